Source: an optimization exercise on an open RTL-to-GDS flow (aim: small area). Production flows keep margins and buffers that such runs may drop.
At most, simulation tests tie the RTL to the original design; equivalence was not proved.
Order is by start time. A run may have started before the one above it ended, and the first run may already hold edits.
The series may have gaps, and a smaller design here may also do less where the tests do not look.
Function not checked in runs 1 and 17: the RTL went through the layout flow alone.
No activity file was given, so power comes from the tool's default toggle rates.

### design.v
module fifo_ns(wr_en, rd_en, state, data_count, next_state); 
  input wr_en, rd_en; 
  input[2:0] state; 
  input[3:0] data_count; 
  output reg[2:0] next_state; 
    always @(*) begin
        if (wr_en == 1'b1 && data_count !== 4'b1000) begin
            next_state = 3'b001;  
        end 
		  else if (rd_en == 1'b1 && data_count != 4'b0000) begin
            next_state = 3'b010;  
        end 
		  else if (wr_en == 1'b1 && data_count == 4'b1000) begin
            next_state = 3'b101;  
        end 
		  else if (rd_en == 1'b1 && data_count == 4'b0000) begin
            next_state = 3'b110;  
        end 
		  else if (wr_en == 1'b0 && rd_en == 1'b0) begin
            next_state = 3'b111;  
        end
		  else begin
			next_state<=state;
		  end
    end
endmodule
module fifo_out(state, data_count, full, empty, wr_ack, wr_err, rd_ack, rd_err);
  input[2:0] state;
  input[3:0] data_count;
  output reg full, empty, wr_ack, wr_err, rd_ack, rd_err;
    always @(*) begin
		wr_ack = 1'b0;
        wr_err = 1'b0;
        rd_ack = 1'b0;
        rd_err = 1'b0;
        full = 1'b0;
        empty = 1'b0;
		  case (state)
            3'b000, 3'b111: begin  
                wr_ack = 1'b0;
                wr_err = 1'b0;
                rd_ack = 1'b0;
                rd_err = 1'b0;
            end
            3'b001: begin  
                wr_ack = 1'b1;
                wr_err = 1'b0;
                rd_ack = 1'b0;
                rd_err = 1'b0;
            end
            3'b010: begin  
                wr_ack = 1'b0;
                wr_err = 1'b0;
                rd_ack = 1'b1;
                rd_err = 1'b0;
            end
            3'b101: begin  
                wr_ack = 1'b0;
                wr_err = 1'b1;
                rd_ack = 1'b0;
                rd_err = 1'b0;
            end
            3'b110: begin  
                wr_ack = 1'b0;
                wr_err = 1'b0;
                rd_ack = 1'b0;
                rd_err = 1'b1;
            end
        endcase
		  if (data_count == 4'b1000) begin  
            full = 1'b1;
        end
        if (data_count == 4'b0000) begin  
            empty = 1'b1;
        end
    end
endmodule
module fifo_cal(state, head, tail, data_count, we, re, next_head, next_tail, next_data_count);
  input[2:0] state, head, tail;
  input[3:0] data_count;
  output reg we, re;
  output reg[2:0] next_head, next_tail;
  output reg[3:0] next_data_count;
  always @(*) begin
	we=1'b0;
	re=1'b0;
	case (state)
		3'b001: begin 
			case (data_count)
				4'b1000: begin 
					next_head<=head;
					next_tail<=tail;
					next_data_count<=data_count;
					we=1'b0;
				end
				default: begin 
					next_head<=head;
					next_tail<=tail+1;
					next_data_count<=data_count+1;
					we=1'b1;
				end
			endcase
		end
		3'b010: begin 
			case (data_count)
				4'b0000: begin 
					next_head<=head;
					next_tail<=tail;
					next_data_count<=data_count;
					re=1'b0;
				end
				default: begin 
					next_head<=head+1;
					next_tail<=tail;
					next_data_count<=data_count-1;
					re=1'b1;
				end
			endcase
		end
		default: begin 
			next_head<=head;
			next_tail<=tail;
			next_data_count<=data_count;
		end
	 endcase
	end
endmodule
module _3to8_decoder(wAddr, out_decoder); 
	input[2:0] wAddr;
	output reg[7:0] out_decoder;
	always @(*) begin
		  out_decoder = 8'b00000000;
		  case (wAddr)
            3'b000: out_decoder = 8'b00000001;
            3'b001: out_decoder = 8'b00000010;
            3'b010: out_decoder = 8'b00000100;
            3'b011: out_decoder = 8'b00001000;
            3'b100: out_decoder = 8'b00010000;
            3'b101: out_decoder = 8'b00100000;
            3'b110: out_decoder = 8'b01000000;
            3'b111: out_decoder = 8'b10000000;
        endcase
	end
endmodule
module register_en(clk, en, d, q); 
	input clk, en;
	input [31:0] d;
	output reg[31:0] q;
  always @(posedge clk) begin 
		if(en==1'b1)
			q<=d;
		else
			q<=q;
	end
endmodule
module _8to1_mux_32bits(q0, q1, q2, q3, q4, q5, q6, q7, rAddr, rData, re); 
	input[31:0] q0, q1, q2, q3, q4, q5, q6, q7;
	input[2:0] rAddr;
  	input re;
	output reg[31:0] rData;
  always @(*) begin
    if(re==1'b1) begin 
		case(rAddr)
			3'b000: rData<=q0;
			3'b001: rData<=q1;
			3'b010: rData<=q2;
			3'b011: rData<=q3;
			3'b100: rData<=q4;
			3'b101: rData<=q5;
			3'b110: rData<=q6;
			3'b111: rData<=q7;
		endcase
    end
    else begin
      rData<=8'h00000000; 
    end
  end
endmodule
module register(wAddr, rAddr, wData, we, re, clk, rData);
  input [2:0] wAddr, rAddr; 
  input [31:0] wData; 
  input we, re, clk; 
  output [31:0] rData; 
	wire [7:0] out_decoder, en_register;
	wire[31:0] out_write[7:0];
	_3to8_decoder decoder_in_reg(wAddr, out_decoder);
	assign en_register[0]=we&out_decoder[0];
	assign en_register[1]=we&out_decoder[1];
	assign en_register[2]=we&out_decoder[2];
	assign en_register[3]=we&out_decoder[3];
	assign en_register[4]=we&out_decoder[4];
	assign en_register[5]=we&out_decoder[5];
	assign en_register[6]=we&out_decoder[6];
	assign en_register[7]=we&out_decoder[7];
	register_en reg0(clk, en_register[0], wData, out_write[0]);
	register_en reg1(clk, en_register[1], wData, out_write[1]);
	register_en reg2(clk, en_register[2], wData, out_write[2]);
	register_en reg3(clk, en_register[3], wData, out_write[3]);
	register_en reg4(clk, en_register[4], wData, out_write[4]);
	register_en reg5(clk, en_register[5], wData, out_write[5]);
	register_en reg6(clk, en_register[6], wData, out_write[6]);
	register_en reg7(clk, en_register[7], wData, out_write[7]);
  _8to1_mux_32bits mux_rData(out_write[0], out_write[1], out_write[2], out_write[3], out_write[4], out_write[5], out_write[6], out_write[7], rAddr, rData, re);
endmodule
module dff_r_3bits(clk, reset_n, d, q); 
	input clk,reset_n;
	input [2:0] d;
	output reg [2:0] q;
	always@(posedge clk or negedge reset_n)
	begin
      if(reset_n == 0) q <= 0; 
		else q <= d;
	end
endmodule
module dff_r_4bits(clk, reset_n, d, q); 
	input clk,reset_n;
	input [3:0] d;
	output reg [3:0] q;
	always@(posedge clk or negedge reset_n)
	begin
      if(reset_n == 0) q <= 0; 
		else q <= d;
	end
endmodule
module dff_r_32bits(clk, reset_n, d, q); 
	input clk,reset_n;
	input [31:0] d;
	output reg [31:0] q;
	always@(posedge clk or negedge reset_n)
	begin
      if(reset_n == 0) q <= 0; 
		else q <= d;
	end
endmodule
module mux_2_32bits(A, B, S, Y);
	input S;
	input[31:0] A, B;
	output[31:0] Y;
  assign Y=(S==1'b0)?A:B; 
endmodule
module fifo(clk, reset_n, rd_en, wr_en, d_in, d_out, full, empty, wr_ack, wr_err, rd_ack, rd_err, data_count, next_data_count); 
  input clk, reset_n, rd_en, wr_en;
  input[31:0] d_in;
  output full, empty, wr_ack, wr_err, rd_ack, rd_err;
  output[3:0] data_count, next_data_count;
  output[31:0] d_out;
  wire[2:0] state, head, tail, next_state, next_head, next_tail;
  wire we, re;
  wire[3:0] cal_data_count;
  wire[31:0] rData, reg_rData;
  fifo_ns Next_state_logic(wr_en, rd_en, state, data_count, next_state); 
  fifo_out Output_logic(state, data_count, full, empty, wr_ack, wr_err, rd_ack, rd_err); 
  fifo_cal Calculate_logic(next_state, head, tail, data_count, we, re, next_head, next_tail, next_data_count);
  register register_file(tail, head, d_in, we, re, clk, rData); 
  dff_r_3bits state_dff(clk, reset_n, next_state, state); 
  dff_r_4bits data_count_dff(clk, reset_n, next_data_count, data_count); 
  dff_r_3bits tail_dff(clk, reset_n, next_tail, tail); 
  dff_r_3bits head_dff(clk, reset_n, next_head, head); 
  mux_2_32bits mux_rData(32'b0, rData, re, reg_rData); 
  dff_r_32bits dout_dff(clk, reset_n, reg_rData, d_out); 
endmodule
### run.sh
#!/bin/bash
# synth_recipe.tcl (not shown) runs the flow's synth.tcl, then flattens the netlist and writes it again
# the make line also repeats each setting of config.mk as NAME=value (left out here)
make -C /OpenROAD-flow-scripts/flow DESIGN_CONFIG=/design/flow/config.mk WORK_HOME=/design/flow/orfs CLKGATE_MAP_FILE= SYNTH_SCRIPT=/design/flow/synth_recipe.tcl finish
### config.mk
export PLATFORM = sky130hd
export DESIGN_NAME = fifo
export DESIGN_NICKNAME = fifo
export VERILOG_FILES = /design/flow/design.v
export SDC_FILE = /design/flow/constraint.sdc
export NUM_CORES = 4
export LEC_CHECK = 0
export CAP_MARGIN = 20
export CORE_MARGIN = 2
export CORE_UTILIZATION = 40
export SLEW_MARGIN = 20
### constraint.sdc
create_clock -name core_clock -period 5.0 [get_ports {clk}]
set_input_delay 1.0000 -clock core_clock [delete_from_list [all_inputs] [get_ports {clk}]]
set_output_delay 1.0000 -clock core_clock [all_outputs]
set_load 0.01 [all_outputs]
==> impl_metrics.csv, run 1 <==
group,metric,value,unit
status,run_status,"timing/DRC/antenna clean",
sta,timing_hold_violations_final,0,
die,die_h,173,um
cells_and_area,antenna_cells,0,
clocking,postCtsSetupRepairBufs,0,
synthesis,mappedNetlistArea,11400,sq um
synthesis,synthesis.yosys.warnings,10,
cells_and_area,n_fill_cell,2335,
worst_setup_path,critical_path.startpoint_type,"input pin",
die,io_pins,82,
sta,rsz0062_at_grt,"false",
clocking,number_of_cells_upsized_or_downsized_after_cts,0,
sta,clock_skew,10.0,ps
sta,tightest_slew,1090,ps
cells_and_area,mostFrequentLayoutCell,"sky130_fd_sc_hd__edfxtp_1",
global_route,first_global_vias,6460,
routing,detail_route.wirelength.met1,10.6,mm
sta,layout_setup_ws,753,ps
flow_run,maxCapViolCount,0,
cells_and_area,finalNetCount,771,
global_route,globalRouteOverflowTotal,0,
placed_design,gp_congestion,0.746,
sta,timing.final.max_slew_violations,0,
die,coreArea,27900,sq um
clocking,cts_max_path_buffers,3,
synthesis,ys_seq_elements,301,
synthesis,ys_async_rst_share,0.150,
routing,wl_met2,12.6,mm
routing,vias_per_cell,5.45,
synthesis,synthesis.area_per_instance,18.0,sq um
routing,route.met3.wl,1.46,mm
power,power_density,595,nW/um^2
clocking,cts_tree,"done",
sta,relSlewSlack,0.270,
power,vdd_ir_drop_max,337,uV
worst_setup_path,crit_fanout,13,
die,row_count,61,
synthesis,synth_fp_nets,685,
clocking,numClockSinks,301,
global_route,initial_antenna_violation_count,1,
cells_and_area,final_design_area_no_fill,13700,sq um
clocking,clock_insertion_delay_worst_skew,550,ps
min_path,worstHoldPathType,"reg2reg",
synthesis,syn_inst,634,
clocking,ctsHtreeMaxLevel,1,
cells_and_area,area.sequential,8810,sq um
clocking,holdBufCountCts,0,
die,die_footprint,29900,sq um
routing,route.final.wire_length,25.1,mm
global_route,wire_length_of_the_first_global_routing_pass,37.9,mm
sta,final_period_minus_worst_setup_slack,4250,ps
synthesis,top_flip_flop_cell_by_instance_count_after_synthesis,"sky130_fd_sc_hd__edfxtp_1",
placed_design,dpl_worst_slack,763,ps
global_route,grt_start_max_net_pins,53,
sta,post-route-period-util,0.849,
cells_and_area,multi_input_comb_area,2360,sq um
routing,routed_wire_length_per_instance,22.3,um
placed_design,portBuffers,81,
worst_setup_path,timing_worst_setup_path_type,"in2out",
routing,dr_total_vias,6115,
power,static-leakage-power,0.00474,uW
worst_setup_path,worst_ep_required_time,4000,ps
routing,route.detailed.drc,0,
worst_setup_path,timing.critical_path.arrival,3250,ps
sta,timing.fmax,235,MHz
clocking,clock_slew_at_reported_path_ffs,60,ps
routing,antenna_left,0,
die,die_width,173,um
sta,finalHoldWorstSlack,496,ps
clocking,cts-buffers-inserted,31,
routing,topRoutingLayerUsed,"met5",
routing,detailedRoute.firstIterationViolations,642,
worst_setup_path,endpoint_kind,"primary output",
cells_and_area,mostFrequentLayoutCells,"sky130_fd_sc_hd__edfxtp_1 (256), sky130_fd_sc_hd__clkdlybuf4s50_1 (80), sky130_fd_sc_hd__dfrtp_1 (44)",
placed_design,detailedPlacementHpwl,12.8,mm
cells_and_area,area_growth,20.1,%
placed_design,placed_area,12600,sq um
synthesis,synth-edff-count,256,
synthesis,post_synth_num_cell_types,45,
cells_and_area,drive_above_1_share,0.185,
sta,finalSetupTns,0,ps
sta,setup-violations-final,0,
global_route,gr-usage-all-layers,0.166,
die,initial_core_util,0.409,
clocking,cts_root_buf,"sky130_fd_sc_hd__clkbuf_16",
routing,drtPass1Iterations,7,
synthesis,sequential_fraction_of_the_synthesis_area,0.771,
==> cell usage after synthesis (2+ instances only) <==
master	n	area (sq um)
sky130_fd_sc_hd__xnor2_1	3	26.3
sky130_fd_sc_hd__nor3_1	4	20.0
sky130_fd_sc_hd__or3_1	2	12.5
sky130_fd_sc_hd__nor3b_1	2	15.0
sky130_fd_sc_hd__nand4_1	2	12.5
sky130_fd_sc_hd__inv_1	10	37.5
sky130_fd_sc_hd__a221oi_1	18	158
sky130_fd_sc_hd__o21ai_0	5	25.0
sky130_fd_sc_hd__dfrtp_1	45	1130
sky130_fd_sc_hd__and3_1	30	188
sky130_fd_sc_hd__mux2_2	28	315
sky130_fd_sc_hd__nand3_1	2	10.0
sky130_fd_sc_hd__buf_1	2	7.51
sky130_fd_sc_hd__a21oi_1	2	10.0
sky130_fd_sc_hd__ha_1	15	188
sky130_fd_sc_hd__buf_4	4	30.0
sky130_fd_sc_hd__a222oi_1	32	320
sky130_fd_sc_hd__mux2_1	8	90.1
sky130_fd_sc_hd__nor2_1	33	124
sky130_fd_sc_hd__and3b_1	2	17.5
sky130_fd_sc_hd__nor3_2	29	290
sky130_fd_sc_hd__a22oi_1	24	180
sky130_fd_sc_hd__nand3b_1	2	15.0
sky130_fd_sc_hd__a22o_1	8	70.1
sky130_fd_sc_hd__o221a_2	2	22.5
sky130_fd_sc_hd__buf_2	11	55.1
sky130_fd_sc_hd__edfxtp_1	256	7690
sky130_fd_sc_hd__o21ai_1	3	15.0
sky130_fd_sc_hd__clkbuf_1	17	63.8
sky130_fd_sc_hd__nand2_1	6	22.5
sky130_fd_sc_hd__buf_6	6	67.6
sky130_fd_sc_hd__o211a_1	8	80.1
==> where the power goes <==
part           internal, uW  switching [uW]  leakage (uW)
clock network          1570             914      0.000556
logic                   955            1340       0.00128
registers              3180             201       0.00291
total                  5710            2450       0.00474
==> flip-flops by register name, summed over array words and instances (netlist names) <==
register and count:
data_count_dff.q 4, dout_dff.q 32, head_dff.q 3, register_file.reg0.q 32, register_file.reg1.q 32, register_file.reg2.q 32, register_file.reg3.q 32, register_file.reg4.q 32
register_file.reg5.q 32, register_file.reg6.q 32, register_file.reg7.q 32, state_dff.q 3, tail_dff.q 3
==> layer usage <==
metal | global-route usage | vias to the layer above
met2 | 0.288 | 203
met3 | 0.0292 | 32
met5 | 0 | -
met1 | 0.215 | 3144
li1 | - | 2734
met4 | 0.0441 | 2
==> layout make-up <==
| class | instances | share of cell area |
|---|---|---|
| multi-input combinational | 282 | 0.172 |
| tap | 378 | 0.0345 |
| sequential | 301 | 0.642 |
| clock inverter | 18 | 0.0202 |
| timing repair buffer | 93 | 0.0653 |
| clock buffer | 40 | 0.0626 |
| inverter | 11 | 0.00301 |
==> critical path, cell delays in order <==
cell	delay, ps
sky130_fd_sc_hd__clkdlybuf4s50_1	660
sky130_fd_sc_hd__and2_1	430
sky130_fd_sc_hd__nor3_1	150
sky130_fd_sc_hd__a221oi_1	400
sky130_fd_sc_hd__clkdlybuf4s50_1	610
==> through the flow <==
step	std cells	utilization	power [uW]
after floorplan	634	-	4860
after global placement	1065	0.451	5670
after detailed placement	1065	0.451	5760
after CTS	1123	0.491	8250
after global routing	1123	0.491	8550
final	1123	0.491	8160
==> cells by family after synthesis <==
group,synth area share
adder cells (fa/ha/maj),0.0164
flip-flops,0.771
AO/OA/AOI/OAI,0.0805
buffers and inverters,0.0232
XOR/XNOR,0.00230
AND/OR/NAND/NOR,0.0696
multiplexers,0.0368
==> worst paths after layout <==
path	from	end	slack [ps]	depth (start not counted)
worst max register to register	head_dff.q[2]	dout_dff.q[8]	2180	5
worst min register to register	register_file.reg0.q[18]	dout_dff.q[18]	500	2
min in group asynchronous	reset_n	state_dff.q[2]	580	2
max in group asynchronous	reset_n	head_dff.q[2]	3950	2
worst min-delay path	register_file.reg0.q[18]	dout_dff.q[18]	500	2
worst max-delay path	wr_en	next_data_count[1]	750	5
==> run 2: changes to the inputs <==
==> design.v (replaced) <==
module fifo(clk, reset_n, rd_en, wr_en, d_in, d_out, full, empty, wr_ack, wr_err, rd_ack, rd_err, data_count, next_data_count);
  input clk, reset_n, rd_en, wr_en;
  input [31:0] d_in;
  output full, empty, wr_ack, wr_err, rd_ack, rd_err;
  output [3:0] data_count, next_data_count;
  output [31:0] d_out;
  reg [3:0] cnt;
  reg wack, rack, err;
  reg [31:0] mem0, mem1, mem2, mem3, mem4, mem5, mem6, mem7;
  wire is_full  = cnt[3];
  wire is_empty = (cnt == 4'd0);
  wire do_wr = wr_en & ~is_full;
  wire do_rd = rd_en & ~is_empty & ~do_wr;
  wire do_err = (wr_en & is_full & ~rd_en) | (rd_en & is_empty & ~wr_en);
  assign next_data_count = do_wr ? cnt + 4'd1 : do_rd ? cnt - 4'd1 : cnt;
  always @(posedge clk or negedge reset_n) begin
    if (!reset_n) begin
      cnt  <= 4'd0;
      wack <= 1'b0;
      rack <= 1'b0;
      err  <= 1'b0;
    end else begin
      cnt  <= next_data_count;
      wack <= do_wr;
      rack <= do_rd;
      err  <= do_err;
    end
  end
  always @(posedge clk) begin
    if (do_wr) begin
      mem0 <= d_in;
      mem1 <= mem0;
      mem2 <= mem1;
      mem3 <= mem2;
      mem4 <= mem3;
      mem5 <= mem4;
      mem6 <= mem5;
      mem7 <= mem6;
    end
  end
  reg [31:0] rdata;
  always @(*) begin
    case (cnt[2:0])
      3'd0: rdata = mem0;
      3'd1: rdata = mem1;
      3'd2: rdata = mem2;
      3'd3: rdata = mem3;
      3'd4: rdata = mem4;
      3'd5: rdata = mem5;
      3'd6: rdata = mem6;
      default: rdata = mem7;
    endcase
  end
  assign d_out = rack ? rdata : 32'd0;
  assign data_count = cnt;
  assign full = is_full;
  assign empty = is_empty;
  assign wr_ack = wack;
  assign rd_ack = rack;
  assign wr_err = err & cnt[3];
  assign rd_err = err & ~cnt[3];
endmodule
==> run 2 against run 1 <==
Against the previous run: register-to-register slack worse by 160 ps; non-clock buffer count unchanged; via count down 6.7%; largest cell class unchanged; critical endpoint is now d_out[18]; critical path type is now reg2out; final cell count down 10%; synthesized cell count down 9.1%; hold slack worse by 49 ps; wire length down 13%; count of clock-buffer cells in the layout down 5; first-iteration DRC count down 15%.
==> impl_metrics.csv, run 2 <==
group,metric,value,unit
status,run_status,"timing/DRC/antenna clean",
sta,finalSetupTns,0,ps
sta,clock_skew,8.40,ps
clocking,cts_root_buf,"sky130_fd_sc_hd__clkbuf_16",
cells_and_area,mostFrequentLayoutCells,"sky130_fd_sc_hd__edfxtp_1 (256), sky130_fd_sc_hd__clkdlybuf4s50_1 (81), sky130_fd_sc_hd__a21oi_1 (40)",
synthesis,synthesis.area_per_instance,17.5,sq um
power,design_power_total,7800,uW
placed_design,gp_congestion,0.773,
clocking,cts_max_path_buffers,3,
worst_setup_path,timing_worst_setup_path_type,"reg2out",
routing,drtPass1Iterations,5,
worst_setup_path,timing.critical_path.arrival,3580,ps
synthesis,synthTopCellsByArea,"sky130_fd_sc_hd__edfxtp_1 (76%), sky130_fd_sc_hd__mux2_2 (3.2%), sky130_fd_sc_hd__a22o_1 (2.7%), sky130_fd_sc_hd__a221o_1 (2.3%), sky130_fd_sc_hd__a221oi_1 (2.2%)",
power,power_report.internal_total,5290,uW
flow_run,maxCapViolCount,0,
routing,vias_per_cell,5.67,
worst_setup_path,worst_setup_path_startpoint,"cnt[0]",
cells_and_area,finalNetCount,696,
synthesis,sequential_fraction_of_the_synthesis_area,0.778,
clocking,number_of_cells_upsized_or_downsized_after_cts,0,
clocking,numClockSinks,263,
sta,setup-violations-final,0,
power,sequential_cell_fraction_of_total_power,0.387,
synthesis,synth_top_cell_by_area,"sky130_fd_sc_hd__edfxtp_1",
clocking,postCtsSetupRepairBufs,0,
cells_and_area,drive_above_1_share,0.149,
power,switching_share,0.322,
cells_and_area,area_growth,21.2,%
worst_setup_path,crit_slowest_cell,"sky130_fd_sc_hd__ha_2",
die,row_count,58,
clocking,cts-buffers-inserted,28,
synthesis,synth-edff-count,256,
worst_setup_path,endpoint_kind,"primary output",
global_route,first_global_vias,5855,
die,initial_core_util,0.405,
routing,dr_total_vias,5708,
min_path,worstHoldPathType,"reg2reg",
routing,antenna_left,0,
clocking,clock_insertion_delay_worst_skew,530,ps
global_route,grt_start_max_net_pins,208,
placed_design,detailedPlacementHpwl,11.7,mm
routing,route.final.wire_length,21.8,mm
die,die_footprint,26500,sq um
synthesis,synth_largest_type_area_fraction,0.761,
die,coreArea,25000,sq um
synthesis,synthesis.yosys.warnings,1,
global_route,globalRouteOverflowTotal,0,
clocking,holdBufCountCts,0,
worst_setup_path,worstReg2RegStart,"cnt[3]",
power,p_clk_frac,0.290,
power,power_density,637,nW/um^2
sta,layout_setup_ws,425,ps
synthesis,top_flip_flop_cell_by_instance_count_after_synthesis,"sky130_fd_sc_hd__edfxtp_1",
routing,route.detailed.drc,0,
synthesis,most_repeated_cell_in_the_gate_level_netlist_after_synthesis,"sky130_fd_sc_hd__edfxtp_1",
sta,timing_hold_violations_final,0,
sta,tightest_slew,1210,ps
worst_setup_path,worst_r2r_endpoint,"mem5[28]",
worst_setup_path,critical-path-max-stage-delay,800,ps
synthesis,ys_async_rst_share,0.0266,
placed_design,dpl_worst_slack,893,ps
sta,relSlewSlack,0.193,
worst_setup_path,reg2reg_slack,2020,ps
clocking,ctsHtreeMaxLevel,1,
synthesis,synth_fp_nets,618,
clocking,clock_slew_at_reported_path_ffs,60,ps
synthesis,syn_inst,576,
die,die_width,163,um
clocking,cts_tree,"done",
worst_setup_path,crit_fanout,35,
sta,final_period_minus_worst_setup_slack,4580,ps
worst_setup_path,critical_path.startpoint_type,"register",
sta,timing.fmax,219,MHz
power,share_comb_of_total_power,0.323,
sta,timing.final.max_slew_violations,0,
sta,rsz0062_at_grt,"false",
cells_and_area,antenna_cells,0,
power,static-leakage-power,0.00393,uW
global_route,initial_antenna_violation_count,0,
synthesis,ys_seq_elements,263,
routing,routed_wire_length_per_instance,21.7,um
die,io_pins,82,
sta,post-route-period-util,0.915,
placed_design,portBuffers,81,
synthesis,post_synth_num_cell_types,40,
synthesis,yosys-top-cells-count,"sky130_fd_sc_hd__edfxtp_1 (256), sky130_fd_sc_hd__a21oi_1 (40), sky130_fd_sc_hd__a22o_1 (31)",
cells_and_area,mostFrequentLayoutCell,"sky130_fd_sc_hd__edfxtp_1",
power,p_sw,2510,uW
synthesis,mappedNetlistArea,10100,sq um
worst_setup_path,worstPathCellList,"inv_1 -> ha_2 -> or4_4 -> o21ai_1 -> a21oi_1 -> clkdlybuf4s50_1",
global_route,wire_length_of_the_first_global_routing_pass,33.6,mm
worst_setup_path,worst-r2r-cell-count,3,
power,vdd_ir_drop_max,304,uV
global_route,gr-usage-all-layers,0.162,
routing,detailedRoute.firstIterationViolations,547,
die,die_h,163,um
worst_setup_path,crit_path_end,"d_out[18]",
worst_setup_path,worst_ep_required_time,4000,ps
run 2: cell types whose count changed in the layout (fill, tap and decap cells not counted), moves of 24 or more:
cell / delta
sky130_fd_sc_hd__dfrtp_1: -39
sky130_fd_sc_hd__a21oi_1: +38
sky130_fd_sc_hd__a222oi_1: -32
sky130_fd_sc_hd__nor2_1: -32
sky130_fd_sc_hd__nor3_2: -29
sky130_fd_sc_hd__and3_1: -26
sky130_fd_sc_hd__o21ai_1: +24
run 2: cells by family after synthesis:
| family | Yosys count | synth area share |
|---|---|---|
| adders and majority gates | 6 | 0.00743 |
| muxes | 29 | 0.0323 |
| and+or+nand+nor | 24 | 0.0147 |
| buffers and inverters | 50 | 0.0250 |
| xor gates and xnor gates | 1 | 0.000867 |
| DFF | 263 | 0.778 |
| AOI/OAI and AO/OA | 203 | 0.141 |
run 2: cell type report:
| class | instances | area [sq um] |
|---|---|---|
| Timing Repair Buffer | 93 | 913 |
| Sequential cell | 263 | 7870 |
| Clock buffer | 35 | 778 |
| Multi-Input combinational cell | 263 | 2000 |
| Clock inverter | 17 | 244 |
| Tap cell | 330 | 413 |
| Inverter | 5 | 18.8 |
| Fill cell | 2103 | 12700 |
run 2: worst max-delay path: cells and delay by family, from the launching register on:
kind / cells / cell delay [ps]
AOI/OAI and AO/OA: 2 / 380
DFF: 1 / 460
and+or+nand+nor: 1 / 640
adders and majority gates: 1 / 800
buffers and inverters: 2 / 720
run 2: worst min-delay path by stage:
stage / startpoint / endpoint / slack [ps] / cells past startpoint
4_1_cts: mem5[3] / mem6[3] / 450 / 0
2_1_floorplan: mem4[13] / mem5[13] / 420 / 0
3_5_place_dp: mem6[22] / mem7[22] / 430 / 0
3_3_place_gp: mem4[7] / mem5[7] / 420 / 0
5_1_grt: mem3[31] / mem4[31] / 450 / 0
6_report: mem6[29] / mem7[29] / 450 / 0
run 2: power groups by stage:
| stage | registers [uW] | logic (uW) | clock network, uW |
|---|---|---|---|
| floorplan | 2970 | 1620 | 0 |
| detailed placement | 3060 | 2530 | 0 |
| CTS | 3020 | 2550 | 2310 |
| global route | 3050 | 2710 | 2390 |
| global placement | 3040 | 2510 | 0 |
| finish | 3020 | 2520 | 2260 |
run 2: stage by stage:
stage                     hold slack [ps]  cell area (sq um)  instances  utilization
after floorplan                       420              10100        576            -
after global placement                423              11200        954        0.449
after detailed placement              431              11200        954        0.449
after CTS                             446              12200       1006        0.490
after global routing                  450              12200       1006        0.490
final                                 447              12200       1006        0.490
run 2: metal layers:
| metal | vias up | track usage | share of wire | wire length [um] |
|---|---|---|---|---|
| met4 | 0 | 0.0523 | 0.023 | 495 |
| met2 | 192 | 0.262 | 0.49 | 10600 |
| met1 | 2936 | 0.227 | 0.44 | 9570 |
| met5 | - | 0 | 0 | 0 |
| met3 | 41 | 0.0237 | 0.051 | 1120 |
| li1 | 2539 | - | - | - |
==> run 3: changes to the inputs <==
--- a/design.v
+++ b/design.v
@@ -38,20 +38,17 @@
       mem7 <= mem6;
     end
   end
-  reg [31:0] rdata;
-  always @(*) begin
-    case (cnt[2:0])
-      3'd0: rdata = mem0;
-      3'd1: rdata = mem1;
-      3'd2: rdata = mem2;
-      3'd3: rdata = mem3;
-      3'd4: rdata = mem4;
-      3'd5: rdata = mem5;
-      3'd6: rdata = mem6;
-      default: rdata = mem7;
-    endcase
-  end
-  assign d_out = rack ? rdata : 32'd0;
+  wire [7:0] sel;
+  genvar gi;
+  generate for (gi = 0; gi < 8; gi = gi + 1) begin : g_sel
+    assign sel[gi] = rack & (cnt[2:0] == gi);
+  end endgenerate
+  genvar gb;
+  generate for (gb = 0; gb < 32; gb = gb + 1) begin : g_rd
+    fifo_rd_bit rd_bit(.sel(sel),
+                       .d({mem7[gb], mem6[gb], mem5[gb], mem4[gb], mem3[gb], mem2[gb], mem1[gb], mem0[gb]}),
+                       .q(d_out[gb]));
+  end endgenerate
   assign data_count = cnt;
   assign full = is_full;
   assign empty = is_empty;
@@ -60,3 +57,22 @@
   assign wr_err = err & cnt[3];
   assign rd_err = err & ~cnt[3];
 endmodule
+module fifo_rd_bit(sel, d, q);
+  input [7:0] sel, d;
+  output q;
+  wire n0, n1, n2;
+  fifo_aoi222 a0(.a(sel[2:0]), .b(d[2:0]), .y(n0));
+  fifo_aoi222 a1(.a(sel[5:3]), .b(d[5:3]), .y(n1));
+  fifo_aoi22  a2(.a(sel[7:6]), .b(d[7:6]), .y(n2));
+  assign q = ~(n0 & n1 & n2);
+endmodule
+module fifo_aoi222(a, b, y);
+  input [2:0] a, b;
+  output y;
+  assign y = ~|(a & b);
+endmodule
+module fifo_aoi22(a, b, y);
+  input [1:0] a, b;
+  output y;
+  assign y = ~|(a & b);
+endmodule
--- a/config.mk
+++ b/config.mk
@@ -9,3 +9,5 @@
 export CORE_MARGIN = 2
 export CORE_UTILIZATION = 40
 export SLEW_MARGIN = 20
+export SYNTH_HIERARCHICAL = 1
+export SYNTH_MINIMUM_KEEP_SIZE = 0
==> run 3 against run 2 <==
Against the previous run: still clean on timing, DRC and antenna; clock power decreased by 22%; total power down 21%; global-route usage down 0.82 points; count of clock-buffer cells in the layout fell by 2; utilization is 0.15 points higher; fmax grew 2.4%; final cell count decreased by 12%; largest power group unchanged.
==> impl_metrics.csv, run 3 <==
group,metric,value,unit
status,run_status,"timing/DRC/antenna clean",
clocking,clock_slew_at_reported_path_ffs,60,ps
die,io_pins,82,
min_path,worstHoldPathType,"reg2reg",
power,power_density,539,nW/um^2
power,design_power_total,6180,uW
global_route,first_global_vias,5158,
die,die_h,158,um
synthesis,synth_top_cell_by_area,"sky130_fd_sc_hd__edfxtp_1",
placed_design,dp_cells,846,
worst_setup_path,critical-path-max-stage-delay,780,ps
synthesis,ys_seq_elements,263,
clocking,cts_tree,"done",
worst_setup_path,worst-r2r-cell-count,4,
synthesis,synth_largest_type_area_fraction,0.812,
cells_and_area,area_growth,21.2,%
die,coreArea,23300,sq um
clocking,postCtsSetupRepairBufs,0,
cells_and_area,finalNetCount,599,
clocking,cts-buffers-inserted,27,
sta,timing.fmax,224,MHz
clocking,ctsHtreeMaxLevel,1,
sta,rsz0062_at_grt,"false",
global_route,grt_start_max_net_pins,177,
worst_setup_path,worstPathCellList,"inv_1 -> ha_1 -> nor2b_2 -> and2_2 -> a222oi_1 -> nand3_1 -> clkdlybuf4s50_1",
worst_setup_path,worst_r2r_endpoint,"mem7[16]",
synthesis,most_repeated_cell_in_the_gate_level_netlist_after_synthesis,"sky130_fd_sc_hd__edfxtp_1",
global_route,initial_antenna_violation_count,0,
worst_setup_path,endpoint_kind,"primary output",
placed_design,gp_congestion,0.769,
clocking,clock_insertion_delay_worst_skew,520,ps
synthesis,synth_top_family_by_area,"compound AO/OA/AOI/OAI gates",
worst_setup_path,timing.critical_path.arrival,3470,ps
global_route,gr-usage-all-layers,0.154,
synthesis,synth-edff-count,256,
cells_and_area,drive_above_1_share,0.148,
synthesis,sequential_fraction_of_the_synthesis_area,0.831,
power,p_clk_frac,0.287,
synthesis,top_flip_flop_cell_by_instance_count_after_synthesis,"sky130_fd_sc_hd__edfxtp_1",
clocking,cts_max_path_buffers,3,
worst_setup_path,reg2reg_slack,1940,ps
die,row_count,56,
sta,post-route-period-util,0.894,
sta,tightest_slew,1000,ps
flow_run,maxCapViolCount,0,
power,vdd_ir_drop_max,395,uV
routing,route.detailed.drc,0,
sta,timing_hold_violations_final,0,
synthesis,synthTopCellsByArea,"sky130_fd_sc_hd__edfxtp_1 (81%), sky130_fd_sc_hd__a222oi_1 (6.8%), sky130_fd_sc_hd__a22oi_2 (4.2%), sky130_fd_sc_hd__dfrtp_1 (1.9%), sky130_fd_sc_hd__nand3_1 (1.8%)",
synthesis,post_synth_num_cell_types,31,
cells_and_area,mostFrequentLayoutCells,"sky130_fd_sc_hd__edfxtp_1 (256), sky130_fd_sc_hd__clkdlybuf4s50_1 (81), sky130_fd_sc_hd__a222oi_1 (64)",
power,switching_share,0.272,
cells_and_area,antenna_cells,0,
power,p_sw,1680,uW
placed_design,portBuffers,81,
clocking,numClockSinks,263,
worst_setup_path,crit_slowest_cell,"sky130_fd_sc_hd__and2_2",
global_route,globalRouteOverflowTotal,0,
placed_design,dpl_worst_slack,964,ps
worst_setup_path,critical_path.n_buffers_inverters,2,
power,power_report.internal_total,4510,uW
synthesis,synth_fp_nets,487,
global_route,wire_length_of_the_first_global_routing_pass,29.8,mm
worst_setup_path,crit_fanout,32,
synthesis,yosys-top-cells-count,"sky130_fd_sc_hd__edfxtp_1 (256), sky130_fd_sc_hd__a222oi_1 (64), sky130_fd_sc_hd__nand3_1 (34)",
sta,layout_setup_ws,531,ps
clocking,number_of_cells_upsized_or_downsized_after_cts,0,
routing,antenna_left,0,
synthesis,synthSimpleGateAreaFrac,0.0350,
synthesis,synth_compound_area_frac,0.118,
routing,route.final.wire_length,19.0,mm
die,die_width,158,um
worst_setup_path,crit_family,"simple AND/OR/NAND/NOR gates",
power,static-leakage-power,0.00363,uW
routing,vias_per_cell,5.71,
cells_and_area,n_fill_cell,1913,
sta,final_period_minus_worst_setup_slack,4470,ps
sta,relSlewSlack,0.333,
sta,setup-violations-final,0,
routing,routed_wire_length_per_instance,21.5,um
synthesis,post_synth_mux_area_share,0.00106,
routing,drtPass1Iterations,8,
worst_setup_path,worstReg2RegStart,"cnt[3]",
synthesis,mappedNetlistArea,9460,sq um
power,share_comb_of_total_power,0.225,
worst_setup_path,cp_num_cells,7,
synthesis,synth_xor_area_frac,0.000926,
cells_and_area,multi_input_comb_area,1570,sq um
synthesis,adder_cell_share_of_the_synthesized_area,0.00926,
worst_setup_path,crit_path_end,"d_out[13]",
sta,finalHoldWorstSlack,443,ps
clocking,cts_root_buf,"sky130_fd_sc_hd__clkbuf_16",
synthesis,synthesis.yosys.warnings,7,
placed_design,detailedPlacementHpwl,10.1,mm
synthesis,synthesis.area_per_instance,21.3,sq um
worst_setup_path,timing_worst_setup_path_type,"reg2out",
sta,timing.final.max_slew_violations,0,
die,die_footprint,24900,sq um
worst_setup_path,worst_ep_required_time,4000,ps
power,sequential_cell_fraction_of_total_power,0.488,
clocking,holdBufCountCts,0,
die,initial_core_util,0.406,
cells_and_area,final_cell_count_no_fill,886,
synthesis,syn_inst,444,
sta,finalSetupTns,0,ps
worst_setup_path,worst_setup_path_startpoint,"cnt[0]",
worst_setup_path,critical_path.startpoint_type,"register",
routing,dr_total_vias,5055,
sta,clock_skew,15.2,ps
cells_and_area,mostFrequentLayoutCell,"sky130_fd_sc_hd__edfxtp_1",
routing,detailedRoute.firstIterationViolations,738,
synthesis,ys_async_rst_share,0.0266,
cells_and_area,area.sequential,7860,sq um
[run 3: worst register-to-register path: stages (launching register included)]
cell                         delay, ps
sky130_fd_sc_hd__dfrtp_1           580
sky130_fd_sc_hd__nand2b_4          260
sky130_fd_sc_hd__clkinvlp_4        110
sky130_fd_sc_hd__buf_12            620
sky130_fd_sc_hd__buf_4            1080
[run 3: cell families after synthesis]
group           count (synthesis)
compound gates                106
xor+xnor                        1
fa+ha+maj                       7
buf+inv                         9
flops                         263
mux                             1
simple gates                   57
[run 3: worst min path at each step]
stage / cells past startpoint / endpoint / slack (ps) / startpoint
floorplan: 0 / mem1[0] / 430 / mem0[0]
global placement: 0 / mem6[27] / 430 / mem5[27]
detailed placement: 0 / mem2[15] / 430 / mem1[15]
CTS: 0 / mem4[23] / 450 / mem3[23]
global route: 0 / mem5[26] / 450 / mem4[26]
finish: 0 / mem4[23] / 440 / mem3[23]
[run 3: layer usage]
layer,global-route usage,share of wire,wire length [um]
met3,0.0339,0.073,1400
met4,0.0429,0.018,346
met2,0.233,0.46,8730
met1,0.225,0.45,8570
met5,0,0,0
[run 3: through the flow]
| step | cell area (sq um) | utilization |
|---|---|---|
| finish | 11500 | 0.492 |
| global route | 11500 | 0.492 |
| detailed placement | 10700 | 0.459 |
| CTS | 11500 | 0.492 |
| floorplan | 9480 | - |
| global placement | 10700 | 0.459 |
[run 3: area by class of cell]
cell class,instances,share of cell area
clock inverters,7,0.00491
clock buffers,33,0.0609
multi-input cells,172,0.136
inverters,5,0.00196
repair buffers,87,0.0757
flip-flops and latches,263,0.685
well taps,319,0.0348
[run 3: per-module statistics from Yosys, one instance, submodules excluded]
module | cells inside | copies in the design | flops+latches | cell area, sq um
fifo_aoi222 | 1 | 64 | 0 | 10.0
fifo_aoi22 | 1 | 32 | 0 | 12.5
fifo_rd_bit | 1 | 32 | 0 | 5.00
fifo | 316 | 1 | 263 | 8260
[run 3: power by group through the flow]
stage                     registers, uW  logic (uW)  clock network, uW
after floorplan                    3050         700                  0
after global placement             3040        1390                  0
after detailed placement           3060        1410                  0
after CTS                          3020        1420               1820
after global routing               3060        1510               1900
final                              3020        1390               1770
==> run 4: changes to the inputs <==
==> flow/run.sh (new file) <==
#!/bin/bash
# Standard ORFS layout with two changes: port buffers use the smallest buffer
# cell, and CTS adds no dummy load cells.
set -euo pipefail
export BUFFER_PORTS_ARGS="-buffer_cell sky130_fd_sc_hd__buf_1"
export CTS_ARGS="-sink_clustering_enable -repair_clock_nets -dont_use_dummy_load"
bash standard.sh > flow_make.log 2>&1
==> standard.sh (new file) <==
#!/bin/bash
# synth_recipe.tcl (not shown) runs the flow's synth.tcl, then flattens the netlist and writes it again
# the make line also repeats each setting of config.mk as NAME=value (left out here)
make -C /OpenROAD-flow-scripts/flow DESIGN_CONFIG=/design/flow/config.mk WORK_HOME=/design/flow/orfs CLKGATE_MAP_FILE= SYNTH_SCRIPT=/design/flow/synth_recipe.tcl "${@:-finish}"
removed: run.sh
==> run 4 against run 3 <==
Against the previous run: final cell count fell by 1.7%; highest routed layer unchanged; largest power group unchanged; flip-flop and latch count did not move; utilization is 2.6 points lower; synthesized area did not move.
==> impl_metrics.csv, run 4 <==
group,metric,value,unit
worst_setup_path,critical_path.n_buffers_inverters,2,
worst_setup_path,worstPathCellList,"inv_1 -> ha_1 -> nor2b_2 -> and2_2 -> a222oi_1 -> nand3_1 -> buf_1",
routing,route.final.wire_length,18.7,mm
clocking,number_of_cells_upsized_or_downsized_after_cts,0,
min_path,worstHoldPathType,"in2async",
worst_setup_path,crit_family,"simple AND/OR/NAND/NOR gates",
sta,timing.final.max_slew_violations,0,
synthesis,mappedNetlistArea,9460,sq um
placed_design,placed_area,10200,sq um
die,die_width,158,um
die,die_h,158,um
power,power_density,531,nW/um^2
clocking,clock_insertion_delay_worst_skew,520,ps
cells_and_area,antenna_cells,0,
flow_run,maxCapViolCount,0,
clocking,holdBufCountCts,0,
global_route,grt_start_max_net_pins,187,
synthesis,post_synth_num_cell_types,31,
routing,routed_wire_length_per_instance,21.4,um
routing,detailedRoute.firstIterationViolations,733,
sta,clock_skew,12.9,ps
cells_and_area,mostFrequentLayoutCell,"sky130_fd_sc_hd__edfxtp_1",
clocking,numClockSinks,263,
global_route,first_global_vias,5051,
synthesis,top_flip_flop_cell_by_instance_count_after_synthesis,"sky130_fd_sc_hd__edfxtp_1",
synthesis,yosys-top-cells-count,"sky130_fd_sc_hd__edfxtp_1 (256), sky130_fd_sc_hd__a222oi_1 (64), sky130_fd_sc_hd__nand3_1 (34)",
worst_setup_path,timing.critical_path.arrival,2980,ps
sta,timing.fmax,251,MHz
die,io_pins,82,
worst_setup_path,crit_fanout,32,
placed_design,detailedPlacementHpwl,10.0,mm
clocking,cts_max_path_buffers,3,
clocking,cts-buffers-inserted,27,
global_route,globalRouteOverflowTotal,0,
sta,tightest_slew,1110,ps
clocking,postCtsSetupRepairBufs,0,
sta,post-route-period-util,0.795,
placed_design,dp_cells,844,
cells_and_area,area_growth,14.9,%
routing,antenna_left,0,
placed_design,portBuffers,81,
sta,setup-violations-final,0,
routing,vias_per_cell,5.69,
global_route,wire_length_of_the_first_global_routing_pass,28.8,mm
global_route,gr-usage-all-layers,0.149,
cells_and_area,finalNetCount,597,
synthesis,synth_top_cell_by_area,"sky130_fd_sc_hd__edfxtp_1",
synthesis,synth-edff-count,256,
synthesis,synthesis.yosys.warnings,7,
routing,drtPass1Iterations,5,
cells_and_area,mostFrequentLayoutCells,"sky130_fd_sc_hd__edfxtp_1 (256), sky130_fd_sc_hd__buf_1 (81), sky130_fd_sc_hd__a222oi_1 (64)",
routing,route.detailed.drc,0,
sta,rsz0062_at_grt,"false",
power,vdd_ir_drop_max,347,uV
synthesis,ys_async_rst_share,0.0266,
die,row_count,56,
status,run_status,"timing/DRC/antenna clean",
sta,final_period_minus_worst_setup_slack,3980,ps
synthesis,synth_fp_nets,487,
worst_setup_path,critical-path-max-stage-delay,700,ps
cells_and_area,final_cell_count_no_fill,871,
die,initial_core_util,0.406,
sta,timing_hold_violations_final,0,
synthesis,ys_seq_elements,263,
sta,finalSetupTns,0,ps
synthesis,sequential_fraction_of_the_synthesis_area,0.831,
die,die_footprint,24900,sq um
synthesis,syn_inst,444,
worst_setup_path,critical_path.startpoint_type,"register",
clocking,clock_slew_at_reported_path_ffs,50,ps
synthesis,synthTopCellsByArea,"sky130_fd_sc_hd__edfxtp_1 (81%), sky130_fd_sc_hd__a222oi_1 (6.8%), sky130_fd_sc_hd__a22oi_2 (4.2%), sky130_fd_sc_hd__dfrtp_1 (1.9%), sky130_fd_sc_hd__nand3_1 (1.8%)",
clocking,cts_tree,"done",
clocking,cts_root_buf,"sky130_fd_sc_hd__clkbuf_16",
worst_setup_path,timing_worst_setup_path_type,"reg2out",
cells_and_area,final_design_area_no_fill,10900,sq um
worst_setup_path,crit_slowest_cell,"sky130_fd_sc_hd__and2_2",
clocking,ctsHtreeMaxLevel,1,
sta,finalHoldWorstSlack,375,ps
power,static-leakage-power,0.00337,uW
routing,dr_total_vias,4955,
synthesis,most_repeated_cell_in_the_gate_level_netlist_after_synthesis,"sky130_fd_sc_hd__edfxtp_1",
synthesis,synth_largest_type_area_fraction,0.812,
worst_setup_path,worst_ep_required_time,4000,ps
cells_and_area,drive_above_1_share,0.141,
sta,relSlewSlack,0.263,
die,coreArea,23300,sq um
global_route,initial_antenna_violation_count,0,
placed_design,gp_congestion,0.771,
worst_setup_path,endpoint_kind,"primary output",
synthesis,synthesis.area_per_instance,21.3,sq um
run 4: cell types whose count changed in the layout (fill, tap and decap cells not counted), sizes merged:
cell           previous run  this run
clkdlybuf4s50            81         0
buf                       6        85
clkbuf                   33        27
clkinv                    6         0
bufinv                    1         0
run 4: modules after synthesis (local to each module, per instance):
module | times used | flops+latches
fifo | 1 | 263
fifo_aoi22 | 32 | 0
fifo_aoi222 | 64 | 0
fifo_rd_bit | 32 | 0
run 4: cells by family (layout without fill, tap and decap cells):
kind of cell,Yosys count,count (layout),synth area share
AND/OR/NAND/NOR,57,57,0.0350
buffers and inverters,9,117,0.00502
flip-flops,263,263,0.831
AO/OA/AOI/OAI,106,106,0.118
multiplexers,1,1,0.00106
XOR/XNOR,1,1,0.000926
adder cells (fa/ha/maj),7,7,0.00926
run 4: layer usage:
metal,wire [um],part of all wire,vias up,GRT usage
met5,0,0,-,0
met4,397,0.021,0,0.0385
met3,1340,0.072,31,0.0274
met2,8330,0.45,220,0.221
met1,8590,0.46,2517,0.228
li1,-,-,2187,-
run 4: final timing paths:
path | start | end | slack (ps) | cells after the start
max | cnt[0] | d_out[1] | 1020 | 7
min | reset_n | err | 370 | 1
max reg2reg | cnt[3] | mem6[29] | 2800 | 3
min reg2reg | mem3[12] | mem4[12] | 440 | 0
max in group asynchronous | reset_n | rack | 4360 | 1
min in group core_clock | mem3[12] | mem4[12] | 440 | 0
run 4: final cells by class:
type                            count  area [sq um]
Fill cell                        1959         12500
Sequential cell                   263          7860
Multi-Input combinational cell    172          1570
Timing Repair Buffer               85           347
Inverter                            5          22.5
Tap cell                          319           399
Clock buffer                       27           676
run 4: worst reg2reg max path: stages (launching register included):
cell	delay, ps
sky130_fd_sc_hd__dfrtp_1	570
sky130_fd_sc_hd__nand2b_4	270
sky130_fd_sc_hd__clkinvlp_4	130
sky130_fd_sc_hd__buf_12	640
run 4: metrics by stage:
stage / worst slack (ps) / power, uW / utilization
finish: 1020 / 5780 / 0.466
CTS: 944 / 5860 / 0.466
global placement: 1620 / 4130 / 0.437
detailed placement: 1500 / 4170 / 0.437
global route: 757 / 6060 / 0.466
floorplan: -1200 / 3750 / -
run 4: power by group:
group / internal [uW] / switching [uW] / leakage (uW)
combinational: 355 / 733 / 0.000606
clock: 942 / 726 / 0.000333
sequential: 2840 / 183 / 0.00243
total: 4140 / 1640 / 0.00337
==> run 5: changes to the inputs <==
--- a/design.v
+++ b/design.v
@@ -8,11 +8,16 @@
   reg wack, rack, err;
   reg [31:0] mem0, mem1, mem2, mem3, mem4, mem5, mem6, mem7;
   wire is_full  = cnt[3];
-  wire is_empty = (cnt == 4'd0);
+  wire is_empty = ~(cnt[3] | cnt[2] | cnt[1] | cnt[0]);
   wire do_wr = wr_en & ~is_full;
   wire do_rd = rd_en & ~is_empty & ~do_wr;
   wire do_err = (wr_en & is_full & ~rd_en) | (rd_en & is_empty & ~wr_en);
-  assign next_data_count = do_wr ? cnt + 4'd1 : do_rd ? cnt - 4'd1 : cnt;
+  wire [3:0] tgl;
+  assign tgl[0] = do_wr | do_rd;
+  assign tgl[1] = (do_wr & cnt[0]) | (do_rd & ~cnt[0]);
+  assign tgl[2] = (do_wr & cnt[0] & cnt[1]) | (do_rd & ~cnt[0] & ~cnt[1]);
+  assign tgl[3] = (do_wr & cnt[0] & cnt[1] & cnt[2]) | (do_rd & cnt[3]);
+  assign next_data_count = cnt ^ tgl;
   always @(posedge clk or negedge reset_n) begin
     if (!reset_n) begin
       cnt  <= 4'd0;
@@ -60,19 +65,13 @@
 module fifo_rd_bit(sel, d, q);
   input [7:0] sel, d;
   output q;
-  wire n0, n1, n2;
+  wire n0, n1;
   fifo_aoi222 a0(.a(sel[2:0]), .b(d[2:0]), .y(n0));
   fifo_aoi222 a1(.a(sel[5:3]), .b(d[5:3]), .y(n1));
-  fifo_aoi22  a2(.a(sel[7:6]), .b(d[7:6]), .y(n2));
-  assign q = ~(n0 & n1 & n2);
+  assign q = ~(n0 & n1) | (sel[6] & d[6]) | (sel[7] & d[7]);
 endmodule
 module fifo_aoi222(a, b, y);
   input [2:0] a, b;
   output y;
   assign y = ~|(a & b);
 endmodule
-module fifo_aoi22(a, b, y);
-  input [1:0] a, b;
-  output y;
-  assign y = ~|(a & b);
-endmodule
==> flow/run.sh (replaced) <==
#!/bin/bash
# Standard ORFS layout with these changes: port buffers use the smallest buffer
# cell, and CTS uses chosen clock buffers, larger sink clusters and no dummy loads.
set -euo pipefail
export BUFFER_PORTS_ARGS="-buffer_cell sky130_fd_sc_hd__buf_1"
export CTS_ARGS="-sink_clustering_enable -repair_clock_nets -dont_use_dummy_load -buf_list {sky130_fd_sc_hd__clkbuf_16} -sink_clustering_size 35 -sink_clustering_max_diameter 60"
bash standard.sh > flow_make.log 2>&1
==> run 5 against run 4 <==
Against the previous run: wire length down 2.3%; hold slack gained 23 ps; cell area decreased by 4.3%; final cell count fell by 5.2%; fmax increased by 1.2%; synthesized cell count fell by 0.68%; sequential share of layout area rose by 3.2 points; synthesized area shrank 2.7%; register-to-register slack worse by 280 ps.
==> impl_metrics.csv, run 5 <==
group,metric,value,unit
sta,relSlewSlack,0.267,
power,static-leakage-power,0.00334,uW
die,die_footprint,24300,sq um
worst_setup_path,crit_fanout,32,
worst_setup_path,worst_ep_required_time,4000,ps
sta,finalSetupTns,0,ps
synthesis,post_synth_num_cell_types,32,
sta,timing.final.max_slew_violations,0,
global_route,grt_start_max_net_pins,96,
synthesis,mappedNetlistArea,9210,sq um
placed_design,dpl_worst_slack,1500,ps
clocking,numClockSinks,263,
power,switching_share,0.258,
worst_setup_path,critical_path.startpoint_type,"register",
die,io_pins,82,
cells_and_area,mostFrequentLayoutCell,"sky130_fd_sc_hd__edfxtp_1",
sta,layout_setup_ws,1070,ps
placed_design,detailedPlacementHpwl,9.93,mm
die,initial_core_util,0.407,
global_route,first_global_vias,4815,
status,run_status,"timing/DRC/antenna clean",
sta,timing_hold_violations_final,0,
global_route,initial_antenna_violation_count,0,
die,die_width,156,um
power,power_report.internal_total,3610,uW
cells_and_area,mostFrequentLayoutCells,"sky130_fd_sc_hd__edfxtp_1 (256), sky130_fd_sc_hd__buf_1 (81), sky130_fd_sc_hd__a222oi_1 (64)",
sta,clock_skew,49.9,ps
global_route,globalRouteOverflowTotal,0,
worst_setup_path,reg2reg_slack,2520,ps
flow_run,maxCapViolCount,0,
clocking,clock_insertion_delay_worst_skew,500,ps
synthesis,synth_largest_type_area_fraction,0.835,
routing,route.detailed.drc,0,
synthesis,yosys-top-cells-count,"sky130_fd_sc_hd__edfxtp_1 (256), sky130_fd_sc_hd__a222oi_1 (64), sky130_fd_sc_hd__a22oi_1 (32), sky130_fd_sc_hd__nand3_1 (32), sky130_fd_sc_hd__nor2_1 (9)",
sta,timing.fmax,255,MHz
synthesis,synth-edff-count,256,
synthesis,synth_fp_nets,477,
min_path,worstHoldPathType,"in2async",
worst_setup_path,worstReg2RegStart,"cnt[3]",
sta,final_period_minus_worst_setup_slack,3930,ps
die,coreArea,22600,sq um
worst_setup_path,critical-path-max-stage-delay,860,ps
clocking,cts-buffers-inserted,18,
synthesis,top_flip_flop_cell_by_instance_count_after_synthesis,"sky130_fd_sc_hd__edfxtp_1",
power,share_comb_of_total_power,0.131,
power,p_clk_frac,0.265,
cells_and_area,drive_above_1_share,0.0684,
routing,antenna_left,0,
clocking,postCtsSetupRepairBufs,0,
clocking,clock_slew_at_reported_path_ffs,70,ps
placed_design,dp_cells,808,
synthesis,synthTopCellsByArea,"sky130_fd_sc_hd__edfxtp_1 (83%), sky130_fd_sc_hd__a222oi_1 (7.0%), sky130_fd_sc_hd__a22oi_1 (2.6%), sky130_fd_sc_hd__dfrtp_1 (1.9%), sky130_fd_sc_hd__nand3_1 (1.7%)",
power,design_power_total,4860,uW
clocking,cts_root_buf,"sky130_fd_sc_hd__clkbuf_16",
worst_setup_path,endpoint_kind,"primary output",
synthesis,most_repeated_cell_in_the_gate_level_netlist_after_synthesis,"sky130_fd_sc_hd__edfxtp_1",
cells_and_area,area_growth,13.0,%
worst_setup_path,crit_slowest_cell,"sky130_fd_sc_hd__nor2_4",
cells_and_area,finalNetCount,579,
worst_setup_path,worst-r2r-cell-count,3,
synthesis,sequential_fraction_of_the_synthesis_area,0.854,
die,die_h,156,um
sta,rsz0062_at_grt,"false",
synthesis,synthesis.area_per_instance,20.9,sq um
die,row_count,55,
synthesis,ys_async_rst_share,0.0266,
placed_design,gp_congestion,0.732,
routing,dr_total_vias,4891,
sta,setup-violations-final,0,
cells_and_area,n_fill_cell,1903,
routing,route.final.wire_length,18.2,mm
power,p_sw,1250,uW
worst_setup_path,timing_worst_setup_path_type,"reg2out",
clocking,holdBufCountCts,0,
sta,post-route-period-util,0.786,
routing,drtPass1Iterations,5,
power,sequential_cell_fraction_of_total_power,0.604,
worst_setup_path,worstPathCellList,"nand2_1 -> nor2_4 -> a22oi_1 -> nand3_1 -> buf_1",
routing,vias_per_cell,5.92,
clocking,cts_tree,"done",
cells_and_area,antenna_cells,0,
power,power_density,467,nW/um^2
synthesis,ys_seq_elements,263,
sta,finalHoldWorstSlack,398,ps
synthesis,synth_top_cell_by_area,"sky130_fd_sc_hd__edfxtp_1",
cells_and_area,final_cell_count_no_fill,826,
placed_design,portBuffers,81,
power,vdd_ir_drop_max,231,uV
routing,routed_wire_length_per_instance,22.1,um
clocking,ctsHtreeMaxLevel,1,
synthesis,synthesis.yosys.warnings,7,
synthesis,syn_inst,441,
global_route,gr-usage-all-layers,0.147,
clocking,cts_max_path_buffers,3,
worst_setup_path,timing.critical_path.arrival,2930,ps
sta,tightest_slew,1100,ps
routing,detailedRoute.firstIterationViolations,813,
worst_setup_path,worst_r2r_endpoint,"mem7[12]",
global_route,wire_length_of_the_first_global_routing_pass,28.0,mm
clocking,number_of_cells_upsized_or_downsized_after_cts,0,
==> run 5: through the flow <==
| step | utilization | cell area (sq um) |
|---|---|---|
| after floorplan | - | 9220 |
| after global placement | 0.440 | 9950 |
| after detailed placement | 0.440 | 9950 |
| after CTS | 0.460 | 10400 |
| after global routing | 0.460 | 10400 |
| final | 0.460 | 10400 |
==> run 5: metal layers <==
layer | vias up | share of wire | track usage
met2 | 211 | 0.46 | 0.221
met3 | 17 | 0.083 | 0.0269
met1 | 2494 | 0.45 | 0.228
li1 | 2169 | - | -
met5 | - | 0 | 0
met4 | 0 | 0.012 | 0.0297
==> run 5: final cells by class <==
| class | count | area [sq um] | share of cell area |
|---|---|---|---|
| flip-flops and latches | 263 | 7860 | 0.755 |
| clock buffers | 18 | 450 | 0.0433 |
| multi-input cells | 171 | 1380 | 0.132 |
| well taps | 285 | 357 | 0.0343 |
| inverters | 2 | 7.51 | 0.000721 |
| repair buffers | 87 | 353 | 0.0339 |
==> run 5: worst max-delay path by stage <==
stage	to	slack (ps)	start
after floorplan	next_data_count[2]	-1380	wr_en
after global placement	d_out[15]	1550	cnt[0]
after detailed placement	mem0[11]	1500	wr_en
after CTS	d_out[15]	1000	cnt[0]
after global routing	d_out[10]	860	cnt[0]
final	d_out[3]	1070	cnt[0]
==> run 5: kinds of logic after synthesis <==
kind of cell              count (synthesis)  share of synthesized area
DFF                                     263                      0.854
AOI/OAI and AO/OA                       107                      0.105
and+or+nand+nor                          62                     0.0357
buffers and inverters                     7                    0.00380
xor gates and xnor gates                  1                   0.000951
muxes                                     1                    0.00109
==> run 5: power groups by stage <==
stage,clock network (uW),logic (uW),registers [uW]
CTS,1340,652,2940
global placement,0,642,2960
finish,1290,638,2930
floorplan,0,415,2920
global route,1410,705,2970
detailed placement,0,650,2980
==> run 5: modules after synthesis (local to each module, per instance) <==
module	area, sq um	cells inside	flip-flops and latches
fifo_aoi222	10.0	1	0
fifo	8170	313	263
fifo_rd_bit	12.5	2	0
==> run 5: critical path: cells and delay by family, from the launching register on <==
kind,cells,cell delay [ps]
compound gates,1,260
flops,1,630
buf+inv,1,170
simple gates,3,1390
==> run 6: changes to the inputs <==
==> flow/run.sh (replaced) <==
#!/bin/bash
# Standard ORFS layout with these changes: port buffers use the smallest buffer
# cell, and CTS uses chosen clock buffers, larger sink clusters and no dummy loads.
set -euo pipefail
export BUFFER_PORTS_ARGS="-buffer_cell sky130_fd_sc_hd__buf_1"
export CTS_ARGS="-sink_clustering_enable -repair_clock_nets -dont_use_dummy_load -buf_list {sky130_fd_sc_hd__clkbuf_16} -sink_clustering_size 32 -sink_clustering_max_diameter 100"
bash standard.sh > flow_make.log 2>&1
==> run 6 against run 5 <==
Against the previous run: fmax down 0.41%; first-iteration DRC count is 3.0% lower; sequential power about the same; critical endpoint unchanged; largest power group unchanged; highest routed layer unchanged.
==> impl_metrics.csv, run 6 <==
group,metric,value,unit
synthesis,most_repeated_cell_in_the_gate_level_netlist_after_synthesis,"sky130_fd_sc_hd__edfxtp_1",
worst_setup_path,worstReg2RegStart,"cnt[3]",
flow_run,maxCapViolCount,0,
worst_setup_path,worst_ep_required_time,4000,ps
die,initial_core_util,0.407,
synthesis,syn_inst,441,
worst_setup_path,worst-r2r-cell-count,3,
worst_setup_path,critical_path.n_buffers_inverters,1,
sta,post-route-period-util,0.789,
synthesis,synthesis.yosys.warnings,7,
placed_design,dp_cells,808,
die,row_count,55,
worst_setup_path,endpoint_kind,"primary output",
sta,tightest_slew,1120,ps
clocking,postCtsSetupRepairBufs,0,
synthesis,synth_largest_type_area_fraction,0.835,
routing,dr_total_vias,4883,
sta,setup-violations-final,0,
global_route,grt_start_max_net_pins,96,
clocking,clock_slew_at_reported_path_ffs,110,ps
sta,timing.fmax,254,MHz
cells_and_area,drive_above_1_share,0.0579,
worst_setup_path,timing.critical_path.arrival,2940,ps
worst_setup_path,critical_path.startpoint_type,"register",
cells_and_area,mostFrequentLayoutCell,"sky130_fd_sc_hd__edfxtp_1",
sta,relSlewSlack,0.252,
synthesis,post_synth_num_cell_types,32,
die,coreArea,22600,sq um
routing,route.final.wire_length,18.1,mm
routing,route.detailed.drc,0,
worst_setup_path,worstPathCellList,"nand2_1 -> nor2_4 -> a22oi_1 -> nand3_1 -> buf_1",
routing,routed_wire_length_per_instance,22.1,um
die,io_pins,82,
cells_and_area,n_fill_cell,1922,
synthesis,ys_seq_elements,263,
clocking,numClockSinks,263,
synthesis,top_flip_flop_cell_by_instance_count_after_synthesis,"sky130_fd_sc_hd__edfxtp_1",
global_route,globalRouteOverflowTotal,0,
min_path,worstHoldPathType,"in2async",
clocking,ctsHtreeMaxLevel,1,
placed_design,portBuffers,81,
status,run_status,"timing/DRC/antenna clean",
routing,detailedRoute.firstIterationViolations,789,
global_route,wire_length_of_the_first_global_routing_pass,27.8,mm
clocking,holdBufCountCts,0,
worst_setup_path,crit_family,"simple AND/OR/NAND/NOR gates",
sta,finalHoldWorstSlack,398,ps
routing,vias_per_cell,5.95,
worst_setup_path,reg2reg_slack,2500,ps
synthesis,ys_async_rst_share,0.0266,
power,power_density,449,nW/um^2
clocking,cts_tree,"done",
worst_setup_path,critical-path-max-stage-delay,860,ps
sta,timing.final.max_slew_violations,0,
cells_and_area,antenna_cells,0,
global_route,gr-usage-all-layers,0.146,
sta,rsz0062_at_grt,"false",
worst_setup_path,crit_slowest_cell,"sky130_fd_sc_hd__nor2_4",
synthesis,synth_fp_nets,477,
cells_and_area,finalNetCount,573,
synthesis,yosys-top-cells-count,"sky130_fd_sc_hd__edfxtp_1 (256), sky130_fd_sc_hd__a222oi_1 (64), sky130_fd_sc_hd__a22oi_1 (32), sky130_fd_sc_hd__nand3_1 (32), sky130_fd_sc_hd__nor2_1 (9)",
routing,drtPass1Iterations,6,
sta,clock_skew,35.2,ps
cells_and_area,final_design_area_no_fill,10300,sq um
worst_setup_path,worst_r2r_endpoint,"mem7[0]",
power,static-leakage-power,0.00327,uW
placed_design,placed_area,9950,sq um
sta,timing_hold_violations_final,0,
synthesis,synth_top_cell_by_area,"sky130_fd_sc_hd__edfxtp_1",
synthesis,mappedNetlistArea,9210,sq um
synthesis,sequential_fraction_of_the_synthesis_area,0.854,
sta,finalSetupTns,0,ps
power,vdd_ir_drop_max,177,uV
routing,antenna_left,0,
global_route,initial_antenna_violation_count,0,
placed_design,detailedPlacementHpwl,9.93,mm
placed_design,gp_congestion,0.732,
synthesis,synthTopCellsByArea,"sky130_fd_sc_hd__edfxtp_1 (83%), sky130_fd_sc_hd__a222oi_1 (7.0%), sky130_fd_sc_hd__a22oi_1 (2.6%), sky130_fd_sc_hd__dfrtp_1 (1.9%), sky130_fd_sc_hd__nand3_1 (1.7%)",
clocking,number_of_cells_upsized_or_downsized_after_cts,0,
clocking,clock_insertion_delay_worst_skew,480,ps
synthesis,synthesis.area_per_instance,20.9,sq um
worst_setup_path,timing_worst_setup_path_type,"reg2out",
cells_and_area,mostFrequentLayoutCells,"sky130_fd_sc_hd__edfxtp_1 (256), sky130_fd_sc_hd__buf_1 (81), sky130_fd_sc_hd__a222oi_1 (64)",
die,die_h,156,um
power,design_power_total,4610,uW
cells_and_area,final_cell_count_no_fill,820,
cells_and_area,area_growth,11.4,%
clocking,cts_root_buf,"sky130_fd_sc_hd__clkbuf_16",
synthesis,synth-edff-count,256,
die,die_footprint,24300,sq um
global_route,first_global_vias,4767,
clocking,cts-buffers-inserted,12,
die,die_width,156,um
clocking,cts_max_path_buffers,3,
sta,final_period_minus_worst_setup_slack,3940,ps
worst_setup_path,crit_fanout,32,
run 6: final cells by class:
| type | count | area (sq um) | area share |
|---|---|---|---|
| timing repair buffer | 87 | 353 | 0.0344 |
| tap | 285 | 357 | 0.0348 |
| multi-input combinational | 171 | 1380 | 0.134 |
| sequential | 263 | 7860 | 0.766 |
| clock buffer | 12 | 300 | 0.0293 |
| inverter | 2 | 7.51 | 0.000732 |
run 6: stage by stage:
step / utilization / worst slack, ps
floorplan: - / -1380
global placement: 0.440 / 1550
detailed placement: 0.440 / 1500
CTS: 0.453 / 997
global route: 0.453 / 849
finish: 0.453 / 1060
run 6: Yosys stat by module (local to each module, per instance):
module,flops+latches,cells inside
fifo_aoi222,0,1
fifo,263,313
fifo_rd_bit,0,2
run 6: logic make-up after synthesis:
family                 count (synthesis)  share of synthesized area
AO/OA/AOI/OAI                        107                      0.105
XOR/XNOR                               1                   0.000951
buffers and inverters                  7                    0.00380
flip-flops                           263                      0.854
multiplexers                           1                    0.00109
AND/OR/NAND/NOR                       62                     0.0357
run 6: where the power goes:
| group | total [uW] | switching, uW | internal [uW] |
|---|---|---|---|
| registers | 2930 | 173 | 2760 |
| clock network | 1040 | 601 | 436 |
| logic | 642 | 434 | 208 |
run 6: worst max-delay path by stage:
stage / start / end / slack [ps] / cells after the start
final: cnt[0] / d_out[3] / 1060 / 5
after global routing: cnt[0] / d_out[10] / 850 / 5
after detailed placement: wr_en / mem0[11] / 1500 / 4
after global placement: cnt[0] / d_out[15] / 1550 / 5
after CTS: cnt[0] / d_out[15] / 1000 / 5
after floorplan: wr_en / next_data_count[2] / -1380 / 3
run 6: metal layers:
layer,track usage,up-vias,wire [um]
met5,0,-,0
met4,0.0232,0,165
met3,0.0233,12,1400
met2,0.221,217,8260
met1,0.228,2495,8260
li1,-,2159,-
==> run 7: changes to the inputs <==
==> flow/run.sh (replaced) <==
#!/bin/bash
# Standard ORFS layout with these changes: port buffers use the smallest buffer
# cell, and CTS uses chosen clock buffers, larger sink clusters and no dummy loads.
set -euo pipefail
export BUFFER_PORTS_ARGS="-buffer_cell sky130_fd_sc_hd__buf_1"
export CTS_ARGS="-sink_clustering_enable -repair_clock_nets -dont_use_dummy_load -buf_list {sky130_fd_sc_hd__clkbuf_8} -sink_clustering_size 18 -sink_clustering_max_diameter 60"
bash standard.sh > flow_make.log 2>&1
==> run 7 against run 6 <==
Against the previous run: still clean on timing, DRC and antenna; cell area decreased by 0.38%; wire length increased by 1.1%; sequential share of layout area is 0.29 points higher; die area did not move; critical path depth unchanged; register-to-register slack better by 30 ps; clock skew increased by 9.8 ps; flip-flop and latch count stayed put; synthesized cell count did not move; critical endpoint is now d_out[10]; highest routed layer unchanged.
==> impl_metrics.csv, run 7 <==
group,metric,value,unit
clocking,number_of_cells_upsized_or_downsized_after_cts,0,
clocking,clock_slew_at_reported_path_ffs,110,ps
clocking,ctsHtreeMaxLevel,1,
cells_and_area,mostFrequentLayoutCells,"sky130_fd_sc_hd__edfxtp_1 (256), sky130_fd_sc_hd__buf_1 (81), sky130_fd_sc_hd__a222oi_1 (64)",
synthesis,sequential_fraction_of_the_synthesis_area,0.854,
die,row_count,55,
worst_setup_path,timing.critical_path.arrival,2990,ps
placed_design,gp_congestion,0.732,
placed_design,detailedPlacementHpwl,9.93,mm
worst_setup_path,worst_ep_required_time,4000,ps
global_route,first_global_vias,4818,
placed_design,dp_cells,808,
die,io_pins,82,
worst_setup_path,critical_path.startpoint_type,"register",
synthesis,syn_inst,441,
sta,clock_skew,45.0,ps
clocking,clock_insertion_delay_worst_skew,520,ps
worst_setup_path,endpoint_kind,"primary output",
clocking,cts-buffers-inserted,19,
synthesis,synth-edff-count,256,
worst_setup_path,worstPathCellList,"nand2b_1 -> nor2_4 -> a222oi_1 -> nand3_1 -> buf_1",
routing,routed_wire_length_per_instance,22.1,um
worst_setup_path,critical-path-max-stage-delay,890,ps
synthesis,synth_fp_nets,477,
clocking,holdBufCountCts,0,
synthesis,mappedNetlistArea,9210,sq um
sta,finalSetupTns,0,ps
routing,drtPass1Iterations,6,
flow_run,maxCapViolCount,0,
global_route,initial_antenna_violation_count,0,
die,die_footprint,24300,sq um
routing,antenna_left,0,
synthesis,ys_async_rst_share,0.0266,
synthesis,most_repeated_cell_in_the_gate_level_netlist_after_synthesis,"sky130_fd_sc_hd__edfxtp_1",
clocking,cts_tree,"done",
routing,detailedRoute.firstIterationViolations,743,
sta,layout_setup_ws,1010,ps
cells_and_area,final_cell_count_no_fill,827,
placed_design,dpl_worst_slack,1500,ps
worst_setup_path,worst_r2r_endpoint,"mem3[0]",
min_path,worstHoldPathType,"in2async",
power,power_density,443,nW/um^2
sta,final_period_minus_worst_setup_slack,3990,ps
die,initial_core_util,0.407,
global_route,globalRouteOverflowTotal,0,
sta,timing.final.max_slew_violations,0,
sta,rsz0062_at_grt,"false",
worst_setup_path,reg2reg_slack,2530,ps
clocking,cts_max_path_buffers,3,
synthesis,ys_seq_elements,263,
sta,relSlewSlack,0.252,
sta,setup-violations-final,0,
global_route,wire_length_of_the_first_global_routing_pass,28.1,mm
routing,route.final.wire_length,18.3,mm
die,die_h,156,um
synthesis,synthesis.area_per_instance,20.9,sq um
clocking,cts_root_buf,"sky130_fd_sc_hd__clkbuf_8",
sta,finalHoldWorstSlack,354,ps
cells_and_area,drive_above_1_share,0.0701,
power,static-leakage-power,0.00326,uW
placed_design,portBuffers,81,
cells_and_area,finalNetCount,580,
synthesis,synth_top_cell_by_area,"sky130_fd_sc_hd__edfxtp_1",
global_route,gr-usage-all-layers,0.148,
cells_and_area,area_growth,10.9,%
sta,tightest_slew,1120,ps
synthesis,synthTopCellsByArea,"sky130_fd_sc_hd__edfxtp_1 (83%), sky130_fd_sc_hd__a222oi_1 (7.0%), sky130_fd_sc_hd__a22oi_1 (2.6%), sky130_fd_sc_hd__dfrtp_1 (1.9%), sky130_fd_sc_hd__nand3_1 (1.7%)",
synthesis,synth_largest_type_area_fraction,0.835,
power,vdd_ir_drop_max,165,uV
sta,post-route-period-util,0.798,
clocking,numClockSinks,263,
synthesis,synthesis.yosys.warnings,7,
die,coreArea,22600,sq um
sta,timing_hold_violations_final,0,
worst_setup_path,worstReg2RegStart,"cnt[3]",
cells_and_area,antenna_cells,0,
cells_and_area,mostFrequentLayoutCell,"sky130_fd_sc_hd__edfxtp_1",
routing,dr_total_vias,4949,
global_route,grt_start_max_net_pins,96,
sta,timing.fmax,251,MHz
status,run_status,"timing/DRC/antenna clean",
routing,vias_per_cell,5.98,
synthesis,post_synth_num_cell_types,32,
worst_setup_path,worst-r2r-cell-count,3,
worst_setup_path,crit_fanout,32,
routing,route.detailed.drc,0,
die,die_width,156,um
synthesis,yosys-top-cells-count,"sky130_fd_sc_hd__edfxtp_1 (256), sky130_fd_sc_hd__a222oi_1 (64), sky130_fd_sc_hd__a22oi_1 (32), sky130_fd_sc_hd__nand3_1 (32), sky130_fd_sc_hd__nor2_1 (9)",
worst_setup_path,crit_slowest_cell,"sky130_fd_sc_hd__nor2_4",
synthesis,top_flip_flop_cell_by_instance_count_after_synthesis,"sky130_fd_sc_hd__edfxtp_1",
worst_setup_path,timing_worst_setup_path_type,"reg2out",
clocking,postCtsSetupRepairBufs,0,
[run 7: worst max path at each step]
stage	to	slack, ps	from
2_1_floorplan	next_data_count[2]	-1380	wr_en
3_3_place_gp	d_out[15]	1550	cnt[0]
3_5_place_dp	mem0[11]	1500	wr_en
4_1_cts	d_out[15]	960	cnt[0]
5_1_grt	d_out[10]	800	cnt[1]
6_report	d_out[10]	1010	cnt[1]
[run 7: modules after synthesis (local to each module, per instance)]
module / cell area (sq um) / copies in the design / cells inside
fifo: 8170 / 1 / 313
fifo_rd_bit: 12.5 / 32 / 2
fifo_aoi222: 10.0 / 64 / 1
[run 7: layer usage]
layer,GRT usage,vias up,part of all wire
met3,0.0278,23,0.088
met4,0.0319,0,0.014
met1,0.229,2511,0.45
met5,0,-,0
li1,-,2169,-
met2,0.220,246,0.45
[run 7: where the power goes]
group	internal, uW	switching [uW]
logic	208	434
clock network	344	608
registers	2760	175
[run 7: logic make-up (layout without fill, tap and decap cells)]
logic type,after synthesis,in the layout,share of synthesized area
flip-flops,263,263,0.854
buffers and inverters,7,108,0.00380
AO/OA/AOI/OAI,107,107,0.105
XOR/XNOR,1,1,0.000951
AND/OR/NAND/NOR,62,62,0.0357
multiplexers,1,1,0.00109
[run 7: layout make-up]
cell class | count | area, sq um
fillers | 1931 | 12400
repair buffers | 87 | 353
well taps | 285 | 357
inverters | 2 | 7.51
flip-flops and latches | 263 | 7860
multi-input cells | 171 | 1380
clock buffers | 19 | 262
[run 7: critical path: cells and delay by family (launching register included)]
kind / cells / cell delay, ps
flip-flops: 1 / 710
AO/OA/AOI/OAI: 1 / 260
AND/OR/NAND/NOR: 3 / 1280
buffers and inverters: 1 / 200
[run 7: stage by stage]
step                       util  power (uW)  instance area, sq um
after floorplan               -        3340                  9220
final                     0.451        4530                 10200
after CTS                 0.451        4590                 10200
after global placement    0.440        3600                  9950
after detailed placement  0.440        3630                  9950
after global routing      0.451        4750                 10200
==> run 8: changes to the inputs <==
==> flow/run.sh (replaced) <==
#!/bin/bash
# Standard ORFS layout with these changes: after floorplan, synthesis buffers
# are removed and cells set to their smallest size (downsize.tcl); port buffers
# use the smallest buffer cell; CTS uses clkbuf_8, larger sink clusters and no
# dummy loads.
set -euo pipefail
here=$(cd "$(dirname "$0")" && pwd)
export POST_FLOORPLAN_TCL="$here/downsize.tcl"
export BUFFER_PORTS_ARGS="-buffer_cell sky130_fd_sc_hd__buf_1"
export CTS_ARGS="-sink_clustering_enable -repair_clock_nets -dont_use_dummy_load -buf_list {sky130_fd_sc_hd__clkbuf_4} -sink_clustering_size 12 -sink_clustering_max_diameter 50"
bash standard.sh > flow_make.log 2>&1
==> flow/downsize.tcl (new file) <==
# After floorplan: drop the buffers synthesis inserted and give every
# combinational cell its smallest drive strength. Placement's repair_design and
# the later repair_timing passes add back whatever drive the layout needs.
remove_buffers
set n 0
foreach inst [get_cells *] {
  set master [get_property $inst ref_name]
  if {![regexp {^(sky130_fd_sc_hd__[a-z0-9]+)_([0-9]+)$} $master -> base sz]} { continue }
  if {[regexp {__(df|edf|sdf|dl|tap|fill|decap|conb|clk)} $base]} { continue }
  if {$sz <= 1} { continue }
  set lc [get_lib_cells -quiet ${base}_1]
  if {$lc == ""} { continue }
  replace_cell $inst $lc
  incr n
}
puts "downsize.tcl: resized $n cells to drive strength 1"
--- a/config.mk
+++ b/config.mk
@@ -7,7 +7,7 @@
 export LEC_CHECK = 0
 export CAP_MARGIN = 20
 export CORE_MARGIN = 2
-export CORE_UTILIZATION = 40
+export CORE_UTILIZATION = 65
 export SLEW_MARGIN = 20
 export SYNTH_HIERARCHICAL = 1
 export SYNTH_MINIMUM_KEEP_SIZE = 0
==> run 8 against run 7 <==
Against the previous run: synthesized cell count unchanged; flip-flop and latch count unchanged; total power decreased by 3.3%; sequential share of layout area increased by 1.6 points; combinational power decreased by 4.5%; hold slack got worse by 100 ps; sequential power about the same; cell area decreased by 2.1%; synthesized area unchanged; wire length decreased by 8.5%; utilization increased by 27 points; critical path type unchanged; largest cell class unchanged.
==> impl_metrics.csv, run 8 <==
group,metric,value,unit
clocking,clock_insertion_delay_worst_skew,650,ps
die,io_pins,82,
die,die_width,123,um
synthesis,ys_async_rst_share,0.0266,
flow_run,maxCapViolCount,0,
sta,timing.fmax,247,MHz
routing,vias_per_cell,6.70,
clocking,cts_max_path_buffers,3,
worst_setup_path,crit_slowest_cell,"sky130_fd_sc_hd__nor2_4",
synthesis,synthTopCellsByArea,"sky130_fd_sc_hd__edfxtp_1 (83%), sky130_fd_sc_hd__a222oi_1 (7.0%), sky130_fd_sc_hd__a22oi_1 (2.6%), sky130_fd_sc_hd__dfrtp_1 (1.9%), sky130_fd_sc_hd__nand3_1 (1.7%)",
sta,final_period_minus_worst_setup_slack,4040,ps
clocking,cts_root_buf,"sky130_fd_sc_hd__clkbuf_4",
cells_and_area,finalNetCount,586,
cells_and_area,final_design_area_no_fill,10000,sq um
clocking,cts_tree,"done",
routing,detailedRoute.firstIterationViolations,795,
cells_and_area,finalCoreUtilization,0.721,
synthesis,post_synth_num_cell_types,32,
synthesis,synth_fp_nets,477,
synthesis,synthesis.yosys.warnings,7,
worst_setup_path,endpoint_kind,"primary output",
global_route,globalRouteOverflowTotal,0,
die,die_footprint,15100,sq um
clocking,holdBufCountCts,0,
die,coreArea,13900,sq um
global_route,grt_start_max_net_pins,193,
routing,dr_total_vias,4880,
routing,antenna_left,0,
die,die_h,123,um
worst_setup_path,timing.critical_path.arrival,3040,ps
routing,route.final.wire_length,16.7,mm
global_route,initial_antenna_violation_count,0,
synthesis,synth-edff-count,256,
placed_design,portBuffers,81,
cells_and_area,n_fill_cell,873,
die,row_count,43,
die,initial_core_util,0.664,
cells_and_area,antenna_cells,0,
sta,timing_hold_violations_final,0,
worst_setup_path,crit_fanout,32,
worst_setup_path,worst_setup_path_startpoint,"cnt[0]",
worst_setup_path,timing_worst_setup_path_type,"reg2out",
synthesis,top_flip_flop_cell_by_instance_count_after_synthesis,"sky130_fd_sc_hd__edfxtp_1",
worst_setup_path,critical-path-max-stage-delay,850,ps
sta,tightest_slew,1050,ps
routing,route.detailed.drc,0,
synthesis,synth_largest_type_area_fraction,0.835,
worst_setup_path,worst_ep_required_time,4000,ps
power,power_density,437,nW/um^2
synthesis,synth_top_cell_by_area,"sky130_fd_sc_hd__edfxtp_1",
worst_setup_path,critical_path.n_buffers_inverters,1,
synthesis,yosys-top-cells-count,"sky130_fd_sc_hd__edfxtp_1 (256), sky130_fd_sc_hd__a222oi_1 (64), sky130_fd_sc_hd__a22oi_1 (32), sky130_fd_sc_hd__nand3_1 (32), sky130_fd_sc_hd__nor2_1 (9)",
worst_setup_path,crit_family,"simple AND/OR/NAND/NOR gates",
min_path,worstHoldPathType,"in2async",
cells_and_area,area_growth,8.62,%
clocking,postCtsSetupRepairBufs,0,
global_route,gr-usage-all-layers,0.223,
synthesis,mappedNetlistArea,9210,sq um
sta,post-route-period-util,0.808,
sta,setup-violations-final,0,
synthesis,syn_inst,441,
synthesis,synthesis.area_per_instance,20.9,sq um
worst_setup_path,worstReg2RegStart,"cnt[3]",
synthesis,most_repeated_cell_in_the_gate_level_netlist_after_synthesis,"sky130_fd_sc_hd__edfxtp_1",
worst_setup_path,worstPathCellList,"nand2_1 -> nor2_4 -> a222oi_1 -> nand3_1 -> buf_1",
sta,clock_skew,31.5,ps
placed_design,gp_congestion,0.767,
placed_design,detailedPlacementHpwl,9.00,mm
cells_and_area,mostFrequentLayoutCells,"sky130_fd_sc_hd__edfxtp_1 (256), sky130_fd_sc_hd__buf_1 (81), sky130_fd_sc_hd__a222oi_1 (64)",
cells_and_area,area.sequential,7860,sq um
worst_setup_path,critical_path.startpoint_type,"register",
sta,relSlewSlack,0.296,
sta,timing.final.max_slew_violations,0,
synthesis,ys_seq_elements,263,
power,vdd_ir_drop_max,323,uV
routing,routed_wire_length_per_instance,23.0,um
cells_and_area,drive_above_1_share,0.0730,
cells_and_area,multi_input_comb_area,1360,sq um
status,run_status,"timing/DRC/antenna clean",
clocking,ctsHtreeMaxLevel,1,
placed_design,placed_area,9820,sq um
global_route,first_global_vias,4819,
routing,drtPass1Iterations,8,
cells_and_area,mostFrequentLayoutCell,"sky130_fd_sc_hd__edfxtp_1",
power,static-leakage-power,0.00324,uW
global_route,wire_length_of_the_first_global_routing_pass,25.7,mm
clocking,numClockSinks,263,
clocking,clock_slew_at_reported_path_ffs,120,ps
synthesis,sequential_fraction_of_the_synthesis_area,0.854,
power,design_power_total,4370,uW
clocking,cts-buffers-inserted,25,
clocking,number_of_cells_upsized_or_downsized_after_cts,0,
sta,rsz0062_at_grt,"false",
[run 8: cell counts after synthesis]
No cell type changed its count.
[run 8: per-module statistics from Yosys, one instance, submodules excluded]
module       area [sq um]  flip-flops and latches  cells  copies in the design
fifo_rd_bit          12.5                       0      2                    32
fifo_aoi222          10.0                       0      1                    64
fifo                 8170                     263    313                     1
[run 8: cell families after synthesis]
kind of cell,share of synthesized area
multiplexers,0.00109
AND/OR/NAND/NOR,0.0357
AO/OA/AOI/OAI,0.105
flip-flops,0.854
buffers and inverters,0.00380
XOR/XNOR,0.000951
[run 8: final timing paths]
kind | endpoint | slack [ps] | cells after the start
setup / recovery | d_out[7] | 960 | 5
hold / removal | cnt[1] | 250 | 1
setup reg to reg | mem3[22] | 2930 | 2
hold reg to reg | mem4[30] | 450 | 0
max in group asynchronous | rack | 4460 | 1
min in group core_clock | mem4[30] | 450 | 0
[run 8: power by group]
| group | internal, uW | switching [uW] | total (uW) |
|---|---|---|---|
| sequential | 2760 | 172 | 2930 |
| clock | 231 | 601 | 832 |
| combinational | 207 | 406 | 613 |
[run 8: routing by layer]
layer / up-vias / share of wire / routed length, um / global-route usage
li1: 2193 / - / - / -
met1: 2427 / 0.42 / 7050 / 0.340
met2: 233 / 0.48 / 8050 / 0.342
met3: 27 / 0.078 / 1300 / 0.0360
met4: 0 / 0.019 / 326 / 0.0646
met5: - / 0 / 0 / 0
[run 8: metrics by stage]
step | setup TNS, ps | hold WS (ps) | std cells | setup WS [ps]
4_1_cts | 0 | 214 | 728 | 924
3_3_place_gp | 0 | 430 | 703 | 1710
2_1_floorplan | -87170 | 425 | 441 | -1380
3_5_place_dp | 0 | 431 | 703 | 1650
6_report | 0 | 252 | 728 | 958
5_1_grt | 0 | 242 | 728 | 684
[run 8: cell type report]
cell class,instances,area share
tap,180,0.0225
sequential,263,0.786
timing repair buffer,87,0.0361
multi-input combinational,171,0.136
inverter,2,0.000750
clock buffer,25,0.0188
[run 8: worst reg2reg max path: stages (launching register included)]
cell,delay (ps)
sky130_fd_sc_hd__dfrtp_1,580
sky130_fd_sc_hd__nor2b_4,280
sky130_fd_sc_hd__buf_12,620
==> run 9: changes to the inputs <==
--- a/flow/run.sh
+++ b/flow/run.sh
@@ -7,5 +7,5 @@
 here=$(cd "$(dirname "$0")" && pwd)
 export POST_FLOORPLAN_TCL="$here/downsize.tcl"
 export BUFFER_PORTS_ARGS="-buffer_cell sky130_fd_sc_hd__buf_1"
-export CTS_ARGS="-sink_clustering_enable -repair_clock_nets -dont_use_dummy_load -buf_list {sky130_fd_sc_hd__clkbuf_4} -sink_clustering_size 12 -sink_clustering_max_diameter 50"
+export CTS_ARGS="-sink_clustering_enable -repair_clock_nets -dont_use_dummy_load -buf_list {sky130_fd_sc_hd__clkbuf_8} -sink_clustering_size 20 -sink_clustering_max_diameter 70"
 bash standard.sh > flow_make.log 2>&1
==> config.mk (replaced) <==
export PLATFORM = sky130hd
export DESIGN_NAME = fifo
export DESIGN_NICKNAME = fifo
export VERILOG_FILES = /design/flow/design.v
export SDC_FILE = /design/flow/constraint.sdc
export NUM_CORES = 4
export LEC_CHECK = 0
export CAP_MARGIN = 0
export CORE_MARGIN = 2
export CORE_UTILIZATION = 40
export SLEW_MARGIN = 0
export SYNTH_HIERARCHICAL = 1
export SYNTH_MINIMUM_KEEP_SIZE = 0
==> run 9 against run 8 <==
Against the previous run: final cell count increased by 13%; fmax about the same; critical path depth unchanged; cell area increased by 1.6%; critical endpoint is now d_out[11]; global-route usage decreased by 7.3 points; first-iteration DRC count decreased by 10%; utilization decreased by 27 points; sequential power about the same; die area increased by 60%; via count increased by 0.55%; synthesized area unchanged; largest cell class unchanged; still clean.
==> impl_metrics.csv, run 9 <==
group,metric,value,unit
status,run_status,"timing/DRC/antenna clean",
worst_setup_path,endpoint_kind,"primary output",
cells_and_area,antenna_cells,0,
min_path,worstHoldPathType,"in2async",
routing,antenna_left,0,
global_route,grt_start_max_net_pins,195,
die,die_width,156,um
placed_design,portBuffers,81,
clocking,cts_root_buf,"sky130_fd_sc_hd__clkbuf_8",
clocking,cts_tree,"done",
clocking,ctsHtreeMaxLevel,1,
cells_and_area,finalCoreUtilization,0.449,
synthesis,post_synth_num_cell_types,32,
placed_design,placed_area,9930,sq um
worst_setup_path,cp_num_cells,5,
sta,rsz0062_at_grt,"false",
clocking,cts-buffers-inserted,17,
die,die_h,156,um
synthesis,ys_async_rst_share,0.0266,
placed_design,detailedPlacementHpwl,9.60,mm
worst_setup_path,critical_path.n_buffers_inverters,1,
clocking,clock_insertion_delay_worst_skew,520,ps
cells_and_area,multi_input_comb_area,1360,sq um
sta,layout_setup_ws,954,ps
sta,tightest_slew,1100,ps
worst_setup_path,crit_family,"simple AND/OR/NAND/NOR gates",
worst_setup_path,timing.critical_path.arrival,3050,ps
power,design_power_total,4480,uW
routing,routed_wire_length_per_instance,22.5,um
power,static-leakage-power,0.00323,uW
sta,timing.final.max_slew_violations,0,
synthesis,synth_largest_type_area_fraction,0.835,
routing,dr_total_vias,4907,
synthesis,most_repeated_cell_in_the_gate_level_netlist_after_synthesis,"sky130_fd_sc_hd__edfxtp_1",
worst_setup_path,worst-r2r-cell-count,3,
sta,relSlewSlack,0.264,
clocking,postCtsSetupRepairBufs,0,
cells_and_area,mostFrequentLayoutCells,"sky130_fd_sc_hd__edfxtp_1 (256), sky130_fd_sc_hd__buf_1 (81), sky130_fd_sc_hd__a222oi_1 (64)",
cells_and_area,n_fill_cell,1933,
worst_setup_path,critical_path.startpoint_type,"register",
synthesis,mappedNetlistArea,9210,sq um
sta,clock_skew,68.7,ps
worst_setup_path,critical-path-max-stage-delay,900,ps
clocking,cts_max_path_buffers,3,
global_route,wire_length_of_the_first_global_routing_pass,28.4,mm
clocking,holdBufCountCts,0,
die,row_count,55,
placed_design,dpl_worst_slack,1520,ps
cells_and_area,mostFrequentLayoutCell,"sky130_fd_sc_hd__edfxtp_1",
cells_and_area,area_growth,10.4,%
routing,vias_per_cell,5.96,
synthesis,ys_seq_elements,263,
cells_and_area,finalNetCount,576,
clocking,number_of_cells_upsized_or_downsized_after_cts,0,
synthesis,synth_fp_nets,477,
cells_and_area,area.sequential,7860,sq um
sta,timing.fmax,247,MHz
die,coreArea,22600,sq um
synthesis,synthesis.area_per_instance,20.9,sq um
sta,setup-violations-final,0,
synthesis,synth_top_cell_by_area,"sky130_fd_sc_hd__edfxtp_1",
routing,detailedRoute.firstIterationViolations,712,
sta,timing_hold_violations_final,0,
die,io_pins,82,
global_route,globalRouteOverflowTotal,0,
global_route,first_global_vias,4767,
synthesis,synth-edff-count,256,
die,initial_core_util,0.407,
clocking,clock_slew_at_reported_path_ffs,110,ps
power,power_density,441,nW/um^2
cells_and_area,final_design_area_no_fill,10200,sq um
synthesis,top_flip_flop_cell_by_instance_count_after_synthesis,"sky130_fd_sc_hd__edfxtp_1",
routing,route.detailed.drc,0,
die,die_footprint,24300,sq um
routing,route.final.wire_length,18.5,mm
worst_setup_path,crit_slowest_cell,"sky130_fd_sc_hd__nor2_4",
synthesis,sequential_fraction_of_the_synthesis_area,0.854,
sta,post-route-period-util,0.809,
synthesis,synthesis.yosys.warnings,7,
sta,finalSetupTns,0,ps
sta,final_period_minus_worst_setup_slack,4050,ps
worst_setup_path,timing_worst_setup_path_type,"reg2out",
global_route,gr-usage-all-layers,0.149,
global_route,initial_antenna_violation_count,0,
synthesis,yosys-top-cells-count,"sky130_fd_sc_hd__edfxtp_1 (256), sky130_fd_sc_hd__a222oi_1 (64), sky130_fd_sc_hd__a22oi_1 (32), sky130_fd_sc_hd__nand3_1 (32), sky130_fd_sc_hd__nor2_1 (9)",
cells_and_area,drive_above_1_share,0.0558,
power,vdd_ir_drop_max,202,uV
flow_run,maxCapViolCount,0,
routing,drtPass1Iterations,5,
synthesis,syn_inst,441,
clocking,numClockSinks,263,
worst_setup_path,worst_ep_required_time,4000,ps
worst_setup_path,worstPathCellList,"nand2_1 -> nor2_4 -> a222oi_1 -> nand3_1 -> buf_1",
placed_design,gp_congestion,0.719,
worst_setup_path,crit_fanout,32,
synthesis,synthTopCellsByArea,"sky130_fd_sc_hd__edfxtp_1 (83%), sky130_fd_sc_hd__a222oi_1 (7.0%), sky130_fd_sc_hd__a22oi_1 (2.6%), sky130_fd_sc_hd__dfrtp_1 (1.9%), sky130_fd_sc_hd__nand3_1 (1.7%)",
==> run 9: area by class of cell <==
cell class | instances | share of cell area
clock buffers | 17 | 0.0230
well taps | 285 | 0.0351
repair buffers | 85 | 0.0341
flip-flops and latches | 263 | 0.773
multi-input cells | 171 | 0.134
inverters | 2 | 0.000738
==> run 9: layer usage <==
layer,global-route usage,vias up,wire (um)
li1,-,2161,-
met1,0.221,2489,8120
met2,0.234,241,8580
met3,0.0297,16,1550
met4,0.0266,0,252
met5,0,-,0
==> run 9: final timing paths <==
path                       startpoint  slack, ps         to
max                            cnt[0]        950  d_out[11]
min                           reset_n        360     cnt[3]
max reg2reg                    cnt[3]       2150   mem0[31]
min reg2reg                  mem2[13]        380   mem3[13]
max in group asynchronous     reset_n       4370     cnt[2]
min in group core_clock      mem2[13]        380   mem3[13]
==> run 9: metrics by stage <==
stage / cells / hold slack (ps)
after global placement: 806 / 428
after detailed placement: 806 / 433
after global routing: 823 / 374
after CTS: 823 / 345
after floorplan: 441 / 425
final: 823 / 360
==> run 9: per-module statistics from Yosys (local to each module, per instance) <==
module | flops+latches | cell area, sq um
fifo | 263 | 8170
fifo_rd_bit | 0 | 12.5
fifo_aoi222 | 0 | 10.0
==> run 9: cells by family (layout without fill, tap and decap cells) <==
logic type / Yosys count / in the layout / share of synthesized area
muxes: 1 / 1 / 0.00109
buffers and inverters: 7 / 104 / 0.00380
DFF: 263 / 263 / 0.854
AOI/OAI and AO/OA: 107 / 107 / 0.105
and+or+nand+nor: 62 / 62 / 0.0357
xor gates and xnor gates: 1 / 1 / 0.000951
==> run 9: where the power goes <==
group	internal [uW]	switching [uW]	total, uW
sequential	2760	170	2930
combinational	203	437	641
clock	309	605	915
==> run 10: changes to the inputs <==
--- a/flow/run.sh
+++ b/flow/run.sh
@@ -7,5 +7,5 @@
 here=$(cd "$(dirname "$0")" && pwd)
 export POST_FLOORPLAN_TCL="$here/downsize.tcl"
 export BUFFER_PORTS_ARGS="-buffer_cell sky130_fd_sc_hd__buf_1"
-export CTS_ARGS="-sink_clustering_enable -repair_clock_nets -dont_use_dummy_load -buf_list {sky130_fd_sc_hd__clkbuf_8} -sink_clustering_size 20 -sink_clustering_max_diameter 70"
+export CTS_ARGS="-sink_clustering_enable -repair_clock_nets -dont_use_dummy_load -buf_list {sky130_fd_sc_hd__clkbuf_8} -sink_clustering_size 21 -sink_clustering_max_diameter 60"
 bash standard.sh > flow_make.log 2>&1
==> config.mk (replaced) <==
export PLATFORM = sky130hd
export DESIGN_NAME = fifo
export DESIGN_NICKNAME = fifo
export VERILOG_FILES = /design/flow/design.v
export SDC_FILE = /design/flow/constraint.sdc
export NUM_CORES = 4
export LEC_CHECK = 0
export CAP_MARGIN = 20
export CORE_MARGIN = 2
export CORE_UTILIZATION = 50
export SLEW_MARGIN = 20
export SYNTH_HIERARCHICAL = 1
export SYNTH_MINIMUM_KEEP_SIZE = 0
==> run 10 against run 9 <==
Against the previous run: die area is 20% lower; critical path depth stayed put; fmax rose by 1.9%; wire length shrank 4.1%; combinational power down 2%; sequential share of layout area increased by 0.27 points; non-clock buffer count increased by 4; final cell count decreased by 6.2%; clock power up 2%; utilization is 11 points higher; critical path type unchanged; largest power group unchanged; highest routed layer unchanged.
==> impl_metrics.csv, run 10 <==
group,metric,value,unit
status,run_status,"timing/DRC/antenna clean",
worst_setup_path,endpoint_kind,"primary output",
cells_and_area,final_design_area_no_fill,10100,sq um
synthesis,post_synth_num_cell_types,32,
placed_design,placed_area,9880,sq um
routing,detailedRoute.firstIterationViolations,689,
routing,vias_per_cell,6.32,
worst_setup_path,worstReg2RegStart,"cnt[3]",
die,io_pins,82,
power,switching_share,0.266,
clocking,clock_insertion_delay_worst_skew,530,ps
clocking,cts_max_path_buffers,3,
sta,relSlewSlack,0.273,
placed_design,dp_cells,754,
routing,routed_wire_length_per_instance,23.0,um
synthesis,synthTopCellsByArea,"sky130_fd_sc_hd__edfxtp_1 (83%), sky130_fd_sc_hd__a222oi_1 (7.0%), sky130_fd_sc_hd__a22oi_1 (2.6%), sky130_fd_sc_hd__dfrtp_1 (1.9%), sky130_fd_sc_hd__nand3_1 (1.7%)",
synthesis,sequential_fraction_of_the_synthesis_area,0.854,
die,die_width,140,um
global_route,grt_start_max_net_pins,92,
global_route,wire_length_of_the_first_global_routing_pass,27.5,mm
synthesis,top_flip_flop_cell_by_instance_count_after_synthesis,"sky130_fd_sc_hd__edfxtp_1",
clocking,ctsHtreeMaxLevel,1,
power,power_density,442,nW/um^2
synthesis,most_repeated_cell_in_the_gate_level_netlist_after_synthesis,"sky130_fd_sc_hd__edfxtp_1",
power,p_clk_frac,0.207,
global_route,globalRouteOverflowTotal,0,
sta,clock_skew,53.4,ps
clocking,cts-buffers-inserted,18,
placed_design,detailedPlacementHpwl,9.43,mm
global_route,gr-usage-all-layers,0.178,
sta,timing_hold_violations_final,0,
worst_setup_path,worst_r2r_endpoint,"mem5[5]",
synthesis,synth-edff-count,256,
worst_setup_path,worst_setup_path_startpoint,"cnt[0]",
cells_and_area,multi_input_comb_area,1360,sq um
cells_and_area,mostFrequentLayoutCells,"sky130_fd_sc_hd__edfxtp_1 (256), sky130_fd_sc_hd__buf_1 (81), sky130_fd_sc_hd__a222oi_1 (64)",
placed_design,portBuffers,81,
sta,tightest_slew,1090,ps
die,row_count,49,
worst_setup_path,timing_worst_setup_path_type,"reg2out",
sta,rsz0062_at_grt,"false",
die,coreArea,18000,sq um
synthesis,syn_inst,441,
sta,timing.fmax,252,MHz
cells_and_area,n_fill_cell,1432,
cells_and_area,finalCoreUtilization,0.562,
die,die_h,140,um
global_route,initial_antenna_violation_count,0,
power,share_comb_of_total_power,0.140,
worst_setup_path,worst_ep_required_time,4000,ps
sta,setup-violations-final,0,
synthesis,mappedNetlistArea,9210,sq um
routing,route.final.wire_length,17.7,mm
clocking,cts_tree,"done",
cells_and_area,mostFrequentLayoutCell,"sky130_fd_sc_hd__edfxtp_1",
flow_run,maxCapViolCount,0,
sta,finalSetupTns,0,ps
global_route,first_global_vias,4845,
worst_setup_path,reg2reg_slack,2360,ps
routing,route.detailed.drc,0,
clocking,numClockSinks,263,
sta,post-route-period-util,0.794,
power,vdd_ir_drop_max,273,uV
clocking,clock_slew_at_reported_path_ffs,110,ps
routing,dr_total_vias,4879,
synthesis,synth_top_cell_by_area,"sky130_fd_sc_hd__edfxtp_1",
power,power_report.internal_total,3290,uW
routing,antenna_left,0,
synthesis,ys_seq_elements,263,
synthesis,synthesis.yosys.warnings,7,
worst_setup_path,critical_path.startpoint_type,"register",
power,p_sw,1190,uW
power,sequential_cell_fraction_of_total_power,0.653,
placed_design,gp_congestion,0.756,
synthesis,yosys-top-cells-count,"sky130_fd_sc_hd__edfxtp_1 (256), sky130_fd_sc_hd__a222oi_1 (64), sky130_fd_sc_hd__a22oi_1 (32), sky130_fd_sc_hd__nand3_1 (32), sky130_fd_sc_hd__nor2_1 (9)",
cells_and_area,antenna_cells,0,
synthesis,synth_largest_type_area_fraction,0.835,
sta,final_period_minus_worst_setup_slack,3970,ps
clocking,holdBufCountCts,0,
cells_and_area,finalNetCount,581,
synthesis,synthesis.area_per_instance,20.9,sq um
power,design_power_total,4480,uW
cells_and_area,area_growth,10.0,%
clocking,postCtsSetupRepairBufs,0,
power,static-leakage-power,0.00326,uW
min_path,worstHoldPathType,"in2async",
clocking,number_of_cells_upsized_or_downsized_after_cts,0,
sta,timing.final.max_slew_violations,0,
worst_setup_path,crit_path_end,"d_out[23]",
clocking,cts_root_buf,"sky130_fd_sc_hd__clkbuf_8",
cells_and_area,area.sequential,7860,sq um
die,initial_core_util,0.511,
die,die_footprint,19500,sq um
synthesis,ys_async_rst_share,0.0266,
routing,drtPass1Iterations,6,
synthesis,synth_fp_nets,477,
cells_and_area,drive_above_1_share,0.0645,
cells_and_area,final_cell_count_no_fill,772,
worst_setup_path,crit_fanout,32,
worst_setup_path,timing.critical_path.arrival,2970,ps
worst_setup_path,worst-r2r-cell-count,3,
==> run 10: cell count changes in the layout (fill, tap and decap cells not counted), sizes merged <==
cell    change
buf         +4
clkbuf      +1
==> run 10: cell families after synthesis <==
logic type	count (synthesis)	synth area share
AO/OA/AOI/OAI	107	0.105
XOR/XNOR	1	0.000951
buffers and inverters	7	0.00380
flip-flops	263	0.854
multiplexers	1	0.00109
AND/OR/NAND/NOR	62	0.0357
==> run 10: how the worst min path moves through the flow <==
stage	from	endpoint	slack [ps]
floorplan	mem0[0]	mem1[0]	430
global placement	mem3[10]	mem4[10]	430
detailed placement	mem4[27]	mem5[27]	430
finish	reset_n	rack	380
CTS	reset_n	rack	360
global route	reset_n	rack	380
==> run 10: worst max-delay path, stage by stage (launching register included) <==
cell                       delay (ps)
sky130_fd_sc_hd__dfrtp_1          600
sky130_fd_sc_hd__nand2_1          310
sky130_fd_sc_hd__nor2_4           890
sky130_fd_sc_hd__a222oi_1         290
sky130_fd_sc_hd__nand3_1          190
sky130_fd_sc_hd__buf_1            170
==> run 10: metal layers <==
metal,up-vias,share of wire,track usage,wire length (um)
met3,19,0.080,0.0310,1410
met2,216,0.47,0.276,8350
met1,2471,0.44,0.273,7760
met4,0,0.012,0.0342,214
li1,2173,-,-,-
met5,-,0,0,0
==> run 10: area by class of cell <==
| type | instances | area share |
|---|---|---|
| Sequential cell | 263 | 0.776 |
| Multi-Input combinational cell | 171 | 0.134 |
| Timing Repair Buffer | 89 | 0.0363 |
| Tap cell | 229 | 0.0283 |
| Clock buffer | 18 | 0.0244 |
| Inverter | 2 | 0.000741 |
==> run 10: through the flow <==
step / hold WS [ps] / setup WS (ps)
after floorplan: 425 / -1380
after global placement: 430 / 1420
after detailed placement: 432 / 1310
after CTS: 364 / 1040
after global routing: 379 / 860
final: 384 / 1030
==> run 10: Yosys stat by module, one instance, submodules excluded <==
module / cells inside / times used / flops+latches / area, sq um
fifo_aoi222: 1 / 64 / 0 / 10.0
fifo_rd_bit: 2 / 32 / 0 / 12.5
fifo: 313 / 1 / 263 / 8170
==> run 10: power by group through the flow <==
stage / sequential [uW] / clock, uW / combinational, uW
4_1_cts: 2930 / 974 / 638
2_1_floorplan: 2920 / 0 / 415
6_report: 2930 / 929 / 627
5_1_grt: 2960 / 1040 / 687
3_5_place_dp: 2970 / 0 / 637
3_3_place_gp: 2950 / 0 / 626
==> run 11: changes to the inputs <==
--- a/flow/run.sh
+++ b/flow/run.sh
@@ -7,5 +7,5 @@
 here=$(cd "$(dirname "$0")" && pwd)
 export POST_FLOORPLAN_TCL="$here/downsize.tcl"
 export BUFFER_PORTS_ARGS="-buffer_cell sky130_fd_sc_hd__buf_1"
-export CTS_ARGS="-sink_clustering_enable -repair_clock_nets -dont_use_dummy_load -buf_list {sky130_fd_sc_hd__clkbuf_8} -sink_clustering_size 21 -sink_clustering_max_diameter 60"
+export CTS_ARGS="-sink_clustering_enable -repair_clock_nets -dont_use_dummy_load -buf_list {sky130_fd_sc_hd__clkbuf_8} -sink_clustering_size 20 -sink_clustering_max_diameter 70"
 bash standard.sh > flow_make.log 2>&1
--- a/config.mk
+++ b/config.mk
@@ -7,7 +7,7 @@
 export LEC_CHECK = 0
 export CAP_MARGIN = 20
 export CORE_MARGIN = 2
-export CORE_UTILIZATION = 50
+export CORE_UTILIZATION = 40
 export SLEW_MARGIN = 20
 export SYNTH_HIERARCHICAL = 1
 export SYNTH_MINIMUM_KEEP_SIZE = 0
==> run 11 against run 10 <==
Against the previous run: still clean; sequential share of layout area shrank 0.27 points; cell area grew 0.35%; hold slack lost 24 ps; utilization shrank 11 points; wire length grew 4.3%; synthesized cell count is the same; first-iteration DRC count grew 3.3%; critical path depth is the same; combinational power grew 2%; register-to-register slack lost 210 ps; sequential power is essentially flat; critical path type unchanged.
==> impl_metrics.csv, run 11 <==
group,metric,value,unit
status,run_status,"timing/DRC/antenna clean",
sta,final_period_minus_worst_setup_slack,4050,ps
clocking,ctsHtreeMaxLevel,1,
sta,timing_hold_violations_final,0,
routing,route.detailed.drc,0,
sta,post-route-period-util,0.809,
global_route,gr-usage-all-layers,0.149,
synthesis,sequential_fraction_of_the_synthesis_area,0.854,
die,row_count,55,
placed_design,gp_congestion,0.719,
global_route,initial_antenna_violation_count,0,
clocking,postCtsSetupRepairBufs,0,
power,share_comb_of_total_power,0.143,
clocking,cts_root_buf,"sky130_fd_sc_hd__clkbuf_8",
sta,timing.fmax,247,MHz
sta,setup-violations-final,0,
sta,rsz0062_at_grt,"false",
worst_setup_path,worstPathCellList,"nand2_1 -> nor2_4 -> a222oi_1 -> nand3_1 -> buf_1",
routing,detailedRoute.firstIterationViolations,712,
power,power_report.internal_total,3270,uW
die,io_pins,82,
synthesis,synth_largest_type_area_fraction,0.835,
worst_setup_path,crit_fanout,32,
placed_design,portBuffers,81,
routing,antenna_left,0,
synthesis,ys_async_rst_share,0.0266,
global_route,first_global_vias,4767,
clocking,number_of_cells_upsized_or_downsized_after_cts,0,
cells_and_area,area.sequential,7860,sq um
global_route,grt_util_met2,0.234,
power,power_density,441,nW/um^2
synthesis,top_flip_flop_cell_by_instance_count_after_synthesis,"sky130_fd_sc_hd__edfxtp_1",
routing,routed_wire_length_per_instance,22.5,um
clocking,cts_max_path_buffers,3,
synthesis,yosys-top-cells-count,"sky130_fd_sc_hd__edfxtp_1 (256), sky130_fd_sc_hd__a222oi_1 (64), sky130_fd_sc_hd__a22oi_1 (32), sky130_fd_sc_hd__nand3_1 (32), sky130_fd_sc_hd__nor2_1 (9)",
clocking,cts_tree,"done",
power,static-leakage-power,0.00323,uW
worst_setup_path,reg2reg_slack,2150,ps
worst_setup_path,worst_ep_required_time,4000,ps
cells_and_area,finalNetCount,576,
global_route,grt_use_met3,0.0297,
power,sequential_cell_fraction_of_total_power,0.653,
die,die_h,156,um
routing,vias_per_cell,5.96,
placed_design,placed_area,9930,sq um
routing,dr_total_vias,4907,
cells_and_area,mostFrequentLayoutCells,"sky130_fd_sc_hd__edfxtp_1 (256), sky130_fd_sc_hd__buf_1 (81), sky130_fd_sc_hd__a222oi_1 (64)",
global_route,globalRouteOverflowTotal,0,
die,initial_core_util,0.407,
synthesis,synth_top_cell_by_area,"sky130_fd_sc_hd__edfxtp_1",
synthesis,synth_fp_nets,477,
clocking,holdBufCountCts,0,
cells_and_area,final_design_area_no_fill,10200,sq um
synthesis,synthesis.yosys.warnings,7,
synthesis,syn_inst,441,
cells_and_area,mostFrequentLayoutCell,"sky130_fd_sc_hd__edfxtp_1",
global_route,grt_start_max_net_pins,195,
clocking,numClockSinks,263,
cells_and_area,drive_above_1_share,0.0558,
worst_setup_path,critical-path-max-stage-delay,900,ps
global_route,wire_length_of_the_first_global_routing_pass,28.4,mm
clocking,cts-buffers-inserted,17,
synthesis,most_repeated_cell_in_the_gate_level_netlist_after_synthesis,"sky130_fd_sc_hd__edfxtp_1",
routing,drtPass1Iterations,5,
placed_design,detailedPlacementHpwl,9.60,mm
min_path,worstHoldPathType,"in2async",
flow_run,maxCapViolCount,0,
clocking,clock_slew_at_reported_path_ffs,110,ps
synthesis,ys_seq_elements,263,
cells_and_area,multi_input_comb_area,1360,sq um
clocking,clock_insertion_delay_worst_skew,520,ps
cells_and_area,n_fill_cell,1933,
synthesis,post_synth_num_cell_types,32,
synthesis,synthesis.area_per_instance,20.9,sq um
die,die_footprint,24300,sq um
global_route,global_route.usage.met1,0.221,
worst_setup_path,critical_path.startpoint_type,"register",
power,p_sw,1210,uW
worst_setup_path,crit_slowest_cell,"sky130_fd_sc_hd__nor2_4",
power,vdd_ir_drop_max,202,uV
sta,relSlewSlack,0.264,
die,die_width,156,um
sta,clock_skew,68.7,ps
power,p_clk_frac,0.204,
sta,finalHoldWorstSlack,360,ps
global_route,most_heavily_used_metal_layer_in_global_routing,"met2",
synthesis,mappedNetlistArea,9210,sq um
power,switching_share,0.270,
sta,tightest_slew,1100,ps
synthesis,synthTopCellsByArea,"sky130_fd_sc_hd__edfxtp_1 (83%), sky130_fd_sc_hd__a222oi_1 (7.0%), sky130_fd_sc_hd__a22oi_1 (2.6%), sky130_fd_sc_hd__dfrtp_1 (1.9%), sky130_fd_sc_hd__nand3_1 (1.7%)",
routing,route.final.wire_length,18.5,mm
sta,timing.final.max_slew_violations,0,
cells_and_area,area_growth,10.4,%
worst_setup_path,timing.critical_path.arrival,3050,ps
worst_setup_path,endpoint_kind,"primary output",
die,coreArea,22600,sq um
cells_and_area,antenna_cells,0,
worst_setup_path,timing_worst_setup_path_type,"reg2out",
synthesis,synth-edff-count,256,
[run 11: metal layers]
metal | wire length, um | share of wire
met1 | 8120 | 0.44
met2 | 8580 | 0.46
met3 | 1550 | 0.084
met4 | 252 | 0.014
met5 | 0 | 0
[run 11: power groups by stage]
stage | sequential [uW] | clock, uW | combinational (uW)
final | 2930 | 915 | 641
after global routing | 2970 | 1030 | 702
after CTS | 2930 | 960 | 650
after detailed placement | 2970 | 0 | 647
after global placement | 2950 | 0 | 636
after floorplan | 2920 | 0 | 415
[run 11: final timing paths]
path                               start        end  depth (start not counted)
worst max-delay path              cnt[0]  d_out[11]                          5
worst min-delay path             reset_n     cnt[3]                          1
worst max register to register    cnt[3]   mem0[31]                          3
worst min register to register  mem2[13]   mem3[13]                          0
max in group asynchronous        reset_n     cnt[2]                          1
min in group core_clock         mem2[13]   mem3[13]                          0
[run 11: cell families (layout without fill, tap and decap cells)]
kind of cell | after synthesis | in the layout | share of synthesized area
muxes | 1 | 1 | 0.00109
DFF | 263 | 263 | 0.854
and+or+nand+nor | 62 | 62 | 0.0357
xor gates and xnor gates | 1 | 1 | 0.000951
buffers and inverters | 7 | 104 | 0.00380
AOI/OAI and AO/OA | 107 | 107 | 0.105
[run 11: final cells by class]
cell class,count,area share
Tap cell,285,0.0351
Inverter,2,0.000738
Sequential cell,263,0.773
Multi-Input combinational cell,171,0.134
Clock buffer,17,0.0230
Timing Repair Buffer,85,0.0341
[run 11: per-module statistics from Yosys, one instance, submodules excluded]
module	cell area (sq um)	flip-flops and latches	copies in the design	cells
fifo_rd_bit	12.5	0	32	2
fifo	8170	263	1	313
fifo_aoi222	10.0	0	64	1
[run 11: critical path, delay by kind of cell, from the launching register on]
family,cells,cell delay (ps)
buffers and inverters,1,180
AOI/OAI and AO/OA,1,290
and+or+nand+nor,3,1440
DFF,1,610
[run 11: metrics by stage]
stage,utilization,TNS [ps],cells,setup WS (ps),total power (uW)
after floorplan,-,-87170,441,-1380,3340
final,0.449,0,823,954,4480
after global routing,0.449,0,823,783,4700
after CTS,0.449,0,823,937,4540
after detailed placement,0.439,0,806,1520,3620
after global placement,0.439,0,806,1610,3590
==> run 12: changes to the inputs <==
==> flow/run.sh (replaced) <==
#!/bin/bash
# Standard ORFS layout with these changes: after floorplan, synthesis buffers
# are removed and cells set to their smallest size (downsize.tcl); port buffers
# use the smallest buffer cell; CTS uses small clock buffers in small sink
# clusters and adds no dummy loads.
set -euo pipefail
here=$(cd "$(dirname "$0")" && pwd)
export POST_FLOORPLAN_TCL="$here/downsize.tcl"
export BUFFER_PORTS_ARGS="-buffer_cell sky130_fd_sc_hd__buf_1"
export CTS_ARGS="-sink_clustering_enable -repair_clock_nets -dont_use_dummy_load -buf_list {sky130_fd_sc_hd__clkbuf_4} -sink_clustering_size 11 -sink_clustering_max_diameter 50"
bash standard.sh > flow_make.log 2>&1
==> run 12 against run 11 <==
Against the previous run: still clean; cell area decreased by 0.16%; clock skew about the same; global-route usage grew 0.15 points; total power decreased by 0.42%; highest routed layer unchanged.
==> impl_metrics.csv, run 12 <==
group,metric,value,unit
placed_design,dp_cells,806,
power,p_clk_frac,0.201,
placed_design,portBuffers,81,
sta,clock_skew,68.5,ps
synthesis,synthesis.yosys.warnings,7,
sta,finalHoldWorstSlack,218,ps
clocking,postCtsSetupRepairBufs,0,
clocking,numClockSinks,263,
clocking,clock_slew_at_reported_path_ffs,120,ps
min_path,worstHoldPathType,"in2async",
status,run_status,"timing/DRC/antenna clean",
die,row_count,55,
routing,detailedRoute.firstIterationViolations,808,
power,power_report.internal_total,3230,uW
flow_run,maxCapViolCount,0,
synthesis,post_synth_num_cell_types,32,
sta,setup-violations-final,0,
routing,routed_wire_length_per_instance,22.4,um
cells_and_area,mostFrequentLayoutCells,"sky130_fd_sc_hd__edfxtp_1 (256), sky130_fd_sc_hd__buf_1 (81), sky130_fd_sc_hd__a222oi_1 (64)",
synthesis,mappedNetlistArea,9210,sq um
routing,drtPass1Iterations,8,
power,share_comb_of_total_power,0.143,
routing,vias_per_cell,5.99,
die,io_pins,82,
global_route,globalRouteOverflowTotal,0,
die,die_h,156,um
clocking,cts_max_path_buffers,3,
worst_setup_path,crit_fanout,32,
sta,timing_hold_violations_final,0,
synthesis,most_repeated_cell_in_the_gate_level_netlist_after_synthesis,"sky130_fd_sc_hd__edfxtp_1",
sta,relSlewSlack,0.238,
cells_and_area,finalNetCount,588,
global_route,wire_length_of_the_first_global_routing_pass,28.8,mm
sta,timing.fmax,237,MHz
power,switching_share,0.277,
clocking,cts-buffers-inserted,29,
synthesis,synth_compound_area_frac,0.105,
sta,rsz0062_at_grt,"false",
sta,post-route-period-util,0.843,
routing,route.detailed.drc,0,
synthesis,synth_top_cell_by_area,"sky130_fd_sc_hd__edfxtp_1",
placed_design,dpl_worst_slack,1520,ps
die,coreArea,22600,sq um
power,p_sw,1240,uW
synthesis,synthTopCellsByArea,"sky130_fd_sc_hd__edfxtp_1 (83%), sky130_fd_sc_hd__a222oi_1 (7.0%), sky130_fd_sc_hd__a22oi_1 (2.6%), sky130_fd_sc_hd__dfrtp_1 (1.9%), sky130_fd_sc_hd__nand3_1 (1.7%)",
power,vdd_ir_drop_max,187,uV
cells_and_area,finalCoreUtilization,0.448,
synthesis,ys_async_rst_share,0.0266,
global_route,first_global_vias,4898,
sta,layout_setup_ws,785,ps
worst_setup_path,timing_worst_setup_path_type,"reg2out",
die,die_width,156,um
placed_design,placed_area,9930,sq um
clocking,ctsHtreeMaxLevel,1,
cells_and_area,final_design_area_no_fill,10200,sq um
sta,timing.final.max_slew_violations,0,
routing,dr_total_vias,5003,
cells_and_area,n_fill_cell,1939,
global_route,gr-usage-all-layers,0.151,
cells_and_area,final_cell_count_no_fill,835,
clocking,cts_root_buf,"sky130_fd_sc_hd__clkbuf_4",
power,static-leakage-power,0.00324,uW
cells_and_area,area_growth,10.2,%
worst_setup_path,worst_ep_required_time,4000,ps
synthesis,ys_seq_elements,263,
power,sequential_cell_fraction_of_total_power,0.656,
global_route,initial_antenna_violation_count,0,
synthesis,syn_inst,441,
synthesis,synth_top_family_by_area,"compound AO/OA/AOI/OAI gates",
worst_setup_path,critical_path.startpoint_type,"register",
cells_and_area,mostFrequentLayoutCell,"sky130_fd_sc_hd__edfxtp_1",
worst_setup_path,worstReg2RegStart,"cnt[3]",
placed_design,detailedPlacementHpwl,9.60,mm
sta,tightest_slew,1140,ps
worst_setup_path,timing.critical_path.arrival,3210,ps
synthesis,adder_cell_share_of_the_synthesized_area,0,
clocking,number_of_cells_upsized_or_downsized_after_cts,0,
sta,final_period_minus_worst_setup_slack,4210,ps
cells_and_area,antenna_cells,0,
routing,antenna_left,0,
power,power_density,440,nW/um^2
synthesis,synth_xor_area_frac,0.000951,
worst_setup_path,endpoint_kind,"primary output",
die,initial_core_util,0.407,
die,die_footprint,24300,sq um
clocking,clock_insertion_delay_worst_skew,680,ps
worst_setup_path,reg2reg_slack,2160,ps
synthesis,synth-edff-count,256,
synthesis,yosys-top-cells-count,"sky130_fd_sc_hd__edfxtp_1 (256), sky130_fd_sc_hd__a222oi_1 (64), sky130_fd_sc_hd__a22oi_1 (32), sky130_fd_sc_hd__nand3_1 (32), sky130_fd_sc_hd__nor2_1 (9)",
synthesis,post_synth_mux_area_share,0.00109,
synthesis,top_flip_flop_cell_by_instance_count_after_synthesis,"sky130_fd_sc_hd__edfxtp_1",
placed_design,gp_congestion,0.719,
clocking,cts_tree,"done",
global_route,grt_start_max_net_pins,195,
worst_setup_path,worst_r2r_endpoint,"mem0[10]",
synthesis,synth_fp_nets,477,
worst_setup_path,worst-r2r-cell-count,3,
synthesis,synthesis.area_per_instance,20.9,sq um
synthesis,synth_largest_type_area_fraction,0.835,
synthesis,sequential_fraction_of_the_synthesis_area,0.854,
routing,route.final.wire_length,18.7,mm
synthesis,synthSimpleGateAreaFrac,0.0357,
clocking,holdBufCountCts,0,
cells_and_area,drive_above_1_share,0.0764,
-- run 12: cells by family after synthesis --
| logic type | Yosys count |
|---|---|
| AO/OA/AOI/OAI | 107 |
| XOR/XNOR | 1 |
| buffers and inverters | 7 |
| flip-flops | 263 |
| multiplexers | 1 |
| AND/OR/NAND/NOR | 62 |
-- run 12: final cells by class --
class / count / area, sq um / area share
Sequential cell: 263 / 7860 / 0.774
Multi-Input combinational cell: 171 / 1360 / 0.134
Tap cell: 285 / 357 / 0.0351
Timing Repair Buffer: 85 / 347 / 0.0341
Clock buffer: 29 / 218 / 0.0214
Inverter: 2 / 7.51 / 0.000739
-- run 12: worst max-delay path, cell delays in order (launching register included) --
cell                       delay (ps)
sky130_fd_sc_hd__dfrtp_1          550
sky130_fd_sc_hd__nand2b_1         380
sky130_fd_sc_hd__nor2_4           950
sky130_fd_sc_hd__a222oi_1         240
sky130_fd_sc_hd__nand3_1          250
sky130_fd_sc_hd__buf_1            180
-- run 12: how the worst max path moves through the flow --
stage / start / cells past startpoint / to / slack (ps)
final: cnt[0] / 5 / d_out[11] / 790
after global routing: cnt[0] / 5 / d_out[11] / 630
after CTS: cnt[0] / 5 / d_out[11] / 780
after detailed placement: cnt[0] / 5 / d_out[11] / 1520
after global placement: cnt[0] / 5 / d_out[11] / 1610
after floorplan: wr_en / 3 / next_data_count[2] / -1380
-- run 12: power by group through the flow --
stage,registers [uW],clock network (uW),logic (uW)
2_1_floorplan,2920,0,415
3_3_place_gp,2950,0,636
3_5_place_dp,2970,0,647
4_1_cts,2930,937,650
5_1_grt,2970,1010,703
6_report,2930,897,641
-- run 12: Yosys stat by module (local to each module, per instance) --
| module | cell area (sq um) | times used | flops+latches |
|---|---|---|---|
| fifo_rd_bit | 12.5 | 32 | 0 |
| fifo | 8170 | 1 | 263 |
| fifo_aoi222 | 10.0 | 64 | 0 |
-- run 12: stage by stage --
stage                     power, uW  setup TNS, ps
after floorplan                3340         -87170
after global placement         3590              0
after detailed placement       3620              0
after CTS                      4520              0
after global routing           4680              0
final                          4470              0
-- run 12: per-layer routing --
layer / track usage / part of all wire / up-vias
met1: 0.221 / 0.43 / 2520
met5: 0 / 0 / -
met2: 0.237 / 0.47 / 265
li1: - / - / 2192
met4: 0.0319 / 0.017 / 0
met3: 0.0300 / 0.088 / 26
==> run 13: changes to the inputs <==
--- a/flow/run.sh
+++ b/flow/run.sh
@@ -7,5 +7,5 @@
 here=$(cd "$(dirname "$0")" && pwd)
 export POST_FLOORPLAN_TCL="$here/downsize.tcl"
 export BUFFER_PORTS_ARGS="-buffer_cell sky130_fd_sc_hd__buf_1"
-export CTS_ARGS="-sink_clustering_enable -repair_clock_nets -dont_use_dummy_load -buf_list {sky130_fd_sc_hd__clkbuf_4} -sink_clustering_size 11 -sink_clustering_max_diameter 50"
+export CTS_ARGS="-sink_clustering_enable -repair_clock_nets -dont_use_dummy_load -buf_list {sky130_fd_sc_hd__clkbuf_4} -sink_clustering_size 10 -sink_clustering_max_diameter 40"
 bash standard.sh > flow_make.log 2>&1
--- a/config.mk
+++ b/config.mk
@@ -7,7 +7,7 @@
 export LEC_CHECK = 0
 export CAP_MARGIN = 20
 export CORE_MARGIN = 2
-export CORE_UTILIZATION = 40
+export CORE_UTILIZATION = 55
 export SLEW_MARGIN = 20
 export SYNTH_HIERARCHICAL = 1
 export SYNTH_MINIMUM_KEEP_SIZE = 0
==> run 13 against run 12 <==
Against the previous run: still clean; sequential power barely moved; first-iteration DRC count fell by 17%; count of clock-buffer cells in the layout rose by 7; non-clock buffer count rose by 1; via count fell by 0.70%; sequential share of layout area barely moved; utilization rose by 17 points; hold slack improved by 90 ps; cell area barely moved.
==> impl_metrics.csv, run 13 <==
group,metric,value,unit
worst_setup_path,critical_path.n_buffers_inverters,2,
clocking,clock_slew_at_reported_path_ffs,70,ps
worst_setup_path,crit_family,"simple AND/OR/NAND/NOR gates",
cells_and_area,final_cell_count_no_fill,779,
placed_design,dp_cells,742,
synthesis,synthTopCellsByArea,"sky130_fd_sc_hd__edfxtp_1 (83%), sky130_fd_sc_hd__a222oi_1 (7.0%), sky130_fd_sc_hd__a22oi_1 (2.6%), sky130_fd_sc_hd__dfrtp_1 (1.9%), sky130_fd_sc_hd__nand3_1 (1.7%)",
power,power_density,445,nW/um^2
routing,route.final.wire_length,17.1,mm
worst_setup_path,crit_fanout,23,
sta,final_period_minus_worst_setup_slack,3960,ps
power,static-leakage-power,0.00328,uW
clocking,cts_max_path_buffers,3,
synthesis,most_repeated_cell_in_the_gate_level_netlist_after_synthesis,"sky130_fd_sc_hd__edfxtp_1",
synthesis,syn_inst,441,
synthesis,synthesis.yosys.warnings,7,
worst_setup_path,critical_path.startpoint_type,"register",
min_path,worstHoldPathType,"in2async",
clocking,clock_insertion_delay_worst_skew,610,ps
die,die_footprint,17800,sq um
sta,post-route-period-util,0.792,
sta,finalHoldWorstSlack,307,ps
cells_and_area,mostFrequentLayoutCells,"sky130_fd_sc_hd__edfxtp_1 (256), sky130_fd_sc_hd__buf_1 (81), sky130_fd_sc_hd__a222oi_1 (64)",
sta,timing_hold_violations_final,0,
power,vdd_ir_drop_max,228,uV
worst_setup_path,worst-r2r-cell-count,2,
worst_setup_path,worst_ep_required_time,4000,ps
global_route,globalRouteOverflowTotal,0,
worst_setup_path,crit_slowest_cell,"sky130_fd_sc_hd__nor3_2",
cells_and_area,finalNetCount,596,
synthesis,sequential_fraction_of_the_synthesis_area,0.854,
synthesis,synth_fp_nets,477,
die,die_width,133,um
die,initial_core_util,0.559,
routing,antenna_left,0,
flow_run,maxCapViolCount,0,
synthesis,ys_seq_elements,263,
synthesis,post_synth_num_cell_types,32,
worst_setup_path,critical-path-max-stage-delay,750,ps
synthesis,top_flip_flop_cell_by_instance_count_after_synthesis,"sky130_fd_sc_hd__edfxtp_1",
synthesis,synthesis.area_per_instance,20.9,sq um
placed_design,portBuffers,81,
clocking,cts-buffers-inserted,36,
sta,timing.fmax,253,MHz
routing,detail_route.wirelength.met1,7.49,mm
worst_setup_path,worst_r2r_endpoint,"mem2[30]",
sta,setup-violations-final,0,
die,coreArea,16500,sq um
sta,tightest_slew,1080,ps
global_route,initial_antenna_violation_count,1,
clocking,holdBufCountCts,0,
worst_setup_path,endpoint_kind,"primary output",
die,row_count,47,
synthesis,synth_top_cell_by_area,"sky130_fd_sc_hd__edfxtp_1",
worst_setup_path,reg2reg_slack,2880,ps
routing,detailedRoute.firstIterationViolations,674,
placed_design,gp_congestion,0.707,
worst_setup_path,timing.critical_path.arrival,2960,ps
routing,routed_wire_length_per_instance,22.0,um
global_route,grt_start_max_net_pins,170,
cells_and_area,n_fill_cell,1228,
sta,rsz0062_at_grt,"false",
synthesis,synth_largest_type_area_fraction,0.835,
synthesis,mappedNetlistArea,9210,sq um
placed_design,dpl_worst_slack,1630,ps
routing,topRoutingLayerUsed,"met4",
routing,drtPass1Iterations,6,
cells_and_area,area_growth,10.1,%
worst_setup_path,worstPathCellList,"nand2_1 -> nor3_2 -> buf_12 -> a222oi_1 -> nand3_1 -> buf_1",
die,die_h,133,um
clocking,postCtsSetupRepairBufs,0,
sta,clock_skew,49.4,ps
cells_and_area,mostFrequentLayoutCell,"sky130_fd_sc_hd__edfxtp_1",
sta,timing.final.max_slew_violations,0,
routing,dr_total_vias,4968,
global_route,gr-usage-all-layers,0.196,
global_route,first_global_vias,4970,
die,io_pins,82,
clocking,cts_tree,"done",
status,run_status,"timing/DRC/antenna clean",
placed_design,detailedPlacementHpwl,8.91,mm
worst_setup_path,timing_worst_setup_path_type,"reg2out",
synthesis,yosys-top-cells-count,"sky130_fd_sc_hd__edfxtp_1 (256), sky130_fd_sc_hd__a222oi_1 (64), sky130_fd_sc_hd__a22oi_1 (32), sky130_fd_sc_hd__nand3_1 (32), sky130_fd_sc_hd__nor2_1 (9)",
worst_setup_path,worstReg2RegStart,"cnt[3]",
sta,relSlewSlack,0.279,
clocking,ctsHtreeMaxLevel,2,
worst_setup_path,cp_num_cells,6,
synthesis,ys_async_rst_share,0.0266,
clocking,number_of_cells_upsized_or_downsized_after_cts,0,
clocking,cts_root_buf,"sky130_fd_sc_hd__clkbuf_4",
power,design_power_total,4520,uW
routing,route.met3.wl,1.07,mm
sta,layout_setup_ws,1040,ps
global_route,wire_length_of_the_first_global_routing_pass,27.1,mm
routing,vias_per_cell,6.38,
routing,route.detailed.drc,0,
cells_and_area,finalCoreUtilization,0.616,
clocking,numClockSinks,263,
synthesis,synth-edff-count,256,
routing,wl_met2,8.25,mm
cells_and_area,drive_above_1_share,0.0896,
run 13: cell counts after synthesis:
No cell type changed its count.
run 13: logic make-up after synthesis:
kind of cell | count (synthesis) | share of synthesized area
xor gates and xnor gates | 1 | 0.000951
muxes | 1 | 0.00109
buffers and inverters | 7 | 0.00380
AOI/OAI and AO/OA | 107 | 0.105
DFF | 263 | 0.854
and+or+nand+nor | 62 | 0.0357
run 13: modules after synthesis (local to each module, per instance):
module,cells inside,cell area (sq um),copies in the design,flip-flops and latches
fifo,313,8170,1,263
fifo_rd_bit,2,12.5,32,0
fifo_aoi222,1,10.0,64,0
run 13: final cells by class:
cell class	instances	area, sq um	share of cell area
multi-input cells	171	1360	0.134
well taps	220	275	0.0271
diodes	1	2.50	0.000247
repair buffers	86	367	0.0361
inverters	2	7.51	0.000740
flip-flops and latches	263	7860	0.775
clock buffers	36	270	0.0266
run 13: power by group:
group | leakage, uW | total [uW] | switching, uW | internal [uW]
registers | 0.00259 | 2920 | 165 | 2760
clock network | 0.000166 | 974 | 641 | 333
logic | 0.000529 | 620 | 411 | 209
total | 0.00328 | 4520 | 1220 | 3300
run 13: worst max-delay path by stage:
stage / from / endpoint / slack, ps
after global placement: cnt[0] / d_out[10] / 1660
after detailed placement: cnt[0] / d_out[28] / 1630
after CTS: cnt[0] / d_out[28] / 990
after global routing: cnt[1] / d_out[4] / 860
after floorplan: wr_en / next_data_count[2] / -1380
final: cnt[0] / d_out[10] / 1040
run 13: routing by layer:
layer | vias up | GRT usage
met1 | 2544 | 0.285
met2 | 172 | 0.305
met3 | 33 | 0.0396
met5 | - | 0
met4 | 0 | 0.0650
li1 | 2219 | -
run 13: stage by stage:
step / area [sq um] / setup TNS [ps]
2_1_floorplan: 9220 / -87170
3_3_place_gp: 9870 / 0
3_5_place_dp: 9870 / 0
4_1_cts: 10100 / 0
5_1_grt: 10100 / 0
6_report: 10100 / 0
==> run 14: changes to the inputs <==
==> flow/run.sh (replaced) <==
#!/bin/bash
# Standard ORFS layout with these changes: after floorplan, synthesis buffers
# are removed and cells set to their smallest size (downsize.tcl); port buffers
# use the smallest buffer cell; CTS uses clkbuf_8, larger sink clusters and no
# dummy loads.
set -euo pipefail
here=$(cd "$(dirname "$0")" && pwd)
export POST_FLOORPLAN_TCL="$here/downsize.tcl"
export BUFFER_PORTS_ARGS="-buffer_cell sky130_fd_sc_hd__buf_1"
export CTS_ARGS="-sink_clustering_enable -repair_clock_nets -dont_use_dummy_load -buf_list {sky130_fd_sc_hd__clkbuf_4 sky130_fd_sc_hd__clkbuf_8} -root_buf sky130_fd_sc_hd__clkbuf_4 -sink_clustering_buffer sky130_fd_sc_hd__clkbuf_8 -sink_clustering_size 20 -sink_clustering_max_diameter 70"
bash standard.sh > flow_make.log 2>&1
--- a/config.mk
+++ b/config.mk
@@ -7,7 +7,7 @@
 export LEC_CHECK = 0
 export CAP_MARGIN = 20
 export CORE_MARGIN = 2
-export CORE_UTILIZATION = 55
+export CORE_UTILIZATION = 40
 export SLEW_MARGIN = 20
 export SYNTH_HIERARCHICAL = 1
 export SYNTH_MINIMUM_KEEP_SIZE = 0
==> run 14 against run 13 <==
Against the previous run: die area up 36%; register-to-register slack got worse by 740 ps; hold slack lost 63 ps; wire length grew 7.8%; sequential power is essentially flat; clock skew rose by 32 ps; first-iteration DRC count is 10% higher; setup slack got worse by 220 ps; critical endpoint is now d_out[11].
==> impl_metrics.csv, run 14 <==
group,metric,value,unit
routing,topRoutingLayerUsed,"met4",
cells_and_area,mostFrequentLayoutCells,"sky130_fd_sc_hd__edfxtp_1 (256), sky130_fd_sc_hd__buf_1 (81), sky130_fd_sc_hd__a222oi_1 (64)",
placed_design,gp_congestion,0.719,
cells_and_area,area.sequential,7860,sq um
sta,clock_skew,81.5,ps
sta,rsz0062_at_grt,"false",
synthesis,synthesis.area_per_instance,20.9,sq um
placed_design,detailedPlacementHpwl,9.60,mm
sta,timing.fmax,239,MHz
power,p_clk_frac,0.199,
routing,detail_route.wirelength.met1,8.09,mm
global_route,wire_length_of_the_first_global_routing_pass,28.4,mm
synthesis,mappedNetlistArea,9210,sq um
cells_and_area,finalNetCount,576,
die,row_count,55,
routing,route.met3.wl,1.48,mm
sta,relSlewSlack,0.254,
worst_setup_path,worst_ep_required_time,4000,ps
synthesis,sequential_fraction_of_the_synthesis_area,0.854,
routing,detailedRoute.firstIterationViolations,743,
routing,antenna_left,0,
cells_and_area,n_fill_cell,1941,
die,initial_core_util,0.407,
global_route,first_global_vias,4766,
routing,vias_per_cell,5.91,
worst_setup_path,worstReg2RegStart,"cnt[3]",
sta,post-route-period-util,0.835,
flow_run,maxCapViolCount,0,
global_route,grt_start_max_net_pins,195,
clocking,postCtsSetupRepairBufs,0,
routing,route.detailed.drc,0,
placed_design,portBuffers,81,
power,vdd_ir_drop_max,201,uV
global_route,globalRouteOverflowTotal,0,
synthesis,synth-edff-count,256,
cells_and_area,drive_above_1_share,0.0558,
synthesis,post_synth_num_cell_types,32,
synthesis,synth_top_cell_by_area,"sky130_fd_sc_hd__edfxtp_1",
sta,final_period_minus_worst_setup_slack,4180,ps
clocking,clock_slew_at_reported_path_ffs,110,ps
cells_and_area,final_cell_count_no_fill,824,
power,power_report.internal_total,3240,uW
sta,finalSetupTns,0,ps
routing,wl_met2,8.57,mm
sta,finalHoldWorstSlack,244,ps
sta,tightest_slew,1120,ps
clocking,cts-buffers-inserted,17,
sta,timing_hold_violations_final,0,
power,sequential_cell_fraction_of_total_power,0.658,
routing,drtPass1Iterations,6,
worst_setup_path,timing.critical_path.arrival,3180,ps
power,switching_share,0.272,
worst_setup_path,crit_fanout,32,
status,run_status,"timing/DRC/antenna clean",
routing,route.final.wire_length,18.5,mm
worst_setup_path,reg2reg_slack,2140,ps
global_route,initial_antenna_violation_count,1,
global_route,gr-usage-all-layers,0.149,
worst_setup_path,critical_path.startpoint_type,"register",
routing,dr_total_vias,4868,
synthesis,most_repeated_cell_in_the_gate_level_netlist_after_synthesis,"sky130_fd_sc_hd__edfxtp_1",
synthesis,syn_inst,441,
synthesis,synth_fp_nets,477,
synthesis,synth_largest_type_area_fraction,0.835,
clocking,number_of_cells_upsized_or_downsized_after_cts,0,
clocking,holdBufCountCts,0,
synthesis,synthesis.yosys.warnings,7,
power,p_sw,1210,uW
min_path,worstHoldPathType,"in2async",
placed_design,dp_cells,806,
power,power_density,439,nW/um^2
clocking,cts_tree,"done",
die,die_footprint,24300,sq um
die,coreArea,22600,sq um
die,die_width,156,um
cells_and_area,mostFrequentLayoutCell,"sky130_fd_sc_hd__edfxtp_1",
clocking,ctsHtreeMaxLevel,1,
sta,setup-violations-final,0,
sta,timing.final.max_slew_violations,0,
power,static-leakage-power,0.00323,uW
clocking,numClockSinks,263,
clocking,cts_root_buf,"sky130_fd_sc_hd__clkbuf_4",
synthesis,top_flip_flop_cell_by_instance_count_after_synthesis,"sky130_fd_sc_hd__edfxtp_1",
worst_setup_path,endpoint_kind,"primary output",
clocking,clock_insertion_delay_worst_skew,630,ps
synthesis,ys_async_rst_share,0.0266,
cells_and_area,multi_input_comb_area,1360,sq um
die,die_h,156,um
synthesis,synthTopCellsByArea,"sky130_fd_sc_hd__edfxtp_1 (83%), sky130_fd_sc_hd__a222oi_1 (7.0%), sky130_fd_sc_hd__a22oi_1 (2.6%), sky130_fd_sc_hd__dfrtp_1 (1.9%), sky130_fd_sc_hd__nand3_1 (1.7%)",
routing,routed_wire_length_per_instance,22.4,um
synthesis,yosys-top-cells-count,"sky130_fd_sc_hd__edfxtp_1 (256), sky130_fd_sc_hd__a222oi_1 (64), sky130_fd_sc_hd__a22oi_1 (32), sky130_fd_sc_hd__nand3_1 (32), sky130_fd_sc_hd__nor2_1 (9)",
clocking,cts_max_path_buffers,3,
die,io_pins,82,
power,share_comb_of_total_power,0.144,
worst_setup_path,worst_r2r_endpoint,"mem0[9]",
worst_setup_path,worst-r2r-cell-count,3,
worst_setup_path,timing_worst_setup_path_type,"reg2out",
cells_and_area,area_growth,10.2,%
synthesis,ys_seq_elements,263,
==> run 14: critical path, cell delays in order, from the launching register on <==
cell	delay, ps
sky130_fd_sc_hd__dfrtp_1	610
sky130_fd_sc_hd__nand2_1	310
sky130_fd_sc_hd__nor2_4	910
sky130_fd_sc_hd__a222oi_1	290
sky130_fd_sc_hd__nand3_1	230
sky130_fd_sc_hd__buf_1	180
==> run 14: per-module statistics from Yosys (local to each module, per instance) <==
module / area [sq um] / times used
fifo_aoi222: 10.0 / 64
fifo_rd_bit: 12.5 / 32
fifo: 8170 / 1
==> run 14: worst max path at each step <==
stage	to	cells past startpoint	from	slack, ps
finish	d_out[11]	5	cnt[0]	820
CTS	d_out[11]	5	cnt[0]	810
detailed placement	d_out[11]	5	cnt[0]	1520
global placement	d_out[11]	5	cnt[0]	1610
global route	d_out[11]	5	cnt[0]	670
floorplan	next_data_count[2]	3	wr_en	-1380
==> run 14: stage by stage <==
| stage | setup slack (ps) | utilization | cell area, sq um | total power, uW |
|---|---|---|---|---|
| finish | 823 | 0.448 | 10200 | 4450 |
| detailed placement | 1520 | 0.439 | 9930 | 3620 |
| floorplan | -1380 | - | 9220 | 3340 |
| global placement | 1610 | 0.439 | 9930 | 3590 |
| CTS | 812 | 0.448 | 10100 | 4500 |
| global route | 674 | 0.448 | 10200 | 4660 |
==> run 14: cell type report <==
cell class | instances | area share
Inverter | 2 | 0.000739
Antenna cell | 1 | 0.000246
Tap cell | 285 | 0.0351
Sequential cell | 263 | 0.774
Multi-Input combinational cell | 171 | 0.134
Timing Repair Buffer | 85 | 0.0341
Clock buffer | 17 | 0.0212
==> run 14: per-layer routing <==
layer	GRT usage	vias to the layer above
met3	0.0272	20
li1	-	2162
met4	0.0301	0
met1	0.220	2461
met2	0.235	225
met5	0	-
==> run 14: cells by family after synthesis <==
family / count (synthesis) / synth area share
AO/OA/AOI/OAI: 107 / 0.105
multiplexers: 1 / 0.00109
buffers and inverters: 7 / 0.00380
flip-flops: 263 / 0.854
XOR/XNOR: 1 / 0.000951
AND/OR/NAND/NOR: 62 / 0.0357
==> run 14: power groups by stage <==
stage	clock network (uW)	logic, uW	registers (uW)
final	884	640	2930
after global routing	996	703	2970
after CTS	927	650	2930
after detailed placement	0	647	2970
after global placement	0	636	2950
after floorplan	0	415	2920
==> run 15: changes to the inputs <==
--- a/design.v
+++ b/design.v
@@ -7,17 +7,24 @@
   reg [3:0] cnt;
   reg wack, rack, err;
   reg [31:0] mem0, mem1, mem2, mem3, mem4, mem5, mem6, mem7;
-  wire is_full  = cnt[3];
-  wire is_empty = ~(cnt[3] | cnt[2] | cnt[1] | cnt[0]);
-  wire do_wr = wr_en & ~is_full;
-  wire do_rd = rd_en & ~is_empty & ~do_wr;
-  wire do_err = (wr_en & is_full & ~rd_en) | (rd_en & is_empty & ~wr_en);
-  wire [3:0] tgl;
-  assign tgl[0] = do_wr | do_rd;
-  assign tgl[1] = (do_wr & cnt[0]) | (do_rd & ~cnt[0]);
-  assign tgl[2] = (do_wr & cnt[0] & cnt[1]) | (do_rd & ~cnt[0] & ~cnt[1]);
-  assign tgl[3] = (do_wr & cnt[0] & cnt[1] & cnt[2]) | (do_rd & cnt[3]);
-  assign next_data_count = cnt ^ tgl;
+  wire is_full = cnt[3];
+  wire is_empty, do_wr, do_rd, do_err, no_req, act;
+  fifo_nor4  g_empty(.a(cnt[3]), .b(cnt[2]), .c(cnt[1]), .d(cnt[0]), .y(is_empty));
+  fifo_andn  g_dowr(.a(wr_en), .b(cnt[3]), .y(do_wr));                  
+  fifo_nor2a g_dord(.a(do_wr), .b(is_empty), .c(rd_en), .y(do_rd));     
+  fifo_nor2  g_noreq(.a(wr_en), .b(rd_en), .y(no_req));
+  fifo_nor3  g_err(.a(do_wr), .b(do_rd), .c(no_req), .y(do_err));     
+  fifo_nor2  g_act(.a(no_req), .b(do_err), .y(act));                  
+  wire m1n, c01, n01, t2n, w3;
+  fifo_xor2  g_n0(.a(cnt[0]), .b(act), .y(next_data_count[0]));
+  fifo_mux2i g_m1(.s(cnt[0]), .a0(do_rd), .a1(do_wr), .y(m1n));
+  fifo_xnor2 g_n1(.a(cnt[1]), .b(m1n), .y(next_data_count[1]));
+  fifo_and2  g_c01(.a(cnt[0]), .b(cnt[1]), .y(c01));
+  fifo_nor2  g_n01(.a(cnt[0]), .b(cnt[1]), .y(n01));
+  fifo_aoi22 g_t2(.a1(do_wr), .a2(c01), .b1(do_rd), .b2(n01), .y(t2n));
+  fifo_xnor2 g_n2(.a(cnt[2]), .b(t2n), .y(next_data_count[2]));
+  fifo_and3  g_w3(.a(do_wr), .b(c01), .c(cnt[2]), .y(w3));
+  fifo_ndc3  g_n3(.full(cnt[3]), .rd(do_rd), .w3(w3), .y(next_data_count[3]));
   always @(posedge clk or negedge reset_n) begin
     if (!reset_n) begin
       cnt  <= 4'd0;
@@ -44,9 +51,15 @@
     end
   end
   wire [7:0] sel;
+  wire [3:0] sel_lo;
+  fifo_sel_lo g_sl0(.r(rack), .c1(cnt[1]), .c0(cnt[0]), .y(sel_lo[0]));
+  fifo_sel_lo g_sl1(.r(rack), .c1(cnt[1]), .c0(~cnt[0]), .y(sel_lo[1]));
+  fifo_sel_lo g_sl2(.r(rack), .c1(~cnt[1]), .c0(cnt[0]), .y(sel_lo[2]));
+  fifo_sel_lo g_sl3(.r(rack), .c1(~cnt[1]), .c0(~cnt[0]), .y(sel_lo[3]));
   genvar gi;
-  generate for (gi = 0; gi < 8; gi = gi + 1) begin : g_sel
-    assign sel[gi] = rack & (cnt[2:0] == gi);
+  generate for (gi = 0; gi < 4; gi = gi + 1) begin : g_sel
+    fifo_andn g_lo(.a(sel_lo[gi]), .b(cnt[2]), .y(sel[gi]));
+    fifo_and2 g_hi(.a(sel_lo[gi]), .b(cnt[2]), .y(sel[gi + 4]));
   end endgenerate
   genvar gb;
   generate for (gb = 0; gb < 32; gb = gb + 1) begin : g_rd
@@ -59,8 +72,8 @@
   assign empty = is_empty;
   assign wr_ack = wack;
   assign rd_ack = rack;
-  assign wr_err = err & cnt[3];
-  assign rd_err = err & ~cnt[3];
+  fifo_and2 g_werr(.a(err), .b(cnt[3]), .y(wr_err));
+  fifo_andn g_rerr(.a(err), .b(cnt[3]), .y(rd_err));
 endmodule
 module fifo_rd_bit(sel, d, q);
   input [7:0] sel, d;
@@ -75,3 +88,68 @@
   output y;
   assign y = ~|(a & b);
 endmodule
+module fifo_nor4(a, b, c, d, y);
+  input a, b, c, d;
+  output y;
+  assign y = ~(a | b | c | d);
+endmodule
+module fifo_nor3(a, b, c, y);
+  input a, b, c;
+  output y;
+  assign y = ~(a | b | c);
+endmodule
+module fifo_nor2(a, b, y);
+  input a, b;
+  output y;
+  assign y = ~(a | b);
+endmodule
+module fifo_nor2a(a, b, c, y);
+  input a, b, c;
+  output y;
+  assign y = c & ~(a | b);
+endmodule
+module fifo_andn(a, b, y);
+  input a, b;
+  output y;
+  assign y = a & ~b;
+endmodule
+module fifo_and2(a, b, y);
+  input a, b;
+  output y;
+  assign y = a & b;
+endmodule
+module fifo_and3(a, b, c, y);
+  input a, b, c;
+  output y;
+  assign y = a & b & c;
+endmodule
+module fifo_xor2(a, b, y);
+  input a, b;
+  output y;
+  assign y = a ^ b;
+endmodule
+module fifo_xnor2(a, b, y);
+  input a, b;
+  output y;
+  assign y = ~(a ^ b);
+endmodule
+module fifo_mux2i(s, a0, a1, y);
+  input s, a0, a1;
+  output y;
+  assign y = ~(s ? a1 : a0);
+endmodule
+module fifo_aoi22(a1, a2, b1, b2, y);
+  input a1, a2, b1, b2;
+  output y;
+  assign y = ~((a1 & a2) | (b1 & b2));
+endmodule
+module fifo_ndc3(full, rd, w3, y);
+  input full, rd, w3;
+  output y;
+  assign y = (full & ~rd) | w3;
+endmodule
+module fifo_sel_lo(r, c1, c0, y);
+  input r, c1, c0;
+  output y;
+  assign y = r & ~c1 & ~c0;
+endmodule
==> run 15 against run 14 <==
Against the previous run: critical endpoint is now d_out[19]; synthesized cell count decreased by 3.9%; total power rose by 15%; clock power barely moved; critical path type unchanged; clock skew fell by 54 ps; critical path depth rose by 1.
==> impl_metrics.csv, run 15 <==
group,metric,value,unit
status,run_status,"timing/DRC/antenna clean",
flow_run,maxCapViolCount,0,
synthesis,synth_largest_type_area_fraction,0.835,
synthesis,synth_fp_nets,460,
routing,drtPass1Iterations,7,
worst_setup_path,timing_worst_setup_path_type,"reg2out",
placed_design,dp_cells,791,
synthesis,post_synth_num_cell_types,19,
sta,relSlewSlack,0.269,
global_route,first_global_vias,4719,
cells_and_area,finalCoreUtilization,0.445,
sta,rsz0062_at_grt,"false",
worst_setup_path,endpoint_kind,"primary output",
clocking,numClockSinks,263,
worst_setup_path,worstReg2RegStart,"cnt[3]",
synthesis,sequential_fraction_of_the_synthesis_area,0.855,
placed_design,gp_congestion,0.768,
min_path,worstHoldPathType,"in2async",
clocking,clock_slew_at_reported_path_ffs,120,ps
worst_setup_path,reg2reg_slack,2430,ps
worst_setup_path,critical-path-max-stage-delay,910,ps
clocking,clock_insertion_delay_worst_skew,610,ps
synthesis,yosys-top-cells-count,"sky130_fd_sc_hd__edfxtp_1 (256), sky130_fd_sc_hd__a222oi_1 (64), sky130_fd_sc_hd__a22oi_1 (32), sky130_fd_sc_hd__nand3_1 (32), sky130_fd_sc_hd__dfrtp_1 (7)",
worst_setup_path,worst_r2r_endpoint,"mem0[27]",
sta,timing.final.max_slew_violations,0,
clocking,cts_root_buf,"sky130_fd_sc_hd__clkbuf_4",
power,design_power_total,5140,uW
worst_setup_path,crit_slowest_cell,"sky130_fd_sc_hd__nor2b_4",
synthesis,ys_async_rst_share,0.0266,
global_route,initial_antenna_violation_count,0,
routing,routed_wire_length_per_instance,22.4,um
cells_and_area,antenna_cells,0,
worst_setup_path,crit_fanout,32,
clocking,number_of_cells_upsized_or_downsized_after_cts,0,
power,power_density,510,nW/um^2
die,coreArea,22600,sq um
routing,dr_total_vias,4843,
die,io_pins,82,
routing,route.detailed.drc,0,
placed_design,portBuffers,81,
placed_design,placed_area,9840,sq um
synthesis,mappedNetlistArea,9200,sq um
sta,clock_skew,27.4,ps
routing,antenna_left,0,
power,static-leakage-power,0.00319,uW
sta,setup-violations-final,0,
cells_and_area,final_cell_count_no_fill,809,
cells_and_area,n_fill_cell,1929,
routing,route.final.wire_length,18.1,mm
sta,finalSetupTns,0,ps
global_route,globalRouteOverflowTotal,0,
clocking,cts-buffers-inserted,17,
synthesis,synthesis.yosys.warnings,7,
synthesis,synthTopCellsByArea,"sky130_fd_sc_hd__edfxtp_1 (84%), sky130_fd_sc_hd__a222oi_1 (7.0%), sky130_fd_sc_hd__a22oi_1 (2.6%), sky130_fd_sc_hd__dfrtp_1 (1.9%), sky130_fd_sc_hd__nand3_1 (1.7%)",
sta,timing_hold_violations_final,0,
sta,post-route-period-util,0.817,
die,die_h,156,um
cells_and_area,finalNetCount,562,
cells_and_area,drive_above_1_share,0.0553,
die,row_count,55,
sta,final_period_minus_worst_setup_slack,4090,ps
synthesis,most_repeated_cell_in_the_gate_level_netlist_after_synthesis,"sky130_fd_sc_hd__edfxtp_1",
synthesis,synthesis.area_per_instance,21.7,sq um
die,die_width,156,um
die,initial_core_util,0.406,
power,vdd_ir_drop_max,568,uV
global_route,gr-usage-all-layers,0.147,
worst_setup_path,timing.critical_path.arrival,3090,ps
routing,vias_per_cell,5.99,
clocking,cts_max_path_buffers,3,
clocking,holdBufCountCts,0,
worst_setup_path,critical_path.startpoint_type,"register",
synthesis,synth-edff-count,256,
worst_setup_path,worst_ep_required_time,4000,ps
cells_and_area,mostFrequentLayoutCell,"sky130_fd_sc_hd__edfxtp_1",
clocking,ctsHtreeMaxLevel,1,
clocking,postCtsSetupRepairBufs,0,
global_route,wire_length_of_the_first_global_routing_pass,27.6,mm
clocking,cts_tree,"done",
sta,timing.fmax,245,MHz
cells_and_area,area_growth,9.60,%
worst_setup_path,worstPathCellList,"inv_1 -> nor3b_1 -> nor2b_4 -> a222oi_1 -> nand3_1 -> buf_1",
synthesis,top_flip_flop_cell_by_instance_count_after_synthesis,"sky130_fd_sc_hd__edfxtp_1",
routing,detailedRoute.firstIterationViolations,840,
cells_and_area,mostFrequentLayoutCells,"sky130_fd_sc_hd__edfxtp_1 (256), sky130_fd_sc_hd__buf_1 (81), sky130_fd_sc_hd__a222oi_1 (64)",
sta,tightest_slew,1090,ps
die,die_footprint,24200,sq um
synthesis,ys_seq_elements,263,
placed_design,detailedPlacementHpwl,9.45,mm
synthesis,synth_top_cell_by_area,"sky130_fd_sc_hd__edfxtp_1",
synthesis,syn_inst,424,
cells_and_area,final_design_area_no_fill,10100,sq um
global_route,grt_start_max_net_pins,167,
worst_setup_path,worst-r2r-cell-count,3,
## run 15: Yosys stat by module, one instance, submodules excluded, excerpt
module / copies in the design / cell area (sq um) / cells / flops+latches
fifo: 1 / 7880 / 266 / 263
fifo_nor3: 1 / 10.0 / 1 / 0
fifo_nor2a: 1 / 12.5 / 1 / 0
fifo_sel_lo: 4 / 12.5 / 1 / 0
fifo_rd_bit: 32 / 12.5 / 2 / 0
fifo_nor4: 1 / 12.5 / 1 / 0
fifo_ndc3: 1 / 11.3 / 2 / 0
fifo_aoi22: 1 / 12.5 / 1 / 0
fifo_andn: 6 / 13.8 / 1 / 0
fifo_xnor2: 2 / 8.76 / 1 / 0
fifo_and3: 1 / 6.26 / 1 / 0
fifo_mux2i: 1 / 10.0 / 1 / 0
fifo_aoi222: 64 / 10.0 / 1 / 0
fifo_nor2: 3 / 3.75 / 1 / 0
fifo_and2: 6 / 6.26 / 1 / 0
## run 15: cells by family after synthesis
| logic type | share of synthesized area |
|---|---|
| compound gates | 0.0979 |
| xor+xnor | 0.00286 |
| buf+inv | 0.00204 |
| flops | 0.855 |
| mux | 0.00109 |
| simple gates | 0.0416 |
## run 15: worst max-delay path, delay by kind of cell, from the launching register on
| family | cells | cell delay [ps] |
|---|---|---|
| buffers and inverters | 2 | 290 |
| DFF | 1 | 550 |
| and+or+nand+nor | 3 | 1340 |
| AOI/OAI and AO/OA | 1 | 280 |
## run 15: metrics by stage
step | worst slack [ps] | hold slack (ps)
after floorplan | -1820 | 425
after global placement | 1450 | 430
after detailed placement | 1370 | 433
after CTS | 847 | 211
after global routing | 638 | 236
final | 915 | 251
## run 15: worst max-delay path by stage
stage	endpoint	slack, ps	start	depth (start not counted)
floorplan	next_data_count[0]	-1820	wr_en	5
global placement	next_data_count[0]	1450	wr_en	7
detailed placement	next_data_count[0]	1370	wr_en	7
CTS	d_out[19]	850	cnt[1]	6
global route	d_out[15]	640	cnt[0]	6
finish	d_out[19]	910	cnt[0]	6
## run 15: final cells by class
class	instances	area (sq um)	share of cell area
flip-flops and latches	263	7860	0.780
repair buffers	84	363	0.0360
clock buffers	17	215	0.0213
well taps	285	357	0.0354
multi-input cells	157	1280	0.127
inverters	3	11.3	0.00112
## run 15: report_power, final
group          switching, uW  internal [uW]
clock network            602            280
logic                    653            274
registers                253           3080
## run 15: per-layer routing
layer,vias to the layer above,wire length (um),GRT usage
met5,-,0,0
met4,0,274,0.0349
met3,20,1490,0.0264
met2,220,8480,0.225
met1,2500,7880,0.222
li1,2103,-,-
==> run 16: changes to the inputs <==
==> flow/run.sh (replaced) <==
#!/bin/bash
# Standard ORFS layout with these changes: after floorplan, synthesis buffers
# are removed and cells set to their smallest size (downsize.tcl); port buffers
# use the smallest buffer cell; CTS uses clkbuf_8, larger sink clusters and no
# dummy loads.
set -euo pipefail
here=$(cd "$(dirname "$0")" && pwd)
export POST_FLOORPLAN_TCL="$here/downsize.tcl"
export BUFFER_PORTS_ARGS="-buffer_cell sky130_fd_sc_hd__buf_1"
export CTS_ARGS="-sink_clustering_enable -repair_clock_nets -dont_use_dummy_load -buf_list {sky130_fd_sc_hd__clkbuf_4 sky130_fd_sc_hd__clkbuf_8} -root_buf sky130_fd_sc_hd__clkbuf_4 -sink_clustering_buffer sky130_fd_sc_hd__clkbuf_8 -sink_clustering_size 18 -sink_clustering_max_diameter 60"
bash standard.sh > flow_make.log 2>&1
==> run 16 against run 15 <==
Against the previous run: register-to-register slack got worse by 50 ps; count of clock-buffer cells in the layout increased by 2; clock power is 5.1% higher; still clean on timing, DRC and antenna.
==> impl_metrics.csv, run 16 <==
group,metric,value,unit
routing,routed_wire_length_per_instance,22.6,um
worst_setup_path,critical_path.startpoint_type,"register",
sta,timing_hold_violations_final,0,
cells_and_area,finalCoreUtilization,0.447,
power,sequential_cell_fraction_of_total_power,0.642,
clocking,ctsHtreeMaxLevel,1,
power,p_sw,1520,uW
die,io_pins,82,
placed_design,gp_congestion,0.768,
clocking,cts_max_path_buffers,3,
synthesis,sequential_fraction_of_the_synthesis_area,0.855,
die,die_width,156,um
die,row_count,55,
synthesis,top_flip_flop_cell_by_instance_count_after_synthesis,"sky130_fd_sc_hd__edfxtp_1",
global_route,initial_antenna_violation_count,1,
min_path,worstHoldPathType,"in2async",
clocking,cts_root_buf,"sky130_fd_sc_hd__clkbuf_4",
sta,relSlewSlack,0.279,
power,design_power_total,5190,uW
routing,dr_total_vias,4815,
synthesis,most_repeated_cell_in_the_gate_level_netlist_after_synthesis,"sky130_fd_sc_hd__edfxtp_1",
worst_setup_path,worst_ep_required_time,4000,ps
power,power_density,513,nW/um^2
sta,timing.final.max_slew_violations,0,
clocking,numClockSinks,263,
worst_setup_path,worstPathCellList,"inv_1 -> nor3b_1 -> nor2b_4 -> a222oi_1 -> nand3_1 -> buf_1",
synthesis,synth_fp_nets,460,
global_route,first_global_vias,4719,
synthesis,ys_async_rst_share,0.0266,
sta,timing.fmax,245,MHz
flow_run,maxCapViolCount,0,
routing,detailedRoute.firstIterationViolations,845,
die,die_h,156,um
placed_design,portBuffers,81,
synthesis,synth-edff-count,256,
power,power_report.internal_total,3670,uW
power,static-leakage-power,0.00320,uW
routing,route.final.wire_length,18.4,mm
cells_and_area,drive_above_1_share,0.0589,
synthesis,syn_inst,424,
worst_setup_path,crit_slowest_cell,"sky130_fd_sc_hd__nor2b_4",
clocking,cts_tree,"done",
synthesis,synthesis.area_per_instance,21.7,sq um
worst_setup_path,endpoint_kind,"primary output",
global_route,wire_length_of_the_first_global_routing_pass,27.8,mm
placed_design,placed_area,9840,sq um
cells_and_area,mostFrequentLayoutCell,"sky130_fd_sc_hd__edfxtp_1",
sta,rsz0062_at_grt,"false",
clocking,clock_slew_at_reported_path_ffs,100,ps
clocking,clock_insertion_delay_worst_skew,670,ps
worst_setup_path,critical-path-max-stage-delay,920,ps
worst_setup_path,crit_fanout,32,
placed_design,dp_cells,791,
sta,post-route-period-util,0.817,
power,p_clk_frac,0.179,
clocking,holdBufCountCts,0,
clocking,number_of_cells_upsized_or_downsized_after_cts,0,
global_route,gr-usage-all-layers,0.149,
routing,route.detailed.drc,0,
synthesis,mappedNetlistArea,9200,sq um
synthesis,synth_largest_type_area_fraction,0.835,
synthesis,ys_seq_elements,263,
power,switching_share,0.294,
die,die_footprint,24200,sq um
cells_and_area,final_design_area_no_fill,10100,sq um
global_route,globalRouteOverflowTotal,0,
synthesis,yosys-top-cells-count,"sky130_fd_sc_hd__edfxtp_1 (256), sky130_fd_sc_hd__a222oi_1 (64), sky130_fd_sc_hd__a22oi_1 (32), sky130_fd_sc_hd__nand3_1 (32), sky130_fd_sc_hd__dfrtp_1 (7)",
die,coreArea,22600,sq um
worst_setup_path,timing_worst_setup_path_type,"reg2out",
synthesis,post_synth_num_cell_types,19,
routing,vias_per_cell,5.93,
clocking,cts-buffers-inserted,19,
routing,antenna_left,0,
sta,setup-violations-final,0,
synthesis,synthesis.yosys.warnings,7,
worst_setup_path,timing.critical_path.arrival,3090,ps
placed_design,detailedPlacementHpwl,9.45,mm
cells_and_area,final_cell_count_no_fill,812,
worst_setup_path,reg2reg_slack,2380,ps
sta,tightest_slew,1080,ps
cells_and_area,area_growth,9.93,%
sta,clock_skew,67.5,ps
routing,drtPass1Iterations,8,
global_route,grt_start_max_net_pins,167,
die,initial_core_util,0.406,
power,share_comb_of_total_power,0.179,
sta,final_period_minus_worst_setup_slack,4090,ps
power,vdd_ir_drop_max,587,uV
cells_and_area,finalNetCount,564,
synthesis,synth_top_cell_by_area,"sky130_fd_sc_hd__edfxtp_1",
clocking,postCtsSetupRepairBufs,0,
cells_and_area,mostFrequentLayoutCells,"sky130_fd_sc_hd__edfxtp_1 (256), sky130_fd_sc_hd__buf_1 (81), sky130_fd_sc_hd__a222oi_1 (64)",
synthesis,synthTopCellsByArea,"sky130_fd_sc_hd__edfxtp_1 (84%), sky130_fd_sc_hd__a222oi_1 (7.0%), sky130_fd_sc_hd__a22oi_1 (2.6%), sky130_fd_sc_hd__dfrtp_1 (1.9%), sky130_fd_sc_hd__nand3_1 (1.7%)",
status,run_status,"timing/DRC/antenna clean",
run 16: cell counts after synthesis:
Identical to the previous run, type by type.
run 16: power groups by stage:
stage                     logic (uW)  registers, uW  clock network, uW
after global routing            1020           3390               1040
final                            929           3330                927
after CTS                        941           3340                960
after floorplan                  591           3360                  0
after detailed placement         940           3380                  0
after global placement           918           3340                  0
run 16: worst max-delay path, delay by kind of cell (launching register included):
kind | cells | cell delay, ps
buffers and inverters | 2 | 290
AND/OR/NAND/NOR | 3 | 1350
AO/OA/AOI/OAI | 1 | 280
flip-flops | 1 | 540
run 16: cell families (layout without fill, tap and decap cells):
logic type | Yosys count | in the layout | synth area share
other | 0 | 1 | 0
flip-flops | 263 | 263 | 0.855
buffers and inverters | 4 | 106 | 0.00204
XOR/XNOR | 3 | 3 | 0.00286
AO/OA/AOI/OAI | 98 | 98 | 0.0979
multiplexers | 1 | 1 | 0.00109
AND/OR/NAND/NOR | 55 | 55 | 0.0416
run 16: stage by stage:
| stage | hold slack [ps] | setup slack [ps] | setup TNS (ps) |
|---|---|---|---|
| after floorplan | 425 | -1820 | -101260 |
| after global placement | 430 | 1450 | 0 |
| after detailed placement | 433 | 1370 | 0 |
| after CTS | 225 | 829 | 0 |
| after global routing | 231 | 625 | 0 |
| final | 270 | 913 | 0 |
run 16: routing by layer:
layer | wire (um) | global-route usage
met5 | 0 | 0
met4 | 316 | 0.0354
met3 | 1470 | 0.0303
met2 | 8600 | 0.227
met1 | 7980 | 0.222
run 16: layout make-up:
type / count / area, sq um
fillers: 1926 / 12500
flip-flops and latches: 263 / 7860
multi-input cells: 157 / 1280
repair buffers: 84 / 363
well taps: 285 / 357
clock buffers: 19 / 243
inverters: 3 / 11.3
diodes: 1 / 2.50
run 16: path summary, 6_finish.rpt:
kind,from,endpoint,cells past startpoint
setup / recovery,cnt[0],d_out[19],6
hold / removal,reset_n,err,1
setup reg to reg,cnt[3],mem0[11],3
hold reg to reg,mem2[27],mem3[27],0
max in group asynchronous,reset_n,cnt[2],1
min in group core_clock,mem2[27],mem3[27],0
run 16: Yosys stat by module, one instance, submodules excluded, excerpt:
module	area, sq um	cells	flip-flops and latches	copies in the design
fifo	7880	266	263	1
fifo_andn	13.8	1	0	6
fifo_aoi22	12.5	1	0	1
fifo_nor2a	12.5	1	0	1
fifo_rd_bit	12.5	2	0	32
fifo_sel_lo	12.5	1	0	4
fifo_nor4	12.5	1	0	1
fifo_ndc3	11.3	2	0	1
fifo_aoi222	10.0	1	0	64
fifo_mux2i	10.0	1	0	1
fifo_nor3	10.0	1	0	1
fifo_xor2	8.76	1	0	1
fifo_and3	6.26	1	0	1
fifo_and2	6.26	1	0	6
fifo_nor2	3.75	1	0	3
==> run 17: changes to the inputs <==
--- a/design.v
+++ b/design.v
@@ -50,20 +50,22 @@
       mem7 <= mem6;
     end
   end
-  wire [7:0] sel;
   wire [3:0] sel_lo;
   fifo_sel_lo g_sl0(.r(rack), .c1(cnt[1]), .c0(cnt[0]), .y(sel_lo[0]));
   fifo_sel_lo g_sl1(.r(rack), .c1(cnt[1]), .c0(~cnt[0]), .y(sel_lo[1]));
   fifo_sel_lo g_sl2(.r(rack), .c1(~cnt[1]), .c0(cnt[0]), .y(sel_lo[2]));
   fifo_sel_lo g_sl3(.r(rack), .c1(~cnt[1]), .c0(~cnt[0]), .y(sel_lo[3]));
+  wire [7:0] sel_a, sel_b;
   genvar gi;
   generate for (gi = 0; gi < 4; gi = gi + 1) begin : g_sel
-    fifo_andn g_lo(.a(sel_lo[gi]), .b(cnt[2]), .y(sel[gi]));
-    fifo_and2 g_hi(.a(sel_lo[gi]), .b(cnt[2]), .y(sel[gi + 4]));
+    fifo_andn g_lo_a(.a(sel_lo[gi]), .b(cnt[2]), .y(sel_a[gi]));
+    fifo_and2 g_hi_a(.a(sel_lo[gi]), .b(cnt[2]), .y(sel_a[gi + 4]));
+    fifo_andn g_lo_b(.a(sel_lo[gi]), .b(cnt[2]), .y(sel_b[gi]));
+    fifo_and2 g_hi_b(.a(sel_lo[gi]), .b(cnt[2]), .y(sel_b[gi + 4]));
   end endgenerate
   genvar gb;
   generate for (gb = 0; gb < 32; gb = gb + 1) begin : g_rd
-    fifo_rd_bit rd_bit(.sel(sel),
+    fifo_rd_bit rd_bit(.sel(gb < 16 ? sel_a : sel_b),
                        .d({mem7[gb], mem6[gb], mem5[gb], mem4[gb], mem3[gb], mem2[gb], mem1[gb], mem0[gb]}),
                        .q(d_out[gb]));
   end endgenerate
==> flow/run.sh (replaced) <==
#!/bin/bash
# Standard ORFS layout with these changes: after floorplan, synthesis buffers
# are removed and cells set to their smallest size (downsize.tcl); port buffers
# use the smallest buffer cell; CTS uses clkbuf_8, larger sink clusters and no
# dummy loads.
set -euo pipefail
here=$(cd "$(dirname "$0")" && pwd)
export POST_FLOORPLAN_TCL="$here/downsize.tcl"
export BUFFER_PORTS_ARGS="-buffer_cell sky130_fd_sc_hd__buf_1"
export CTS_ARGS="-sink_clustering_enable -repair_clock_nets -dont_use_dummy_load -buf_list {sky130_fd_sc_hd__clkbuf_4 sky130_fd_sc_hd__clkbuf_8} -root_buf sky130_fd_sc_hd__clkbuf_4 -sink_clustering_buffer sky130_fd_sc_hd__clkbuf_8 -sink_clustering_size 20 -sink_clustering_max_diameter 70"
bash standard.sh > flow_make.log 2>&1
==> run 17 against run 16 <==
Against the previous run: sequential power about the same; register-to-register slack got worse by 20 ps; cell area increased by 0.15%; setup slack improved by 130 ps; utilization decreased by 0.069 points; flip-flop and latch count unchanged; clock power decreased by 4.7%; final cell count increased by 1.7%; critical endpoint is now d_out[25]; sequential share of layout area decreased by 0.12 points.
==> impl_metrics.csv, run 17 <==
group,metric,value,unit
cells_and_area,drive_above_1_share,0.0537,
power,share_comb_of_total_power,0.181,
die,coreArea,22700,sq um
sta,timing_hold_violations_final,0,
worst_setup_path,worst_r2r_endpoint,"mem0[16]",
sta,relSlewSlack,0.270,
flow_run,maxCapViolCount,0,
sta,post-route-period-util,0.792,
synthesis,ys_seq_elements,263,
worst_setup_path,worstReg2RegStart,"cnt[3]",
synthesis,synthesis.area_per_instance,21.5,sq um
power,switching_share,0.294,
sta,timing.final.max_slew_violations,0,
synthesis,syn_inst,432,
die,row_count,55,
power,power_density,508,nW/um^2
worst_setup_path,worst_setup_path_startpoint,"cnt[0]",
power,sequential_cell_fraction_of_total_power,0.648,
global_route,gr-usage-all-layers,0.145,
synthesis,synth_fp_nets,468,
synthesis,synth-edff-count,256,
power,vdd_ir_drop_max,392,uV
die,initial_core_util,0.409,
cells_and_area,finalCoreUtilization,0.446,
die,die_width,156,um
worst_setup_path,timing_worst_setup_path_type,"reg2out",
synthesis,top_flip_flop_cell_by_instance_count_after_synthesis,"sky130_fd_sc_hd__edfxtp_1",
placed_design,dpl_worst_slack,1120,ps
cells_and_area,mostFrequentLayoutCells,"sky130_fd_sc_hd__edfxtp_1 (256), sky130_fd_sc_hd__buf_1 (81), sky130_fd_sc_hd__a222oi_1 (64)",
clocking,cts_tree,"done",
sta,clock_skew,52.5,ps
clocking,postCtsSetupRepairBufs,0,
min_path,worstHoldPathType,"in2async",
power,p_clk_frac,0.171,
sta,rsz0062_at_grt,"false",
clocking,cts-buffers-inserted,17,
worst_setup_path,crit_fanout,16,
worst_setup_path,critical_path.startpoint_type,"register",
synthesis,mappedNetlistArea,9280,sq um
worst_setup_path,reg2reg_slack,2360,ps
clocking,clock_insertion_delay_worst_skew,620,ps
die,die_footprint,24400,sq um
global_route,wire_length_of_the_first_global_routing_pass,27.6,mm
worst_setup_path,worst-r2r-cell-count,3,
power,design_power_total,5150,uW
cells_and_area,mostFrequentLayoutCell,"sky130_fd_sc_hd__edfxtp_1",
routing,routed_wire_length_per_instance,22.0,um
routing,detailedRoute.firstIterationViolations,790,
clocking,cts_max_path_buffers,3,
routing,dr_total_vias,4891,
placed_design,gp_congestion,0.732,
clocking,numClockSinks,263,
cells_and_area,finalNetCount,578,
clocking,cts_root_buf,"sky130_fd_sc_hd__clkbuf_4",
worst_setup_path,worst_ep_required_time,4000,ps
sta,layout_setup_ws,1040,ps
sta,tightest_slew,1100,ps
sta,setup-violations-final,0,
routing,antenna_left,0,
status,run_status,"timing/DRC/antenna clean",
global_route,initial_antenna_violation_count,1,
clocking,holdBufCountCts,0,
routing,route.final.wire_length,18.1,mm
placed_design,portBuffers,81,
sta,final_period_minus_worst_setup_slack,3960,ps
die,io_pins,82,
global_route,grt_start_max_net_pins,93,
synthesis,synth_top_cell_by_area,"sky130_fd_sc_hd__edfxtp_1",
global_route,first_global_vias,4849,
sta,timing.fmax,253,MHz
routing,drtPass1Iterations,7,
global_route,globalRouteOverflowTotal,0,
worst_setup_path,timing.critical_path.arrival,2960,ps
clocking,number_of_cells_upsized_or_downsized_after_cts,0,
power,static-leakage-power,0.00324,uW
synthesis,most_repeated_cell_in_the_gate_level_netlist_after_synthesis,"sky130_fd_sc_hd__edfxtp_1",
synthesis,synthTopCellsByArea,"sky130_fd_sc_hd__edfxtp_1 (83%), sky130_fd_sc_hd__a222oi_1 (6.9%), sky130_fd_sc_hd__a22oi_1 (2.6%), sky130_fd_sc_hd__dfrtp_1 (1.9%), sky130_fd_sc_hd__nand3_1 (1.7%)",
worst_setup_path,endpoint_kind,"primary output",
die,die_h,156,um
cells_and_area,area_growth,9.14,%
synthesis,ys_async_rst_share,0.0266,
synthesis,synth_largest_type_area_fraction,0.828,
power,power_report.internal_total,3630,uW
routing,vias_per_cell,5.92,
clocking,clock_slew_at_reported_path_ffs,120,ps
routing,route.detailed.drc,0,
synthesis,sequential_fraction_of_the_synthesis_area,0.847,
clocking,ctsHtreeMaxLevel,1,
power,p_sw,1510,uW
synthesis,post_synth_num_cell_types,19,
synthesis,yosys-top-cells-count,"sky130_fd_sc_hd__edfxtp_1 (256), sky130_fd_sc_hd__a222oi_1 (64), sky130_fd_sc_hd__a22oi_1 (32), sky130_fd_sc_hd__nand3_1 (32)",
synthesis,synthesis.yosys.warnings,7,
placed_design,detailedPlacementHpwl,10.0,mm
==> run 17: worst max-delay path by stage <==
stage / endpoint / cells after the start
global route: d_out[10] / 6
CTS: d_out[0] / 6
finish: d_out[25] / 6
detailed placement: next_data_count[2] / 6
global placement: next_data_count[2] / 6
floorplan: next_data_count[0] / 5
==> run 17: modules after synthesis, one instance, submodules excluded, excerpt <==
module	cells inside	flops+latches	times used
fifo_nor4	1	0	1
fifo_mux2i	1	0	1
fifo_and2	1	0	10
fifo	266	263	1
fifo_aoi222	1	0	64
fifo_xor2	1	0	1
fifo_aoi22	1	0	1
fifo_xnor2	1	0	2
fifo_nor2	1	0	3
fifo_and3	1	0	1
fifo_rd_bit	2	0	32
fifo_sel_lo	1	0	4
fifo_nor3	1	0	1
fifo_ndc3	2	0	1
fifo_andn	1	0	10
==> run 17: per-layer routing <==
layer / vias up / track usage / routed length (um)
met3: 17 / 0.0252 / 1310
met2: 209 / 0.228 / 8750
li1: 2139 / - / -
met4: 0 / 0.0415 / 261
met1: 2526 / 0.208 / 7810
met5: - / 0 / 0
==> run 17: cells by family after synthesis <==
family	after synthesis	synth area share
buf+inv	4	0.00202
xor+xnor	3	0.00283
simple gates	63	0.0499
mux	1	0.00108
flops	263	0.847
compound gates	98	0.0971
==> run 17: area by class of cell <==
cell class                      instances  area, sq um
Inverter                                3         11.3
Clock buffer                           17          215
Sequential cell                       263         7860
Tap cell                              285          357
Antenna cell                            1         2.50
Fill cell                            1976        12600
Timing Repair Buffer                   92          390
Multi-Input combinational cell        165         1290
==> run 17: critical path, stage by stage, from the launching register on <==
cell,delay (ps)
sky130_fd_sc_hd__dfrtp_1,540
sky130_fd_sc_hd__inv_1,100
sky130_fd_sc_hd__nor3b_1,400
sky130_fd_sc_hd__and2_1,750
sky130_fd_sc_hd__a22oi_1,210
sky130_fd_sc_hd__nand3_1,180
sky130_fd_sc_hd__buf_1,180
==> run 17: power by group through the flow <==
stage                     registers, uW  clock network [uW]  logic (uW)
after floorplan                    3370                   0         598
after global placement             3340                   0         918
after detailed placement           3380                   0         944
after CTS                          3330                 934         946
after global routing               3390                1000        1020
final                              3330                 883         931
==> run 17: stage by stage <==
step | hold WS (ps) | instances | TNS [ps] | area, sq um
3_5_place_dp | 431 | 808 | 0 | 9910
6_report | 274 | 826 | 0 | 10100
4_1_cts | 216 | 825 | 0 | 10100
2_1_floorplan | 425 | 432 | -101260 | 9280
3_3_place_gp | 431 | 808 | 0 | 9910
5_1_grt | 234 | 826 | 0 | 10100
==> run 18: changes to the inputs <==
--- a/design.v
+++ b/design.v
@@ -50,22 +50,20 @@
       mem7 <= mem6;
     end
   end
+  wire [7:0] sel;
   wire [3:0] sel_lo;
   fifo_sel_lo g_sl0(.r(rack), .c1(cnt[1]), .c0(cnt[0]), .y(sel_lo[0]));
   fifo_sel_lo g_sl1(.r(rack), .c1(cnt[1]), .c0(~cnt[0]), .y(sel_lo[1]));
   fifo_sel_lo g_sl2(.r(rack), .c1(~cnt[1]), .c0(cnt[0]), .y(sel_lo[2]));
   fifo_sel_lo g_sl3(.r(rack), .c1(~cnt[1]), .c0(~cnt[0]), .y(sel_lo[3]));
-  wire [7:0] sel_a, sel_b;
   genvar gi;
   generate for (gi = 0; gi < 4; gi = gi + 1) begin : g_sel
-    fifo_andn g_lo_a(.a(sel_lo[gi]), .b(cnt[2]), .y(sel_a[gi]));
-    fifo_and2 g_hi_a(.a(sel_lo[gi]), .b(cnt[2]), .y(sel_a[gi + 4]));
-    fifo_andn g_lo_b(.a(sel_lo[gi]), .b(cnt[2]), .y(sel_b[gi]));
-    fifo_and2 g_hi_b(.a(sel_lo[gi]), .b(cnt[2]), .y(sel_b[gi + 4]));
+    fifo_andn g_lo(.a(sel_lo[gi]), .b(cnt[2]), .y(sel[gi]));
+    fifo_and2 g_hi(.a(sel_lo[gi]), .b(cnt[2]), .y(sel[gi + 4]));
   end endgenerate
   genvar gb;
   generate for (gb = 0; gb < 32; gb = gb + 1) begin : g_rd
-    fifo_rd_bit rd_bit(.sel(gb < 16 ? sel_a : sel_b),
+    fifo_rd_bit rd_bit(.sel(sel),
                        .d({mem7[gb], mem6[gb], mem5[gb], mem4[gb], mem3[gb], mem2[gb], mem1[gb], mem0[gb]}),
                        .q(d_out[gb]));
   end endgenerate
--- a/config.mk
+++ b/config.mk
@@ -7,7 +7,7 @@
 export LEC_CHECK = 0
 export CAP_MARGIN = 20
 export CORE_MARGIN = 2
-export CORE_UTILIZATION = 40
+export CORE_UTILIZATION = 60
 export SLEW_MARGIN = 20
 export SYNTH_HIERARCHICAL = 1
 export SYNTH_MINIMUM_KEEP_SIZE = 0
==> run 18 against run 17 <==
Against the previous run: register-to-register slack improved by 180 ps; via count fell by 3.3%; cell area fell by 1.9%; largest cell class unchanged; critical path type unchanged; non-clock buffer count fell by 8; setup slack got worse by 71 ps; wire length fell by 7.8%; hold slack got worse by 8.5 ps; die area fell by 33%; sequential share of layout area rose by 1.5 points; final cell count fell by 14%; sequential power barely moved; synthesized area fell by 0.86%.
==> impl_metrics.csv, run 18 <==
group,metric,value,unit
routing,vias_per_cell,6.63,
global_route,initial_antenna_violation_count,1,
power,static-leakage-power,0.00318,uW
worst_setup_path,endpoint_kind,"primary output",
synthesis,synthesis.yosys.warnings,7,
die,row_count,45,
clocking,clock_insertion_delay_worst_skew,610,ps
worst_setup_path,critical_path.startpoint_type,"register",
cells_and_area,area_growth,8.00,%
routing,route.final.wire_length,16.7,mm
worst_setup_path,worst-r2r-cell-count,3,
worst_setup_path,reg2reg_slack,2540,ps
synthesis,synthTopCellsByArea,"sky130_fd_sc_hd__edfxtp_1 (84%), sky130_fd_sc_hd__a222oi_1 (7.0%), sky130_fd_sc_hd__a22oi_1 (2.6%), sky130_fd_sc_hd__dfrtp_1 (1.9%), sky130_fd_sc_hd__nand3_1 (1.7%)",
global_route,globalRouteOverflowTotal,0,
synthesis,synth-edff-count,256,
power,switching_share,0.288,
routing,routed_wire_length_per_instance,23.5,um
worst_setup_path,worstReg2RegStart,"cnt[3]",
routing,drtPass1Iterations,6,
clocking,cts_tree,"done",
die,initial_core_util,0.610,
clocking,clock_slew_at_reported_path_ffs,110,ps
sta,setup-violations-final,0,
routing,antenna_left,0,
sta,finalHoldWorstSlack,266,ps
cells_and_area,final_design_area_no_fill,9940,sq um
die,coreArea,15100,sq um
synthesis,sequential_fraction_of_the_synthesis_area,0.855,
worst_setup_path,timing.critical_path.arrival,3030,ps
power,sequential_cell_fraction_of_total_power,0.654,
die,die_width,128,um
placed_design,portBuffers,81,
clocking,cts_max_path_buffers,3,
power,share_comb_of_total_power,0.175,
global_route,first_global_vias,4711,
status,run_status,"timing/DRC/antenna clean",
die,io_pins,82,
synthesis,synth_top_cell_by_area,"sky130_fd_sc_hd__edfxtp_1",
routing,detailedRoute.firstIterationViolations,863,
global_route,grt_start_max_net_pins,99,
min_path,worstHoldPathType,"in2async",
routing,route.detailed.drc,0,
sta,post-route-period-util,0.806,
cells_and_area,mostFrequentLayoutCells,"sky130_fd_sc_hd__edfxtp_1 (256), sky130_fd_sc_hd__buf_1 (81), sky130_fd_sc_hd__a222oi_1 (64)",
clocking,cts-buffers-inserted,17,
cells_and_area,drive_above_1_share,0.0553,
cells_and_area,finalCoreUtilization,0.659,
synthesis,synthesis.area_per_instance,21.7,sq um
worst_setup_path,crit_slowest_cell,"sky130_fd_sc_hd__nor2b_4",
placed_design,detailedPlacementHpwl,8.50,mm
synthesis,mappedNetlistArea,9200,sq um
sta,tightest_slew,1070,ps
clocking,ctsHtreeMaxLevel,1,
die,die_footprint,16300,sq um
worst_setup_path,critical-path-max-stage-delay,900,ps
worst_setup_path,crit_family,"simple AND/OR/NAND/NOR gates",
power,design_power_total,5090,uW
clocking,postCtsSetupRepairBufs,0,
sta,clock_skew,66.4,ps
synthesis,ys_seq_elements,263,
power,vdd_ir_drop_max,471,uV
worst_setup_path,worst_ep_required_time,4000,ps
synthesis,syn_inst,424,
synthesis,ys_async_rst_share,0.0266,
worst_setup_path,worstPathCellList,"inv_1 -> nor3b_1 -> nor2b_4 -> a222oi_1 -> nand3_1 -> buf_1",
worst_setup_path,timing_worst_setup_path_type,"reg2out",
sta,relSlewSlack,0.284,
cells_and_area,finalNetCount,562,
worst_setup_path,crit_fanout,32,
synthesis,top_flip_flop_cell_by_instance_count_after_synthesis,"sky130_fd_sc_hd__edfxtp_1",
flow_run,maxCapViolCount,0,
sta,timing.fmax,248,MHz
placed_design,placed_area,9710,sq um
worst_setup_path,critical_path.n_buffers_inverters,2,
sta,timing_hold_violations_final,0,
global_route,wire_length_of_the_first_global_routing_pass,25.9,mm
sta,timing.final.max_slew_violations,0,
routing,dr_total_vias,4728,
sta,rsz0062_at_grt,"false",
clocking,cts_root_buf,"sky130_fd_sc_hd__clkbuf_4",
cells_and_area,mostFrequentLayoutCell,"sky130_fd_sc_hd__edfxtp_1",
power,power_density,512,nW/um^2
power,p_sw,1470,uW
sta,final_period_minus_worst_setup_slack,4030,ps
synthesis,yosys-top-cells-count,"sky130_fd_sc_hd__edfxtp_1 (256), sky130_fd_sc_hd__a222oi_1 (64), sky130_fd_sc_hd__a22oi_1 (32), sky130_fd_sc_hd__nand3_1 (32), sky130_fd_sc_hd__dfrtp_1 (7)",
power,p_clk_frac,0.171,
placed_design,gp_congestion,0.724,
die,die_h,128,um
synthesis,most_repeated_cell_in_the_gate_level_netlist_after_synthesis,"sky130_fd_sc_hd__edfxtp_1",
worst_setup_path,worst_r2r_endpoint,"mem7[31]",
power,power_report.internal_total,3620,uW
clocking,holdBufCountCts,0,
sta,layout_setup_ws,970,ps
synthesis,synth_fp_nets,460,
synthesis,synth_largest_type_area_fraction,0.835,
synthesis,post_synth_num_cell_types,19,
clocking,numClockSinks,263,
placed_design,dpl_worst_slack,1380,ps
global_route,gr-usage-all-layers,0.206,
clocking,number_of_cells_upsized_or_downsized_after_cts,0,
run 18: cell count changes in the layout (fill, tap and decap cells not counted), sizes merged:
cell	before	now
and2	10	6
buf	92	84
nor2b	10	6
run 18: modules after synthesis, one instance, submodules excluded, excerpt:
module | times used | cell area [sq um] | cells inside | flip-flops and latches
fifo_andn | 6 | 13.8 | 1 | 0
fifo_aoi222 | 64 | 10.0 | 1 | 0
fifo_mux2i | 1 | 10.0 | 1 | 0
fifo_nor2 | 3 | 3.75 | 1 | 0
fifo_and2 | 6 | 6.26 | 1 | 0
fifo_sel_lo | 4 | 12.5 | 1 | 0
run 18: logic make-up after synthesis:
family                 after synthesis  share of synthesized area
flip-flops                         263                      0.855
multiplexers                         1                    0.00109
AO/OA/AOI/OAI                       98                     0.0979
buffers and inverters                4                    0.00204
AND/OR/NAND/NOR                     55                     0.0416
XOR/XNOR                             3                    0.00286
run 18: cell type report:
cell class / count / area, sq um
clock buffers: 17 / 215
fillers: 1061 / 5150
multi-input cells: 157 / 1280
well taps: 188 / 235
inverters: 3 / 11.3
flip-flops and latches: 263 / 7860
diodes: 1 / 2.50
repair buffers: 84 / 334
run 18: worst max path at each step:
stage | from | end | cells past startpoint
after floorplan | wr_en | next_data_count[0] | 5
after global placement | wr_en | next_data_count[0] | 7
after detailed placement | wr_en | next_data_count[2] | 6
after CTS | cnt[0] | d_out[6] | 6
after global routing | cnt[0] | d_out[27] | 6
final | cnt[0] | d_out[31] | 6
run 18: through the flow:
| stage | instances | setup TNS [ps] |
|---|---|---|
| 3_3_place_gp | 695 | 0 |
| 3_5_place_dp | 695 | 0 |
| 4_1_cts | 712 | 0 |
| 2_1_floorplan | 424 | -101260 |
| 5_1_grt | 713 | 0 |
| 6_report | 713 | 0 |
run 18: power by group through the flow:
stage,combinational [uW],sequential (uW),clock [uW]
after floorplan,591,3360,0
after global placement,878,3340,0
after detailed placement,902,3380,0
after CTS,902,3330,905
after global routing,982,3390,968
final,892,3330,869
run 18: layer usage:
| layer | global-route usage | vias to the layer above | share of wire | routed length (um) |
|---|---|---|---|---|
| li1 | - | 2097 | - | - |
| met1 | 0.305 | 2406 | 0.41 | 6840 |
| met2 | 0.335 | 206 | 0.50 | 8360 |
| met3 | 0.0338 | 19 | 0.078 | 1310 |
| met4 | 0.0368 | 0 | 0.013 | 218 |
| met5 | 0 | - | 0 | 0 |
==> run 19: changes to the inputs <==
--- a/design.v
+++ b/design.v
@@ -56,9 +56,11 @@
   fifo_sel_lo g_sl1(.r(rack), .c1(cnt[1]), .c0(~cnt[0]), .y(sel_lo[1]));
   fifo_sel_lo g_sl2(.r(rack), .c1(~cnt[1]), .c0(cnt[0]), .y(sel_lo[2]));
   fifo_sel_lo g_sl3(.r(rack), .c1(~cnt[1]), .c0(~cnt[0]), .y(sel_lo[3]));
+  wire cnt2_n;
+  fifo_inv g_c2n(.a(cnt[2]), .y(cnt2_n));
   genvar gi;
   generate for (gi = 0; gi < 4; gi = gi + 1) begin : g_sel
-    fifo_andn g_lo(.a(sel_lo[gi]), .b(cnt[2]), .y(sel[gi]));
+    fifo_and2 g_lo(.a(sel_lo[gi]), .b(cnt2_n), .y(sel[gi]));
     fifo_and2 g_hi(.a(sel_lo[gi]), .b(cnt[2]), .y(sel[gi + 4]));
   end endgenerate
   genvar gb;
@@ -153,3 +155,8 @@
   output y;
   assign y = r & ~c1 & ~c0;
 endmodule
+module fifo_inv(a, y);
+  input a;
+  output y;
+  assign y = ~a;
+endmodule
==> run 19 against run 18 <==
Against the previous run: synthesized area is 0.29% lower; combinational power hardly changed; clock power hardly changed; hold slack better by 9.9 ps; global-route usage is 0.14 points lower; count of clock-buffer cells in the layout stayed put; non-clock buffer count is 1 lower; flip-flop and latch count stayed put; final cell count stayed put; register-to-register slack better by 570 ps; sequential share of layout area is 0.19 points higher; critical endpoint is now d_out[23].
==> impl_metrics.csv, run 19 <==
group,metric,value,unit
synthesis,post_synth_num_cell_types,19,
synthesis,syn_inst,425,
sta,timing.final.max_slew_violations,0,
cells_and_area,finalNetCount,562,
synthesis,ys_async_rst_share,0.0266,
routing,drtPass1Iterations,6,
sta,clock_skew,47.2,ps
placed_design,gp_congestion,0.738,
synthesis,synthesis.yosys.warnings,7,
power,power_density,512,nW/um^2
cells_and_area,drive_above_1_share,0.0534,
routing,routed_wire_length_per_instance,23.4,um
global_route,first_global_vias,4642,
power,design_power_total,5080,uW
sta,rsz0062_at_grt,"false",
die,die_h,128,um
synthesis,ys_seq_elements,263,
routing,route.final.wire_length,16.7,mm
sta,finalHoldWorstSlack,276,ps
clocking,cts_tree,"done",
power,vdd_ir_drop_max,742,uV
cells_and_area,area.sequential,7860,sq um
cells_and_area,mostFrequentLayoutCells,"sky130_fd_sc_hd__edfxtp_1 (256), sky130_fd_sc_hd__buf_1 (81), sky130_fd_sc_hd__a222oi_1 (64)",
cells_and_area,n_fill_cell,1054,
flow_run,maxCapViolCount,0,
worst_setup_path,worst_ep_required_time,4000,ps
worst_setup_path,timing_worst_setup_path_type,"reg2out",
sta,final_period_minus_worst_setup_slack,3780,ps
routing,route.detailed.drc,0,
clocking,ctsHtreeMaxLevel,1,
worst_setup_path,critical_path.startpoint_type,"register",
clocking,number_of_cells_upsized_or_downsized_after_cts,0,
routing,dr_total_vias,4749,
die,die_width,128,um
min_path,worstHoldPathType,"in2async",
synthesis,yosys-top-cells-count,"sky130_fd_sc_hd__edfxtp_1 (256), sky130_fd_sc_hd__a222oi_1 (64), sky130_fd_sc_hd__a22oi_1 (32), sky130_fd_sc_hd__nand3_1 (32), sky130_fd_sc_hd__and2_1 (10)",
die,initial_core_util,0.608,
sta,relSlewSlack,0.351,
cells_and_area,multi_input_comb_area,1250,sq um
routing,antenna_left,0,
global_route,initial_antenna_violation_count,1,
worst_setup_path,endpoint_kind,"primary output",
synthesis,synth-edff-count,256,
die,die_footprint,16300,sq um
die,coreArea,15100,sq um
global_route,grt_start_max_net_pins,184,
synthesis,synth_top_cell_by_area,"sky130_fd_sc_hd__edfxtp_1",
synthesis,synth_fp_nets,461,
worst_setup_path,crit_fanout,32,
sta,setup-violations-final,0,
clocking,numClockSinks,263,
cells_and_area,area_growth,8.05,%
clocking,holdBufCountCts,0,
placed_design,detailedPlacementHpwl,8.42,mm
placed_design,dp_cells,695,
sta,post-route-period-util,0.755,
clocking,postCtsSetupRepairBufs,0,
clocking,clock_slew_at_reported_path_ffs,100,ps
routing,vias_per_cell,6.66,
synthesis,most_repeated_cell_in_the_gate_level_netlist_after_synthesis,"sky130_fd_sc_hd__edfxtp_1",
status,run_status,"timing/DRC/antenna clean",
synthesis,sequential_fraction_of_the_synthesis_area,0.857,
routing,detailedRoute.firstIterationViolations,881,
cells_and_area,finalCoreUtilization,0.657,
clocking,cts_max_path_buffers,3,
sta,timing_hold_violations_final,0,
sta,timing.fmax,265,MHz
clocking,cts_root_buf,"sky130_fd_sc_hd__clkbuf_4",
placed_design,dpl_worst_slack,1290,ps
sta,tightest_slew,973,ps
global_route,globalRouteOverflowTotal,0,
clocking,clock_insertion_delay_worst_skew,620,ps
worst_setup_path,timing.critical_path.arrival,2780,ps
global_route,wire_length_of_the_first_global_routing_pass,25.9,mm
synthesis,synthTopCellsByArea,"sky130_fd_sc_hd__edfxtp_1 (84%), sky130_fd_sc_hd__a222oi_1 (7.0%), sky130_fd_sc_hd__a22oi_1 (2.6%), sky130_fd_sc_hd__dfrtp_1 (1.9%), sky130_fd_sc_hd__nand3_1 (1.7%)",
synthesis,synthesis.area_per_instance,21.6,sq um
synthesis,mappedNetlistArea,9180,sq um
die,row_count,45,
cells_and_area,mostFrequentLayoutCell,"sky130_fd_sc_hd__edfxtp_1",
power,static-leakage-power,0.00319,uW
sta,layout_setup_ws,1220,ps
clocking,cts-buffers-inserted,17,
cells_and_area,final_cell_count_no_fill,713,
synthesis,synth_largest_type_area_fraction,0.838,
placed_design,portBuffers,81,
die,io_pins,82,
synthesis,top_flip_flop_cell_by_instance_count_after_synthesis,"sky130_fd_sc_hd__edfxtp_1",
global_route,gr-usage-all-layers,0.204,
[run 19: changes by cell type after synthesis, sizes merged]
cell / previous run / this run
nor2b: 6 / 2
and2: 6 / 10
inv: 3 / 4
[run 19: Yosys stat by module (local to each module, per instance), a selection]
module / cell area, sq um / flops+latches / times used / cells
fifo: 7880 / 263 / 1 / 266
fifo_sel_lo: 12.5 / 0 / 4 / 1
fifo_rd_bit: 12.5 / 0 / 32 / 2
fifo_aoi22: 12.5 / 0 / 1 / 1
fifo_nor4: 12.5 / 0 / 1 / 1
fifo_nor2a: 12.5 / 0 / 1 / 1
fifo_ndc3: 11.3 / 0 / 1 / 2
fifo_mux2i: 10.0 / 0 / 1 / 1
fifo_and2: 6.26 / 0 / 10 / 1
fifo_and3: 6.26 / 0 / 1 / 1
fifo_nor2: 3.75 / 0 / 3 / 1
[run 19: layout make-up]
cell class | count | area share
multi-input cells | 157 | 0.126
flip-flops and latches | 263 | 0.793
clock buffers | 17 | 0.0217
inverters | 4 | 0.00151
repair buffers | 83 | 0.0334
well taps | 188 | 0.0237
diodes | 1 | 0.000252
[run 19: critical path, stage by stage (launching register included)]
cell	delay, ps
sky130_fd_sc_hd__dfrtp_1	530
sky130_fd_sc_hd__inv_1	100
sky130_fd_sc_hd__nor3b_1	220
sky130_fd_sc_hd__and2_2	740
sky130_fd_sc_hd__a222oi_1	250
sky130_fd_sc_hd__nand3_1	160
sky130_fd_sc_hd__buf_1	170
[run 19: logic make-up (layout without fill, tap and decap cells)]
| family | count (synthesis) | count (layout) | share of synthesized area |
|---|---|---|---|
| flip-flops | 263 | 263 | 0.857 |
| AND/OR/NAND/NOR | 55 | 55 | 0.0385 |
| XOR/XNOR | 3 | 3 | 0.00286 |
| AO/OA/AOI/OAI | 98 | 98 | 0.0982 |
| other | 0 | 1 | 0 |
| multiplexers | 1 | 1 | 0.00109 |
| buffers and inverters | 5 | 104 | 0.00245 |
[run 19: final timing paths]
| path | start | depth (start not counted) | slack (ps) | endpoint |
|---|---|---|---|---|
| worst max-delay path | cnt[0] | 6 | 1220 | d_out[23] |
| worst min-delay path | reset_n | 1 | 280 | err |
| worst max register to register | cnt[3] | 4 | 3110 | cnt[2] |
| worst min register to register | mem1[12] | 0 | 390 | mem2[12] |
| max in group asynchronous | reset_n | 1 | 4410 | rack |
| min in group core_clock | mem1[12] | 0 | 390 | mem2[12] |
[run 19: metrics by stage]
step           area [sq um]  TNS [ps]
2_1_floorplan          9180   -101260
3_3_place_gp           9700         0
3_5_place_dp           9700         0
4_1_cts                9910         0
5_1_grt                9910         0
6_report               9910         0
[run 19: per-layer routing]
metal	vias to the layer above	wire length [um]	track usage
li1	2099	-	-
met1	2448	7280	0.319
met2	178	7950	0.316
met3	24	1150	0.0326
met4	0	318	0.0407
met5	-	0	0
[run 19: where the power goes]
group          switching (uW)  total (uW)  leakage (uW)  internal, uW
clock                     592         872      0.000114           280
sequential                238        3320       0.00256          3080
combinational             628         890      0.000515           262
total                    1460        5080       0.00319          3620
==> run 20: changes to the inputs <==
--- a/config.mk
+++ b/config.mk
@@ -7,7 +7,7 @@
 export LEC_CHECK = 0
 export CAP_MARGIN = 20
 export CORE_MARGIN = 2
-export CORE_UTILIZATION = 60
+export CORE_UTILIZATION = 70
 export SLEW_MARGIN = 20
 export SYNTH_HIERARCHICAL = 1
 export SYNTH_MINIMUM_KEEP_SIZE = 0
==> run 20 against run 19 <==
Against the previous run: still clean on timing, DRC and antenna; total power increased by 0.21%; clock power about the same; synthesized cell count unchanged; via count increased by 2.7%; sequential power about the same; wire length increased by 0.43%; combinational power about the same; flip-flop and latch count unchanged; non-clock buffer count unchanged; first-iteration DRC count increased by 26%; setup slack got worse by 52 ps; register-to-register slack got worse by 150 ps; critical path type unchanged; critical endpoint is now d_out[16]; largest cell class unchanged.
==> impl_metrics.csv, run 20 <==
group,metric,value,unit
status,run_status,"timing/DRC/antenna clean",
synthesis,synthSimpleGateAreaFrac,0.0385,
synthesis,synth_compound_area_frac,0.0982,
synthesis,adder_cell_share_of_the_synthesized_area,0,
synthesis,top_flip_flop_cell_by_instance_count_after_synthesis,"sky130_fd_sc_hd__edfxtp_1",
global_route,wire_length_of_the_first_global_routing_pass,26.0,mm
die,initial_core_util,0.721,
clocking,clock_insertion_delay_worst_skew,620,ps
clocking,cts_root_buf,"sky130_fd_sc_hd__clkbuf_4",
synthesis,ys_seq_elements,263,
power,vdd_ir_drop_max,632,uV
routing,drtPass1Iterations,7,
cells_and_area,n_fill_cell,771,
synthesis,synth_xor_area_frac,0.00286,
die,die_h,118,um
worst_setup_path,timing.critical_path.arrival,2830,ps
worst_setup_path,worst_ep_required_time,4000,ps
sta,relSlewSlack,0.315,
placed_design,dpl_worst_slack,1210,ps
die,die_width,118,um
flow_run,maxCapViolCount,0,
routing,route.detailed.drc,0,
routing,detailedRoute.firstIterationViolations,1113,
die,die_footprint,14000,sq um
worst_setup_path,crit_fanout,32,
sta,clock_skew,52.4,ps
routing,routed_wire_length_per_instance,24.1,um
synthesis,syn_inst,425,
cells_and_area,drive_above_1_share,0.0534,
synthesis,sequential_fraction_of_the_synthesis_area,0.857,
global_route,grt_start_max_net_pins,199,
sta,layout_setup_ws,1170,ps
die,coreArea,12700,sq um
clocking,cts_tree,"done",
cells_and_area,mostFrequentLayoutCells,"sky130_fd_sc_hd__edfxtp_1 (256), sky130_fd_sc_hd__buf_1 (81), sky130_fd_sc_hd__a222oi_1 (64)",
global_route,first_global_vias,4762,
synthesis,synthTopCellsByArea,"sky130_fd_sc_hd__edfxtp_1 (84%), sky130_fd_sc_hd__a222oi_1 (7.0%), sky130_fd_sc_hd__a22oi_1 (2.6%), sky130_fd_sc_hd__dfrtp_1 (1.9%), sky130_fd_sc_hd__nand3_1 (1.7%)",
placed_design,gp_congestion,0.730,
worst_setup_path,timing_worst_setup_path_type,"reg2out",
placed_design,portBuffers,81,
clocking,ctsHtreeMaxLevel,1,
cells_and_area,finalNetCount,562,
clocking,clock_slew_at_reported_path_ffs,100,ps
cells_and_area,mostFrequentLayoutCell,"sky130_fd_sc_hd__edfxtp_1",
min_path,worstHoldPathType,"in2async",
synthesis,synth_fp_nets,461,
worst_setup_path,endpoint_kind,"primary output",
synthesis,synthesis.area_per_instance,21.6,sq um
die,io_pins,82,
clocking,cts_max_path_buffers,3,
synthesis,ys_async_rst_share,0.0266,
routing,vias_per_cell,7.01,
global_route,grt_util_met2,0.391,
synthesis,yosys-top-cells-count,"sky130_fd_sc_hd__edfxtp_1 (256), sky130_fd_sc_hd__a222oi_1 (64), sky130_fd_sc_hd__a22oi_1 (32), sky130_fd_sc_hd__nand3_1 (32), sky130_fd_sc_hd__and2_1 (10)",
routing,antenna_left,0,
sta,timing_hold_violations_final,0,
worst_setup_path,critical_path.startpoint_type,"register",
synthesis,post_synth_mux_area_share,0.00109,
worst_setup_path,worstPathCellList,"inv_1 -> nor3b_1 -> and2_2 -> a22oi_1 -> nand3_1 -> buf_1",
sta,timing.final.max_slew_violations,0,
synthesis,synthesis.yosys.warnings,7,
power,static-leakage-power,0.00319,uW
placed_design,placed_area,9680,sq um
routing,route.final.wire_length,16.8,mm
global_route,most_heavily_used_metal_layer_in_global_routing,"met2",
synthesis,post_synth_num_cell_types,19,
global_route,globalRouteOverflowTotal,0,
global_route,gr-usage-all-layers,0.238,
global_route,initial_antenna_violation_count,0,
synthesis,synth_top_cell_by_area,"sky130_fd_sc_hd__edfxtp_1",
die,row_count,41,
synthesis,synth-edff-count,256,
clocking,number_of_cells_upsized_or_downsized_after_cts,0,
worst_setup_path,crit_family,"simple AND/OR/NAND/NOR gates",
worst_setup_path,critical_path.n_buffers_inverters,2,
synthesis,most_repeated_cell_in_the_gate_level_netlist_after_synthesis,"sky130_fd_sc_hd__edfxtp_1",
placed_design,detailedPlacementHpwl,8.98,mm
sta,tightest_slew,1030,ps
sta,post-route-period-util,0.766,
synthesis,synth_top_family_by_area,"compound AO/OA/AOI/OAI gates",
synthesis,synth_largest_type_area_fraction,0.838,
clocking,holdBufCountCts,0,
synthesis,mappedNetlistArea,9180,sq um
cells_and_area,antenna_cells,0,
sta,timing.fmax,261,MHz
clocking,cts-buffers-inserted,17,
worst_setup_path,reg2reg_slack,2960,ps
global_route,grt_use_met3,0.0352,
worst_setup_path,crit_slowest_cell,"sky130_fd_sc_hd__and2_2",
power,power_density,515,nW/um^2
sta,final_period_minus_worst_setup_slack,3830,ps
routing,dr_total_vias,4877,
cells_and_area,final_design_area_no_fill,9890,sq um
worst_setup_path,critical-path-max-stage-delay,730,ps
cells_and_area,area_growth,7.80,%
clocking,postCtsSetupRepairBufs,0,
clocking,numClockSinks,263,
global_route,global_route.usage.met1,0.353,
sta,rsz0062_at_grt,"false",
sta,setup-violations-final,0,
-- run 20: cell families (layout without fill, tap and decap cells) --
group,count (synthesis),in the layout
mux,1,1
buf+inv,5,104
xor+xnor,3,3
compound gates,98,98
simple gates,55,55
flops,263,263
-- run 20: cell type report --
| class | instances | area, sq um | area share |
|---|---|---|---|
| Timing Repair Buffer | 83 | 332 | 0.0335 |
| Clock buffer | 17 | 215 | 0.0218 |
| Inverter | 4 | 15.0 | 0.00152 |
| Multi-Input combinational cell | 157 | 1250 | 0.127 |
| Tap cell | 172 | 215 | 0.0218 |
| Sequential cell | 263 | 7860 | 0.795 |
-- run 20: worst register-to-register path, delay by kind of cell, from the launching register on --
family	cells	cell delay, ps
buf+inv	1	690
flops	1	480
compound gates	1	300
xor+xnor	1	260
simple gates	1	220
-- run 20: worst paths after layout --
check,start,cells after the start,end
worst max register to register,cnt[3],4,cnt[2]
min in group core_clock,mem3[16],0,mem4[16]
worst max-delay path,cnt[0],6,d_out[16]
max in group asynchronous,reset_n,1,rack
worst min-delay path,reset_n,1,cnt[1]
worst min register to register,mem3[16],0,mem4[16]
-- run 20: Yosys stat by module, one instance, submodules excluded, a selection --
module	cells inside	area (sq um)	flip-flops and latches	times used
fifo_aoi22	1	12.5	0	1
fifo_and2	1	6.26	0	10
fifo_nor2	1	3.75	0	3
fifo_xor2	1	8.76	0	1
fifo_nor2a	1	12.5	0	1
fifo_ndc3	2	11.3	0	1
fifo_nor4	1	12.5	0	1
fifo_xnor2	1	8.76	0	2
fifo_inv	1	3.75	0	1
-- run 20: power breakdown --
part	total, uW	switching, uW	leakage (uW)	internal, uW
clock network	869	589	0.000114	280
registers	3330	247	0.00256	3080
logic	893	631	0.000515	262
-- run 20: through the flow --
| stage | cells | hold WS (ps) | utilization | setup TNS (ps) | power (uW) |
|---|---|---|---|---|---|
| after global routing | 696 | 270 | 0.777 | 0 | 5310 |
| after global placement | 679 | 429 | 0.761 | 0 | 4190 |
| after detailed placement | 679 | 433 | 0.761 | 0 | 4270 |
| after CTS | 696 | 243 | 0.777 | 0 | 5110 |
| final | 696 | 259 | 0.777 | 0 | 5090 |
| after floorplan | 425 | 425 | - | -101260 | 3930 |
-- run 20: metal layers --
layer  vias up  routed length, um
met5         -                  0
met4         0                280
met2       253               8250
met1      2498               6890
met3        31               1350
li1       2095                  -
==> run 21: changes to the inputs <==
==> flow/run.sh (replaced) <==
#!/bin/bash
# Standard ORFS layout with these changes: after floorplan, synthesis buffers
# are removed and cells set to their smallest size (downsize.tcl); port buffers
# use the smallest buffer cell; CTS uses clkbuf_8, larger sink clusters and no
# dummy loads.
set -euo pipefail
here=$(cd "$(dirname "$0")" && pwd)
export POST_FLOORPLAN_TCL="$here/downsize.tcl"
export BUFFER_PORTS_ARGS="-buffer_cell sky130_fd_sc_hd__buf_1"
export CTS_ARGS="-sink_clustering_enable -repair_clock_nets -dont_use_dummy_load -buf_list {sky130_fd_sc_hd__clkbuf_4} -sink_clustering_size 11 -sink_clustering_max_diameter 40"
bash standard.sh > flow_make.log 2>&1
--- a/config.mk
+++ b/config.mk
@@ -7,7 +7,7 @@
 export LEC_CHECK = 0
 export CAP_MARGIN = 20
 export CORE_MARGIN = 2
-export CORE_UTILIZATION = 70
+export CORE_UTILIZATION = 60
 export SLEW_MARGIN = 20
 export SYNTH_HIERARCHICAL = 1
 export SYNTH_MINIMUM_KEEP_SIZE = 0
==> run 21 against run 20 <==
Against the previous run: fmax decreased by 0.19%; sequential share of layout area decreased by 0.56 points; sequential power about the same; total power increased by 1.6%; largest power group unchanged; still clean; clock skew increased by 14 ps; clock power increased by 11%; critical endpoint is now d_out[25]; highest routed layer unchanged; critical path type unchanged.
==> impl_metrics.csv, run 21 <==
group,metric,value,unit
clocking,postCtsSetupRepairBufs,0,
worst_setup_path,timing.critical_path.arrival,2830,ps
sta,rsz0062_at_grt,"false",
synthesis,mappedNetlistArea,9180,sq um
sta,final_period_minus_worst_setup_slack,3830,ps
die,die_width,128,um
global_route,first_global_vias,4807,
die,initial_core_util,0.608,
clocking,clock_slew_at_reported_path_ffs,110,ps
cells_and_area,mostFrequentLayoutCells,"sky130_fd_sc_hd__edfxtp_1 (256), sky130_fd_sc_hd__buf_1 (81), sky130_fd_sc_hd__a222oi_1 (64)",
sta,relSlewSlack,0.300,
placed_design,placed_area,9700,sq um
cells_and_area,final_cell_count_no_fill,731,
worst_setup_path,timing_worst_setup_path_type,"reg2out",
placed_design,portBuffers,81,
clocking,holdBufCountCts,0,
worst_setup_path,crit_fanout,32,
synthesis,most_repeated_cell_in_the_gate_level_netlist_after_synthesis,"sky130_fd_sc_hd__edfxtp_1",
clocking,cts_root_buf,"sky130_fd_sc_hd__clkbuf_4",
synthesis,synthesis.yosys.warnings,7,
routing,routed_wire_length_per_instance,23.3,um
clocking,number_of_cells_upsized_or_downsized_after_cts,0,
routing,vias_per_cell,6.66,
sta,timing.fmax,261,MHz
die,row_count,45,
die,die_h,128,um
synthesis,synth_top_cell_by_area,"sky130_fd_sc_hd__edfxtp_1",
global_route,gr-usage-all-layers,0.212,
sta,clock_skew,66.3,ps
cells_and_area,area_growth,8.56,%
synthesis,syn_inst,425,
die,io_pins,82,
worst_setup_path,crit_slowest_cell,"sky130_fd_sc_hd__and2_2",
clocking,cts-buffers-inserted,35,
clocking,clock_insertion_delay_worst_skew,620,ps
power,vdd_ir_drop_max,745,uV
routing,route.detailed.drc,0,
power,power_density,519,nW/um^2
clocking,cts_max_path_buffers,3,
routing,dr_total_vias,4870,
synthesis,synthTopCellsByArea,"sky130_fd_sc_hd__edfxtp_1 (84%), sky130_fd_sc_hd__a222oi_1 (7.0%), sky130_fd_sc_hd__a22oi_1 (2.6%), sky130_fd_sc_hd__dfrtp_1 (1.9%), sky130_fd_sc_hd__nand3_1 (1.7%)",
min_path,worstHoldPathType,"in2async",
power,static-leakage-power,0.00323,uW
synthesis,synth_fp_nets,461,
cells_and_area,mostFrequentLayoutCell,"sky130_fd_sc_hd__edfxtp_1",
synthesis,post_synth_num_cell_types,19,
synthesis,sequential_fraction_of_the_synthesis_area,0.857,
cells_and_area,drive_above_1_share,0.0849,
sta,tightest_slew,1050,ps
clocking,cts_tree,"done",
worst_setup_path,crit_family,"simple AND/OR/NAND/NOR gates",
synthesis,yosys-top-cells-count,"sky130_fd_sc_hd__edfxtp_1 (256), sky130_fd_sc_hd__a222oi_1 (64), sky130_fd_sc_hd__a22oi_1 (32), sky130_fd_sc_hd__nand3_1 (32), sky130_fd_sc_hd__and2_1 (10)",
routing,detailedRoute.firstIterationViolations,881,
cells_and_area,finalNetCount,580,
placed_design,dp_cells,695,
worst_setup_path,worstPathCellList,"inv_1 -> nor3b_1 -> and2_2 -> a222oi_1 -> nand3_1 -> buf_1",
worst_setup_path,endpoint_kind,"primary output",
clocking,ctsHtreeMaxLevel,2,
global_route,globalRouteOverflowTotal,0,
flow_run,maxCapViolCount,0,
status,run_status,"timing/DRC/antenna clean",
synthesis,top_flip_flop_cell_by_instance_count_after_synthesis,"sky130_fd_sc_hd__edfxtp_1",
sta,timing.final.max_slew_violations,0,
synthesis,synthesis.area_per_instance,21.6,sq um
synthesis,synth_largest_type_area_fraction,0.838,
clocking,numClockSinks,263,
die,die_footprint,16300,sq um
global_route,wire_length_of_the_first_global_routing_pass,26.6,mm
placed_design,gp_congestion,0.738,
synthesis,synth-edff-count,256,
placed_design,dpl_worst_slack,1290,ps
cells_and_area,final_design_area_no_fill,9960,sq um
routing,drtPass1Iterations,6,
worst_setup_path,critical_path.n_buffers_inverters,2,
synthesis,ys_seq_elements,263,
global_route,grt_start_max_net_pins,184,
global_route,initial_antenna_violation_count,1,
worst_setup_path,critical_path.startpoint_type,"register",
routing,antenna_left,0,
die,coreArea,15100,sq um
synthesis,ys_async_rst_share,0.0266,
sta,setup-violations-final,0,
routing,route.final.wire_length,17.0,mm
sta,timing_hold_violations_final,0,
sta,layout_setup_ws,1170,ps
worst_setup_path,critical-path-max-stage-delay,780,ps
sta,post-route-period-util,0.767,
worst_setup_path,worst_ep_required_time,4000,ps
placed_design,detailedPlacementHpwl,8.42,mm
==> run 21: cell counts after synthesis <==
Identical to the previous run, type by type.
==> run 21: per-module statistics from Yosys, one instance, submodules excluded, excerpt <==
module | copies in the design | cell area, sq um | flops+latches | cells inside
fifo_inv | 1 | 3.75 | 0 | 1
fifo_xnor2 | 2 | 8.76 | 0 | 1
fifo_nor4 | 1 | 12.5 | 0 | 1
fifo_sel_lo | 4 | 12.5 | 0 | 1
fifo_andn | 2 | 13.8 | 0 | 1
fifo_aoi222 | 64 | 10.0 | 0 | 1
fifo_and2 | 10 | 6.26 | 0 | 1
fifo | 1 | 7880 | 263 | 266
fifo_rd_bit | 32 | 12.5 | 0 | 2
fifo_nor3 | 1 | 10.0 | 0 | 1
fifo_aoi22 | 1 | 12.5 | 0 | 1
fifo_ndc3 | 1 | 11.3 | 0 | 2
==> run 21: area by class of cell <==
type                            instances  area, sq um
Clock buffer                           35          263
Timing Repair Buffer                   83          332
Tap cell                              188          235
Inverter                                4         15.0
Fill cell                            1060         5130
Sequential cell                       263         7860
Antenna cell                            1         2.50
Multi-Input combinational cell        157         1250
==> run 21: path summary, 6_finish.rpt <==
check,start,end,slack (ps),depth (start not counted)
max,cnt[1],d_out[25],1170,6
min,reset_n,cnt[1],260,1
max reg2reg,cnt[2],cnt[0],3100,5
min reg2reg,mem3[12],mem4[12],420,0
max in group asynchronous,reset_n,cnt[3],4390,1
min in group core_clock,mem3[12],mem4[12],420,0
==> run 21: routing by layer <==
layer | routed length [um] | global-route usage
met3 | 1240 | 0.0442
met2 | 8140 | 0.316
met4 | 259 | 0.0653
met1 | 7390 | 0.324
met5 | 0 | 0
==> run 21: cells by family (layout without fill, tap and decap cells) <==
logic type             Yosys count  count (layout)  synth area share
multiplexers                     1               1           0.00109
AND/OR/NAND/NOR                 55              55            0.0385
other                            0               1                 0
XOR/XNOR                         3               3           0.00286
AO/OA/AOI/OAI                   98              98            0.0982
buffers and inverters            5             122           0.00245
flip-flops                     263             263             0.857
==> run 21: report_power, final <==
part	switching, uW	leakage [uW]	total, uW	internal [uW]
Sequential	238	0.00256	3320	3080
Clock	638	0.000161	962	324
Combinational	629	0.000515	891	262
Total	1510	0.00323	5170	3670
==> run 21: stage by stage <==
stage          setup TNS, ps  hold WS (ps)  utilization  total power (uW)
2_1_floorplan        -101260           425            -              3930
3_3_place_gp               0           429        0.643              4210
3_5_place_dp               0           433        0.643              4260
4_1_cts                    0           216        0.660              5230
5_1_grt                    0           230        0.660              5440
6_report                   0           258        0.660              5170

-- static timing again, ports no longer ideal --
Ports are ideal in the flow. The routed layouts listed here were re-timed in OpenROAD. Step 1 (the two cells are an assumption about what drives the block):
set clk [get_ports {clk}]
set_driving_cell -lib_cell sky130_fd_sc_hd__clkbuf_16 $clk
set_driving_cell -lib_cell sky130_fd_sc_hd__buf_2 [delete_from_list [all_inputs] $clk]
Step 2, shift: input delay + t, output delay - t, t = (earliest + latest rising clock arrival at the registers) / 2. This alone moves slack from input paths to output paths. Three values: no drivers, after step 1, after step 2; two values: the first two.
run | t, ns | setup slack, ns | worst setup path after step 2 | slew at the worst register clock pin (ns) | pins driven straight from the clock port
run 1 | 0.594 | 0.753 / 0.722 / 0.722 | input to output | 0.06 / 0.06 | 1
run 2 | 0.576 | 0.425 / 0.379 / 0.955 | register to output | 0.06 / 0.06 | 1
run 3 | 0.562 | 0.531 / 0.483 / 0.920 | input to register | 0.06 / 0.06 | 1
run 4 | 0.555 | 1.023 / 0.977 / 1.532 | register to output | 0.06 / 0.06 | 1
run 5 | 0.521 | 1.071 / 1.028 / 1.549 | register to output | 0.10 / 0.10 | 1
run 6 | 0.504 | 1.055 / 1.013 / 1.517 | register to output | 0.12 / 0.12 | 1
run 7 | 0.538 | 1.011 / 0.973 / 1.511 | register to output | 0.11 / 0.11 | 1
run 8 | 0.669 | 0.958 / 0.922 / 1.592 | register to output | 0.12 / 0.12 | 1
run 9 | 0.523 | 0.954 / 0.916 / 1.439 | register to output | 0.12 / 0.12 | 1
run 10 | 0.543 | 1.031 / 0.993 / 1.334 | input to output | 0.12 / 0.12 | 1
run 11 | 0.523 | 0.954 / 0.916 / 1.439 | register to output | 0.12 / 0.12 | 1
run 12 | 0.680 | 0.785 / 0.749 / 1.429 | register to output | 0.12 / 0.12 | 1
run 13 | 0.621 | 1.042 / 1.003 / 1.623 | register to output | 0.11 / 0.11 | 1
run 14 | 0.631 | 0.823 / 0.786 / 1.417 | register to output | 0.12 / 0.12 | 1
run 15 | 0.630 | 0.915 / 0.880 / 1.464 | input to output | 0.12 / 0.12 | 1
run 16 | 0.652 | 0.913 / 0.875 / 1.451 | input to output | 0.11 / 0.11 | 1
run 17 | 0.633 | 1.041 / 1.004 / 1.386 | input to output | 0.12 / 0.12 | 1
run 18 | 0.613 | 0.970 / 0.931 / 1.387 | input to output | 0.12 / 0.12 | 1
run 19 | 0.633 | 1.224 / 1.187 / 1.342 | input to output | 0.12 / 0.12 | 1
run 20 | 0.624 | 1.172 / 1.137 / 1.206 | input to output | 0.12 / 0.12 | 1
run 21 | 0.619 | 1.165 / 1.129 / 1.372 | input to output | 0.11 / 0.11 | 1
After both steps setup and hold are still met in every run listed. The setup slack of run 1, which loses most, moves by -0.031 ns with the drivers and by -0.031 ns with both steps.
